Source: an optimization exercise on an open RTL-to-GDS flow (aim: small area). Production flows keep margins and buffers that such runs may drop. Where RTL was checked, it was by simulation tests only, not by an equivalence proof against the original. The runs stand in the order in which they began. Some may have run side by side, so a run need not build on the results above it, and the first need not be the original design. The series may have gaps, and a smaller design here may also do less where the tests do not look. For runs 2, 6 to 9, 15, 17 and 18, only the layout was checked, not whether the RTL still works. The clock port is modelled as an ideal driver; clocking choices that lean on that would not hold on a real chip. Power is estimated from default activity; no workload was simulated.

==> flow/design.v <==
module clockdivider(input logic clock,
						  input logic reset,
						  output logic clk_25MHz);
reg [1:0] counter;
always@(posedge reset or posedge clock)
begin
	if (reset == 1)
	begin
		clk_25MHz <= 0;
		counter <= 0;
	end
	else
	begin
		counter <= counter + 1;
		if(counter == 0)
		begin
			counter <= 0;
			clk_25MHz <= ~clk_25MHz;
		end
	end
end
endmodule
module clock_divider_1Hz (input logic clock,
		    input logic reset,
		    output logic clk_1Hz);
reg [27:0] counter;
always@(posedge reset or posedge clock)
begin
	if (reset == 1)
	begin
		clk_1Hz <= 0;
		counter <= 0;
	end
	else
	begin
		counter <= counter + 1;
		if(counter == 25_000_000)
		begin
			counter <= 0;
			clk_1Hz <= ~clk_1Hz;
		end
	end
end
endmodule
module fsm_snes (input clk,
					  input reset,										 
					  input strobe,										 
					  input data,											 
					  output reg [11:0] controller_state,			 
					  output finish,										 
					  output idle,											 
					  output snes_latch,									 
					  output snes_clk);									 
parameter s0 = 10'b0101000001;							 
parameter s1 = 10'b1100000010;							 
parameter s2 = 10'b0100000100;							 
parameter s3 = 10'b0000001000;							 
parameter s4 = 10'b0100010000;							 
parameter s5 = 10'b0110100000;							 
reg [9:0] state;										 
reg [9:0] delay;									 
reg [3:0] clks;										 
reg [14:0] controller_state_temp;				 
wire prefinish = (state[9:0] == s4) ? 1'b1:0;		 
assign snes_latch = state[9];								 
assign snes_clk = state[8];								 
assign finish = state[7];									 
assign idle = state[6];										 
always @(posedge clk or posedge reset)
begin
	if(reset)
	begin
		state <= s0;
		delay <= 10'd600;
		clks <= 4'd0;
	end
	else
	case(state[9:0])
	s0:									 
	begin									
		state <= s0;					 
		delay <= 10'd600;				 
		clks <= 4'd0;					 
		if(strobe == 1)				 
			state <= s1;				 
	end
	s1:									 
	begin
		state <= s1;					 
		delay <= delay - 1'b1;		 
		clks <= 4'd1;					 
		if(delay == 10'd0)			 
		begin
			delay <= 10'd300;			 
			state <= s2;				 
		end
	end
	s2:									 
	begin
		state <= s2;					 
		delay <= delay - 1'b1;		 
		clks <= clks;					 
		if(delay == 10'd0)			 
		begin
			delay <= 10'd300;			 
			state <= s3;				 
		end
	end
	s3:									 
	begin
		state <= s3;					 
		delay <= delay - 1'b1;		 
		clks <= clks;					 
		if(delay == 10'd0)			 
		begin
			clks <= clks + 1'b1;		 
			if(clks < 4'd15)			 
			begin
				delay <= 10'd300;		 
				state <= s2;			 
			end
			else							 
			begin
				delay <= 10'd600;		 
				state <= s4;			 
			end
		end
	end
	s4:									 
	begin
		state <= s4;					 
		delay <= delay - 1'b1;		 
		clks <= 4'd0;					 
		if(delay == 10'd0)			 
			state <= s5;				 
	end
	s5:									 
	begin
		state <= s0;					 
		delay <= 10'd0;				 
		clks <= 4'd0;					 
	end
	default:								 
	begin
		state <= s0;
		delay <= 10'd0;
		clks <= 4'd0;
	end
	endcase
end
wire snes_clk_fall = (state[9:0] == s1) & (delay == 10'd0);
wire prefinish_rise = (state[9:0] == s3) & (delay == 10'd0) & ~(clks < 4'd15);
always@(posedge clk or posedge reset)
begin
	if(reset)
		controller_state_temp[14:0] <= 15'd0;
	else if(snes_clk_fall)
		controller_state_temp[14:0] <= {data, controller_state_temp[14:1]};	 
end
always@(posedge clk or posedge reset)
begin
	if(reset)
		controller_state[11:0] <= 12'hFFF;
	else if(prefinish_rise)
		controller_state[11:0] <= controller_state_temp [11:0];					 
end
endmodule
module VGA (input logic clk,
				input logic strobe,
				input logic reset,
				output logic hsync,
				output logic vsync,
				output logic active_draw,
				output logic finished,
				output logic [9:0] curr_x,
				output logic [8:0] curr_y);
parameter hsync_begin = 16;
parameter hsync_end = 112;
parameter h_active = 160;
parameter vsync_begin = 490;
parameter vsync_end = 492;
parameter v_active_end = 480;
parameter pixel_line = 800;
parameter line_screen = 525;
reg [9:0] h_count;
reg [9:0] v_count;
assign hsync = ~((h_count >= hsync_begin) & (h_count < hsync_end));
assign vsync = ~((v_count >= vsync_begin) & (v_count < vsync_end));
assign curr_x = (h_count < h_active) ? 0 : (h_count - h_active);
assign curr_y = (v_count >= v_active_end) ? (v_active_end - 1) : (v_count);
assign active_draw = ~((h_count < h_active) | (v_count > v_active_end - 1));
assign finished = ((v_count == line_screen - 1) & (h_count == pixel_line));
always @ (posedge clk)
begin
	if(reset)
	begin
		h_count <= 0;
		v_count <= 0;
	end
	if(strobe)
	begin
		if(h_count == pixel_line)
		begin
			h_count <= 0;
			v_count <= v_count + 1;
		end
		else
			h_count <= h_count + 1;
		if(v_count == line_screen)
			v_count <= 0;
	end
end
endmodule
module rgb_decoder (input logic clk,
						  input logic reset,
						  input wire [11:0] controller_state,
						  input logic [9:0] curr_x,
						  input logic [8:0] curr_y,
						  output logic [3:0] r_out,
						  output logic [3:0] g_out,
						  output logic [3:0] b_out);
reg [9:0] x_pos;
reg [8:0] y_pos;
reg [3:0] r_out_sprite;
reg [3:0] g_out_sprite;
reg [3:0] b_out_sprite;
wire clk_1Hz;
reg [30:0] counter;
reg [30:0] counter2;
reg [30:0] counter3;
reg [7:0] size;
clock_divider_1Hz clk_div_1 (
	.clock (clk),
	.reset (reset),
	.clk_1Hz (clk_1Hz));
always @ (posedge clk or posedge reset)
begin
	if(reset)
	begin
		x_pos = 10'b1000000000;
		y_pos = 9'b100000000;
		counter = 31'd0;
		counter2 = 31'd0;
		counter3 = 31'd0;
		r_out_sprite = 4'b1111;
		g_out_sprite = 4'b1111;
		b_out_sprite = 4'b1111;
		size = 8'b000010100;
		r_out <= 4'b0000;
		g_out <= 4'b0000;
		b_out <= 4'b0000;
	end
	else
	begin
		counter = counter + 1;
		counter2 = counter2 + 1;
		counter3 = counter3 + 1;
		if(counter == 31'd100000)
		begin
			if(~controller_state[4])
				y_pos = y_pos - 1;
			if(~controller_state[5])
				y_pos = y_pos + 1;
			if(~controller_state[6])
				x_pos = x_pos - 1;
			if(~controller_state[7])
				x_pos = x_pos + 1;
			counter = 31'd0;
		end
		if(counter2 == 31'd10000000)
		begin
			if(~controller_state[10])
				r_out_sprite = r_out_sprite - 1;
			if(~controller_state[11])
				r_out_sprite = r_out_sprite + 1;
			if(~controller_state[0])
				g_out_sprite = g_out_sprite - 1;
			if(~controller_state[8])
				g_out_sprite = g_out_sprite + 1;
			if(~controller_state[1])
				b_out_sprite = b_out_sprite - 1;
			if(~controller_state[9])
				b_out_sprite = b_out_sprite + 1;
			if(~controller_state[2])
				size = size - 1;
			if(~controller_state[3])
				size = size + 1;
			counter2 = 31'd0;
		end
		if(curr_x > x_pos - size & curr_x < x_pos + size)
		begin
			if(curr_y > y_pos - size & curr_y < y_pos + size)
			begin
				r_out <= r_out_sprite;
				g_out <= g_out_sprite;
				b_out <= b_out_sprite;
			end
		end
		else
		begin
			r_out <= 4'b0000;
			g_out <= 4'b0000;
			b_out <= 4'b0000;
		end
	end
end
endmodule
module vga_generator(input logic active_draw,
							input logic [3:0] r,
							input logic [3:0] g,
							input logic [3:0] b,
							output logic [3:0] r_out,
							output logic [3:0] g_out,
							output logic [3:0] b_out);
always_comb
	if(active_draw)
	begin
		r_out = r;
		g_out = g;
		b_out = b;
	end
	else
	begin
		r_out = 4'b0000;
		g_out = 4'b0000;
		b_out = 4'b0000;
	end
endmodule
module top_level(input logic clk,
					  input logic strobe,
					  input logic data,
					  input logic reset,
					  output logic snes_latch,
					  output logic snes_clk,
					  output logic v_sync,
					  output logic h_sync,
					  output logic [3:0] r,
					  output logic [3:0] g,
					  output logic [3:0] b);
reg [11:0] controller_state;
wire clk_25MHz, active_draw;
reg [3:0] r_reg;
reg [3:0] g_reg;
reg [3:0] b_reg;
reg [9:0] curr_x;
reg [8:0] curr_y;
fsm_snes snes_decode (
	.clk (clk),
	.reset (reset),
	.strobe (strobe),
	.data (data),
	.snes_latch (snes_latch),
	.controller_state (controller_state),
	.snes_clk (snes_clk));
clockdivider my_clk_div (
	.clock (clk),
	.reset (reset),
	.clk_25MHz (clk_25MHz));
VGA my_VGA (
	.clk (clk),
	.strobe (clk_25MHz),
	.reset (reset),
	.hsync (h_sync),
	.vsync (v_sync),
	.curr_x (curr_x),
	.curr_y (curr_y),
	.active_draw (active_draw));
rgb_decoder my_decoder (
	.clk (clk),
	.controller_state (controller_state),
	.reset (reset),
	.curr_x (curr_x),
	.curr_y (curr_y),
	.r_out (r_reg),
	.g_out (g_reg),
	.b_out (b_reg));
vga_generator my_generator (
	.active_draw (active_draw),
	.r (r_reg),
	.g (g_reg),
	.b (b_reg),
	.r_out (r),
	.g_out (g),
	.b_out (b));
endmodule
==> flow/run.sh <==
#!/bin/bash
# synth_recipe.tcl (not shown) runs the flow's synth.tcl, then flattens the netlist and writes it again
# the make line also repeats each setting of config.mk as NAME=value (left out here)
make -C /OpenROAD-flow-scripts/flow DESIGN_CONFIG=/design/flow/config.mk WORK_HOME=/design/flow/orfs CLKGATE_MAP_FILE= SYNTH_SCRIPT=/design/flow/synth_recipe.tcl finish
==> flow/config.mk <==
export PLATFORM = sky130hd
export DESIGN_NAME = top_level
export DESIGN_NICKNAME = top_level
export VERILOG_FILES = /design/flow/design.v
export SDC_FILE = /design/flow/constraint.sdc
export NUM_CORES = 4
export LEC_CHECK = 0
export CAP_MARGIN = 20
export CORE_MARGIN = 2
export CORE_UTILIZATION = 40
export SLEW_MARGIN = 20
==> flow/constraint.sdc <==
create_clock -name core_clock -period 10.0 [get_ports {clk}]
set_input_delay 2.0000 -clock core_clock [delete_from_list [all_inputs] [get_ports {clk}]]
set_output_delay 2.0000 -clock core_clock [all_outputs]
set_load 0.01 [all_outputs]
==> results.yml, run 1 <==
run_status:
  status: "no timing/DRC/antenna violations"
clocking:
  cts-root-buf: "clkbuf_16"
  clk_pin_slew_worst_paths_ns: 0.07
  htreeDepth: 4
  cts_sinks: 184
  cts_tree: "done"
  cts_hold_buf: 0
  cts.path.max_buffers: 2
  post_cts_buffers: 0
  cts_resized: 0
  cts_made_buffers: 17
  clk_latency_ns: 0.44
floorplanning:
  die_w_um: 181
  start_util_pct: 40.9
  rows: 64
  coreArea_sq_um: 30700
  dieArea_sq_um: 32900
  die_h_um: 181
  io_pins: 20
timing:
  worst_slack_ns: 2.61
  setup_violations: 0
  fin_crit_ns: 7.39
  relSlewSlack_pct: 36.8
  fin_skew_ns: 0.0199
  finalHoldViolations: 0
  grt_setup_unrepaired: "no"
  post-route-period-util_pct: 73.9
  tightest_slew_ns: 0.948
  maxSlewViolCount: 0
  final.setup.tns_ns: 0
  fmax_mhz: 135
global_route:
  grt_first_pass_wirelength_um: 45700
  grt_max_degree: 75
  grt.total_usage_pct: 16.8
  overflow: 0
  grt_pass1_vias: 9242
  antenna_found_initial: 1
critical_path:
  endpoint_kind: "flop"
  cp.required_ns: 10.38
  crit_fanout: 21
  max_stage_delay_ns: 0.62
  timing.rr.start: "my_decoder.counter2[0]"
  path_class: "flop to flop"
  crit_family: "compound AO/OA/AOI/OAI gates"
  ff2ff_path_depth: 29
  arrival_ns: 7.76
  worstSetupStartpointType: "flop"
  crit_slowest_cell: "a2111oi_0"
  worst-path-buf-inv: 2
  r2r-end: "my_decoder.b_out[1]"
  reg2reg_slack_ns: 2.61
  cp.depth: 29
pwr:
  finalPower_w: 0.00170
  p_int_w: 0.00125
  p_switching_w: 0.000445
  p_clk_share_pct: 41.6
  p_seq_share_pct: 47.8
  power.density_nw_per_um2: 124
  irDropWorstVdd_mv: 0.118
  sw_frac_of_total_pct: 26.2
  p_comb_share_pct: 10.6
  p_leak_nw: 6.07
synth:
  netlist_area_sq_um: 12600
  synthCells: 1351
  synth_fp_nets: 1452
  ys_warn_count: 6
  synth-edff-count: 10
  synth-seq-cells: 184
  netlist-cell-type-count: 84
  synth_ff_type: "dfrtp_1"
  seq_area_frac_synth_pct: 36.9
  async_reset_ff_share_pct: 89.1
  synth.avg_cell_area_sq_um: 9.32
place:
  post-place-ws_ns: 2.65
  gp_congestion: 0.804
  port_buffers: 19
  dp.cells: 1721
  hpwl_um: 19700
routing:
  dr.first_iter.drc_count: 433
  drt_wl_total_um: 26500
  ant_nets: 0
  viasPerCell: 5.31
  vias: 9312
  drc_errors: 0
  first_pass_iters: 5
  detail_route.wl_per_cell_um: 15.1
worst_hold_path:
  hold_path_end: "my_decoder.counter[0]"
  hp-class: "flop to flop"
  hp-start: "my_decoder.counter[0]"
  hold-path-cell-count: 1
finish:
  post-route-util_pct: 44.6
  nNetsFinal: 1445
  stdcell_count: 1753
  layout_commonest_cell: "nor2_1"
  drive_gt1_share_pct: 11.1
  final_cell_mix: "nor2_1 (141), dfrtp_1 (130), xnor2_1 (119), ha_1 (93), inv_1 (77)"
  num_antenna_cells: 0
  syn_to_final_growth_pct: 9.05
flow_run:
  max-cap-violations: 0
## metal layers
layer	track usage, %	routed length, um	vias up	part of all wire, %
met4	3.84	341	0	1.3
met1	22.6	13100	4485	49
met2	28.4	12500	106	47
met5	0	0	-	0
met3	2.67	595	20	2.2
li1	-	-	4701	-
## synthesized netlist by cell type, types with 5 or more instances
library cell,n,area share [%]
a211oi_1,15,0.89
a21o_1,9,0.54
a21oi_1,68,2.7
a31oi_1,6,0.30
and2_1,14,0.70
and3_1,30,1.5
and4_1,9,0.63
buf_2,7,0.28
clkbuf_1,41,1.2
dfrtp_1,130,26
dfstp_2,34,7.1
dfxtp_1,10,1.6
edfxtp_1,10,2.4
ha_1,93,9.2
inv_1,78,2.3
mux2_2,34,3.0
mux2i_1,9,0.72
nand2_1,68,2.0
nand2b_1,10,0.50
nand3_1,43,1.7
nand3b_1,7,0.42
nand4_1,31,1.5
nand4b_1,5,0.35
nor2_1,142,4.2
nor2b_1,21,1.0
nor3_1,42,1.7
nor4_1,11,0.55
o211ai_1,6,0.36
o21a_1,5,0.30
o21ai_0,40,1.6
o21bai_1,17,1.0
o31ai_1,6,0.36
or2_2,11,0.55
or3_1,22,1.1
or4_1,7,0.42
xnor2_1,119,8.3
xor2_1,64,4.5
## worst max path at each step
stage                                start             endpoint  slack (ns)
finish              my_decoder.counter2[0]  my_decoder.b_out[1]        2.61
detailed placement  my_decoder.counter2[0]  my_decoder.b_out[1]        2.65
global route        my_decoder.counter2[0]  my_decoder.b_out[1]        1.95
global placement    my_decoder.counter2[0]  my_decoder.r_out[1]        2.94
floorplan                            reset    my_VGA.h_count[0]        3.03
CTS                 my_decoder.counter2[0]  my_decoder.b_out[1]        2.56
## power by group through the flow
stage / Combinational, W / Sequential, W / Clock (W)
after floorplan: 0.000138 / 0.000819 / 0
after CTS: 0.000183 / 0.000812 / 0.000722
after global placement: 0.000181 / 0.000825 / 0
after detailed placement: 0.000182 / 0.000825 / 0
final: 0.000180 / 0.000812 / 0.000706
after global routing: 0.000209 / 0.000816 / 0.000752
## registers in the layout (all words and copies together) (netlist names), 7 cells and up
signal,flops
my_decoder.counter2,31
my_decoder.counter,31
snes_decode.controller_state_temp,15
snes_decode.controller_state,12
my_VGA.h_count,10
my_VGA.v_count,10
my_decoder.x_pos,10
snes_decode.delay,10
my_decoder.y_pos,9
my_decoder.size,8
snes_decode.state,7
## layout make-up
cell class,count,area [sq um]
clock buffers,21,470
inverters,78,298
multi-input cells,1038,7440
repair buffers,25,235
fillers,2961,17000
well taps,396,495
flip-flops and latches,184,4650
clock inverters,11,136
## cell families (layout without fill, tap and decap cells)
logic type	count (synthesis)	count (layout)	share of synthesized area, %
AOI/OAI and AO/OA	210	210	10.9
xor gates and xnor gates	186	186	13.1
adders and majority gates	97	97	9.88
buffers and inverters	129	135	4.11
DFF	184	184	36.9
muxes	44	44	3.88
and+or+nand+nor	501	501	21.2
## stage by stage
| step | hold WS [ns] | area [sq um] |
|---|---|---|
| 6_report | 0.458 | 13700 |
| 3_5_place_dp | 0.453 | 13100 |
| 2_1_floorplan | 0.433 | 12600 |
| 3_3_place_gp | 0.445 | 13100 |
| 4_1_cts | 0.463 | 13700 |
| 5_1_grt | 0.488 | 13700 |
==> run 2, diff against run 1 <==
==> flow/design.v (replaced) <==
module clockdivider(input logic clock,
                    input logic reset,
                    output logic pe);
always @(posedge clock)
	pe <= ~(pe | reset);
endmodule
module clock_divider_1Hz (input logic clock,
                          input logic reset,
                          output logic tick,
                          output logic tick2);
reg [16:0] c;
reg [6:0] k;    
assign tick = ~c[0] & c[1] & ~c[3] & c[4] & ~c[5] & c[6] & c[7] & ~c[8] & c[9] &
              c[10] & ~c[11] & ~c[12] & c[13] & ~c[14] & c[16];
assign tick2 = tick & k[6] & k[5] & k[1] & k[0];    
wire [7:0] kc;
wire [6:0] kn;
assign kc[0] = tick;
genvar i;
for (i = 0; i < 7; i = i + 1) begin : gk
	assign kn[i] = (k[i] ^ kc[i]) & ~tick2;
	assign kc[i+1] = k[i] & kc[i];
end
always @(posedge clock or posedge reset)
begin
	if (reset)
	begin
		c <= 17'h04DA4;
		k <= 7'd0;
	end
	else
	begin
		c <= {c[15:3], c[2] & ~tick, c[1:0], c[16] ^ c[2]};
		k <= kn;
	end
end
endmodule
module fsm_snes (input clk,
                 input reset,
                 input strobe,
                 input data,
                 output [11:0] cs,            
                 output blank_cs,
                 output snes_latch,
                 output snes_clk);
reg [8:0] d;
reg [5:0] hc;
reg [14:0] sr;
reg dbit;
reg blank_r;
assign cs = sr[11:0];
assign blank_cs = blank_r;
wire idle = hc[5] & hc[1];                                     
wire go = idle & strobe;
wire term = d[0] & ~d[1] & d[2] & ~d[4] & ~d[5] & ~d[7] & d[8];  
wire f = term | (idle & ~strobe);                               
assign snes_latch = ~(hc[5] | hc[4] | hc[3] | hc[2] | hc[1]);   
assign snes_clk = ~(hc[0] & ~hc[5] & (hc[4] | hc[3] | hc[2] | hc[1]));  
wire [6:0] hcc;
wire [5:0] hcn;
assign hcc[0] = term;
genvar i;
for (i = 0; i < 6; i = i + 1) begin : gh
	assign hcn[i] = hc[i] ^ hcc[i];
	assign hcc[i+1] = hc[i] & hcc[i];
end
always @(posedge clk or posedge reset)
begin
	if (reset)
	begin
		d <= 9'h001;
		hc <= 6'd34;
	end
	else
	begin
		d <= {d[7:3], d[2] & ~f, d[1], d[0] & ~f, (d[8] ^ d[3]) | f};
		hc <= {hcn[5] & ~go, hcn[4:2], hcn[1] & ~go, hcn[0]};
	end
end
wire capture = term & snes_latch & hc[0];                       
wire load = term & hc[4] & hc[3] & hc[2] & hc[1] & hc[0];       
always @(posedge clk)
	if (capture)
		dbit <= data;
always @(posedge clk or posedge reset)
begin
	if (reset)
	begin
		sr <= 15'd0;
		blank_r <= 1'b1;
	end
	else if (load)
	begin
		sr <= {dbit, sr[14:1]};
		blank_r <= 1'b0;
	end
end
endmodule
module VGA (input logic clk,
            input logic pe,
            input logic reset,
            output logic hsync,
            output logic vsync,
            output logic blank,
            output logic active_draw,
            output logic [9:0] curr_x,
            output logic [8:0] curr_y);
reg [9:0] hq;
reg [9:0] v;
assign blank = hq[9] & hq[8];
wire h_wrap = hq[9] & ~hq[8] & hq[7];              
wire v_wrap = v[9] & v[3] & v[2] & v[0];            
wire vblank = v[9] | (v[8] & v[7] & v[6] & v[5]);   
assign hsync = ~(blank & (hq[7] | (hq[6] & hq[5] & hq[4])) & ~(hq[7] & hq[6] & (hq[5] | hq[4])));
assign vsync = ~(~v[9] & v[8] & v[7] & v[6] & v[5] & ~v[4] & v[3] & ~v[2] & v[1]);  
assign active_draw = ~blank & ~vblank;
assign curr_x = hq;
assign curr_y = v[8:0];
wire hload = reset | (pe & h_wrap);                
wire vinc = pe & h_wrap;
wire vclr = reset | (pe & v_wrap);
wire [10:0] hc, vc;
wire [9:0] hn, vn;
assign hc[0] = pe;
assign vc[0] = vinc;
genvar i;
for (i = 0; i < 10; i = i + 1) begin : g
	assign hn[i] = hq[i] ^ hc[i];
	assign hc[i+1] = hq[i] & hc[i];
	assign vn[i] = (v[i] ^ vc[i]) & ~vclr;
	assign vc[i+1] = v[i] & vc[i];
end
always @(posedge clk)
begin
	hq <= {hn[9] | hload, hn[8] | hload, hn[7] & ~hload, hn[6] | hload, hn[5] | hload,
	       hn[4:0] & {5{~hload}}};
	v <= vn;
end
endmodule
module updn #(parameter W = 4) (input logic [W-1:0] q,
                                input logic en,
                                input logic up_n,
                                input logic dn_n,
                                output logic [W-1:0] n);
wire [W:0] a;
assign a[0] = en & (up_n ^ dn_n);
genvar i;
for (i = 0; i < W; i = i + 1) begin : g
	assign a[i+1] = a[i] & ~(q[i] ^ dn_n);
	assign n[i] = q[i] ^ a[i];
end
endmodule
module sub_r #(parameter W = 10) (input logic [W-1:0] a,
                                  input logic [W-1:0] b,
                                  output logic [W-1:0] d);
wire [W:0] br;
assign br[0] = 1'b0;
genvar i;
for (i = 0; i < W; i = i + 1) begin : g
	assign d[i] = a[i] ^ b[i] ^ br[i];
	assign br[i+1] = (~a[i] & b[i]) | (~(a[i] ^ b[i]) & br[i]);
end
endmodule
module add_r #(parameter W = 10) (input logic [W-1:0] a,
                                  input logic [W-1:0] b,
                                  output logic [W-1:0] s);
wire [W:0] c;
assign c[0] = 1'b0;
genvar i;
for (i = 0; i < W; i = i + 1) begin : g
	assign s[i] = a[i] ^ b[i] ^ c[i];
	assign c[i+1] = (a[i] & b[i]) | ((a[i] ^ b[i]) & c[i]);
end
endmodule
module gt_r #(parameter W = 10) (input logic [W-1:0] a,
                                 input logic [W-1:0] b,
                                 output logic gt);
wire [W:0] g;
assign g[0] = 1'b0;
genvar i;
for (i = 0; i < W; i = i + 1) begin : gg
	assign g[i+1] = (a[i] & ~b[i]) | (~(a[i] ^ b[i]) & g[i]);
end
assign gt = g[W];
endmodule
module rgb_decoder (input logic clk,
                    input logic reset,
                    input logic [11:0] cs,         
                    input logic blank_cs,
                    input logic tick,
                    input logic tick2,
                    input logic blank,
                    input logic [9:0] curr_x,
                    input logic [8:0] curr_y,
                    output logic [3:0] r_out,
                    output logic [3:0] g_out,
                    output logic [3:0] b_out);
reg [9:0] x_pos;
reg [8:0] y_pos;
reg [7:0] size;
reg [3:0] rs, gs, bs;
wire [9:0] xn;
wire [8:0] yn;
wire [7:0] sn;
wire [3:0] rn, gn, bn;
wire t1 = tick & ~blank_cs;
wire t2 = tick2 & ~blank_cs;
updn #(10) ux (.q(x_pos), .en(t1), .up_n(cs[7]), .dn_n(cs[6]), .n(xn));
updn #(9)  uy (.q(y_pos), .en(t1), .up_n(cs[5]), .dn_n(cs[4]), .n(yn));
updn #(8)  us (.q(size), .en(t2), .up_n(cs[3]), .dn_n(cs[2]), .n(sn));
updn #(4)  ur (.q(rs), .en(t2), .up_n(cs[11]), .dn_n(cs[10]), .n(rn));
updn #(4)  ug (.q(gs), .en(t2), .up_n(cs[8]), .dn_n(cs[0]), .n(gn));
updn #(4)  ub (.q(bs), .en(t2), .up_n(cs[9]), .dn_n(cs[1]), .n(bn));
wire [9:0] xl, xr;
wire [8:0] yl, yr;
sub_r #(10) sxl (.a(xn), .b({2'd0, sn}), .d(xl));
add_r #(10) sxr (.a(xn), .b({2'd0, sn}), .s(xr));
sub_r #(9)  syl (.a(yn), .b({1'd0, sn}), .d(yl));
add_r #(9)  syr (.a(yn), .b({1'd0, sn}), .s(yr));
wire c_xl, c_xr, c_yl, c_yr;
gt_r #(10) cxl (.a(curr_x), .b(xl), .gt(c_xl));
gt_r #(10) cxr (.a(xr), .b(curr_x), .gt(c_xr));
gt_r #(9)  cyl (.a(curr_y), .b(yl), .gt(c_yl));
gt_r #(9)  cyr (.a(yr), .b(curr_y), .gt(c_yr));
wire xin = ~blank & c_xl & c_xr;
wire yin = c_yl & c_yr;
always @(posedge clk or posedge reset)
begin
	if (reset)
	begin
		x_pos <= 10'd512;
		y_pos <= 9'd256;
		size <= 8'd20;
		rs <= 4'hF;
		gs <= 4'hF;
		bs <= 4'hF;
		r_out <= 4'd0;
		g_out <= 4'd0;
		b_out <= 4'd0;
	end
	else
	begin
		x_pos <= xn;
		y_pos <= yn;
		size <= sn;
		rs <= rn;
		gs <= gn;
		bs <= bn;
		if (xin)
		begin
			if (yin)
			begin
				r_out <= rn;
				g_out <= gn;
				b_out <= bn;
			end
		end
		else
		begin
			r_out <= 4'd0;
			g_out <= 4'd0;
			b_out <= 4'd0;
		end
	end
end
endmodule
module vga_generator(input logic active_draw,
                     input logic [3:0] r,
                     input logic [3:0] g,
                     input logic [3:0] b,
                     output logic [3:0] r_out,
                     output logic [3:0] g_out,
                     output logic [3:0] b_out);
assign r_out = active_draw ? r : 4'b0000;
assign g_out = active_draw ? g : 4'b0000;
assign b_out = active_draw ? b : 4'b0000;
endmodule
module top_level(input logic clk,
                 input logic strobe,
                 input logic data,
                 input logic reset,
                 output logic snes_latch,
                 output logic snes_clk,
                 output logic v_sync,
                 output logic h_sync,
                 output logic [3:0] r,
                 output logic [3:0] g,
                 output logic [3:0] b);
wire [11:0] cs;
wire blank_cs;
wire pe, active_draw, blank;
wire [9:0] curr_x;
wire [8:0] curr_y;
wire [3:0] r_reg, g_reg, b_reg;
wire tick, tick2;
fsm_snes snes_decode (
	.clk (clk),
	.reset (reset),
	.strobe (strobe),
	.data (data),
	.cs (cs),
	.blank_cs (blank_cs),
	.snes_latch (snes_latch),
	.snes_clk (snes_clk));
clockdivider my_clk_div (
	.clock (clk),
	.reset (reset),
	.pe (pe));
VGA my_VGA (
	.clk (clk),
	.pe (pe),
	.reset (reset),
	.hsync (h_sync),
	.vsync (v_sync),
	.curr_x (curr_x),
	.curr_y (curr_y),
	.blank (blank),
	.active_draw (active_draw));
clock_divider_1Hz my_ticks (
	.clock (clk),
	.reset (reset),
	.tick (tick),
	.tick2 (tick2));
rgb_decoder my_decoder (
	.clk (clk),
	.reset (reset),
	.cs (cs),
	.blank_cs (blank_cs),
	.tick (tick),
	.tick2 (tick2),
	.blank (blank),
	.curr_x (curr_x),
	.curr_y (curr_y),
	.r_out (r_reg),
	.g_out (g_reg),
	.b_out (b_reg));
vga_generator my_generator (
	.active_draw (active_draw),
	.r (r_reg),
	.g (g_reg),
	.b (b_reg),
	.r_out (r),
	.g_out (g),
	.b_out (b));
endmodule
==> results.yml, run 2 <==
run_status:
  status: "no timing/DRC/antenna violations"
routing:
  ant_nets: 0
  dr.first_iter.drc_count: 221
  first_pass_iters: 4
  detail_route.wl_per_cell_um: 15.1
  drc_errors: 0
  viasPerCell: 5.18
  vias: 4752
  drt_wl_total_um: 13900
timing:
  fin_skew_ns: 0.00673
  maxSlewViolCount: 0
  worst_slack_ns: 2.73
  fin_crit_ns: 7.27
  setup_violations: 0
  relSlewSlack_pct: 46.0
  grt_setup_unrepaired: "no"
  tightest_slew_ns: 0.807
  finalHoldViolations: 0
  final.setup.tns_ns: 0
  post-route-period-util_pct: 72.7
  fmax_mhz: 138
synth:
  synth_fp_nets: 752
  yosys.cell_count.top_type: "dfrtp_1"
  synthTopCellsByCount: "dfrtp_1 (79), ha_1 (69), inv_1 (63)"
  seq_area_frac_synth_pct: 42.6
  synth_ff_type: "dfrtp_1"
  synth_top_area_cell: "dfrtp_1"
  netlist_area_sq_um: 7370
  synth-edff-count: 1
  synth.avg_cell_area_sq_um: 11.3
  netlist.area_leader.share_pct: 26.8
  netlist-cell-type-count: 57
  async_reset_ff_share_pct: 82.8
  synthCells: 651
  ys_top_cells_by_area: "dfrtp_1 (27%), ha_1 (12%), dfstp_2 (9.6%)"
  synth-seq-cells: 128
  ys_warn_count: 5
clocking:
  post_cts_buffers: 0
  cts_resized: 0
  clk_latency_ns: 0.42
  clk_pin_slew_worst_paths_ns: 0.06
  cts-root-buf: "clkbuf_16"
  cts_sinks: 128
  cts_hold_buf: 0
  cts.path.max_buffers: 2
  cts_tree: "done"
  htreeDepth: 4
  cts_made_buffers: 17
finish:
  top_register: "my_ticks.c"
  num_antenna_cells: 0
  seq_area_sq_um: 3140
  final_cell_mix: "dfrtp_1 (79), ha_1 (69), inv_1 (62), xor2_1 (46), and2_1 (39)"
  drive_gt1_share_pct: 13.9
  nNetsFinal: 777
  syn_to_final_growth_pct: 14.7
  post-route-util_pct: 46.9
  layout_commonest_cell: "dfrtp_1"
  multi_input_area_sq_um: 3930
  largest_reg_flops: 17
  num-fill-cells: 1667
  final_cell_area_sq_um: 8450
pwr:
  irDropWorstVdd_mv: 0.171
  p_leak_nw: 4.01
  power.density_nw_per_um2: 150
  finalPower_w: 0.00127
worst_hold_path:
  hp-class: "flop to flop"
flow_run:
  max-cap-violations: 0
global_route:
  grt_pass1_vias: 5083
  grt.total_usage_pct: 15.3
  grt_max_degree: 61
  grt_first_pass_wirelength_um: 24100
  antenna_found_initial: 0
  overflow: 0
floorplanning:
  io_pins: 20
  rows: 49
  dieArea_sq_um: 19500
  die_h_um: 140
  start_util_pct: 40.9
  die_w_um: 140
  coreArea_sq_um: 18000
critical_path:
  crit_top_cell: "fa_1"
  worstSetupStartpointType: "flop"
  arrival_ns: 7.59
  path_class: "flop to flop"
  crit_slowest_cell: "dfstp_2"
  cp.required_ns: 10.32
  crit_fanout: 21
  max_stage_delay_ns: 0.52
  endpoint_kind: "flop"
  path_cells: "or4b_4 -> nor4_4 -> buf_4 -> nand2_2 -> nor2_1 -> xor2_1 -> ha_1 -> fa_1 -> inv_1 -> fa_1 -> fa_1 -> fa_1 -> fa_1 -> fa_1 -> fa_1 -> xor2_1 -> ha_1 -> a2111oi_0 -> o21ai_0 -> buf_4 -> and3_1 -> a211oi_1"
place:
  post-place-ws_ns: 2.73
  port_buffers: 19
  gp_congestion: 0.838
  hpwl_um: 10600
  dpl_cell_area_sq_um: 7810
run 2: worst paths after layout:
check | start | to | slack [ns] | cells after the start
worst min register to register | my_ticks.c[15] | my_ticks.c[16] | 0.35 | 0
worst max-delay path | my_ticks.c[7] | my_decoder.r_out[0] | 2.73 | 22
worst min-delay path | my_ticks.c[15] | my_ticks.c[16] | 0.35 | 0
max in group asynchronous | reset | my_decoder.size[0] | 6.62 | 3
min in group asynchronous | reset | my_decoder.x_pos[7] | 2.21 | 2
worst max register to register | my_ticks.c[7] | my_decoder.r_out[0] | 2.73 | 22
run 2: worst max-delay path: cells and delay by family (launching register included):
family | cells | cell delay (ns)
buf+inv | 3 | 0.58
simple gates | 5 | 1.40
xor+xnor | 2 | 0.59
fa+ha+maj | 9 | 3.19
flops | 1 | 0.52
compound gates | 3 | 0.86
run 2: cell type report:
| class | instances | area share (%) |
|---|---|---|
| Clock buffer | 18 | 5.20 |
| Clock inverter | 14 | 2.40 |
| Timing Repair Buffer | 23 | 2.61 |
| Multi-Input combinational cell | 443 | 46.5 |
| Sequential cell | 128 | 37.1 |
| Inverter | 63 | 2.83 |
| Tap cell | 229 | 3.39 |
run 2: stage by stage:
step | hold WS (ns) | cells
global placement | 0.338 | 885
CTS | 0.358 | 918
finish | 0.354 | 918
global route | 0.363 | 918
detailed placement | 0.342 | 886
floorplan | 0.331 | 651
run 2: cell families (layout without fill, tap and decap cells):
logic type	count (synthesis)	count (layout)	share of synthesized area [%]
and+or+nand+nor	170	170	14.3
adders and majority gates	97	97	19.3
xor gates and xnor gates	82	82	9.75
muxes	19	19	2.84
buffers and inverters	80	118	4.18
AOI/OAI and AO/OA	75	75	7.00
DFF	128	128	42.6
run 2: power by group:
part	internal (W)	switching [W]
sequential	0.000545	0.0000154
combinational	0.0000203	0.0000236
clock	0.000427	0.000240
total	0.000993	0.000279
run 2: routing by layer:
layer  part of all wire, %  GRT usage (%)
met1                    46           19.0
met2                    49           26.4
met4                   1.8           4.58
met5                     0              0
met3                   2.5           3.96
==> run 3, diff against run 2 <==
--- a/flow/design.v
+++ b/flow/design.v
@@ -103,5 +103,5 @@
             output logic vsync,
             output logic blank,
-            output logic active_draw,
+            output logic active_next,    
             output logic [9:0] curr_x,
             output logic [8:0] curr_y);
@@ -111,8 +111,6 @@
 wire h_wrap = hq[9] & ~hq[8] & hq[7];              
 wire v_wrap = v[9] & v[3] & v[2] & v[0];            
-wire vblank = v[9] | (v[8] & v[7] & v[6] & v[5]);   
 assign hsync = ~(blank & (hq[7] | (hq[6] & hq[5] & hq[4])) & ~(hq[7] & hq[6] & (hq[5] | hq[4])));
 assign vsync = ~(~v[9] & v[8] & v[7] & v[6] & v[5] & ~v[4] & v[3] & ~v[2] & v[1]);  
-assign active_draw = ~blank & ~vblank;
 assign curr_x = hq;
 assign curr_y = v[8:0];
@@ -131,8 +129,10 @@
 	assign vc[i+1] = v[i] & vc[i];
 end
+wire [9:0] hqn = {hn[9] | hload, hn[8] | hload, hn[7] & ~hload, hn[6] | hload, hn[5] | hload,
+                  hn[4:0] & {5{~hload}}};
+assign active_next = ~(hqn[9] & hqn[8]) & ~(vn[9] | (vn[8] & vn[7] & vn[6] & vn[5]));
 always @(posedge clk)
 begin
-	hq <= {hn[9] | hload, hn[8] | hload, hn[7] & ~hload, hn[6] | hload, hn[5] | hload,
-	       hn[4:0] & {5{~hload}}};
+	hq <= hqn;
 	v <= vn;
 end
@@ -191,4 +191,5 @@
                     input logic tick2,
                     input logic blank,
+                    input logic active_next,
                     input logic [9:0] curr_x,
                     input logic [8:0] curr_y,
@@ -223,6 +224,13 @@
 gt_r #(9)  cyl (.a(curr_y), .b(yl), .gt(c_yl));
 gt_r #(9)  cyr (.a(yr), .b(curr_y), .gt(c_yr));
-wire xin = ~blank & c_xl & c_xr;
+wire xin = ~blank & active_next & c_xl & c_xr;
 wire yin = c_yl & c_yr;
+wire [11:0] pix;
+vga_generator my_generator (
+	.x_in (xin),
+	.y_in (yin),
+	.sprite ({rn, gn, bn}),
+	.cur ({r_out, g_out, b_out}),
+	.nxt (pix));
 always @(posedge clk or posedge reset)
 begin
@@ -235,7 +243,5 @@
 		gs <= 4'hF;
 		bs <= 4'hF;
-		r_out <= 4'd0;
-		g_out <= 4'd0;
-		b_out <= 4'd0;
+		{r_out, g_out, b_out} <= 12'd0;
 	end
 	else
@@ -247,32 +253,14 @@
 		gs <= gn;
 		bs <= bn;
-		if (xin)
-		begin
-			if (yin)
-			begin
-				r_out <= rn;
-				g_out <= gn;
-				b_out <= bn;
-			end
-		end
-		else
-		begin
-			r_out <= 4'd0;
-			g_out <= 4'd0;
-			b_out <= 4'd0;
-		end
+		{r_out, g_out, b_out} <= pix;
 	end
 end
 endmodule
-module vga_generator(input logic active_draw,
-                     input logic [3:0] r,
-                     input logic [3:0] g,
-                     input logic [3:0] b,
-                     output logic [3:0] r_out,
-                     output logic [3:0] g_out,
-                     output logic [3:0] b_out);
-assign r_out = active_draw ? r : 4'b0000;
-assign g_out = active_draw ? g : 4'b0000;
-assign b_out = active_draw ? b : 4'b0000;
+module vga_generator(input logic x_in,
+                     input logic y_in,
+                     input logic [11:0] sprite,
+                     input logic [11:0] cur,
+                     output logic [11:0] nxt);
+assign nxt = x_in ? (y_in ? sprite : cur) : 12'd0;
 endmodule
 module top_level(input logic clk,
@@ -289,8 +277,7 @@
 wire [11:0] cs;
 wire blank_cs;
-wire pe, active_draw, blank;
+wire pe, active_next, blank;
 wire [9:0] curr_x;
 wire [8:0] curr_y;
-wire [3:0] r_reg, g_reg, b_reg;
 wire tick, tick2;
 fsm_snes snes_decode (
@@ -316,5 +303,5 @@
 	.curr_y (curr_y),
 	.blank (blank),
-	.active_draw (active_draw));
+	.active_next (active_next));
 clock_divider_1Hz my_ticks (
 	.clock (clk),
@@ -330,14 +317,7 @@
 	.tick2 (tick2),
 	.blank (blank),
+	.active_next (active_next),
 	.curr_x (curr_x),
 	.curr_y (curr_y),
-	.r_out (r_reg),
-	.g_out (g_reg),
-	.b_out (b_reg));
-vga_generator my_generator (
-	.active_draw (active_draw),
-	.r (r_reg),
-	.g (g_reg),
-	.b (b_reg),
 	.r_out (r),
 	.g_out (g),
==> flow/flow/run.sh (new file) <==
#!/bin/bash
# Standard layout (standard.sh: standard synthesis, floorplan, placement,
# routing) with two changes passed to ORFS through its environment variables:
#  - clock tree: small clock buffers and no dummy loads at the tree's leaves;
#  - port buffers: the smallest buffer cell instead of the default choice.
set -euo pipefail
export CTS_ARGS="-sink_clustering_enable -repair_clock_nets -dont_use_dummy_load -buf_list sky130_fd_sc_hd__clkbuf_8"
export BUFFER_PORTS_ARGS="-buffer_cell sky130_fd_sc_hd__buf_1"
bash standard.sh finish > flow_make.log 2>&1
==> flow/standard.sh (new file) <==
#!/bin/bash
# synth_recipe.tcl (not shown) runs the flow's synth.tcl, then flattens the netlist and writes it again
# the make line also repeats each setting of config.mk as NAME=value (left out here)
make -C /OpenROAD-flow-scripts/flow DESIGN_CONFIG=/design/flow/config.mk WORK_HOME=/design/flow/orfs CLKGATE_MAP_FILE= SYNTH_SCRIPT=/design/flow/synth_recipe.tcl "${@:-finish}"
removed: flow/run.sh
==> results.yml, run 3 <==
run_status:
  status: "no timing/DRC/antenna violations"
synth:
  netlist-cell-type-count: 68
  ys_top_cells_by_area: "dfrtp_1 (26%), ha_1 (12%), dfstp_2 (9.5%)"
  synth_top_area_cell: "dfrtp_1"
  async_reset_ff_share_pct: 82.8
  synthCells: 651
  yosys.cell_count.top_type: "dfrtp_1"
  synth_ff_type: "dfrtp_1"
  synthTopCellsByCount: "dfrtp_1 (79), ha_1 (69), inv_1 (65)"
  synth.avg_cell_area_sq_um: 11.5
  synth_fp_nets: 752
  synth-edff-count: 1
  ys_warn_count: 5
  netlist.area_leader.share_pct: 26.4
  synth-seq-cells: 128
  seq_area_frac_synth_pct: 41.8
  netlist_area_sq_um: 7500
place:
  dpl_cell_area_sq_um: 7820
  gp_congestion: 0.847
  hpwl_um: 11100
  post-place-ws_ns: 2.98
  port_buffers: 19
timing:
  final.setup.tns_ns: 0
  worst_slack_ns: 2.97
  setup_violations: 0
  fin_crit_ns: 7.03
  post-route-period-util_pct: 70.3
  tightest_slew_ns: 0.930
  relSlewSlack_pct: 37.6
  grt_setup_unrepaired: "no"
  hold_ws_ns: 0.365
  finalHoldViolations: 0
  fin_skew_ns: 0.0348
  maxSlewViolCount: 0
  fmax_mhz: 142
clocking:
  cts-root-buf: "clkbuf_8"
  clk_latency_ns: 0.45
  cts_sinks: 128
  cts_made_buffers: 17
  cts_hold_buf: 0
  cts.path.max_buffers: 2
  cts_tree: "done"
  post_cts_buffers: 0
  htreeDepth: 4
  cts_resized: 0
  clk_pin_slew_worst_paths_ns: 0.07
routing:
  ant_nets: 0
  drt_wl_total_um: 14700
  dr.max_layer_used: "met4"
  first_pass_iters: 4
  vias: 4733
  dr.first_iter.drc_count: 176
  wl_met2_um: 7130
  met1_length_um: 6960
  detail_route.wl_per_cell_um: 16.1
  drc_errors: 0
  viasPerCell: 5.21
  wl_met3_um: 369
global_route:
  overflow: 0
  grt.total_usage_pct: 16.0
  antenna_found_initial: 0
  grt_max_degree: 61
  grt_pass1_vias: 4931
  grt_first_pass_wirelength_um: 24800
critical_path:
  path_cells: "nor4b_4 -> nand4_4 -> or2_1 -> nor2_1 -> xor2_1 -> ha_1 -> fa_1 -> inv_1 -> fa_1 -> fa_1 -> fa_1 -> fa_1 -> fa_1 -> fa_1 -> xnor2_1 -> ha_1 -> a2111oi_0 -> o21ai_1 -> and3_1 -> a211oi_1"
  crit_top_cell: "fa_1"
  worst-path-buf-inv: 1
  crit_fanout: 17
  cp.required_ns: 10.34
  path_class: "flop to flop"
  max_stage_delay_ns: 0.55
  crit_family: "adder cells"
  arrival_ns: 7.37
  worstSetupStartpointType: "flop"
  crit_slowest_cell: "dfstp_2"
  endpoint_kind: "flop"
finish:
  syn_to_final_growth_pct: 7.34
  layout_commonest_cell: "dfrtp_1"
  nNetsFinal: 777
  final_cell_area_sq_um: 8050
  top_register: "my_ticks.c"
  multi_input_area_sq_um: 4060
  largest_reg_flops: 17
  final_cell_mix: "dfrtp_1 (79), ha_1 (69), inv_1 (64), xnor2_1 (42), xor2_1 (33)"
  drive_gt1_share_pct: 13.9
  seq_area_sq_um: 3140
  num-fill-cells: 1743
  num_antenna_cells: 0
pwr:
  power.density_nw_per_um2: 114
  irDropWorstVdd_mv: 0.116
  p_leak_nw: 3.75
flow_run:
  max-cap-violations: 0
floorplanning:
  die_w_um: 141
  coreArea_sq_um: 18600
  dieArea_sq_um: 19900
  io_pins: 20
  die_h_um: 141
  start_util_pct: 40.4
  rows: 50
worst_hold_path:
  hp-class: "flop to flop"
-- run 3: cell type report --
cell class / count / area share, %
inverters: 65 / 3.06
repair buffers: 21 / 1.07
multi-input cells: 443 / 50.4
clock buffers: 17 / 2.91
well taps: 234 / 3.64
flip-flops and latches: 128 / 39.0
-- run 3: final timing paths --
kind                                      from                  end  slack [ns]  depth (start not counted)
worst max-delay path            my_ticks.c[10]  my_decoder.r_out[2]        2.97                         20
worst min-delay path             my_ticks.c[7]        my_ticks.c[8]        0.37                          0
worst max register to register  my_ticks.c[10]  my_decoder.r_out[2]        2.97                         20
worst min register to register   my_ticks.c[7]        my_ticks.c[8]        0.37                          0
max in group asynchronous                reset  my_decoder.x_pos[5]        7.00                          3
min in group asynchronous                reset   my_decoder.size[0]        1.83                          2
-- run 3: per-layer routing --
layer	global-route usage, %	vias to the layer above
met4	4.89	0
met3	4.04	16
met2	26.4	45
li1	-	2320
met5	0	-
met1	20.9	2352
-- run 3: where the power goes --
part           leakage [nW]   total, W  internal, W  switching (W)
clock network         0.122   0.000322     0.000149       0.000173
logic                  2.08  0.0000382    0.0000155      0.0000226
registers              1.54   0.000562     0.000545      0.0000170
total                  3.75   0.000922     0.000709       0.000212
-- run 3: logic make-up (layout without fill, tap and decap cells) --
logic type | count (synthesis) | count (layout) | synth area share [%]
buffers and inverters | 80 | 103 | 4.12
and+or+nand+nor | 169 | 169 | 15.3
xor gates and xnor gates | 75 | 75 | 8.76
AOI/OAI and AO/OA | 83 | 83 | 8.21
muxes | 19 | 19 | 2.80
adders and majority gates | 97 | 97 | 19.0
DFF | 128 | 128 | 41.8
-- run 3: per-stage QoR --
stage          std cells  util [%]  power (W)
6_report             908      43.3   0.000922
5_1_grt              908      43.3   0.000966
4_1_cts              908      43.3   0.000939
3_5_place_dp         891      42.1   0.000610
3_3_place_gp         891      42.1   0.000607
2_1_floorplan        651         -   0.000594
==> run 4, diff against run 3 <==
==> flow/flow/run.sh (replaced) <==
#!/bin/bash
# The standard layout (standard.sh: standard synthesis, floorplan, placement,
# routing) with these changes:
#  - after the floorplan step, combinational cells get their smallest drive strength
#    (flow/downsize.tcl); placement and routing repair size up what needs it;
#  - clock tree: clkbuf_4 and clkbuf_8 buffers, and no dummy loads at the tree's leaves;
#  - port buffers: the smallest buffer cell.
# Each tool's output goes to a log file here.
set -euo pipefail
export CTS_ARGS="-sink_clustering_enable -repair_clock_nets -dont_use_dummy_load -buf_list \"sky130_fd_sc_hd__clkbuf_4 sky130_fd_sc_hd__clkbuf_8\""
export BUFFER_PORTS_ARGS="-buffer_cell sky130_fd_sc_hd__buf_1"
bash standard.sh floorplan > flow_make_floorplan.log 2>&1
export RES=orfs/results/$FLOW_PLATFORM/top_level/base
openroad -no_init -exit flow/downsize.tcl > flow_downsize.log 2>&1
bash standard.sh finish > flow_make_finish.log 2>&1
==> flow/flow/downsize.tcl (new file) <==
# Give every combinational cell of the synthesized netlist the smallest drive strength
# of its kind; the later repair steps size up whatever then needs more drive.
read_db $::env(RES)/2_floorplan.odb
set db [ord::get_db]
set n 0
foreach inst [[ord::get_db_block] getInsts] {
  set mn [[$inst getMaster] getName]
  if {![regexp {^(sky130_fd_sc_hd__[a-z0-9]+)_([0-9]+)$} $mn -> base drv]} { continue }
  if {[regexp {df|dl|clk|tap|fill|decap|conb|diode} $base]} { continue }
  foreach d {0 1 2} {
    if {$d >= $drv} { break }
    set m [$db findMaster ${base}_$d]
    if {$m ne "NULL" && $m ne ""} {
      if {[$inst swapMaster $m]} { incr n }
      break
    }
  }
}
puts "downsized $n cells"
write_db $::env(RES)/2_floorplan.odb
==> results.yml, run 4 <==
routing:
  detail_route.wl_per_cell_um: 15.7
  wl_met3_um: 430
  vias: 4763
  drt_wl_total_um: 14200
  met1_length_um: 6730
  wl_met2_um: 6980
  drc_errors: 0
  dr.max_layer_used: "met4"
  ant_nets: 0
  first_pass_iters: 4
  viasPerCell: 5.24
  dr.first_iter.drc_count: 329
pwr:
  p_leak_nw: 3.71
  power.density_nw_per_um2: 117
  irDropWorstVdd_mv: 0.0955
critical_path:
  crit_fanout: 17
  worstSetupStartpointType: "flop"
  endpoint_kind: "flop"
  path_class: "flop to flop"
  arrival_ns: 7.58
  cp.required_ns: 10.34
  crit_slowest_cell: "nand4_1"
  max_stage_delay_ns: 0.65
  path_cells: "nor4b_1 -> nand4_1 -> or2_0 -> nor2_1 -> xor2_1 -> ha_1 -> fa_1 -> inv_1 -> fa_1 -> fa_1 -> fa_1 -> fa_1 -> fa_1 -> fa_1 -> xnor2_1 -> ha_1 -> a2111oi_0 -> o21ai_0 -> buf_4 -> and3_1 -> a211oi_1"
  crit_top_cell: "fa_1"
floorplanning:
  start_util_pct: 40.4
  io_pins: 20
  coreArea_sq_um: 18600
  die_w_um: 141
  rows: 50
  dieArea_sq_um: 19900
  die_h_um: 141
place:
  port_buffers: 19
  post-place-ws_ns: 2.73
  gp_congestion: 0.844
  dpl_cell_area_sq_um: 7640
  hpwl_um: 10800
timing:
  post-route-period-util_pct: 72.4
  fin_crit_ns: 7.24
  fin_skew_ns: 0.0278
  final.setup.tns_ns: 0
  finalHoldViolations: 0
  grt_setup_unrepaired: "no"
  fmax_mhz: 138
  tightest_slew_ns: 0.872
  relSlewSlack_pct: 41.9
  setup_violations: 0
  maxSlewViolCount: 0
  worst_slack_ns: 2.76
clocking:
  cts_made_buffers: 17
  clk_latency_ns: 0.44
  cts_sinks: 128
  post_cts_buffers: 0
  cts_resized: 0
  htreeDepth: 4
  cts_tree: "done"
  cts_hold_buf: 0
  clk_pin_slew_worst_paths_ns: 0.07
  cts.path.max_buffers: 2
  cts-root-buf: "clkbuf_8"
global_route:
  antenna_found_initial: 0
  grt_max_degree: 70
  overflow: 0
  grt_pass1_vias: 4993
  grt_first_pass_wirelength_um: 24800
  grt.total_usage_pct: 15.8
flow_run:
  max-cap-violations: 0
synth:
  ys_warn_count: 5
  yosys.cell_count.top_type: "dfrtp_1"
  synth_fp_nets: 752
  synth_top_area_cell: "dfrtp_1"
  netlist_area_sq_um: 7500
  ys_top_cells_by_area: "dfrtp_1 (26%), ha_1 (12%), dfstp_2 (9.5%)"
  seq_area_frac_synth_pct: 41.8
  async_reset_ff_share_pct: 82.8
  synth-seq-cells: 128
  synth.avg_cell_area_sq_um: 11.5
  netlist.area_leader.share_pct: 26.4
  synthTopCellsByCount: "dfrtp_1 (79), ha_1 (69), inv_1 (65)"
  synthCells: 651
  netlist-cell-type-count: 68
  synth_ff_type: "dfrtp_1"
  synth-edff-count: 1
run_status:
  status: "no timing/DRC/antenna violations"
finish:
  drive_gt1_share_pct: 7.11
  seq_area_sq_um: 3140
  multi_input_area_sq_um: 3870
  layout_commonest_cell: "dfrtp_1"
  top_register: "my_ticks.c"
  largest_reg_flops: 17
  final_cell_mix: "dfrtp_1 (79), ha_1 (69), inv_1 (64), xnor2_1 (42), xor2_1 (33)"
  syn_to_final_growth_pct: 5.04
  final_cell_area_sq_um: 7880
  num-fill-cells: 1748
  num_antenna_cells: 0
  nNetsFinal: 778
worst_hold_path:
  hp-class: "flop to flop"
==> run 4: metal layers <==
layer  GRT usage (%)  vias up
met5               0        -
met4            4.16        0
met3            3.91        9
met2            26.1       59
met1            20.8     2369
li1                -     2326
==> run 4: stage by stage <==
stage                     hold WS [ns]  cells  power [W]  utilization, %
after detailed placement         0.339    892   0.000609            41.1
after global routing             0.371    909   0.000963            42.4
after global placement           0.336    892   0.000605            41.1
after CTS                        0.355    909   0.000934            42.4
after floorplan                  0.331    651   0.000594               -
final                            0.352    909   0.000919            42.4
==> run 4: final timing paths <==
path	start	to	slack [ns]	cells past startpoint
worst min register to register	my_ticks.c[15]	my_ticks.c[16]	0.35	0
worst min-delay path	my_ticks.c[15]	my_ticks.c[16]	0.35	0
worst max register to register	my_ticks.c[10]	my_decoder.b_out[0]	2.76	21
max in group asynchronous	reset	my_decoder.size[3]	7.00	3
min in group asynchronous	reset	my_ticks.k[0]	1.76	2
worst max-delay path	my_ticks.c[10]	my_decoder.b_out[0]	2.76	21
==> run 4: kinds of logic (layout without fill, tap and decap cells) <==
group | Yosys count | in the layout | share of synthesized area (%)
AND/OR/NAND/NOR | 169 | 169 | 15.3
flip-flops | 128 | 128 | 41.8
adder cells (fa/ha/maj) | 97 | 97 | 19.0
AO/OA/AOI/OAI | 83 | 83 | 8.21
buffers and inverters | 80 | 104 | 4.12
XOR/XNOR | 75 | 75 | 8.76
multiplexers | 19 | 19 | 2.80
==> run 4: area by class of cell <==
class	instances	share of cell area, %
Clock buffer	17	2.97
Sequential cell	128	39.8
Tap cell	234	3.72
Multi-Input combinational cell	443	49.2
Timing Repair Buffer	22	1.19
Inverter	65	3.13
==> run 4: power breakdown <==
part           internal (W)  leakage, nW  switching, W
clock network      0.000149        0.122      0.000171
logic             0.0000150         2.04     0.0000225
registers          0.000545         1.54     0.0000159
==> run 4: worst max-delay path: cells and delay by family, from the launching register on <==
kind	cells	cell delay (ns)
adder cells (fa/ha/maj)	9	3.06
AND/OR/NAND/NOR	5	1.86
AO/OA/AOI/OAI	3	0.86
flip-flops	1	0.55
XOR/XNOR	2	0.52
buffers and inverters	2	0.28
==> run 5, diff against run 4 <==
==> flow/flow/run.sh (replaced) <==
#!/bin/bash
# The standard layout (standard.sh: standard synthesis, floorplan, placement,
# routing) with these changes:
#  - after the floorplan step, combinational cells get their smallest drive strength
#    (flow/downsize.tcl); placement and routing repair size up what needs it;
#  - clock tree: clkbuf_8 buffers only, and no dummy loads at the tree's leaves;
#  - port buffers: the smallest buffer cell.
# Each tool's output goes to a log file here.
set -euo pipefail
export CTS_ARGS="-sink_clustering_enable -repair_clock_nets -dont_use_dummy_load -buf_list sky130_fd_sc_hd__clkbuf_8"
export BUFFER_PORTS_ARGS="-buffer_cell sky130_fd_sc_hd__buf_1"
bash standard.sh floorplan > flow_make_floorplan.log 2>&1
export RES=orfs/results/$FLOW_PLATFORM/top_level/base
openroad -no_init -exit flow/downsize.tcl > flow_downsize.log 2>&1
bash standard.sh finish > flow_make_finish.log 2>&1
==> results.yml, run 5 <==
pwr:
  power.density_nw_per_um2: 117
  irDropWorstVdd_mv: 0.0955
  p_leak_nw: 3.71
synth:
  synthTopCellsByCount: "dfrtp_1 (79), ha_1 (69), inv_1 (65)"
  synth-compound-area-share_pct: 8.21
  ys_top_cells_by_area: "dfrtp_1 (26%), ha_1 (12%), dfstp_2 (9.5%)"
  synth_top_family_by_area: "adder cells"
  async_reset_ff_share_pct: 82.8
  synth-edff-count: 1
  synth_ff_type: "dfrtp_1"
  yosys.area_share.simple_pct: 15.3
  netlist_area_sq_um: 7500
  synth.avg_cell_area_sq_um: 11.5
  netlist.area_leader.share_pct: 26.4
  synthAdderAreaFrac_pct: 19.0
  netlist-cell-type-count: 68
  seq_area_frac_synth_pct: 41.8
  muxShareOfSynthArea_pct: 2.80
  synth_xor_area_share_pct: 8.76
  synth-seq-cells: 128
  synthCells: 651
  synth_top_area_cell: "dfrtp_1"
  yosys.cell_count.top_type: "dfrtp_1"
  ys_warn_count: 5
  synth_fp_nets: 752
worst_hold_path:
  hold-path-cell-count: 0
  hold_path_end: "my_ticks.c[16]"
  hp-class: "flop to flop"
  hp-start: "my_ticks.c[15]"
floorplanning:
  die_w_um: 141
  coreArea_sq_um: 18600
  die_h_um: 141
  dieArea_sq_um: 19900
  rows: 50
  start_util_pct: 40.4
  io_pins: 20
finish:
  multi_input_area_sq_um: 3870
  syn_to_final_growth_pct: 5.04
  num_antenna_cells: 0
  drive_gt1_share_pct: 7.11
  seq_area_sq_um: 3140
  largest_reg_flops: 17
  post-route-util_pct: 42.4
  layout_commonest_cell: "dfrtp_1"
  final_cell_mix: "dfrtp_1 (79), ha_1 (69), inv_1 (64), xnor2_1 (42), xor2_1 (33)"
  top_register: "my_ticks.c"
  num-fill-cells: 1748
  nNetsFinal: 778
critical_path:
  ff2ff_path_depth: 21
  arrival_ns: 7.58
  cp.required_ns: 10.34
  endpoint_kind: "flop"
  timing.rr.start: "my_ticks.c[10]"
  r2r-end: "my_decoder.b_out[0]"
  worstSetupStartpointType: "flop"
  crit_fanout: 17
  path_class: "flop to flop"
  reg2reg_slack_ns: 2.76
timing:
  maxSlewViolCount: 0
  final.setup.tns_ns: 0
  finalHoldViolations: 0
  relSlewSlack_pct: 41.9
  fin_skew_ns: 0.0278
  fin_crit_ns: 7.24
  tightest_slew_ns: 0.872
  setup_violations: 0
  worst_slack_ns: 2.76
  post-route-period-util_pct: 72.4
  fmax_mhz: 138
  hold_ws_ns: 0.352
  grt_setup_unrepaired: "no"
place:
  gp_congestion: 0.844
  port_buffers: 19
  post-place-ws_ns: 2.73
  hpwl_um: 10800
global_route:
  overflow: 0
  antenna_found_initial: 0
  grt_pass1_vias: 4993
  grt_max_degree: 70
  grt_first_pass_wirelength_um: 24800
  grt.total_usage_pct: 15.8
routing:
  dr.first_iter.drc_count: 329
  first_pass_iters: 4
  detail_route.wl_per_cell_um: 15.7
  vias: 4763
  drt_wl_total_um: 14200
  ant_nets: 0
  viasPerCell: 5.24
  drc_errors: 0
run_status:
  status: "no timing/DRC/antenna violations"
clocking:
  cts-root-buf: "clkbuf_8"
  htreeDepth: 4
  cts_made_buffers: 17
  cts_hold_buf: 0
  clk_pin_slew_worst_paths_ns: 0.07
  clk_latency_ns: 0.44
  post_cts_buffers: 0
  cts_tree: "done"
  cts.path.max_buffers: 2
  cts_sinks: 128
  cts_resized: 0
flow_run:
  max-cap-violations: 0
## run 5: worst max path at each step
stage / start / end / slack (ns) / depth (start not counted)
after CTS: my_ticks.c[10] / my_decoder.r_out[1] / 2.73 / 21
after detailed placement: my_ticks.c[10] / my_decoder.b_out[0] / 2.73 / 21
after floorplan: my_ticks.c[10] / my_decoder.b_out[0] / 3.87 / 23
after global placement: my_ticks.c[10] / my_decoder.b_out[0] / 2.93 / 21
after global routing: my_ticks.c[10] / my_decoder.g_out[0] / 2.14 / 21
final: my_ticks.c[10] / my_decoder.b_out[0] / 2.76 / 21
## run 5: layer usage
| layer | track usage, % | wire (um) | up-vias | share of wire [%] |
|---|---|---|---|---|
| li1 | - | - | 2326 | - |
| met1 | 20.8 | 6730 | 2369 | 47 |
| met2 | 26.1 | 6980 | 59 | 49 |
| met3 | 3.91 | 430 | 9 | 3.0 |
| met4 | 4.16 | 103 | 0 | 0.72 |
| met5 | 0 | 0 | - | 0 |
## run 5: report_power, final
group	internal (W)	leakage, nW	switching (W)	total, W
logic	0.0000150	2.04	0.0000225	0.0000376
clock network	0.000149	0.122	0.000171	0.000320
registers	0.000545	1.54	0.0000159	0.000561
## run 5: cells by family (layout without fill, tap and decap cells)
group / count (synthesis) / count (layout)
buffers and inverters: 80 / 104
multiplexers: 19 / 19
flip-flops: 128 / 128
AND/OR/NAND/NOR: 169 / 169
adder cells (fa/ha/maj): 97 / 97
XOR/XNOR: 75 / 75
AO/OA/AOI/OAI: 83 / 83
## run 5: final cells by class
type	count	area share, %
Tap cell	234	3.72
Clock buffer	17	2.97
Multi-Input combinational cell	443	49.2
Sequential cell	128	39.8
Inverter	65	3.13
Timing Repair Buffer	22	1.19
## run 5: worst max-delay path: stages (launching register included)
cell	delay, ns
dfstp_2	0.55
nor4b_1	0.22
nand4_1	0.65
or2_0	0.52
nor2_1	0.16
xor2_1	0.37
ha_1	0.25
fa_1	0.16
inv_1	0.05
fa_1	0.38
fa_1	0.38
fa_1	0.41
fa_1	0.42
fa_1	0.43
fa_1	0.41
xnor2_1	0.15
ha_1	0.22
a2111oi_0	0.36
o21ai_0	0.20
buf_4	0.23
and3_1	0.31
a211oi_1	0.30
## run 5: stage by stage
stage	power [W]	cells	area, sq um
after floorplan	0.000594	651	7500
after global placement	0.000605	892	7640
after detailed placement	0.000609	892	7640
after CTS	0.000934	909	7880
after global routing	0.000963	909	7880
final	0.000919	909	7880
==> run 6, diff against run 5 <==
--- a/flow/design.v
+++ b/flow/design.v
@@ -19,5 +19,5 @@
 genvar i;
 for (i = 0; i < 7; i = i + 1) begin : gk
-	assign kn[i] = (k[i] ^ kc[i]) & ~tick2;
+	assign kn[i] = (k[i] ^ kc[i]) & ~(tick2 | reset);
 	assign kc[i+1] = k[i] & kc[i];
 end
@@ -25,14 +25,10 @@
 begin
 	if (reset)
-	begin
 		c <= 17'h04DA4;
-		k <= 7'd0;
-	end
 	else
-	begin
 		c <= {c[15:3], c[2] & ~tick, c[1:0], c[16] ^ c[2]};
-		k <= kn;
-	end
 end
+always @(posedge clock)
+	k <= kn;
 endmodule
 module fsm_snes (input clk,
--- a/flow/flow/run.sh
+++ b/flow/flow/run.sh
@@ -4,9 +4,9 @@
 #  - after the floorplan step, combinational cells get their smallest drive strength
 #    (flow/downsize.tcl); placement and routing repair size up what needs it;
-#  - clock tree: clkbuf_8 buffers only, and no dummy loads at the tree's leaves;
+#  - clock tree: clkbuf_4 buffers only, and no dummy loads at the tree's leaves;
 #  - port buffers: the smallest buffer cell.
 # Each tool's output goes to a log file here.
 set -euo pipefail
-export CTS_ARGS="-sink_clustering_enable -repair_clock_nets -dont_use_dummy_load -buf_list sky130_fd_sc_hd__clkbuf_8"
+export CTS_ARGS="-sink_clustering_enable -repair_clock_nets -dont_use_dummy_load -buf_list sky130_fd_sc_hd__clkbuf_4"
 export BUFFER_PORTS_ARGS="-buffer_cell sky130_fd_sc_hd__buf_1"
 bash standard.sh floorplan > flow_make_floorplan.log 2>&1
--- a/flow/config.mk
+++ b/flow/config.mk
@@ -8,4 +8,5 @@
 export CAP_MARGIN = 20
 export CORE_MARGIN = 2
-export CORE_UTILIZATION = 40
+export CORE_UTILIZATION = 70
+export PLACE_DENSITY = 0.8
 export SLEW_MARGIN = 20
==> results.yml, run 6 <==
routing:
  ant_nets: 0
  detail_route.wl_per_cell_um: 16.7
  drc_errors: 0
  drt_wl_total_um: 13600
  vias: 4833
  viasPerCell: 5.96
  dr.first_iter.drc_count: 284
  first_pass_iters: 4
timing:
  relSlewSlack_pct: 47.7
  finalHoldViolations: 0
  tightest_slew_ns: 0.783
  setup_violations: 0
  final.setup.tns_ns: 0
  fin_crit_ns: 6.84
  fmax_mhz: 146
  maxSlewViolCount: 0
  hold_ws_ns: 0.331
  fin_skew_ns: 0.0303
  grt_setup_unrepaired: "no"
  post-route-period-util_pct: 68.4
global_route:
  grt_max_degree: 57
  grt_pass1_vias: 5079
  overflow: 0
  grt_first_pass_wirelength_um: 23500
  grt.total_usage_pct: 26.6
  antenna_found_initial: 1
run_status:
  status: "no timing/DRC/antenna violations"
critical_path:
  crit_fanout: 15
  crit_path_start: "my_ticks.k[6]"
  max_stage_delay_ns: 0.53
  cp.depth: 24
  arrival_ns: 7.21
  crit_slowest_cell: "nand4_1"
  ff2ff_path_depth: 24
  path_cells: "nand4_1 -> inv_1 -> nand2b_1 -> nor2_1 -> xor2_1 -> ha_1 -> inv_1 -> fa_1 -> inv_1 -> fa_1 -> fa_1 -> fa_1 -> fa_1 -> fa_1 -> fa_1 -> ha_1 -> xor2_1 -> ha_1 -> or4_1 -> a211oi_1 -> o21ai_0 -> o211ai_1 -> clkbuf_4 -> a211oi_1"
  reg2reg_slack_ns: 3.16
  path_class: "flop to flop"
  r2r-end: "my_decoder.r_out[0]"
  cp.required_ns: 10.38
  crit_top_cell: "fa_1"
  crit_family: "adder cells"
  cp-endpoint: "my_decoder.r_out[0]"
  worst-path-buf-inv: 4
  endpoint_kind: "flop"
  worstSetupStartpointType: "flop"
  timing.rr.start: "my_ticks.k[6]"
clocking:
  cts_sinks: 128
  cts_made_buffers: 17
  post_cts_buffers: 0
  cts-root-buf: "clkbuf_4"
  cts_hold_buf: 0
  clk_pin_slew_worst_paths_ns: 0.11
  cts_tree: "done"
  htreeDepth: 4
  cts.path.max_buffers: 2
  clk_latency_ns: 0.52
  cts_resized: 0
synth:
  seq_area_frac_synth_pct: 42.1
  synth-edff-count: 1
  synthTopCellsByCount: "dfrtp_1 (72), ha_1 (69), inv_1 (65)"
  synth_top_area_cell: "dfrtp_1"
  netlist.area_leader.share_pct: 24.4
  async_reset_ff_share_pct: 77.3
  synth_fp_nets: 750
  yosys.cell_count.top_type: "dfrtp_1"
  synth-seq-cells: 128
  synth_ff_type: "dfrtp_1"
  netlist-cell-type-count: 60
  synthCells: 649
  netlist_area_sq_um: 7370
  synth.avg_cell_area_sq_um: 11.4
  ys_top_cells_by_area: "dfrtp_1 (24%), ha_1 (12%), dfstp_2 (9.6%)"
  ys_warn_count: 5
floorplanning:
  io_pins: 20
  start_util_pct: 71.7
  coreArea_sq_um: 10300
  die_h_um: 107
  rows: 37
  die_w_um: 107
  dieArea_sq_um: 11400
finish:
  syn_to_final_growth_pct: 3.51
  top_register: "my_ticks.c"
  largest_reg_flops: 17
  nNetsFinal: 777
  layout_commonest_cell: "dfrtp_1"
  drive_gt1_share_pct: 7.42
  final_cell_mix: "dfrtp_1 (72), ha_1 (69), inv_1 (64), xnor2_1 (44), xor2_1 (31)"
  post-route-util_pct: 74.2
  num-fill-cells: 733
  stdcell_count: 811
pwr:
  p_switching_w: 0.000192
  p_leak_nw: 3.64
  finalPower_w: 0.000828
  p_comb_share_pct: 4.7
  sw_frac_of_total_pct: 23.2
  irDropWorstVdd_mv: 0.178
  p_seq_share_pct: 67.5
  power.density_nw_per_um2: 109
  p_clk_share_pct: 27.8
  p_int_w: 0.000636
place:
  port_buffers: 19
  hpwl_um: 10400
  dp.cells: 792
  gp_congestion: 0.790
worst_hold_path:
  hp-start: "snes_decode.d[6]"
  hp-class: "flop to flop"
flow_run:
  max-cap-violations: 0
[run 6: changes by cell type after synthesis, sizes merged, moves of 3 or more]
cell,previous run,this run
dfrtp,79,72
dfxtp,21,28
and2,21,27
nor2b,13,7
nor2,22,18
nor3,18,21
[run 6: per-layer routing]
layer,vias up,routed length [um],GRT usage [%]
met5,-,0,0
met4,0,297,10.4
met3,21,338,4.98
met2,76,6880,45.1
met1,2415,6060,34.0
li1,2321,-,-
[run 6: worst min-delay path by stage]
stage	to	slack, ns	depth (start not counted)
CTS	snes_decode.d[7]	0.34	0
global route	snes_decode.d[7]	0.33	0
detailed placement	my_ticks.c[16]	0.34	0
floorplan	my_ticks.c[16]	0.33	0
global placement	snes_decode.d[7]	0.34	0
finish	snes_decode.d[7]	0.33	0
[run 6: cell type report]
cell class                      count  area (sq um)  area share [%]
Inverter                           65           246            3.23
Sequential cell                   128          3100            40.7
Clock buffer                       17           128            1.67
Multi-Input combinational cell    440          3870            50.7
Antenna cell                        1          2.50          0.0328
Tap cell                          136           170            2.23
Timing Repair Buffer               24           109            1.43
[run 6: power by group through the flow]
stage	Combinational, W	Clock (W)	Sequential [W]
after detailed placement	0.0000403	0	0.000569
after CTS	0.0000403	0.000242	0.000559
after floorplan	0.0000293	0	0.000565
final	0.0000391	0.000230	0.000559
after global placement	0.0000379	0	0.000568
after global routing	0.0000448	0.000261	0.000563
[run 6: stage by stage]
step / worst slack (ns) / area (sq um)
after global routing: 2.64 / 7630
after global placement: 3.33 / 7490
after floorplan: 3.80 / 7370
final: 3.16 / 7630
after CTS: 3.12 / 7620
after detailed placement: 3.15 / 7490
[run 6: cell families after synthesis]
logic type | count (synthesis) | synth area share, %
adders and majority gates | 97 | 19.3
muxes | 19 | 2.85
xor gates and xnor gates | 75 | 8.91
AOI/OAI and AO/OA | 87 | 8.47
DFF | 128 | 42.1
buffers and inverters | 81 | 4.23
and+or+nand+nor | 162 | 14.1
==> run 7, diff against run 6 <==
--- a/flow/flow/run.sh
+++ b/flow/flow/run.sh
@@ -4,9 +4,9 @@
 #  - after the floorplan step, combinational cells get their smallest drive strength
 #    (flow/downsize.tcl); placement and routing repair size up what needs it;
-#  - clock tree: clkbuf_4 buffers only, and no dummy loads at the tree's leaves;
+#  - clock tree: clkbuf_8 buffers only, and no dummy loads at the tree's leaves;
 #  - port buffers: the smallest buffer cell.
 # Each tool's output goes to a log file here.
 set -euo pipefail
-export CTS_ARGS="-sink_clustering_enable -repair_clock_nets -dont_use_dummy_load -buf_list sky130_fd_sc_hd__clkbuf_4"
+export CTS_ARGS="-sink_clustering_enable -repair_clock_nets -dont_use_dummy_load -buf_list sky130_fd_sc_hd__clkbuf_8"
 export BUFFER_PORTS_ARGS="-buffer_cell sky130_fd_sc_hd__buf_1"
 bash standard.sh floorplan > flow_make_floorplan.log 2>&1
==> results.yml, run 7 <==
routing:
  drc_errors: 0
  first_pass_iters: 5
  ant_nets: 0
  dr.first_iter.drc_count: 276
  drt_wl_total_um: 13700
  viasPerCell: 5.99
  vias: 4853
  detail_route.wl_per_cell_um: 16.9
floorplanning:
  rows: 37
  dieArea_sq_um: 11400
  die_w_um: 107
  coreArea_sq_um: 10300
  start_util_pct: 71.7
  io_pins: 20
  die_h_um: 107
worst_hold_path:
  hp-class: "flop to flop"
  hold_path_end: "snes_decode.d[7]"
  hp-start: "snes_decode.d[6]"
  hold-path-cell-count: 0
place:
  port_buffers: 19
  hpwl_um: 10400
  gp_congestion: 0.790
flow_run:
  max-cap-violations: 0
finish:
  drive_gt1_share_pct: 7.42
  num_antenna_cells: 0
  post-route-util_pct: 75.2
  layout_commonest_cell: "dfrtp_1"
  final_cell_mix: "dfrtp_1 (72), ha_1 (69), inv_1 (64), xnor2_1 (44), xor2_1 (31)"
  seq_area_sq_um: 3100
  syn_to_final_growth_pct: 4.92
  nNetsFinal: 777
  num-fill-cells: 718
  top_register: "my_ticks.c"
  largest_reg_flops: 17
  multi_input_area_sq_um: 3870
pwr:
  irDropWorstVdd_mv: 0.128
  p_clk_share_pct: 34.2
  power.density_nw_per_um2: 118
  p_seq_share_pct: 61.4
  p_leak_nw: 3.68
  p_comb_share_pct: 4.4
  finalPower_w: 0.000912
  sw_frac_of_total_pct: 22.3
  p_switching_w: 0.000203
  p_int_w: 0.000709
synth:
  ys_top_cells_by_area: "dfrtp_1 (24%), ha_1 (12%), dfstp_2 (9.6%)"
  netlist_area_sq_um: 7370
  synthCells: 649
  synth_fp_nets: 750
  async_reset_ff_share_pct: 77.3
  netlist.area_leader.share_pct: 24.4
  synth-seq-cells: 128
  seq_area_frac_synth_pct: 42.1
  synth_ff_type: "dfrtp_1"
  synth-edff-count: 1
  ys_warn_count: 5
  yosys.cell_count.top_type: "dfrtp_1"
  synth_top_area_cell: "dfrtp_1"
  synth.avg_cell_area_sq_um: 11.4
  synthTopCellsByCount: "dfrtp_1 (72), ha_1 (69), inv_1 (65)"
  netlist-cell-type-count: 60
clocking:
  clk_latency_ns: 0.43
  cts_resized: 0
  clk_pin_slew_worst_paths_ns: 0.07
  cts_made_buffers: 17
  post_cts_buffers: 0
  cts_hold_buf: 0
  cts.path.max_buffers: 2
  cts_sinks: 128
  htreeDepth: 4
  cts_tree: "done"
  cts-root-buf: "clkbuf_8"
critical_path:
  endpoint_kind: "flop"
  arrival_ns: 7.14
  crit_family: "adder cells"
  max_stage_delay_ns: 0.55
  crit_slowest_cell: "dfstp_2"
  worstSetupStartpointType: "flop"
  worst-path-buf-inv: 3
  cp.required_ns: 10.29
  r2r-end: "my_decoder.b_out[2]"
  ff2ff_path_depth: 24
  timing.rr.start: "my_ticks.c[10]"
  reg2reg_slack_ns: 3.14
  crit_fanout: 10
  crit_top_cell: "fa_1"
  path_cells: "nor4b_1 -> nand4_1 -> nand2b_1 -> nor2_1 -> xor2_1 -> ha_1 -> inv_1 -> fa_1 -> inv_1 -> fa_1 -> fa_1 -> fa_1 -> fa_1 -> fa_1 -> fa_1 -> ha_1 -> xor2_1 -> ha_1 -> or4_1 -> a211oi_1 -> o21ai_0 -> o211ai_1 -> clkbuf_4 -> a211oi_1"
  path_class: "flop to flop"
timing:
  fin_skew_ns: 0.0191
  maxSlewViolCount: 0
  grt_setup_unrepaired: "no"
  setup_violations: 0
  fmax_mhz: 146
  fin_crit_ns: 6.86
  tightest_slew_ns: 0.781
  post-route-period-util_pct: 68.6
  final.setup.tns_ns: 0
  finalHoldViolations: 0
  relSlewSlack_pct: 47.5
global_route:
  grt.total_usage_pct: 26.7
  grt_pass1_vias: 5084
  grt_max_degree: 57
  antenna_found_initial: 0
  overflow: 0
  grt_first_pass_wirelength_um: 23600
run_status:
  status: "no timing/DRC/antenna violations"
-- run 7: cell types whose count changed in the layout (fill, tap and decap cells not counted), sizes merged --
cell,delta
diode,-1
-- run 7: routing by layer --
| metal | part of all wire [%] | vias up | track usage (%) |
|---|---|---|---|
| met1 | 44 | 2416 | 34.3 |
| met2 | 51 | 97 | 44.7 |
| met3 | 3.2 | 29 | 5.23 |
| li1 | - | 2311 | - |
| met4 | 2.5 | 0 | 10.9 |
| met5 | 0 | - | 0 |
-- run 7: kinds of logic (layout without fill, tap and decap cells) --
group / after synthesis / in the layout / synth area share, %
AO/OA/AOI/OAI: 87 / 87 / 8.47
XOR/XNOR: 75 / 75 / 8.91
adder cells (fa/ha/maj): 97 / 97 / 19.3
buffers and inverters: 81 / 106 / 4.23
flip-flops: 128 / 128 / 42.1
multiplexers: 19 / 19 / 2.85
AND/OR/NAND/NOR: 162 / 162 / 14.1
-- run 7: final cells by class --
| type | count | share of cell area (%) |
|---|---|---|
| repair buffers | 24 | 1.41 |
| inverters | 65 | 3.19 |
| multi-input cells | 440 | 50.1 |
| well taps | 136 | 2.20 |
| flip-flops and latches | 128 | 40.1 |
| clock buffers | 17 | 3.03 |
-- run 7: power groups by stage --
stage	Combinational, W	Sequential, W	Clock, W
after floorplan	0.0000293	0.000565	0
after global placement	0.0000379	0.000568	0
after detailed placement	0.0000403	0.000569	0
after CTS	0.0000414	0.000560	0.000324
after global routing	0.0000455	0.000564	0.000344
final	0.0000398	0.000560	0.000312
-- run 7: metrics by stage --
stage	setup slack, ns	cells	area (sq um)	hold slack [ns]
6_report	3.14	810	7730	0.337
5_1_grt	2.59	810	7730	0.340
4_1_cts	3.10	809	7720	0.337
3_3_place_gp	3.33	792	7490	0.337
3_5_place_dp	3.15	792	7490	0.341
2_1_floorplan	3.80	649	7370	0.331
-- run 7: worst max path at each step --
stage	from	endpoint	slack, ns	cells after the start
2_1_floorplan	my_ticks.c[7]	my_decoder.b_out[3]	3.80	25
3_3_place_gp	my_ticks.c[10]	my_decoder.b_out[3]	3.33	23
3_5_place_dp	my_ticks.c[10]	my_decoder.b_out[1]	3.15	23
4_1_cts	my_ticks.c[10]	my_decoder.b_out[3]	3.10	23
5_1_grt	my_ticks.k[6]	my_decoder.r_out[0]	2.59	21
6_report	my_ticks.c[10]	my_decoder.b_out[2]	3.14	24
-- run 7: worst reg2reg max path, delay by kind of cell, from the launching register on --
family / cells / cell delay (ns)
buf+inv: 3 / 0.46
flops: 1 / 0.55
compound gates: 4 / 0.67
simple gates: 5 / 1.32
xor+xnor: 2 / 0.32
fa+ha+maj: 10 / 3.39
==> run 8, diff against run 7 <==
--- a/flow/flow/run.sh
+++ b/flow/flow/run.sh
@@ -4,9 +4,9 @@
 #  - after the floorplan step, combinational cells get their smallest drive strength
 #    (flow/downsize.tcl); placement and routing repair size up what needs it;
-#  - clock tree: clkbuf_8 buffers only, and no dummy loads at the tree's leaves;
+#  - clock tree: clkbuf_4 buffers only, and no dummy loads at the tree's leaves;
 #  - port buffers: the smallest buffer cell.
 # Each tool's output goes to a log file here.
 set -euo pipefail
-export CTS_ARGS="-sink_clustering_enable -repair_clock_nets -dont_use_dummy_load -buf_list sky130_fd_sc_hd__clkbuf_8"
+export CTS_ARGS="-sink_clustering_enable -repair_clock_nets -dont_use_dummy_load -buf_list sky130_fd_sc_hd__clkbuf_4"
 export BUFFER_PORTS_ARGS="-buffer_cell sky130_fd_sc_hd__buf_1"
 bash standard.sh floorplan > flow_make_floorplan.log 2>&1
--- a/flow/config.mk
+++ b/flow/config.mk
@@ -8,5 +8,5 @@
 export CAP_MARGIN = 20
 export CORE_MARGIN = 2
-export CORE_UTILIZATION = 70
-export PLACE_DENSITY = 0.8
+export CORE_UTILIZATION = 80
+export PLACE_DENSITY = 0.95
 export SLEW_MARGIN = 20
==> results.yml, run 8 <==
clocking:
  clk_latency_ns: 0.51
  cts.path.max_buffers: 2
  cts_made_buffers: 17
  cts-root-buf: "clkbuf_4"
  cts_hold_buf: 0
  cts_tree: "done"
  post_cts_buffers: 0
  cts_sinks: 128
  cts_resized: 0
  htreeDepth: 4
  clk_pin_slew_worst_paths_ns: 0.11
timing:
  tightest_slew_ns: 1.12
  post-route-period-util_pct: 71.6
  grt_setup_unrepaired: "no"
  final.setup.tns_ns: 0
  worst_slack_ns: 2.84
  fmax_mhz: 140
  maxSlewViolCount: 0
  relSlewSlack_pct: 25.2
  setup_violations: 0
  fin_skew_ns: 0.0361
  finalHoldViolations: 0
  hold_ws_ns: 0.379
  fin_crit_ns: 7.16
critical_path:
  cp.required_ns: 10.32
  max_stage_delay_ns: 0.56
  crit_family: "adder cells"
  worstSetupStartpointType: "flop"
  path_cells: "nor4b_1 -> nand4_1 -> buf_4 -> nand2b_1 -> nor2_1 -> xor2_1 -> ha_1 -> inv_1 -> fa_1 -> inv_1 -> fa_1 -> fa_1 -> fa_1 -> fa_1 -> fa_1 -> fa_1 -> ha_1 -> xor2_1 -> ha_1 -> or4_1 -> a211oi_1 -> o21ai_0 -> o211ai_1 -> a211oi_1"
  crit_slowest_cell: "dfstp_2"
  arrival_ns: 7.48
  worst-path-buf-inv: 3
  crit_top_cell: "fa_1"
  path_class: "flop to flop"
  crit_fanout: 21
  endpoint_kind: "flop"
synth:
  synth.avg_cell_area_sq_um: 11.4
  synth_ff_type: "dfrtp_1"
  synth_top_area_cell: "dfrtp_1"
  netlist.area_leader.share_pct: 24.4
  async_reset_ff_share_pct: 77.3
  ys_warn_count: 5
  yosys.cell_count.top_type: "dfrtp_1"
  synth-seq-cells: 128
  ys_top_cells_by_area: "dfrtp_1 (24%), ha_1 (12%), dfstp_2 (9.6%)"
  netlist-cell-type-count: 60
  synth-edff-count: 1
  netlist_area_sq_um: 7370
  seq_area_frac_synth_pct: 42.1
  synthCells: 649
  synth_fp_nets: 750
  synthTopCellsByCount: "dfrtp_1 (72), ha_1 (69), inv_1 (65)"
place:
  hpwl_um: 11600
  dpl_cell_area_sq_um: 7460
  port_buffers: 19
  post-place-ws_ns: 3.02
  gp_congestion: 0.883
floorplanning:
  start_util_pct: 80.9
  rows: 35
  coreArea_sq_um: 9110
  die_w_um: 100
  die_h_um: 100
  io_pins: 20
  dieArea_sq_um: 10000
global_route:
  grt_first_pass_wirelength_um: 26500
  grt.total_usage_pct: 34.6
  antenna_found_initial: 0
  overflow: 0
  globalRouteMet2Util_pct: 57.9
  grt_busiest_layer: "met2"
  grt_use_met1_pct: 41.9
  grt_max_degree: 81
  grt_pass1_vias: 5465
  grtUsageMet3_pct: 6.48
finish:
  num_antenna_cells: 0
  layout_commonest_cell: "dfrtp_1"
  num-fill-cells: 464
  top_register: "my_ticks.c"
  largest_reg_flops: 17
  nNetsFinal: 777
  syn_to_final_growth_pct: 3.31
  drive_gt1_share_pct: 7.42
  final_cell_area_sq_um: 7610
  final_cell_mix: "dfrtp_1 (72), ha_1 (69), inv_1 (64), xnor2_1 (44), xor2_1 (31)"
pwr:
  p_int_w: 0.000638
  p_switching_w: 0.000198
  p_leak_nw: 3.65
  sw_frac_of_total_pct: 23.7
  p_comb_share_pct: 4.8
  p_seq_share_pct: 67.1
  irDropWorstVdd_mv: 0.103
  p_clk_share_pct: 28.1
  power.density_nw_per_um2: 110
routing:
  vias: 5207
  viasPerCell: 6.63
  drc_errors: 0
  detail_route.wl_per_cell_um: 20.3
  drt_wl_total_um: 15900
  first_pass_iters: 7
  ant_nets: 0
  dr.first_iter.drc_count: 413
flow_run:
  max-cap-violations: 0
worst_hold_path:
  hp-class: "flop to flop"
run_status:
  status: "no timing/DRC/antenna violations"
-- run 8: changes by cell type in the layout (fill, tap and decap cells not counted), sizes merged --
cell / delta
buf: +1
clkbuf: -1
clkinv: +1
inv: -1
-- run 8: final timing paths --
path / from / end / slack [ns] / cells after the start
min reg2reg: my_ticks.c[7] / my_ticks.c[8] / 0.38 / 0
max: my_ticks.c[10] / my_decoder.b_out[2] / 2.84 / 24
max reg2reg: my_ticks.c[10] / my_decoder.b_out[2] / 2.84 / 24
max in group asynchronous: reset / snes_decode.blank_r / 7.27 / 4
min: my_ticks.c[7] / my_ticks.c[8] / 0.38 / 0
min in group asynchronous: reset / my_decoder.size[1] / 1.65 / 2
-- run 8: logic make-up (layout without fill, tap and decap cells) --
logic type,after synthesis,in the layout,synth area share (%)
and+or+nand+nor,162,162,14.1
DFF,128,128,42.1
adders and majority gates,97,97,19.3
AOI/OAI and AO/OA,87,87,8.47
buffers and inverters,81,106,4.23
xor gates and xnor gates,75,75,8.91
muxes,19,19,2.85
-- run 8: layout make-up --
type | count | area, sq um | share of cell area (%)
Clock buffer | 17 | 128 | 1.68
Inverter | 65 | 245 | 3.22
Multi-Input combinational cell | 440 | 3870 | 50.8
Sequential cell | 128 | 3100 | 40.7
Tap cell | 111 | 139 | 1.82
Timing Repair Buffer | 24 | 129 | 1.69
-- run 8: worst reg2reg max path: cells and delay by family (launching register included) --
family	cells	cell delay (ns)
AO/OA/AOI/OAI	4	1.01
AND/OR/NAND/NOR	5	1.26
buffers and inverters	3	0.37
XOR/XNOR	2	0.34
flip-flops	1	0.56
adder cells (fa/ha/maj)	10	3.42
-- run 8: metrics by stage --
stage / utilization [%] / cells / total power, W
floorplan: - / 649 / 0.000594
global placement: 81.9 / 767 / 0.000605
detailed placement: 81.9 / 767 / 0.000610
CTS: 83.3 / 784 / 0.000837
global route: 83.6 / 785 / 0.000869
finish: 83.6 / 785 / 0.000836
-- run 8: metal layers --
metal | share of wire, % | wire (um)
met1 | 38 | 5980
met2 | 50 | 8030
met4 | 5.8 | 925
met5 | 0 | 0
met3 | 6.3 | 997
-- run 8: power groups by stage --
stage	Clock, W	Combinational [W]	Sequential, W
global route	0.000257	0.0000476	0.000565
CTS	0.000236	0.0000399	0.000561
global placement	0	0.0000375	0.000567
floorplan	0	0.0000293	0.000565
detailed placement	0	0.0000395	0.000571
finish	0.000235	0.0000403	0.000561
==> run 9, diff against run 8 <==
--- a/flow/config.mk
+++ b/flow/config.mk
@@ -6,7 +6,8 @@
 export NUM_CORES = 4
 export LEC_CHECK = 0
+export ABC_AREA = 1
 export CAP_MARGIN = 20
 export CORE_MARGIN = 2
-export CORE_UTILIZATION = 80
-export PLACE_DENSITY = 0.95
+export CORE_UTILIZATION = 70
+export PLACE_DENSITY = 0.8
 export SLEW_MARGIN = 20
==> results.yml, run 9 <==
run_status:
  status: "no timing/DRC/antenna violations"
timing:
  grt_setup_unrepaired: "no"
  final.setup.tns_ns: 0
  relSlewSlack_pct: 49.7
  fin_crit_ns: 6.81
  finalHoldViolations: 0
  post-route-period-util_pct: 68.1
  fin_skew_ns: 0.0344
  setup_violations: 0
  fmax_mhz: 147
  maxSlewViolCount: 0
  tightest_slew_ns: 0.746
global_route:
  grt_max_degree: 52
  overflow: 0
  grt_pass1_vias: 5267
  antenna_found_initial: 0
  grt_first_pass_wirelength_um: 23100
  grt.total_usage_pct: 26.0
finish:
  num_antenna_cells: 0
  post-route-util_pct: 74.1
  drive_gt1_share_pct: 5.50
  layout_commonest_cell: "inv_1"
  syn_to_final_growth_pct: 3.10
  final_cell_mix: "inv_1 (182), nand2_1 (171), dfrtp_1 (72), ha_1 (69), nor2_1 (59)"
  nNetsFinal: 957
  largest_reg_flops: 17
  top_register: "my_ticks.c"
pwr:
  power.density_nw_per_um2: 101
  irDropWorstVdd_mv: 0.116
  p_leak_nw: 3.69
worst_hold_path:
  hp-class: "flop to flop"
critical_path:
  path_class: "flop to flop"
  crit_family: "adder cells"
  crit_fanout: 13
  arrival_ns: 7.20
  worstSetupStartpointType: "flop"
  cp.required_ns: 10.39
  worst-path-buf-inv: 4
  crit_top_cell: "nand2_1"
  crit_slowest_cell: "dfstp_2"
  max_stage_delay_ns: 0.54
  endpoint_kind: "flop"
clocking:
  cts_hold_buf: 0
  htreeDepth: 4
  post_cts_buffers: 0
  clk_latency_ns: 0.54
  cts-root-buf: "clkbuf_4"
  cts_sinks: 128
  cts_made_buffers: 17
  clk_pin_slew_worst_paths_ns: 0.09
  cts_resized: 0
  cts_tree: "done"
  cts.path.max_buffers: 2
synth:
  synth-seq-cells: 128
  synth-edff-count: 1
  ys_top_cells_by_area: "dfrtp_1 (24%), ha_1 (12%), dfstp_2 (9.6%)"
  synthTopCellsByCount: "inv_1 (182), nand2_1 (163), dfrtp_1 (72)"
  netlist-cell-type-count: 38
  synthCells: 827
  netlist.area_leader.share_pct: 24.4
  synth_fp_nets: 928
  ys_warn_count: 5
  synth_ff_type: "dfrtp_1"
  async_reset_ff_share_pct: 77.3
  synth.avg_cell_area_sq_um: 8.93
  synth_top_area_cell: "dfrtp_1"
  seq_area_frac_synth_pct: 42.0
  yosys.cell_count.top_type: "inv_1"
  netlist_area_sq_um: 7380
routing:
  wl_met2_um: 6610
  dr.max_layer_used: "met4"
  first_pass_iters: 5
  viasPerCell: 5.10
  wl_met3_um: 333
  drc_errors: 0
  dr.first_iter.drc_count: 321
  ant_nets: 0
  drt_wl_total_um: 13200
  detail_route.wl_per_cell_um: 13.3
  met1_length_um: 6050
  vias: 5047
floorplanning:
  coreArea_sq_um: 10300
  dieArea_sq_um: 11400
  rows: 37
  die_w_um: 107
  io_pins: 20
  start_util_pct: 71.8
  die_h_um: 107
place:
  hpwl_um: 10200
  port_buffers: 19
  gp_congestion: 0.840
flow_run:
  max-cap-violations: 0
## run 9: per-stage QoR
| step | total power, W | hold slack, ns | setup WS [ns] | instances | cell area [sq um] |
|---|---|---|---|---|---|
| global placement | 0.000544 | 0.342 | 3.58 | 972 | 7470 |
| global route | 0.000800 | 0.371 | 2.61 | 990 | 7610 |
| CTS | 0.000775 | 0.367 | 3.21 | 990 | 7610 |
| detailed placement | 0.000545 | 0.341 | 3.23 | 973 | 7480 |
| floorplan | 0.000539 | 0.331 | 4.31 | 827 | 7380 |
| finish | 0.000767 | 0.363 | 3.19 | 990 | 7610 |
## run 9: per-layer routing
metal  up-vias  track usage [%]
met5         -                0
met4         0             7.24
met3        17             7.17
met2        48             44.4
met1      2417             32.7
li1       2565                -
## run 9: cell type report
type	instances	area [sq um]
repair buffers	21	90.1
fillers	804	2670
well taps	136	170
multi-input cells	504	3430
clock buffers	17	128
inverters	184	693
flip-flops and latches	128	3100
## run 9: report_power, final
part | internal [W] | total [W] | switching, W
combinational | 0.00000282 | 0.0000149 | 0.0000121
clock | 0.0000774 | 0.000233 | 0.000155
sequential | 0.000518 | 0.000519 | 0.00000124
total | 0.000598 | 0.000767 | 0.000169
## run 9: kinds of logic (layout without fill, tap and decap cells)
family	after synthesis	count (layout)	synth area share, %
AO/OA/AOI/OAI	45	45	3.49
XOR/XNOR	50	50	6.44
adder cells (fa/ha/maj)	97	97	19.3
buffers and inverters	195	222	9.95
flip-flops	128	128	42.0
multiplexers	1	1	0.153
AND/OR/NAND/NOR	311	311	18.7
## run 9: worst paths after layout
kind,from,to,slack [ns],depth (start not counted)
max in group asynchronous,reset,my_ticks.c[0],7.32,3
worst min-delay path,my_ticks.c[15],my_ticks.c[16],0.36,0
worst max-delay path,my_ticks.c[10],my_decoder.g_out[1],3.19,27
worst max register to register,my_ticks.c[10],my_decoder.g_out[1],3.19,27
worst min register to register,my_ticks.c[15],my_ticks.c[16],0.36,0
min in group asynchronous,reset,snes_decode.d[8],1.60,2
==> run 10, diff against run 9 <==
--- a/flow/design.v
+++ b/flow/design.v
@@ -176,5 +176,5 @@
 genvar i;
 for (i = 0; i < W; i = i + 1) begin : gg
-	assign g[i+1] = (a[i] & ~b[i]) | (~(a[i] ^ b[i]) & g[i]);
+	assign g[i+1] = (a[i] ^ b[i]) ? a[i] : g[i];
 end
 assign gt = g[W];
==> results.yml, run 10 <==
run_status:
  status: "no timing/DRC/antenna violations"
clocking:
  cts-root-buf: "clkbuf_4"
  cts_sinks: 128
  cts.path.max_buffers: 2
  htreeDepth: 4
  cts_hold_buf: 0
  clk_pin_slew_worst_paths_ns: 0.11
  cts_tree: "done"
  cts_made_buffers: 17
  post_cts_buffers: 0
  cts_resized: 0
  clk_latency_ns: 0.53
pwr:
  sw_frac_of_total_pct: 21.9
  p_leak_nw: 3.46
  irDropWorstVdd_mv: 0.0598
  p_clk_share_pct: 30.4
  p_seq_share_pct: 67.7
  p_int_w: 0.000598
  power.density_nw_per_um2: 105
  p_switching_w: 0.000168
  p_comb_share_pct: 1.9
routing:
  first_pass_iters: 8
  dr.first_iter.drc_count: 277
  drt_wl_total_um: 13500
  ant_nets: 0
  vias: 5228
  detail_route.wl_per_cell_um: 13.9
  drc_errors: 0
  viasPerCell: 5.37
floorplanning:
  start_util_pct: 72.2
  rows: 36
  die_w_um: 105
  io_pins: 20
  coreArea_sq_um: 9820
  dieArea_sq_um: 11000
  die_h_um: 105
synth:
  ys_top_cells_by_area: "dfrtp_1 (25%), dfstp_2 (10%), nand2_1 (8.7%)"
  synthTopCellsByCount: "nand2_1 (165), inv_1 (149), dfrtp_1 (72)"
  synthAdderAreaFrac_pct: 14.1
  seq_area_frac_synth_pct: 43.7
  synth-seq-cells: 128
  synth_fp_nets: 878
  synth_xor_area_share_pct: 5.43
  async_reset_ff_share_pct: 77.3
  synth_top_area_cell: "dfrtp_1"
  netlist.area_leader.share_pct: 25.4
  netlist-cell-type-count: 42
  synth.avg_cell_area_sq_um: 8.74
  yosys.cell_count.top_type: "nand2_1"
  synth-edff-count: 1
  ys_warn_count: 5
  netlist_area_sq_um: 7090
  synth_ff_type: "dfrtp_1"
  synthCells: 811
  synth-compound-area-share_pct: 6.33
  yosys.area_share.simple_pct: 21.2
  muxShareOfSynthArea_pct: 0.159
  synth_top_family_by_area: "simple AND/OR/NAND/NOR gates"
place:
  dp.cells: 955
  post-place-ws_ns: 3.08
  port_buffers: 19
  hpwl_um: 10500
  gp_congestion: 0.856
timing:
  fin_crit_ns: 6.82
  finalHoldViolations: 0
  setup_violations: 0
  tightest_slew_ns: 0.740
  maxSlewViolCount: 0
  post-route-period-util_pct: 68.2
  grt_setup_unrepaired: "no"
  fmax_mhz: 147
  relSlewSlack_pct: 50.7
  worst_slack_ns: 3.18
  fin_skew_ns: 0.0451
  final.setup.tns_ns: 0
finish:
  stdcell_count: 973
  top_register: "my_ticks.c"
  drive_gt1_share_pct: 5.71
  syn_to_final_growth_pct: 3.21
  nNetsFinal: 909
  num-fill-cells: 766
  num_antenna_cells: 0
  post-route-util_pct: 74.5
  layout_commonest_cell: "nand2_1"
  final_cell_mix: "nand2_1 (173), inv_1 (152), dfrtp_1 (72), nor2_1 (63), nand3_1 (57)"
  largest_reg_flops: 17
global_route:
  overflow: 0
  grt_pass1_vias: 5305
  grt_max_degree: 58
  grt.total_usage_pct: 27.1
  antenna_found_initial: 0
  grt_first_pass_wirelength_um: 23500
critical_path:
  endpoint_kind: "flop"
  max_stage_delay_ns: 0.55
  cp.required_ns: 10.42
  path_cells: "nand3b_1 -> nor2_1 -> nand2_1 -> nor2_1 -> nand2_1 -> a21oi_1 -> xor2_1 -> ha_1 -> inv_1 -> fa_1 -> fa_1 -> fa_1 -> fa_1 -> fa_1 -> fa_1 -> fa_1 -> o22a_1 -> nand2_1 -> nand3_1 -> a21oi_1 -> nand2_1 -> nand3_1 -> nand2_1"
  path_class: "flop to flop"
  crit_fanout: 12
  crit_slowest_cell: "dfstp_2"
  worstSetupStartpointType: "flop"
  arrival_ns: 7.24
  crit_top_cell: "fa_1"
flow_run:
  max-cap-violations: 0
worst_hold_path:
  hp-class: "flop to flop"
-- run 10: metrics by stage --
step                total power (W)  hold WS, ns  instance area (sq um)
finish                     0.000766        0.365                   7320
CTS                        0.000772        0.361                   7300
global route               0.000799        0.366                   7320
detailed placement         0.000544        0.336                   7180
global placement           0.000543        0.334                   7180
floorplan                  0.000539        0.331                   7090
-- run 10: power groups by stage --
stage	Combinational [W]	Sequential, W	Clock [W]
floorplan	0.0000104	0.000528	0
global placement	0.0000143	0.000529	0
detailed placement	0.0000151	0.000529	0
CTS	0.0000151	0.000519	0.000238
global route	0.0000173	0.000519	0.000263
finish	0.0000145	0.000519	0.000233
-- run 10: routing by layer --
metal / global-route usage (%) / routed length [um] / up-vias / share of wire (%)
li1: - / - / 2587 / -
met4: 9.90 / 289 / 0 / 2.1
met5: 0 / 0 / - / 0
met3: 5.49 / 500 / 29 / 3.7
met1: 32.9 / 5720 / 2518 / 42
met2: 47.8 / 7020 / 94 / 52
-- run 10: final timing paths --
| kind | from | endpoint | depth (start not counted) | slack [ns] |
|---|---|---|---|---|
| min reg2reg | my_ticks.c[15] | my_ticks.c[16] | 0 | 0.37 |
| max reg2reg | my_ticks.c[10] | my_decoder.b_out[2] | 23 | 3.18 |
| max | my_ticks.c[10] | my_decoder.b_out[2] | 23 | 3.18 |
| min in group asynchronous | reset | snes_decode.d[6] | 2 | 1.59 |
| min | my_ticks.c[15] | my_ticks.c[16] | 0 | 0.37 |
| max in group asynchronous | reset | my_decoder.y_pos[6] | 3 | 7.26 |
-- run 10: cell type report --
type	count	area, sq um	area share, %
Clock buffer	17	128	1.74
Inverter	154	581	7.93
Multi-Input combinational cell	520	3250	44.4
Sequential cell	128	3100	42.4
Tap cell	133	166	2.27
Timing Repair Buffer	21	90.1	1.23
-- run 10: critical path: cells and delay by family, from the launching register on --
kind / cells / cell delay, ns
adders and majority gates: 8 / 3.29
and+or+nand+nor: 10 / 1.58
AOI/OAI and AO/OA: 3 / 0.82
DFF: 1 / 0.55
xor gates and xnor gates: 1 / 0.41
buffers and inverters: 1 / 0.06
-- run 10: cell families after synthesis --
family          count (synthesis)
flops                         128
simple gates                  336
fa+ha+maj                      63
mux                             1
buf+inv                       163
compound gates                 76
xor+xnor                       44
==> run 11, diff against run 10 <==
--- a/flow/config.mk
+++ b/flow/config.mk
@@ -6,5 +6,4 @@
 export NUM_CORES = 4
 export LEC_CHECK = 0
-export ABC_AREA = 1
 export CAP_MARGIN = 20
 export CORE_MARGIN = 2
==> results.yml, run 11 <==
global_route:
  grt_first_pass_wirelength_um: 22200
  grt_pass1_vias: 4783
  antenna_found_initial: 0
  grt_max_degree: 71
  overflow: 0
  grt.total_usage_pct: 25.8
routing:
  drc_errors: 0
  drt_wl_total_um: 12600
  detail_route.wl_per_cell_um: 15.8
  ant_nets: 0
  first_pass_iters: 4
  vias: 4610
  viasPerCell: 5.80
  dr.first_iter.drc_count: 328
synth:
  synth_top_family_by_area: "simple AND/OR/NAND/NOR gates"
  netlist.area_leader.share_pct: 25.7
  synth-compound-area-share_pct: 7.21
  synth-seq-cells: 128
  async_reset_ff_share_pct: 77.3
  netlist_area_sq_um: 7010
  synth.avg_cell_area_sq_um: 11.0
  yosys.area_share.simple_pct: 17.9
  synth-edff-count: 1
  synth_ff_type: "dfrtp_1"
  ys_top_cells_by_area: "dfrtp_1 (26%), dfstp_2 (10%), dfxtp_1 (8.0%)"
  synthAdderAreaFrac_pct: 15.0
  synthTopCellsByCount: "dfrtp_1 (72), nor2_1 (60), inv_1 (49)"
  muxShareOfSynthArea_pct: 4.70
  netlist-cell-type-count: 69
  seq_area_frac_synth_pct: 44.3
  synth_xor_area_share_pct: 7.52
  synth_fp_nets: 702
  synthCells: 635
  synth_top_area_cell: "dfrtp_1"
  ys_warn_count: 5
  yosys.cell_count.top_type: "dfrtp_1"
critical_path:
  max_stage_delay_ns: 0.53
  path_cells: "nor4b_1 -> nand4_1 -> nor2_1 -> nand2_1 -> nor2_1 -> xor2_1 -> ha_1 -> fa_1 -> fa_1 -> fa_1 -> fa_1 -> fa_1 -> fa_1 -> fa_1 -> inv_1 -> maj3_1 -> o211ai_1 -> nand2_1 -> maj3_1 -> o32a_1 -> nor3_1"
  crit_slowest_cell: "fa_1"
  worstSetupStartpointType: "flop"
  crit_fanout: 17
  crit_family: "adder cells"
  arrival_ns: 7.48
  endpoint_kind: "flop"
  path_class: "flop to flop"
  worst-path-buf-inv: 1
  cp.required_ns: 10.42
  crit_top_cell: "fa_1"
clocking:
  cts_hold_buf: 0
  cts.path.max_buffers: 2
  cts_made_buffers: 17
  post_cts_buffers: 0
  cts-root-buf: "clkbuf_4"
  htreeDepth: 4
  cts_tree: "done"
  clk_latency_ns: 0.51
  clk_pin_slew_worst_paths_ns: 0.09
  cts_resized: 0
  cts_sinks: 128
floorplanning:
  start_util_pct: 72.0
  rows: 36
  io_pins: 20
  die_w_um: 104
  coreArea_sq_um: 9730
  die_h_um: 104
  dieArea_sq_um: 10800
finish:
  syn_to_final_growth_pct: 3.14
  final_cell_mix: "dfrtp_1 (72), nor2_1 (60), inv_1 (48), ha_1 (35), xnor2_1 (32)"
  layout_commonest_cell: "dfrtp_1"
  top_register: "my_ticks.c"
  post-route-util_pct: 74.3
  nNetsFinal: 731
  largest_reg_flops: 17
  drive_gt1_share_pct: 7.40
  num_antenna_cells: 0
pwr:
  irDropWorstVdd_mv: 0.124
  finalPower_w: 0.000829
  power.density_nw_per_um2: 115
  p_leak_nw: 3.33
run_status:
  status: "no timing/DRC/antenna violations"
timing:
  fin_crit_ns: 7.07
  relSlewSlack_pct: 43.9
  maxSlewViolCount: 0
  final.setup.tns_ns: 0
  finalHoldViolations: 0
  tightest_slew_ns: 0.842
  setup_violations: 0
  post-route-period-util_pct: 70.7
  grt_setup_unrepaired: "no"
  fmax_mhz: 141
  fin_skew_ns: 0.0383
place:
  hpwl_um: 9390
  port_buffers: 19
  gp_congestion: 0.826
worst_hold_path:
  hp-class: "flop to flop"
flow_run:
  max-cap-violations: 0
==> run 11: worst paths after layout <==
path                                  start             endpoint  slack [ns]  depth (start not counted)
min in group asynchronous             reset     snes_decode.d[2]        1.72                          2
hold / removal             snes_decode.d[6]     snes_decode.d[7]        0.36                          0
setup / recovery             my_ticks.c[12]  my_decoder.b_out[0]        2.93                         21
hold reg to reg            snes_decode.d[6]     snes_decode.d[7]        0.36                          0
setup reg to reg             my_ticks.c[12]  my_decoder.b_out[0]        2.93                         21
max in group asynchronous             reset    snes_decode.sr[6]        7.10                          3
==> run 11: cell type report <==
class	instances	area, sq um
Multi-Input combinational cell	446	3550
Fill cell	698	2500
Timing Repair Buffer	22	93.8
Tap cell	133	166
Sequential cell	128	3100
Inverter	49	186
Clock buffer	17	128
==> run 11: power breakdown <==
| group | switching [W] | leakage (nW) | internal, W |
|---|---|---|---|
| registers | 0.0000157 | 1.50 | 0.000543 |
| logic | 0.0000233 | 1.75 | 0.0000150 |
| clock network | 0.000153 | 0.0782 | 0.0000777 |
==> run 11: logic make-up (layout without fill, tap and decap cells) <==
kind of cell | count (synthesis) | count (layout)
flops | 128 | 128
simple gates | 216 | 216
compound gates | 73 | 73
fa+ha+maj | 68 | 68
buf+inv | 61 | 88
xor+xnor | 58 | 58
mux | 31 | 31
==> run 11: worst reg2reg max path: stages, from the launching register on <==
cell	delay, ns
dfrtp_1	0.41
nor4b_1	0.37
nand4_1	0.28
nor2_1	0.15
nand2_1	0.33
nor2_1	0.23
xor2_1	0.18
ha_1	0.25
fa_1	0.41
fa_1	0.43
fa_1	0.43
fa_1	0.42
fa_1	0.42
fa_1	0.43
fa_1	0.53
inv_1	0.05
maj3_1	0.35
o211ai_1	0.11
nand2_1	0.08
maj3_1	0.37
o32a_1	0.53
nor3_1	0.23
==> run 11: per-stage QoR <==
stage,std cells,setup slack (ns),area [sq um],hold WS (ns)
finish,795,2.93,7230,0.355
CTS,795,2.91,7230,0.357
global placement,778,3.06,7100,0.339
detailed placement,778,2.93,7100,0.341
floorplan,635,3.48,7010,0.331
global route,795,2.42,7230,0.362
==> run 11: layer usage <==
metal	track usage, %	up-vias	routed length [um]
met5	0	-	0
met4	10.1	0	335
met3	5.33	22	491
met2	43.0	87	6220
met1	33.4	2277	5520
li1	-	2224	-
==> run 12, diff against run 11 <==
==> flow/flow/run.sh (replaced) <==
#!/bin/bash
# The standard layout (standard.sh) with these changes:
#  - after the standard synthesis, its combinational cells other than the full/half
#    adders are mapped again by ABC for area (flow/reabc.tcl); flip-flops and their
#    names are untouched;
#  - after the floorplan step, combinational cells get their smallest drive strength
#    (flow/downsize.tcl); placement and routing repair size up what needs it;
#  - clock tree: clkbuf_4 buffers, and no dummy loads at the tree's leaves;
#  - port buffers: the smallest buffer cell.
# Each tool's output goes to a log file of its own here.
set -euo pipefail
export CTS_ARGS="-sink_clustering_enable -repair_clock_nets -dont_use_dummy_load -buf_list sky130_fd_sc_hd__clkbuf_4"
export BUFFER_PORTS_ARGS="-buffer_cell sky130_fd_sc_hd__buf_1"
RES=orfs/results/$FLOW_PLATFORM/top_level/base
YOSYS=$(command -v yosys || echo "$FLOW_HOME/../tools/install/yosys/bin/yosys")
bash standard.sh synth > flow_make_synth.log 2>&1
cp $RES/1_2_yosys.v $RES/1_2_yosys_standard.v
LIB=$FLOW_HOME/platforms/$FLOW_PLATFORM/lib/sky130_fd_sc_hd__tt_025C_1v80.lib \
  IN=$RES/1_2_yosys_standard.v OUT=$RES/1_2_yosys.v TOP=$FLOW_TOP OUTDIR=. \
  "$YOSYS" -c flow/reabc.tcl > flow_reabc.log 2>&1
bash standard.sh do-1_synth > flow_make_synth_odb.log 2>&1
bash standard.sh floorplan > flow_make_floorplan.log 2>&1
export RES
openroad -no_init -exit flow/downsize.tcl > flow_downsize.log 2>&1
bash standard.sh finish > flow_make_finish.log 2>&1
==> flow/flow/reabc.tcl (new file) <==
# Area remap of the standard synthesis's combinational logic.
# The flip-flops and the full/half adder cells of the standard netlist stay as they
# are (kept as black boxes, so their instance names and types do not change); the
# other cells are read as their liberty functions and mapped again by ABC with an
# area-oriented script.
yosys -import
set lib $::env(LIB)
read_liberty -ignore_miss_func $lib
foreach m [split [exec grep -o {sky130_fd_sc_hd__[A-Za-z0-9_]*} $lib | sort -u] "\n"] {
  if {[regexp {__(df|dl|sdf|edf|fa_|ha_|conb)} $m]} { catch {setattr -mod -set blackbox 1 $m} }
}
read_verilog $::env(IN)
hierarchy -top $::env(TOP)
flatten
opt_clean
set dont_use {}
foreach m [split [exec grep -o {sky130_fd_sc_hd__[A-Za-z0-9_]*} $lib | sort -u] "\n"] {
  if {[regexp {lpflow|probe} $m]} { lappend dont_use -dont_use $m }
}
abc -script "+strash;ifraig;dc2;dch,-f;amap;topo" -liberty $lib {*}$dont_use
opt_clean -purge
hilomap -singleton -hicell sky130_fd_sc_hd__conb_1 HI -locell sky130_fd_sc_hd__conb_1 LO
splitnets
insbuf -buf sky130_fd_sc_hd__buf_1 A X
opt_clean -purge
tee -o $::env(OUTDIR)/reabc_stat.txt stat -liberty $lib
write_verilog -noattr -noexpr -nohex -nodec $::env(OUT)
==> results.yml, run 12 <==
critical_path:
  reg2reg_slack_ns: 1.59
  arrival_ns: 8.87
  crit_slowest_cell: "nor2_1"
  worst-path-buf-inv: 3
  path_class: "flop to flop"
  worstSetupStartpointType: "flop"
  ff2ff_path_depth: 23
  crit_family: "adder cells"
  crit_top_cell: "fa_1"
  path_cells: "nand4bb_1 -> or4b_1 -> nor3_1 -> clkinv_1 -> or3_1 -> nor2_1 -> nor2_1 -> a21oi_1 -> clkinv_1 -> fa_1 -> fa_1 -> fa_1 -> fa_1 -> fa_1 -> fa_1 -> fa_1 -> ha_1 -> clkinv_1 -> o22ai_1 -> a222oi_1 -> o21ai_0 -> nor2_1 -> o221a_1"
  crit_fanout: 19
  endpoint_kind: "flop"
  r2r-end: "my_decoder.g_out[3]"
  max_stage_delay_ns: 0.77
  cp.required_ns: 10.46
  timing.rr.start: "my_ticks.c[7]"
clocking:
  cts_tree: "done"
  cts_sinks: 128
  cts_hold_buf: 0
  cts_resized: 0
  post_cts_buffers: 0
  cts.path.max_buffers: 2
  clk_pin_slew_worst_paths_ns: 0.10
  cts-root-buf: "clkbuf_4"
  cts_made_buffers: 17
  clk_latency_ns: 0.54
  htreeDepth: 4
timing:
  final.setup.tns_ns: 0
  fin_skew_ns: 0.0399
  relSlewSlack_pct: 31.6
  setup_violations: 0
  fin_crit_ns: 8.41
  post-route-period-util_pct: 84.1
  tightest_slew_ns: 1.02
  fmax_mhz: 119
  finalHoldViolations: 0
  worst_slack_ns: 1.59
  grt_setup_unrepaired: "no"
  maxSlewViolCount: 0
floorplanning:
  start_util_pct: 71.3
  coreArea_sq_um: 9150
  die_h_um: 101
  die_w_um: 101
  rows: 35
  io_pins: 20
  dieArea_sq_um: 10100
finish:
  largest_reg_flops: 17
  stdcell_count: 804
  top_register: "my_ticks.c"
  num_antenna_cells: 0
  drive_gt1_share_pct: 6.93
  final_cell_mix: "clkinv_1 (123), dfrtp_1 (72), nor2_1 (65), nand2_1 (43), o21ai_0 (36)"
  nNetsFinal: 762
  layout_commonest_cell: "clkinv_1"
  syn_to_final_growth_pct: 4.87
  post-route-util_pct: 74.8
pwr:
  irDropWorstVdd_mv: 0.0636
  p_int_w: 0.000598
  finalPower_w: 0.000763
  p_clk_share_pct: 30.2
  p_leak_nw: 2.85
  power.density_nw_per_um2: 111
  p_switching_w: 0.000165
  p_seq_share_pct: 67.9
  sw_frac_of_total_pct: 21.6
  p_comb_share_pct: 1.9
place:
  port_buffers: 19
  hpwl_um: 9220
  post-place-ws_ns: 1.56
  gp_congestion: 0.817
  dp.cells: 787
worst_hold_path:
  hold_path_end: "my_ticks.c[11]"
  hp-class: "flop to flop"
  hp-start: "my_ticks.c[10]"
  hold-path-cell-count: 0
global_route:
  grt_first_pass_wirelength_um: 20400
  overflow: 0
  antenna_found_initial: 0
  grt.total_usage_pct: 26.2
  grt_pass1_vias: 4625
  grt_max_degree: 53
routing:
  drc_errors: 0
  viasPerCell: 5.91
  dr.first_iter.drc_count: 172
  vias: 4750
  detail_route.wl_per_cell_um: 15.0
  drt_wl_total_um: 12000
  ant_nets: 0
  first_pass_iters: 6
synth:
  netlist_area_sq_um: 6530
  synthCells: 666
  synth.avg_cell_area_sq_um: 9.80
  synth_fp_nets: 733
  ys_warn_count: 5
flow_run:
  max-cap-violations: 0
run_status:
  status: "no timing/DRC/antenna violations"
## run 12: cell count changes in the layout (fill, tap and decap cells not counted), sizes merged, moves of 24 or more
cell	previous run	this run
clkinv	0	123
o21ai	12	36
and2	30	2
xnor2	32	0
o22ai	6	31
inv	49	1
xor2	26	2
## run 12: worst max path at each step
| stage | slack, ns | cells past startpoint | from | endpoint |
|---|---|---|---|---|
| after floorplan | 2.51 | 25 | my_ticks.c[7] | my_decoder.b_out[0] |
| after global placement | 1.90 | 23 | my_ticks.c[7] | my_decoder.r_out[3] |
| after detailed placement | 1.56 | 23 | my_ticks.c[7] | my_decoder.g_out[3] |
| after CTS | 1.54 | 23 | my_ticks.c[7] | my_decoder.g_out[3] |
| after global routing | 0.90 | 23 | my_ticks.c[7] | my_decoder.r_out[2] |
| final | 1.59 | 23 | my_ticks.c[7] | my_decoder.g_out[3] |
## run 12: area by class of cell
type / instances / area (sq um)
fillers: 659 / 2300
inverters: 124 / 468
flip-flops and latches: 128 / 3100
clock buffers: 17 / 128
well taps: 111 / 139
repair buffers: 22 / 93.8
multi-input cells: 402 / 2920
## run 12: power by group through the flow
stage / Combinational (W) / Sequential [W] / Clock, W
after floorplan: 0.0000108 / 0.000528 / 0
after global placement: 0.0000149 / 0.000529 / 0
after detailed placement: 0.0000151 / 0.000529 / 0
after CTS: 0.0000153 / 0.000519 / 0.000236
after global routing: 0.0000181 / 0.000519 / 0.000257
final: 0.0000145 / 0.000519 / 0.000230
## run 12: layer usage
metal  vias to the layer above  global-route usage [%]  wire length, um
met1                      2294                    31.7             5270
met2                        70                    43.6             6010
li1                       2356                       -                -
met3                        30                    7.14              419
met4                         0                    12.3              318
met5                         -                       0                0
## run 12: per-stage QoR
step / area [sq um] / hold WS (ns)
after floorplan: 6530 / 0.331
after global placement: 6720 / 0.338
after detailed placement: 6720 / 0.339
after CTS: 6850 / 0.358
after global routing: 6850 / 0.360
final: 6850 / 0.357
==> run 13, diff against run 12 <==
--- a/flow/design.v
+++ b/flow/design.v
@@ -20,5 +20,5 @@
 for (i = 0; i < 7; i = i + 1) begin : gk
 	assign kn[i] = (k[i] ^ kc[i]) & ~(tick2 | reset);
-	assign kc[i+1] = k[i] & kc[i];
+	assign kc[i+1] = tick & (&k[i:0]);
 end
 always @(posedge clock or posedge reset)
@@ -59,5 +59,5 @@
 for (i = 0; i < 6; i = i + 1) begin : gh
 	assign hcn[i] = hc[i] ^ hcc[i];
-	assign hcc[i+1] = hc[i] & hcc[i];
+	assign hcc[i+1] = term & (&hc[i:0]);
 end
 always @(posedge clk or posedge reset)
@@ -121,7 +121,7 @@
 for (i = 0; i < 10; i = i + 1) begin : g
 	assign hn[i] = hq[i] ^ hc[i];
-	assign hc[i+1] = hq[i] & hc[i];
+	assign hc[i+1] = pe & (&hq[i:0]);
 	assign vn[i] = (v[i] ^ vc[i]) & ~vclr;
-	assign vc[i+1] = v[i] & vc[i];
+	assign vc[i+1] = vinc & (&v[i:0]);
 end
 wire [9:0] hqn = {hn[9] | hload, hn[8] | hload, hn[7] & ~hload, hn[6] | hload, hn[5] | hload,
@@ -143,5 +143,5 @@
 genvar i;
 for (i = 0; i < W; i = i + 1) begin : g
-	assign a[i+1] = a[i] & ~(q[i] ^ dn_n);
+	assign a[i+1] = a[0] & (&(~(q[i:0] ^ {(i+1){dn_n}})));
 	assign n[i] = q[i] ^ a[i];
 end
@@ -229,5 +229,5 @@
 	.cur ({r_out, g_out, b_out}),
 	.nxt (pix));
-always @(posedge clk or posedge reset)
+always @(posedge clk)
 begin
 	if (reset)
@@ -239,5 +239,4 @@
 		gs <= 4'hF;
 		bs <= 4'hF;
-		{r_out, g_out, b_out} <= 12'd0;
 	end
 	else
@@ -249,7 +248,11 @@
 		gs <= gn;
 		bs <= bn;
-		{r_out, g_out, b_out} <= pix;
 	end
 end
+always @(posedge clk or posedge reset)
+	if (reset)
+		{r_out, g_out, b_out} <= 12'd0;
+	else
+		{r_out, g_out, b_out} <= pix;
 endmodule
 module vga_generator(input logic x_in,
==> results.yml, run 13 <==
routing:
  dr.first_iter.drc_count: 282
  vias: 5185
  wl_met3_um: 532
  dr.max_layer_used: "met4"
  wl_met2_um: 6010
  detail_route.wl_per_cell_um: 14.3
  ant_nets: 0
  first_pass_iters: 6
  met1_length_um: 5920
  drt_wl_total_um: 12600
  viasPerCell: 5.89
  drc_errors: 0
clocking:
  clk_latency_ns: 0.51
  cts_hold_buf: 0
  cts_sinks: 128
  clk_pin_slew_worst_paths_ns: 0.09
  cts.path.max_buffers: 2
  htreeDepth: 4
  cts-root-buf: "clkbuf_4"
  cts_made_buffers: 17
  post_cts_buffers: 0
  cts_resized: 0
  cts_tree: "done"
timing:
  fin_crit_ns: 8.38
  final.setup.tns_ns: 0
  finalHoldViolations: 0
  grt_setup_unrepaired: "no"
  setup_violations: 0
  relSlewSlack_pct: 41.1
  post-route-period-util_pct: 83.8
  maxSlewViolCount: 0
  fin_skew_ns: 0.0496
  fmax_mhz: 119
  hold_ws_ns: 0.360
  tightest_slew_ns: 0.875
place:
  port_buffers: 19
  gp_congestion: 0.912
  hpwl_um: 9340
critical_path:
  crit_fanout: 13
  crit_slowest_cell: "a221oi_1"
  reg2reg_slack_ns: 1.62
  endpoint_kind: "flop"
  cp.required_ns: 10.36
  crit_top_cell: "fa_1"
  path_class: "flop to flop"
  arrival_ns: 8.73
  max_stage_delay_ns: 0.53
  worstSetupStartpointType: "flop"
pwr:
  p_leak_nw: 2.52
  power.density_nw_per_um2: 122
  irDropWorstVdd_mv: 0.0904
  finalPower_w: 0.000818
finish:
  drive_gt1_share_pct: 4.15
  final_cell_mix: "nor2_1 (121), clkinv_1 (109), nand2_1 (80), dfxtp_1 (67), a21oi_1 (51)"
  layout_commonest_cell: "nor2_1"
  syn_to_final_growth_pct: 4.88
  top_register: "my_ticks.c"
  largest_reg_flops: 17
  num_antenna_cells: 0
  nNetsFinal: 816
synth:
  synth_fp_nets: 787
  netlist_area_sq_um: 6380
  synthCells: 745
  synth.avg_cell_area_sq_um: 8.57
  ys_warn_count: 5
floorplanning:
  rows: 34
  die_w_um: 99.5
  die_h_um: 99.5
  coreArea_sq_um: 8760
  dieArea_sq_um: 9900
  io_pins: 20
  start_util_pct: 72.8
run_status:
  status: "no timing/DRC/antenna violations"
global_route:
  grt.total_usage_pct: 28.1
  antenna_found_initial: 0
  grt_pass1_vias: 4998
  overflow: 0
  grt_max_degree: 69
  grt_first_pass_wirelength_um: 22300
flow_run:
  max-cap-violations: 0
worst_hold_path:
  hp-class: "flop to flop"
run 13: cell types whose count changed in the layout (fill, tap and decap cells not counted), sizes merged, moves of 11 or more:
cell	previous run	this run
nor2	65	121
dfstp	27	11
dfrtp	72	49
clkinv	123	109
a21oi	27	51
o221a	12	1
dfxtp	28	67
ha	35	10
a211oi	3	15
nor2b	20	6
nand2	43	80
run 13: path summary, 6_finish.rpt:
path / to / cells after the start / from
worst max-delay path: my_decoder.g_out[3] / 28 / my_ticks.c[16]
worst min-delay path: my_ticks.c[16] / 0 / my_ticks.c[15]
worst max register to register: my_decoder.g_out[3] / 28 / my_ticks.c[16]
worst min register to register: my_ticks.c[16] / 0 / my_ticks.c[15]
max in group asynchronous: my_ticks.c[12] / 4 / reset
min in group asynchronous: snes_decode.sr[10] / 4 / reset
run 13: power breakdown:
group / total (W) / leakage (nW) / internal (W) / switching (W)
sequential: 0.000553 / 1.33 / 0.000539 / 0.0000134
clock: 0.000232 / 0.0782 / 0.0000778 / 0.000154
combinational: 0.0000336 / 1.11 / 0.0000110 / 0.0000226
run 13: metal layers:
layer | vias up | GRT usage, %
met1 | 2461 | 38.7
met2 | 110 | 45.7
met4 | 0 | 6.43
met5 | - | 0
li1 | 2593 | -
met3 | 21 | 6.82
run 13: layout make-up:
class	count	area, sq um
clock buffers	17	128
multi-input cells	495	3040
repair buffers	22	93.8
flip-flops and latches	128	2890
fillers	630	2070
inverters	110	413
well taps	108	135
run 13: worst max-delay path, delay by kind of cell, from the launching register on:
family	cells	cell delay, ns
fa+ha+maj	7	2.92
flops	1	0.38
simple gates	8	2.00
compound gates	8	1.88
buf+inv	5	1.06
run 13: metrics by stage:
| step | worst slack (ns) | cell area, sq um | utilization [%] | instances |
|---|---|---|---|---|
| after floorplan | 2.29 | 6380 | - | 745 |
| after global placement | 2.03 | 6570 | 74.9 | 863 |
| after detailed placement | 1.66 | 6570 | 74.9 | 863 |
| after CTS | 1.61 | 6700 | 76.4 | 880 |
| after global routing | 0.760 | 6700 | 76.4 | 880 |
| final | 1.62 | 6700 | 76.4 | 880 |
==> run 14, diff against run 13 <==
--- a/flow/flow/run.sh
+++ b/flow/flow/run.sh
@@ -6,5 +6,6 @@
 #  - after the floorplan step, combinational cells get their smallest drive strength
 #    (flow/downsize.tcl); placement and routing repair size up what needs it;
-#  - clock tree: clkbuf_4 buffers, and no dummy loads at the tree's leaves;
+#  - clock tree: clkbuf_4 buffers, and no dummy loads at the tree's leaves; after CTS
+#    the leaf buffers whose clock pins see a slow slew become clkbuf_8 (flow/post_cts.tcl);
 #  - port buffers: the smallest buffer cell.
 # Each tool's output goes to a log file of its own here.
@@ -12,4 +13,5 @@
 export CTS_ARGS="-sink_clustering_enable -repair_clock_nets -dont_use_dummy_load -buf_list sky130_fd_sc_hd__clkbuf_4"
 export BUFFER_PORTS_ARGS="-buffer_cell sky130_fd_sc_hd__buf_1"
+export POST_CTS_TCL=$PWD/flow/post_cts.tcl
 RES=orfs/results/$FLOW_PLATFORM/top_level/base
 YOSYS=$(command -v yosys || echo "$FLOW_HOME/../tools/install/yosys/bin/yosys")
==> flow/flow/post_cts.tcl (new file) <==
proc upsize_slow_clock_leaves {limit} {
  estimate_parasitics -placement
  set db [ord::get_db]
  set big [$db findMaster sky130_fd_sc_hd__clkbuf_8]
  set n 0
  foreach inst [[ord::get_db_block] getInsts] {
    if {[[$inst getMaster] getName] ne "sky130_fd_sc_hd__clkbuf_4"} { continue }
    set out [$inst findITerm X]
    set net [$out getNet]
    if {$net eq "NULL"} { continue }
    set worst 0
    foreach it [$net getITerms] {
      if {[$it isOutputSignal]} { continue }
      set pin [get_pins -quiet "[[$it getInst] getName]/[[$it getMTerm] getName]"]
      if {$pin eq ""} { continue }
      set s [get_property $pin slew_max]
      if {$s > $worst} { set worst $s }
    }
    if {$worst > $limit} { $inst swapMaster $big; incr n }
  }
  puts "upsized $n clock buffers"
  estimate_parasitics -placement
}
set_propagated_clock [all_clocks]
upsize_slow_clock_leaves 0.105
detailed_placement
check_placement -verbose
==> results.yml, run 14 <==
run_status:
  status: "no timing/DRC/antenna violations"
global_route:
  grt.total_usage_pct: 28.1
  grt_pass1_vias: 4998
  overflow: 0
  grt_max_degree: 69
  grt_first_pass_wirelength_um: 22300
  antenna_found_initial: 0
pwr:
  sw_frac_of_total_pct: 22.9
  p_int_w: 0.000642
  p_leak_nw: 2.53
  power.density_nw_per_um2: 124
  p_switching_w: 0.000191
  finalPower_w: 0.000833
  p_clk_share_pct: 29.6
  p_comb_share_pct: 4.0
  irDropWorstVdd_mv: 0.0901
  p_seq_share_pct: 66.3
synth:
  synthCells: 745
  synth.avg_cell_area_sq_um: 8.57
  synth_fp_nets: 787
  netlist_area_sq_um: 6380
  ys_warn_count: 5
routing:
  detail_route.wl_per_cell_um: 14.4
  dr.first_iter.drc_count: 346
  viasPerCell: 5.91
  drt_wl_total_um: 12700
  vias: 5201
  first_pass_iters: 6
  drc_errors: 0
  ant_nets: 0
floorplanning:
  rows: 34
  start_util_pct: 72.8
  die_h_um: 99.5
  dieArea_sq_um: 9900
  die_w_um: 99.5
  coreArea_sq_um: 8760
  io_pins: 20
clocking:
  clk_latency_ns: 0.40
  cts_sinks: 128
  cts_tree: "done"
  clk_pin_slew_worst_paths_ns: 0.09
timing:
  relSlewSlack_pct: 36.7
  fin_crit_ns: 8.44
  grt_setup_unrepaired: "no"
  final.setup.tns_ns: 0
  fmax_mhz: 118
  setup_violations: 0
  worst_slack_ns: 1.56
  fin_skew_ns: 0.0293
  post-route-period-util_pct: 84.4
  maxSlewViolCount: 0
  finalHoldViolations: 0
  tightest_slew_ns: 0.939
critical_path:
  crit_slowest_cell: "or4b_1"
  crit_fanout: 13
  arrival_ns: 8.69
  cp.required_ns: 10.25
  max_stage_delay_ns: 0.54
  crit_top_cell: "fa_1"
  endpoint_kind: "flop"
  crit_family: "adder cells"
  path_class: "flop to flop"
  worst-path-buf-inv: 5
  worstSetupStartpointType: "flop"
finish:
  drive_gt1_share_pct: 4.15
  num-fill-cells: 624
  post-route-util_pct: 76.6
  num_antenna_cells: 0
  seq_area_sq_um: 2890
  syn_to_final_growth_pct: 5.17
  multi_input_area_sq_um: 3040
  largest_reg_flops: 17
  nNetsFinal: 816
  final_cell_mix: "nor2_1 (121), clkinv_1 (109), nand2_1 (80), dfxtp_1 (67), a21oi_1 (51)"
  layout_commonest_cell: "nor2_1"
  top_register: "my_ticks.c"
place:
  gp_congestion: 0.912
  hpwl_um: 9340
  post-place-ws_ns: 1.66
  port_buffers: 19
worst_hold_path:
  hp-class: "flop to flop"
flow_run:
  max-cap-violations: 0
run 14: per-layer routing:
metal	vias to the layer above	track usage (%)	part of all wire, %
met3	18	6.82	4.4
li1	2591	-	-
met4	0	6.43	1.1
met2	111	45.7	48
met1	2481	38.8	47
met5	-	0	0
run 14: per-stage QoR:
stage	cell area, sq um	std cells	hold WS [ns]
finish	6710	880	0.359
global placement	6570	863	0.336
global route	6710	880	0.377
detailed placement	6570	863	0.343
floorplan	6380	745	0.331
run 14: cell type report:
class / count / share of cell area, %
well taps: 108 / 2.01
multi-input cells: 495 / 45.3
inverters: 110 / 6.15
repair buffers: 22 / 1.40
flip-flops and latches: 128 / 43.0
clock buffers: 17 / 2.18
run 14: final timing paths:
check	startpoint	endpoint	cells after the start	slack, ns
max in group asynchronous	reset	my_ticks.c[9]	4	7.28
max	my_ticks.c[16]	my_decoder.r_out[0]	28	1.56
min reg2reg	my_ticks.c[15]	my_ticks.c[16]	0	0.36
min in group asynchronous	reset	my_decoder.g_out[0]	4	2.16
max reg2reg	my_ticks.c[16]	my_decoder.r_out[0]	28	1.56
min	my_ticks.c[15]	my_ticks.c[16]	0	0.36
run 14: power by group through the flow:
| stage | clock [W] | combinational [W] | sequential (W) |
|---|---|---|---|
| final | 0.000247 | 0.0000337 | 0.000553 |
| after floorplan | 0 | 0.0000240 | 0.000559 |
| after global placement | 0 | 0.0000328 | 0.000562 |
| after global routing | 0.000275 | 0.0000402 | 0.000556 |
| after detailed placement | 0 | 0.0000342 | 0.000563 |
==> run 15, diff against run 14 <==
--- a/flow/design.v
+++ b/flow/design.v
@@ -127,5 +127,5 @@
 wire [9:0] hqn = {hn[9] | hload, hn[8] | hload, hn[7] & ~hload, hn[6] | hload, hn[5] | hload,
                   hn[4:0] & {5{~hload}}};
-assign active_next = ~(hqn[9] & hqn[8]) & ~(vn[9] | (vn[8] & vn[7] & vn[6] & vn[5]));
+assign active_next = ~(pe & h_wrap) & ~(v[9] | (v[8] & v[7] & v[6] & v[5]));
 always @(posedge clk)
 begin
==> results.yml, run 15 <==
floorplanning:
  rows: 35
  die_h_um: 100
  coreArea_sq_um: 9060
  start_util_pct: 71.1
  dieArea_sq_um: 9990
  die_w_um: 100
  io_pins: 20
critical_path:
  timing.rr.start: "my_ticks.c[16]"
  crit_slowest_cell: "nor2_1"
  cp.required_ns: 10.32
  crit_fanout: 12
  r2r-end: "my_decoder.g_out[1]"
  reg2reg_slack_ns: 1.67
  arrival_ns: 8.65
  crit_top_cell: "fa_1"
  endpoint_kind: "flop"
  worstSetupStartpointType: "flop"
  worst-path-buf-inv: 3
  path_class: "flop to flop"
  ff2ff_path_depth: 26
  crit_path_start: "my_ticks.c[16]"
  crit_family: "adder cells"
  max_stage_delay_ns: 0.73
synth:
  synth.avg_cell_area_sq_um: 8.77
  synthCells: 735
  synth_fp_nets: 777
  netlist_area_sq_um: 6440
  ys_warn_count: 5
timing:
  final.setup.tns_ns: 0
  post-route-period-util_pct: 83.3
  fmax_mhz: 120
  fin_crit_ns: 8.33
  relSlewSlack_pct: 36.3
  finalHoldViolations: 0
  setup_violations: 0
  grt_setup_unrepaired: "no"
  fin_skew_ns: 0.0296
  maxSlewViolCount: 0
  hold_ws_ns: 0.343
  tightest_slew_ns: 0.945
pwr:
  p_leak_nw: 2.54
  irDropWorstVdd_mv: 0.104
  finalPower_w: 0.000851
  power.density_nw_per_um2: 125
routing:
  drc_errors: 0
  vias: 5258
  ant_nets: 0
  detail_route.wl_per_cell_um: 15.2
  drt_wl_total_um: 13200
  dr.first_iter.drc_count: 294
  viasPerCell: 6.02
  first_pass_iters: 10
global_route:
  overflow: 0
  grt_pass1_vias: 5182
  grt_first_pass_wirelength_um: 23300
  antenna_found_initial: 0
  grt_max_degree: 67
  grt.total_usage_pct: 29.3
finish:
  top_register: "my_ticks.c"
  num_antenna_cells: 0
  num-fill-cells: 677
  syn_to_final_growth_pct: 5.67
  largest_reg_flops: 17
  drive_gt1_share_pct: 4.46
  layout_commonest_cell: "nor2_1"
  nNetsFinal: 807
  final_cell_mix: "nor2_1 (129), clkinv_1 (120), dfxtp_1 (67), dfrtp_1 (49), nand2_1 (45)"
clocking:
  cts_sinks: 128
  clk_latency_ns: 0.42
  clk_pin_slew_worst_paths_ns: 0.09
  cts_tree: "done"
worst_hold_path:
  hold-path-cell-count: 0
  hp-start: "snes_decode.d[6]"
  hp-class: "flop to flop"
  hold_path_end: "snes_decode.d[7]"
run_status:
  status: "no timing/DRC/antenna violations"
place:
  gp_congestion: 0.848
  hpwl_um: 9760
  port_buffers: 19
flow_run:
  max-cap-violations: 0
==> run 15: how the worst max path moves through the flow <==
stage                          endpoint  slack [ns]  cells past startpoint
floorplan           my_decoder.b_out[0]        2.62                     23
global placement    my_decoder.g_out[2]        2.11                     26
detailed placement  my_decoder.b_out[0]        1.83                     26
global route        my_decoder.g_out[2]        1.27                     29
finish              my_decoder.g_out[1]        1.67                     26
==> run 15: cell type report <==
type                       count  area [sq um]  share of cell area (%)
tap                          111           139                    2.04
multi-input combinational    474          3060                    45.0
clock buffer                  17           165                    2.43
timing repair buffer          23           101                    1.49
sequential                   128          2890                    42.4
inverter                     121           454                    6.67
==> run 15: layer usage <==
| metal | wire, um | up-vias | GRT usage [%] | part of all wire [%] |
|---|---|---|---|---|
| li1 | - | 2585 | - | - |
| met1 | 5950 | 2486 | 39.4 | 45 |
| met2 | 6290 | 154 | 47.2 | 47 |
| met3 | 802 | 33 | 7.10 | 6.1 |
| met4 | 204 | 0 | 9.80 | 1.5 |
| met5 | 0 | - | 0 | 0 |
==> run 15: worst register-to-register path: stages, from the launching register on <==
cell and delay, ns:
dfrtp_1 0.38, clkinv_1 0.09, or4b_1 0.53, nor3_1 0.49
nand3_1 0.16, or4_1 0.60, nor2_1 0.18, nor2_1 0.05
a21oi_1 0.17, clkinv_1 0.17, ha_1 0.23, fa_1 0.42
fa_1 0.44, fa_1 0.45, fa_1 0.45, fa_1 0.45
fa_1 0.43, fa_1 0.41, ha_1 0.20, clkinv_1 0.07
o22ai_1 0.09, a21oi_1 0.18, o21a_1 0.14, nor2_1 0.04
or4_1 0.40, nor2_1 0.73, o221a_1 0.32
==> run 15: through the flow <==
stage / util, % / cell area [sq um] / std cells / setup slack [ns]
after floorplan: - / 6440 / 735 / 2.62
after global placement: 73.3 / 6640 / 857 / 2.11
after detailed placement: 73.3 / 6640 / 857 / 1.83
after global routing: 75.1 / 6810 / 874 / 1.27
final: 75.1 / 6810 / 874 / 1.67
==> run 15: report_power, final <==
group	leakage (nW)	total, W	switching (W)	internal [W]
Clock	0.0937	0.000266	0.000162	0.000104
Sequential	1.33	0.000552	0.0000128	0.000539
Combinational	1.12	0.0000335	0.0000226	0.0000109
==> run 16, diff against run 15 <==
--- a/flow/design.v
+++ b/flow/design.v
@@ -127,5 +127,5 @@
 wire [9:0] hqn = {hn[9] | hload, hn[8] | hload, hn[7] & ~hload, hn[6] | hload, hn[5] | hload,
                   hn[4:0] & {5{~hload}}};
-assign active_next = ~(pe & h_wrap) & ~(v[9] | (v[8] & v[7] & v[6] & v[5]));
+assign active_next = ~(hqn[9] & hqn[8]) & ~(vn[9] | (vn[8] & vn[7] & vn[6] & vn[5]));
 always @(posedge clk)
 begin
--- a/flow/config.mk
+++ b/flow/config.mk
@@ -8,5 +8,5 @@
 export CAP_MARGIN = 20
 export CORE_MARGIN = 2
-export CORE_UTILIZATION = 70
+export CORE_UTILIZATION = 60
 export PLACE_DENSITY = 0.8
 export SLEW_MARGIN = 20
==> results.yml, run 16 <==
run_status:
  status: "no timing/DRC/antenna violations"
finish:
  post-route-util_pct: 65.4
  largest_reg_flops: 17
  nNetsFinal: 816
  final_cell_mix: "nor2_1 (121), clkinv_1 (109), nand2_1 (80), dfxtp_1 (67), a21oi_1 (51)"
  final_cell_area_sq_um: 6750
  num_antenna_cells: 0
  syn_to_final_growth_pct: 5.72
  top_register: "my_ticks.c"
  stdcell_count: 908
  drive_gt1_share_pct: 4.15
  layout_commonest_cell: "nor2_1"
global_route:
  grt_first_pass_wirelength_um: 22700
  overflow: 0
  grt.total_usage_pct: 24.8
  grt_max_degree: 69
  grt_use_met1_pct: 32.0
  grt_busiest_layer: "met2"
  grtUsageMet3_pct: 5.59
  globalRouteMet2Util_pct: 41.7
  grt_pass1_vias: 5160
  antenna_found_initial: 0
timing:
  fin_skew_ns: 0.0301
  finalHoldViolations: 0
  relSlewSlack_pct: 45.1
  maxSlewViolCount: 0
  fin_crit_ns: 8.42
  setup_violations: 0
  tightest_slew_ns: 0.823
  grt_setup_unrepaired: "no"
  fmax_mhz: 119
  final.setup.tns_ns: 0
  post-route-period-util_pct: 84.2
synth:
  synthCells: 745
  netlist_area_sq_um: 6380
  synth.avg_cell_area_sq_um: 8.57
  synth_fp_nets: 787
  ys_warn_count: 5
clocking:
  clk_pin_slew_worst_paths_ns: 0.10
  clk_latency_ns: 0.42
  cts_tree: "done"
  cts_sinks: 128
critical_path:
  crit_top_cell: "fa_1"
  reg2reg_slack_ns: 1.58
  endpoint_kind: "flop"
  cp.required_ns: 10.26
  max_stage_delay_ns: 0.53
  crit_slowest_cell: "or4b_1"
  r2r-end: "my_decoder.g_out[3]"
  ff2ff_path_depth: 28
  path_class: "flop to flop"
  crit_fanout: 13
  arrival_ns: 8.68
  timing.rr.start: "my_ticks.c[16]"
  worstSetupStartpointType: "flop"
pwr:
  sw_frac_of_total_pct: 23.5
  irDropWorstVdd_mv: 0.105
  p_int_w: 0.000642
  power.density_nw_per_um2: 124
  p_clk_share_pct: 29.9
  p_seq_share_pct: 65.9
  p_leak_nw: 2.53
  p_comb_share_pct: 4.2
  p_switching_w: 0.000197
floorplanning:
  die_w_um: 107
  start_util_pct: 61.8
  coreArea_sq_um: 10300
  rows: 37
  io_pins: 20
  die_h_um: 107
  dieArea_sq_um: 11500
flow_run:
  max-cap-violations: 0
worst_hold_path:
  hp-class: "flop to flop"
  hp-start: "snes_decode.d[6]"
  hold_path_end: "snes_decode.d[7]"
  hold-path-cell-count: 0
routing:
  detail_route.wl_per_cell_um: 14.5
  viasPerCell: 5.78
  vias: 5250
  dr.first_iter.drc_count: 311
  first_pass_iters: 5
  ant_nets: 0
  drc_errors: 0
  drt_wl_total_um: 13200
place:
  gp_congestion: 0.893
  dp.cells: 891
  dpl_cell_area_sq_um: 6600
  port_buffers: 19
  hpwl_um: 9870
[run 16: layout make-up]
class,instances,area (sq um)
fill,870,3570
multi-input combinational,495,3040
sequential,128,2890
inverter,110,413
tap,136,170
clock buffer,17,146
timing repair buffer,22,93.8
[run 16: power by group through the flow]
stage               clock [W]  sequential [W]  combinational (W)
finish               0.000250        0.000553          0.0000354
detailed placement          0        0.000563          0.0000350
global placement            0        0.000562          0.0000332
floorplan                   0        0.000559          0.0000240
global route         0.000274        0.000556          0.0000414
[run 16: how the worst max path moves through the flow]
stage,cells past startpoint,slack [ns],end,from
2_1_floorplan,27,2.29,my_decoder.b_out[3],my_ticks.c[16]
3_3_place_gp,28,1.98,my_decoder.r_out[1],my_ticks.c[16]
3_5_place_dp,28,1.60,my_decoder.g_out[3],my_ticks.c[16]
5_1_grt,28,0.83,my_decoder.g_out[1],my_ticks.c[16]
6_report,28,1.58,my_decoder.g_out[3],my_ticks.c[16]
[run 16: critical path, delay by kind of cell, from the launching register on]
family / cells / cell delay (ns)
fa+ha+maj: 7 / 2.98
simple gates: 8 / 2.00
compound gates: 8 / 1.82
buf+inv: 5 / 1.12
flops: 1 / 0.37
[run 16: through the flow]
stage               total power (W)  hold slack, ns  setup slack [ns]
global route               0.000871           0.372             0.833
global placement           0.000595           0.335              1.98
floorplan                  0.000583           0.331              2.29
detailed placement         0.000598           0.348              1.60
finish                     0.000839           0.363              1.58
[run 16: layer usage]
layer  up-vias  part of all wire [%]
li1       2566                     -
met1      2573                    45
met2        93                    50
met3        18                   3.6
met4         0                   1.2
met5         -                     0
==> run 17, diff against run 16 <==
--- a/flow/design.v
+++ b/flow/design.v
@@ -37,5 +37,4 @@
                  input data,
                  output [11:0] cs,            
-                 output blank_cs,
                  output snes_latch,
                  output snes_clk);
@@ -44,7 +43,5 @@
 reg [14:0] sr;
 reg dbit;
-reg blank_r;
 assign cs = sr[11:0];
-assign blank_cs = blank_r;
 wire idle = hc[5] & hc[1];                                     
 wire go = idle & strobe;
@@ -84,10 +81,8 @@
 	begin
 		sr <= 15'd0;
-		blank_r <= 1'b1;
 	end
 	else if (load)
 	begin
 		sr <= {dbit, sr[14:1]};
-		blank_r <= 1'b0;
 	end
 end
@@ -183,5 +178,4 @@
                     input logic reset,
                     input logic [11:0] cs,         
-                    input logic blank_cs,
                     input logic tick,
                     input logic tick2,
@@ -201,6 +195,6 @@
 wire [7:0] sn;
 wire [3:0] rn, gn, bn;
-wire t1 = tick & ~blank_cs;
-wire t2 = tick2 & ~blank_cs;
+wire t1 = tick;
+wire t2 = tick2;
 updn #(10) ux (.q(x_pos), .en(t1), .up_n(cs[7]), .dn_n(cs[6]), .n(xn));
 updn #(9)  uy (.q(y_pos), .en(t1), .up_n(cs[5]), .dn_n(cs[4]), .n(yn));
@@ -275,5 +269,4 @@
                  output logic [3:0] b);
 wire [11:0] cs;
-wire blank_cs;
 wire pe, active_next, blank;
 wire [9:0] curr_x;
@@ -286,5 +279,4 @@
 	.data (data),
 	.cs (cs),
-	.blank_cs (blank_cs),
 	.snes_latch (snes_latch),
 	.snes_clk (snes_clk));
@@ -312,5 +304,4 @@
 	.reset (reset),
 	.cs (cs),
-	.blank_cs (blank_cs),
 	.tick (tick),
 	.tick2 (tick2),
--- a/flow/config.mk
+++ b/flow/config.mk
@@ -8,5 +8,5 @@
 export CAP_MARGIN = 20
 export CORE_MARGIN = 2
-export CORE_UTILIZATION = 60
+export CORE_UTILIZATION = 70
 export PLACE_DENSITY = 0.8
 export SLEW_MARGIN = 20
==> results.yml, run 17 <==
run_status:
  status: "no timing/DRC/antenna violations"
finish:
  drive_gt1_share_pct: 4.16
  syn_to_final_growth_pct: 5.25
  nNetsFinal: 813
  layout_commonest_cell: "nor2_1"
  num-fill-cells: 651
  seq_area_sq_um: 2860
  top_register: "my_ticks.c"
  final_cell_mix: "nor2_1 (135), clkinv_1 (115), dfxtp_1 (67), nand2_1 (57), dfrtp_1 (49)"
  multi_input_area_sq_um: 3090
  largest_reg_flops: 17
  num_antenna_cells: 0
place:
  hpwl_um: 9920
  gp_congestion: 0.873
  port_buffers: 19
routing:
  vias: 5218
  drt_wl_total_um: 13100
  drc_errors: 0
  viasPerCell: 5.95
  ant_nets: 0
  detail_route.wl_per_cell_um: 14.9
  dr.first_iter.drc_count: 264
  first_pass_iters: 5
critical_path:
  timing.rr.start: "my_ticks.c[16]"
  max_stage_delay_ns: 0.75
  worstSetupStartpointType: "flop"
  path_cells: "clkinv_1 -> or4_1 -> nor3_1 -> buf_4 -> and3_1 -> nand3_1 -> nor2_1 -> nor2_1 -> a21oi_1 -> clkinv_1 -> fa_1 -> fa_1 -> fa_1 -> fa_1 -> fa_1 -> fa_1 -> fa_1 -> o22ai_1 -> o21ai_0 -> o32ai_1 -> nor2b_1 -> clkinv_1 -> o221a_1"
  path_class: "flop to flop"
  arrival_ns: 8.75
  cp.required_ns: 10.27
  endpoint_kind: "flop"
  crit_fanout: 19
  crit_path_start: "my_ticks.c[16]"
  crit_top_cell: "fa_1"
  crit_slowest_cell: "nor2b_1"
timing:
  tightest_slew_ns: 0.936
  finalHoldViolations: 0
  final.setup.tns_ns: 0
  fin_skew_ns: 0.0337
  setup_violations: 0
  maxSlewViolCount: 0
  relSlewSlack_pct: 37.5
  fin_crit_ns: 8.48
  grt_setup_unrepaired: "no"
  fmax_mhz: 118
  post-route-period-util_pct: 84.8
synth:
  synth.avg_cell_area_sq_um: 8.68
  netlist_area_sq_um: 6430
  synth_fp_nets: 783
  synthCells: 741
  ys_warn_count: 5
floorplanning:
  start_util_pct: 73.0
  io_pins: 20
  die_h_um: 99.8
  coreArea_sq_um: 8810
  dieArea_sq_um: 9970
  die_w_um: 99.8
  rows: 34
pwr:
  finalPower_w: 0.000828
  p_leak_nw: 2.57
  power.density_nw_per_um2: 122
  irDropWorstVdd_mv: 0.0799
global_route:
  grt.total_usage_pct: 28.9
  overflow: 0
  grt_pass1_vias: 5182
  grt_first_pass_wirelength_um: 22800
  antenna_found_initial: 0
  grt_max_degree: 70
clocking:
  cts_tree: "done"
  clk_pin_slew_worst_paths_ns: 0.10
  cts_sinks: 127
  clk_latency_ns: 0.41
worst_hold_path:
  hp-start: "my_ticks.c[15]"
  hp-class: "flop to flop"
flow_run:
  max-cap-violations: 0
run 17: layer usage:
layer | wire length, um | GRT usage, % | vias up
li1 | - | - | 2606
met1 | 5690 | 35.6 | 2457
met2 | 6640 | 50.7 | 133
met3 | 557 | 5.85 | 22
met4 | 218 | 10.2 | 0
met5 | 0 | 0 | -
run 17: final cells by class:
| cell class | count | share of cell area, % |
|---|---|---|
| inverters | 116 | 6.43 |
| well taps | 108 | 2.00 |
| multi-input cells | 486 | 45.6 |
| clock buffers | 17 | 2.16 |
| repair buffers | 23 | 1.50 |
| flip-flops and latches | 127 | 42.3 |
run 17: final timing paths:
kind	endpoint	slack (ns)	cells past startpoint
setup / recovery	my_decoder.r_out[0]	1.52	23
hold / removal	my_ticks.c[16]	0.36	0
setup reg to reg	my_decoder.r_out[0]	1.52	23
hold reg to reg	my_ticks.c[16]	0.36	0
max in group asynchronous	my_ticks.c[13]	7.30	4
min in group asynchronous	snes_decode.sr[9]	2.14	4
run 17: report_power, final:
part | total (W) | switching [W] | internal, W
Clock | 0.000245 | 0.000153 | 0.0000917
Sequential | 0.000549 | 0.0000139 | 0.000535
Combinational | 0.0000343 | 0.0000237 | 0.0000106
Total | 0.000828 | 0.000190 | 0.000638
run 17: critical path, delay by kind of cell (launching register included):
family	cells	cell delay, ns
AO/OA/AOI/OAI	5	1.31
adder cells (fa/ha/maj)	7	2.91
buffers and inverters	4	1.12
flip-flops	1	0.39
AND/OR/NAND/NOR	7	2.61
run 17: metrics by stage:
| step | utilization (%) | cell area (sq um) | cells | worst slack (ns) | hold WS, ns |
|---|---|---|---|---|---|
| floorplan | - | 6430 | 741 | 2.51 | 0.331 |
| global placement | 75.2 | 6620 | 860 | 1.99 | 0.337 |
| detailed placement | 75.2 | 6620 | 860 | 1.57 | 0.340 |
| global route | 76.9 | 6770 | 877 | 0.765 | 0.368 |
| finish | 76.9 | 6770 | 877 | 1.52 | 0.355 |
==> run 18, diff against run 17 <==
--- a/flow/flow/run.sh
+++ b/flow/flow/run.sh
@@ -2,6 +2,6 @@
 # The standard layout (standard.sh) with these changes:
 #  - after the standard synthesis, its combinational cells other than the full/half
-#    adders are mapped again by ABC for area (flow/reabc.tcl); flip-flops and their
-#    names are untouched;
+#    adders are mapped again by ABC for area (flow/reabc.tcl, a few area scripts, the
+#    smallest result kept); flip-flops and their names are untouched;
 #  - after the floorplan step, combinational cells get their smallest drive strength
 #    (flow/downsize.tcl); placement and routing repair size up what needs it;
@@ -18,7 +18,26 @@
 bash standard.sh synth > flow_make_synth.log 2>&1
 cp $RES/1_2_yosys.v $RES/1_2_yosys_standard.v
-LIB=$FLOW_HOME/platforms/$FLOW_PLATFORM/lib/sky130_fd_sc_hd__tt_025C_1v80.lib \
-  IN=$RES/1_2_yosys_standard.v OUT=$RES/1_2_yosys.v TOP=$FLOW_TOP OUTDIR=. \
-  "$YOSYS" -c flow/reabc.tcl > flow_reabc.log 2>&1
+# try a few ABC area scripts and keep the smallest netlist
+best=""; best_area=""
+i=0
+for s in "+strash;ifraig;dc2;dch,-f;amap;topo" \
+         "+strash;ifraig;dc2;dch,-f;amap,-F,5,-A,5;topo" \
+         "+strash;ifraig;dc2;resub;dch,-f;amap;topo" \
+         "+strash;ifraig;resub;dc2;dch,-f;amap;topo" \
+         "+strash;ifraig;dc2;dch;amap;topo" \
+         "+strash;ifraig;dc2;dc2;dch,-f;amap;topo"; do
+  i=$((i+1))
+  mkdir -p reabc_$i
+  ABC_SCRIPT="$s" LIB=$FLOW_HOME/platforms/$FLOW_PLATFORM/lib/sky130_fd_sc_hd__tt_025C_1v80.lib \
+    IN=$RES/1_2_yosys_standard.v OUT=reabc_$i/netlist.v TOP=$FLOW_TOP OUTDIR=reabc_$i \
+    "$YOSYS" -c flow/reabc.tcl > flow_reabc_$i.log 2>&1 || continue
+  a=$(awk '/Chip area/ {print $NF}' reabc_$i/reabc_stat.txt | tail -1)
+  echo "script $i ($s): area $a" >> flow_reabc_choice.log
+  if [[ -n "$a" ]] && { [[ -z "$best_area" ]] || awk -v x="$a" -v y="$best_area" 'BEGIN{exit !(x<y)}'; }; then
+    best=$i; best_area=$a
+  fi
+done
+echo "chosen: script $best, area $best_area" >> flow_reabc_choice.log
+cp reabc_$best/netlist.v $RES/1_2_yosys.v
 bash standard.sh do-1_synth > flow_make_synth_odb.log 2>&1
 bash standard.sh floorplan > flow_make_floorplan.log 2>&1
--- a/flow/flow/reabc.tcl
+++ b/flow/flow/reabc.tcl
@@ -2,6 +2,6 @@
 # The flip-flops and the full/half adder cells of the standard netlist stay as they
 # are (kept as black boxes, so their instance names and types do not change); the
-# other cells are read as their liberty functions and mapped again by ABC with an
-# area-oriented script.
+# other cells are read as their liberty functions and mapped again by ABC with the
+# area-oriented script ABC_SCRIPT.
 yosys -import
 set lib $::env(LIB)
@@ -18,6 +18,8 @@
   if {[regexp {lpflow|probe} $m]} { lappend dont_use -dont_use $m }
 }
-abc -script "+strash;ifraig;dc2;dch,-f;amap;topo" -liberty $lib {*}$dont_use
+abc -script $::env(ABC_SCRIPT) -liberty $lib {*}$dont_use
 opt_clean -purge
+# every remaining cell must be a library cell
+select -assert-none {t:$*}
 hilomap -singleton -hicell sky130_fd_sc_hd__conb_1 HI -locell sky130_fd_sc_hd__conb_1 LO
 splitnets
==> results.yml, run 18 <==
routing:
  viasPerCell: 6.10
  drt_wl_total_um: 13400
  detail_route.wl_per_cell_um: 15.3
  dr.first_iter.drc_count: 405
  first_pass_iters: 5
  drc_errors: 0
  vias: 5322
  ant_nets: 0
pwr:
  irDropWorstVdd_mv: 0.125
  sw_frac_of_total_pct: 21.6
  p_int_w: 0.000614
  p_switching_w: 0.000169
  p_leak_nw: 2.65
  power.density_nw_per_um2: 116
  p_comb_share_pct: 1.7
  p_clk_share_pct: 32.8
  p_seq_share_pct: 65.5
clocking:
  cts_sinks: 127
  clk_latency_ns: 0.41
  cts_tree: "done"
  clk_pin_slew_worst_paths_ns: 0.09
floorplanning:
  start_util_pct: 72.8
  rows: 34
  die_w_um: 99.5
  io_pins: 20
  dieArea_sq_um: 9900
  coreArea_sq_um: 8760
  die_h_um: 99.5
finish:
  largest_reg_flops: 17
  num-fill-cells: 655
  layout_commonest_cell: "nor2_1"
  top_register: "my_ticks.c"
  final_cell_mix: "nor2_1 (124), clkinv_1 (112), dfxtp_1 (67), o21ai_0 (57), nand2_1 (53)"
  num_antenna_cells: 0
  stdcell_count: 872
  seq_area_sq_um: 2860
  drive_gt1_share_pct: 4.45
  multi_input_area_sq_um: 3060
  nNetsFinal: 808
  syn_to_final_growth_pct: 5.61
critical_path:
  timing.rr.start: "my_ticks.c[16]"
  worst-path-buf-inv: 5
  crit_slowest_cell: "o21ai_0"
  reg2reg_slack_ns: 1.77
  crit_fanout: 12
  ff2ff_path_depth: 26
  crit_family: "adder cells"
  r2r-end: "my_decoder.g_out[2]"
  cp.required_ns: 10.32
  max_stage_delay_ns: 0.58
  arrival_ns: 8.55
  worstSetupStartpointType: "flop"
  crit_top_cell: "fa_1"
  endpoint_kind: "flop"
  path_class: "flop to flop"
synth:
  netlist_area_sq_um: 6380
  ys_warn_count: 5
  synth.avg_cell_area_sq_um: 8.67
  synthCells: 736
  synth_fp_nets: 778
worst_hold_path:
  hp-class: "flop to flop"
  hold-path-cell-count: 0
  hp-start: "my_ticks.c[10]"
  hold_path_end: "my_ticks.c[11]"
timing:
  fin_skew_ns: 0.0382
  finalHoldViolations: 0
  maxSlewViolCount: 0
  fmax_mhz: 122
  hold_ws_ns: 0.347
  setup_violations: 0
  tightest_slew_ns: 1.01
  grt_setup_unrepaired: "no"
  post-route-period-util_pct: 82.3
  worst_slack_ns: 1.77
  relSlewSlack_pct: 32.5
  final.setup.tns_ns: 0
  fin_crit_ns: 8.23
global_route:
  grt.total_usage_pct: 29.1
  antenna_found_initial: 0
  overflow: 0
  grt_first_pass_wirelength_um: 22800
  grt_max_degree: 62
  grt_pass1_vias: 5085
place:
  gp_congestion: 0.860
  dp.cells: 855
  port_buffers: 19
  post-place-ws_ns: 1.76
  hpwl_um: 10000
run_status:
  status: "no timing/DRC/antenna violations"
flow_run:
  max-cap-violations: 0
run 18: worst max path at each step:
stage	startpoint	end	slack, ns	depth (start not counted)
global placement	my_ticks.c[16]	my_decoder.b_out[2]	2.08	26
floorplan	my_ticks.c[16]	my_decoder.b_out[0]	2.05	24
detailed placement	my_ticks.c[16]	my_decoder.g_out[0]	1.76	26
finish	my_ticks.c[16]	my_decoder.g_out[2]	1.77	26
global route	my_ticks.c[16]	my_decoder.g_out[1]	1.30	25
run 18: cell type report:
type                    count  area share, %
multi-input cells         484           45.4
flip-flops and latches    127           42.4
inverters                 113           6.29
clock buffers              17           2.36
well taps                 108           2.00
repair buffers             23           1.52
run 18: power groups by stage:
stage                logic [W]  clock network (W)  registers (W)
detailed placement   0.0000136                  0       0.000523
floorplan           0.00000723                  0       0.000523
global route         0.0000155           0.000281       0.000512
finish               0.0000132           0.000257       0.000512
global placement     0.0000131                  0       0.000523
run 18: per-stage QoR:
stage          total power, W  instance area (sq um)  utilization (%)
2_1_floorplan        0.000530                   6380                -
3_5_place_dp         0.000537                   6580             75.1
3_3_place_gp         0.000536                   6580             75.1
6_report             0.000782                   6740             76.9
5_1_grt              0.000809                   6740             76.9
run 18: worst register-to-register path, cell delays in order (launching register included):
cell      delay [ns]
dfrtp_1         0.36
clkinv_1        0.08
or4b_1          0.54
nor3_1          0.23
buf_4           0.21
and3_1          0.21
nand3_1         0.34
clkinv_1        0.31
o21ai_0         0.16
o21ai_0         0.58
clkinv_1        0.31
fa_1            0.53
fa_1            0.44
fa_1            0.43
fa_1            0.43
fa_1            0.42
fa_1            0.43
fa_1            0.40
ha_1            0.34
o21ai_0         0.12
o221ai_1        0.17
o31a_1          0.16
nor2_1          0.04
nor2_1          0.07
nor4bb_2        0.40
buf_4           0.27
o221a_1         0.19
run 18: layer usage:
layer | share of wire [%] | GRT usage (%) | wire length [um]
met3 | 5.3 | 6.18 | 705
met2 | 49 | 47.9 | 6520
met4 | 2.0 | 9.38 | 261
met1 | 44 | 39.1 | 5890
met5 | 0 | 0 | 0

## what the ideal ports hide
How much do the figures lean on ideal ports? The routed layouts below were timed once more, with nothing changed but the port constraints.
Step 1 (the two cells are an assumption about what drives the block):
set clk [get_ports {clk}]
set_driving_cell -lib_cell sky130_fd_sc_hd__clkbuf_16 $clk
set_driving_cell -lib_cell sky130_fd_sc_hd__buf_2 [delete_from_list [all_inputs] $clk]
Step 2, shift: input delay + t, output delay - t, t = (earliest + latest rising clock arrival at the registers) / 2. This alone moves slack from input paths to output paths.
Slacks: no drivers / after step 1 / after step 2; pairs: no drivers / after step 1.
| run | t, ns | setup WS [ns] | worst register clock-pin slew, ns | pins driven straight from the clock port |
|---|---|---|---|---|
| run 1 | 0.479 | 2.615 / 2.615 / 2.615 | 0.08 / 0.08 | 1 |
| run 2 | 0.455 | 2.730 / 2.730 / 2.730 | 0.06 / 0.06 | 1 |
| run 3 | 0.469 | 2.975 / 2.975 / 2.975 | 0.08 / 0.08 | 1 |
| run 4 | 0.462 | 2.764 / 2.764 / 2.764 | 0.08 / 0.08 | 1 |
| run 5 | 0.462 | 2.764 / 2.764 / 2.764 | 0.08 / 0.08 | 1 |
| run 6 | 0.544 | 3.163 / 3.163 / 3.163 | 0.11 / 0.11 | 1 |
| run 7 | 0.458 | 3.143 / 3.143 / 3.143 | 0.07 / 0.07 | 1 |
| run 8 | 0.520 | 2.838 / 2.838 / 2.838 | 0.12 / 0.12 | 1 |
| run 9 | 0.557 | 3.188 / 3.188 / 3.188 | 0.11 / 0.11 | 1 |
| run 10 | 0.538 | 3.181 / 3.181 / 3.181 | 0.12 / 0.12 | 1 |
| run 11 | 0.528 | 2.933 / 2.933 / 2.933 | 0.11 / 0.11 | 1 |
| run 12 | 0.556 | 1.592 / 1.592 / 1.592 | 0.11 / 0.11 | 1 |
| run 13 | 0.518 | 1.624 / 1.624 / 1.624 | 0.12 / 0.12 | 1 |
| run 14 | 0.421 | 1.558 / 1.558 / 1.558 | 0.10 / 0.10 | 1 |
| run 15 | 0.431 | 1.670 / 1.670 / 1.670 | 0.10 / 0.10 | 1 |
| run 16 | 0.439 | 1.576 / 1.576 / 1.576 | 0.10 / 0.10 | 1 |
| run 17 | 0.431 | 1.523 / 1.523 / 1.523 | 0.10 / 0.10 | 1 |
| run 18 | 0.426 | 1.773 / 1.773 / 1.773 | 0.10 / 0.10 | 1 |
After both steps every run listed still meets setup and hold.
